From an optimization exercise on the open Yosys and OpenROAD flow, aimed at small area; shortcuts taken in it are not production practice. Function was checked by simulation only, so behaviour that the tests miss may differ from the original. Order is by start time. A run may have started before the one above it ended, and the first run may already hold edits. The series may have gaps, and a smaller design here may also do less where the tests do not look. Power is estimated from default activity; no workload was simulated.

--- flow/run.sh ---
#!/bin/bash
# synth_recipe.tcl (not shown) runs the flow's synth.tcl, then flattens the netlist and writes it again
# the make line also repeats each setting of config.mk as NAME=value (left out here)
make -C /OpenROAD-flow-scripts/flow DESIGN_CONFIG=/design/flow/config.mk WORK_HOME=/design/flow/orfs CLKGATE_MAP_FILE= SYNTH_SCRIPT=/design/flow/synth_recipe.tcl finish
--- flow/config.mk ---
export PLATFORM = sky130hd
export DESIGN_NAME = NewDatabusArbiter_v2
export DESIGN_NICKNAME = NewDatabusArbiter_v2
export VERILOG_FILES = /design/flow/design.v
export SDC_FILE = /design/flow/constraint.sdc
export NUM_CORES = 4
export LEC_CHECK = 0
export CAP_MARGIN = 20
export CORE_MARGIN = 2
export CORE_UTILIZATION = 40
export SLEW_MARGIN = 20
--- flow/constraint.sdc ---
create_clock -name core_clock -period 5.0 [get_ports {sys_clk}]
set_input_delay 1.0000 -clock core_clock [delete_from_list [all_inputs] [get_ports {sys_clk}]]
set_output_delay 1.0000 -clock core_clock [all_outputs]
set_load 0.01 [all_outputs]
--- flow/design.v ---
module NewDatabusArbiter_v2 (
    sys_clk,
    data_in,  
    valid,
    porb,
    por_pulseb,
    timeoutb,
    eep_loadb,
    en_rail_rail,
    eeprom_cache,
    data_out,
    read_eep,
    pgm_eep,
    cache_out,
    p2s_en,
    reg0_ldb,
    reg1_ldb,
    reg2_ldb,
    reg3_ldb,
    eep_cycleb,
    eep_clrb
);
parameter MESSAGE_WIDTH         = 30;
parameter DATA_WIDTH                = 16;
parameter MODE_WIDTH                = 4;
parameter DATA_SEL_WIDTH        = 3;
parameter CHIP_ID_REV           = 16'hF001;
parameter CACHE_WIDTH           = 64;
input wire sys_clk;
input wire [MESSAGE_WIDTH-1:0] data_in;
input wire valid;
input wire porb;
input wire por_pulseb;
input wire timeoutb;
input wire eep_loadb;
input wire en_rail_rail;
input wire [CACHE_WIDTH-1:0] eeprom_cache;
output reg [DATA_WIDTH-1:0] data_out;
output reg read_eep;
output reg pgm_eep;
output wire [CACHE_WIDTH-1:0] cache_out;
output reg p2s_en;
output reg reg0_ldb;
output reg reg1_ldb;
output reg reg2_ldb;
output reg reg3_ldb;
output reg eep_cycleb;
output reg eep_clrb;
wire int_rstb;
assign int_rstb = porb & por_pulseb & timeoutb;
reg [MODE_WIDTH-1:0] int_mode;
reg [DATA_SEL_WIDTH-1:0] int_data_sel;
reg [DATA_WIDTH-1:0] reg0;
reg [DATA_WIDTH-1:0] reg1;
reg [DATA_WIDTH-1:0] reg2;
reg [DATA_WIDTH-1:0] reg3;
assign cache_out = {reg3, reg2, reg1, reg0};
reg en_rail_rail_ff;
reg [2:0] sel_eep_state;
reg [2:0] sel_reg_state;
reg readback_eep;
reg readback_reg;
reg write_reg;
reg [3:0] addr_code;
reg readback_id_rev;
reg [7:0] fxn_code;
reg select_eep;
reg select_reg;
reg selecting_eep;
reg selecting_reg;
wire eep_clrb_int;
assign eep_clrb_int = ~pgm_eep & porb;
reg write_reg_ff;
reg valid_ff;
always @(posedge sys_clk, negedge int_rstb) begin
    if (int_rstb == 1'b0) begin
        int_mode <= {MODE_WIDTH {1'b0}};
        int_data_sel <= {DATA_SEL_WIDTH {1'b0}};
        valid_ff <= 1'b0;
    end else if (valid == 1'b1) begin
        int_mode <= data_in[21:18];
        int_data_sel <= data_in[4:2];
        valid_ff <= 1'b1;
    end else if (valid == 1'b0) begin
        valid_ff <= 1'b0;
    end
end
always @(posedge sys_clk) begin
    eep_clrb <= eep_clrb_int;
end
always @(posedge sys_clk, negedge int_rstb) begin
    if (int_rstb == 1'b0) begin
        select_reg <= 1'b0;
        select_eep <= 1'b0;
        read_eep <= 1'b0;
        pgm_eep <= 1'b0;
        en_rail_rail_ff <= 1'b0;
        eep_cycleb <= 1'b1;
        p2s_en <= 1'b0;
        readback_eep <= 1'b0;
        readback_reg <= 1'b0;
        fxn_code <= 8'h00;
        readback_id_rev <= 1'b0;
        write_reg <= 1'b0;
        addr_code <= 4'h0;
    end else if (valid_ff == 1'b1) begin
        if (int_mode == 4'h0) begin
            write_reg <= 1'b1;
            addr_code <= 4'b0001;
        end else if (int_mode == 4'h1) begin
            write_reg <= 1'b1;
            addr_code <= 4'b0010;
        end else if (int_mode == 4'h2) begin
            write_reg <= 1'b1;
            addr_code <= 4'b0100;
        end else if (int_mode == 4'h3) begin
            write_reg <= 1'b1;
            addr_code <= 4'b1000;
        end else if (int_mode == 4'h4) begin
            readback_id_rev <= 1'b1;
            p2s_en <= 1'b1;
        end else if (int_mode == 4'h5 && int_data_sel == 3'b000) begin
            fxn_code <= 8'b00000001;
            readback_reg <= 1'b1;
            p2s_en <= 1'b1;
        end else if (int_mode == 4'h5 && int_data_sel == 3'b001) begin
            fxn_code <= 8'b00000010;
            readback_reg <= 1'b1;
            p2s_en <= 1'b1;
        end else if (int_mode == 4'h5 && int_data_sel == 3'b010) begin
            fxn_code <= 8'b00000100;
            readback_reg <= 1'b1;
            p2s_en <= 1'b1;
        end else if (int_mode == 4'h5 && int_data_sel == 3'b011) begin
            fxn_code <= 8'b00001000;
            readback_reg <= 1'b1;
            p2s_en <= 1'b1;
        end else if (int_mode == 4'h5 && int_data_sel == 3'b100) begin
            fxn_code <= 8'b00010000;
            read_eep <= 1'b1;
            readback_eep <= 1'b1;
            p2s_en <= 1'b1;
        end else if (int_mode == 4'h5 && int_data_sel == 3'b101) begin
            fxn_code <= 8'b00100000;
            read_eep <= 1'b1;
            readback_eep <= 1'b1;
            p2s_en <= 1'b1;
        end else if (int_mode == 4'h5 && int_data_sel == 3'b110) begin
            fxn_code <= 8'b01000000;
            read_eep <= 1'b1;
            readback_eep <= 1'b1;
            p2s_en <= 1'b1;
        end else if (int_mode == 4'h5 && int_data_sel == 3'b111) begin
            fxn_code <= 8'b10000000;
            read_eep <= 1'b1;
            readback_eep <= 1'b1;
            p2s_en <= 1'b1;
        end else if (int_mode == 4'h6) begin
            eep_cycleb <= 1'b0;
            if (en_rail_rail == 1'b1) begin
                en_rail_rail_ff <= 1'b1;
            end else if (en_rail_rail == 1'b0 && en_rail_rail_ff == 1'b1) begin
                pgm_eep <= 1'b1;
            end
        end else if (int_mode == 4'h7 && int_data_sel == 3'b000) begin
            read_eep <= 1'b1;
            select_eep <= 1'b1;
        end else if (int_mode == 4'h7 && int_data_sel == 3'b001) begin
            select_reg <= 1'b1;
        end     
    end else if (valid_ff == 1'b0) begin
        select_reg <= 1'b0;
        select_eep <= 1'b0;
        read_eep <= 1'b0;
        pgm_eep <= 1'b0;
        en_rail_rail_ff <= 1'b0;
        eep_cycleb <= 1'b1;
        p2s_en <= 1'b0;
        readback_eep <= 1'b0;
        readback_reg <= 1'b0;
        fxn_code <= 8'h00;
        readback_id_rev <= 1'b0;
        write_reg <= 1'b0;
        addr_code <= 4'h0;
    end
end
always @(posedge sys_clk, negedge porb) begin
    if (!porb) begin
        reg0 <= {DATA_WIDTH {1'b0}};
        reg1 <= {DATA_WIDTH {1'b0}};
        reg2 <= {DATA_WIDTH {1'b0}};
        reg3 <= {DATA_WIDTH {1'b0}};
    end else if (int_rstb == 1'b1 && write_reg == 1'b1 && write_reg_ff == 1'b0) begin
        case (addr_code)
            4'b0001:    reg0 <= data_in[17:2];
            4'b0010:    reg1 <= data_in[17:2];
            4'b0100: reg2 <= data_in[17:2];
            4'b1000: reg3 <= data_in[17:2];
        endcase
    end
end
always @(posedge sys_clk, negedge int_rstb) begin
    if (!int_rstb) begin
        sel_eep_state <= 3'b000;
        sel_reg_state <= 3'b000;
        data_out <= {DATA_WIDTH {1'b0}};
        reg0_ldb <= 1'b0;
        reg1_ldb <= 1'b0;
        reg2_ldb <= 1'b0;
        reg3_ldb <= 1'b0;
        selecting_eep <= 1'b0;
        selecting_reg <= 1'b0;
        write_reg_ff <= 1'b0;
    end else if (write_reg == 1'b1 && write_reg_ff == 1'b0) begin
        write_reg_ff <= 1'b1;
    end else if (readback_id_rev) begin
        data_out <= CHIP_ID_REV;
    end else if (readback_reg) begin
        case (fxn_code)
            8'b00000001: data_out <= reg0;
            8'b00000010: data_out <= reg1;
            8'b00000100: data_out <= reg2;
            8'b00001000: data_out <= reg3;
            default: data_out <= {DATA_WIDTH {1'b0}};
        endcase
    end else if (readback_eep) begin 
        case (fxn_code)
            8'b00010000: data_out <= eeprom_cache[15:0];
            8'b00100000: data_out <= eeprom_cache[31:16];
            8'b01000000: data_out <= eeprom_cache[47:32];
            8'b10000000: data_out <= eeprom_cache[63:48];
            default: data_out <= {DATA_WIDTH {1'b0}};
        endcase
    end else if (!eep_cycleb) begin
        data_out <= {DATA_WIDTH {1'b0}};
    end else if (select_eep == 1'b1 || selecting_eep == 1'b1) begin
        case (sel_eep_state)
            3'b000: begin
                selecting_eep <= 1'b1;
                data_out <= eeprom_cache[15:0];
                reg0_ldb <= 1'b1;
                reg1_ldb <= 1'b0;
                reg2_ldb <= 1'b0;
                reg3_ldb <= 1'b0;
                sel_eep_state <= 3'b001;
            end
            3'b001: begin
                selecting_eep <= 1'b1;
                data_out <= eeprom_cache[31:16];
                reg0_ldb <= 1'b0;
                reg1_ldb <= 1'b1;
                reg2_ldb <= 1'b0;
                reg3_ldb <= 1'b0;
                sel_eep_state <= 3'b010;
            end
            3'b010: begin
                selecting_eep <= 1'b1;
                data_out <= eeprom_cache[47:32];
                reg0_ldb <= 1'b0;
                reg1_ldb <= 1'b0;
                reg2_ldb <= 1'b1;
                reg3_ldb <= 1'b0;
                sel_eep_state <= 3'b011;
            end
            3'b011: begin
                selecting_eep <= 1'b1;
                data_out <= eeprom_cache[63:48];
                reg0_ldb <= 1'b0;
                reg1_ldb <= 1'b0;
                reg2_ldb <= 1'b0;
                reg3_ldb <= 1'b1;
                sel_eep_state <= 3'b100;
            end
            default: begin
                selecting_eep <= 1'b0;
                data_out <= {DATA_WIDTH {1'b0}};
                reg0_ldb <= 1'b0;
                reg1_ldb <= 1'b0;
                reg2_ldb <= 1'b0;
                reg3_ldb <= 1'b0;
                sel_eep_state <= 3'b100;
            end
        endcase
    end else if (select_reg == 1'b1 || selecting_reg == 1'b1) begin
        case(sel_reg_state)
            3'b000: begin
                selecting_reg <= 1'b1;
                data_out <= reg0;
                reg0_ldb <= 1'b1;
                reg1_ldb <= 1'b0;
                reg2_ldb <= 1'b0;
                reg3_ldb <= 1'b0;
                sel_reg_state <= 3'b001;
            end
            3'b001: begin
                selecting_reg <= 1'b1;
                data_out <= reg1;
                reg0_ldb <= 1'b0;
                reg1_ldb <= 1'b1;
                reg2_ldb <= 1'b0;
                reg3_ldb <= 1'b0;
                sel_reg_state <= 3'b010;
            end
            3'b010: begin
                selecting_reg <= 1'b1;
                data_out <= reg2;
                reg0_ldb <= 1'b0;
                reg1_ldb <= 1'b0;
                reg2_ldb <= 1'b1;
                reg3_ldb <= 1'b0;
                sel_reg_state <= 3'b011;
            end
            3'b011: begin
                selecting_reg <= 1'b1;
                data_out <= reg3;
                reg0_ldb <= 1'b0;
                reg1_ldb <= 1'b0;
                reg2_ldb <= 1'b0;
                reg3_ldb <= 1'b1;
                sel_reg_state <= 3'b100;
            end
            default: begin
                selecting_reg <= 1'b0;
                data_out <= {DATA_WIDTH {1'b0}};
                reg0_ldb <= 1'b0;
                reg1_ldb <= 1'b0;
                reg2_ldb <= 1'b0;
                reg3_ldb <= 1'b0;
                sel_reg_state <= 3'b100;
            end
        endcase
    end else begin
        sel_eep_state <= 3'b000;
        sel_reg_state <= 3'b000;
        data_out <= {DATA_WIDTH {1'b0}};
        reg0_ldb <= 1'b0;
        reg1_ldb <= 1'b0;
        reg2_ldb <= 1'b0;
        reg3_ldb <= 1'b0;
        if (addr_code == 4'h0) begin
            write_reg_ff <= 1'b0;
        end
    end
end
endmodule
==> summary.md, run 1 <==
The run finished with no timing, DRC or antenna violations. The tools report the number of antenna violations at the first check in global routing as 0. The growth of design area from synthesis to finish is 34.7%. The logs give 66 for the number of different library cells in the post-synthesis netlist and 5 for the number of iterations in the first detailed-routing pass.

The detailed router finished its first iteration with 505 violations. The sequential standard cell area was 3120 sq um; the ratio of total power to cell area was 347 nW/um^2. The worst-case IR drop observed on VDD is 275 uV. Total power for the finished layout comes to 3.37 mW.

The mean instance size in the synthesized netlist works out to 11.3 sq um. The global routing met1 resource utilization was 36.0%; the post-detailed-route wirelength per cell was 23.5 um. The maximum fanout count along the critical path works out to 16.

The region available for standard cell placement spans 17800 sq um. Of the total power, the share spent switching nets is 30.9%. For this design, the CTS-stage hold fixing added 0 buffers. Per report_power, the clock group accounts for 37.2% of the total. Max-cap violations in this run came to 0. Summing every instance area after synthesis gives 7210 sq um. The clock network latency to the later pin of the worst-skew pair was 0.42 ns. The CTS buffer count was 17. Entering global routing, the biggest net connects 66 pins. The initial utilization of the core area, before any placement, comes to 40.4%. The run gives 3.98 nW as the static leakage.

Detailed placement finished with a half-perimeter wire length of 17500 um. STA classifies the critical path endpoint as a flop. Combinational logic is responsible for 26.2% of the overall power.

The data arrival at the endpoint of the critical path is 3.15 ns, and the yosys synthesis warning count is 1. In this run the remaining antenna-violating nets after routing total 0. The internal power of the cells totals 2.33 mW. The total congestion overflow is 0, and the maximum clock rate is 0.350 GHz.

The clock passes through at most 2 buffers. Counting I/O delays and the setup requirement, the final critical path takes 2.86 ns. The run gives 5.44% as the met3 layer usage reported by global route.

The element type at the critical path start was an input pin. The first-pass GRT wire length was 38500 um. The tools report the sequential fraction of design power as 36.6%. The net count of the finished layout is 897.

When the netlist entered floorplanning its net count stood at 741. In the finished design, the share of the clock period the worst path needs comes to 57.2%. The final number of max-transition violations was 0; the transition time of the tightest slew-check pin was 1.09 ns.

The number of cells on the worst hold path came out at 1. The run gives 6444 as the number of global-route vias before repair. The overall fraction of global-route tracks in use is 25.7%, and the detail-routed via count per cell is 6.20. OpenSTA, run right after detailed placement, puts the worst setup slack at 1.72 ns. In the final layout, the multi-input gates occupy 3820 sq um. Routability-driven placement finished with a final weighted congestion of 0.888. Summed over all nets, the switching power comes to 1.04 mW. In this run the horizontal extent of the chip is 138 um. The run gives 43.3% as the sequential share of the synthesized area. For the synthesized netlist cell count, the log shows 640. The final layout contains routed wiring with a total length of 24400 um.

During I/O placement, the number of pins put on the boundary was 190. The number of cells on the worst reg-to-reg path is 5. In this run the number of H-tree levels came out at 4.

The buffers inserted during post-CTS setup optimization is 0, and the share of flip-flops with an asynchronous set or reset after synthesis is 99.2%. The start-to-end type of the worst setup path was input pin to flop. The vertical die dimension was 138 um. Data on the critical path is required at its endpoint by 5.29 ns. Setup total negative slack on the finished layout was measured at 0 ns. The tools report the area enclosed by the die boundary as 19100 sq um. Setup violations remaining at the end of the flow were counted as 0. Clock root buffer: sky130_fd_sc_hd__clkbuf_16. The clock arrives with 0.00678 ns of skew.

The global routing met2 resource utilization is 40.8%, and the clock sink count is 125. TritonCTS built the clock tree. In this run the worst hold path is classified as flop to flop.

The run gives 0 as the final hold violation count. The filler cells instantiated in the layout total 1527. The post-layout worst setup margin came out at 2.14 ns. In this run the most used layer during global routing was met2. Of the cells placed in the final design, the portion with a size suffix greater than 1 is 13.5%. Headroom to the max-slew limit came out at 26.9%. The tools report the via count of the routed design as 6432.

The count of input and output buffers is 178. Gates resized during post-CTS repair numbered 0. For the antenna diode instance count, the log shows 0.

Setup repair after global routing left no endpoint under its margin. The clock slew seen by the registers of the worst setup and hold paths is 0.06 ns. Most instantiated flip-flop cell in the synthesis netlist: sky130_fd_sc_hd__dfrtp_1. The post-synthesis register bit count is 125.

The number of placement rows came out at 49. In the routed design, unresolved DRC markers number 0. In this run, synthesis inferred 0 flip-flops with an integrated enable.
==> per-stage QoR <==
step / utilization [%] / std cells / hold slack (ns) / instance area (sq um)
6_report: 54.4 / 1038 / 0.464 / 9710
4_1_cts: 54.4 / 1038 / 0.467 / 9710
5_1_grt: 54.4 / 1038 / 0.492 / 9710
3_3_place_gp: 51.0 / 1006 / 0.449 / 9110
3_5_place_dp: 51.0 / 1006 / 0.459 / 9110
2_1_floorplan: - / 640 / 0.464 / 7210
==> path summary, 6_finish.rpt <==
kind,from,slack [ns],to
max,timeoutb,2.14,reg0[9]
min,pgm_eep,0.46,eep_clrb
max reg2reg,readback_reg,2.22,sel_reg_state[2]
min reg2reg,pgm_eep,0.46,eep_clrb
max in group asynchronous,timeoutb,3.16,data_out[10]
min in group asynchronous,porb,0.88,reg0[4]
==> cells in the mapped netlist, types with 4 or more instances <==
cell / count / area [sq um]
sky130_fd_sc_hd__a21boi_0: 9 / 67.6
sky130_fd_sc_hd__a21oi_1: 19 / 95.1
sky130_fd_sc_hd__a221o_1: 7 / 70.1
sky130_fd_sc_hd__a222oi_1: 6 / 60.1
sky130_fd_sc_hd__a22o_1: 26 / 228
sky130_fd_sc_hd__a22oi_1: 42 / 315
sky130_fd_sc_hd__a31oi_1: 13 / 81.3
sky130_fd_sc_hd__a32oi_1: 6 / 52.6
sky130_fd_sc_hd__and3_1: 8 / 50.1
sky130_fd_sc_hd__buf_2: 16 / 80.1
sky130_fd_sc_hd__clkbuf_1: 27 / 101
sky130_fd_sc_hd__dfrtp_1: 123 / 3080
sky130_fd_sc_hd__inv_1: 8 / 30.0
sky130_fd_sc_hd__mux2_1: 46 / 518
sky130_fd_sc_hd__mux2_2: 25 / 282
sky130_fd_sc_hd__mux2i_1: 12 / 120
sky130_fd_sc_hd__mux4_2: 26 / 586
sky130_fd_sc_hd__nand2_1: 34 / 128
sky130_fd_sc_hd__nand2b_1: 11 / 68.8
sky130_fd_sc_hd__nand3_1: 6 / 30.0
sky130_fd_sc_hd__nand4_1: 5 / 31.3
sky130_fd_sc_hd__nand4b_2: 4 / 60.1
sky130_fd_sc_hd__nor2_1: 28 / 105
sky130_fd_sc_hd__nor2b_1: 9 / 56.3
sky130_fd_sc_hd__nor3_1: 4 / 20.0
sky130_fd_sc_hd__o21a_1: 8 / 60.1
sky130_fd_sc_hd__o21ai_0: 30 / 150
sky130_fd_sc_hd__o21ai_1: 6 / 30.0
sky130_fd_sc_hd__o221ai_1: 4 / 35.0
sky130_fd_sc_hd__o22ai_1: 12 / 75.1
sky130_fd_sc_hd__o2bb2ai_1: 4 / 35.0
sky130_fd_sc_hd__o31ai_1: 4 / 30.0
==> per-layer routing <==
layer  up-vias  part of all wire, %  routed length (um)
li1       2830                    -                   -
met1      3258                   43               10600
met5         -                    0                   0
met4         0                  1.6                 399
met3        27                  7.9                1920
met2       317                   47               11500
==> critical path, stage by stage <==
cell and delay, ns:
sky130_fd_sc_hd__clkdlybuf4s50_1 0.45, sky130_fd_sc_hd__and3_2 0.20, sky130_fd_sc_hd__and2_1 0.24, sky130_fd_sc_hd__nand4b_2 0.67, sky130_fd_sc_hd__mux2_1 0.58
==> cell type report <==
class	count	area share [%]
well taps	229	2.95
clock buffers	18	4.42
clock inverters	14	1.78
multi-input cells	457	39.4
flip-flops and latches	125	32.2
inverters	8	0.309
repair buffers	187	19.0
==> cell usage in the layout, fill, tap and decap left out, types with 7 or more instances in the layout <==
cell / n
sky130_fd_sc_hd__dfrtp_1: 123
sky130_fd_sc_hd__o21ai_0: 30
sky130_fd_sc_hd__nand2_1: 34
sky130_fd_sc_hd__mux2_1: 46
sky130_fd_sc_hd__nand2b_1: 11
sky130_fd_sc_hd__nor2_1: 27
sky130_fd_sc_hd__o21a_1: 8
sky130_fd_sc_hd__a21oi_1: 19
sky130_fd_sc_hd__a22o_1: 26
sky130_fd_sc_hd__buf_4: 9
sky130_fd_sc_hd__a221o_1: 7
sky130_fd_sc_hd__nor2b_1: 9
sky130_fd_sc_hd__a21boi_0: 9
sky130_fd_sc_hd__a31oi_1: 13
sky130_fd_sc_hd__o22ai_1: 12
sky130_fd_sc_hd__inv_1: 8
sky130_fd_sc_hd__a22oi_1: 42
sky130_fd_sc_hd__mux4_2: 26
sky130_fd_sc_hd__clkdlybuf4s50_1: 177
sky130_fd_sc_hd__mux2i_1: 12
sky130_fd_sc_hd__clkbuf_16: 17
sky130_fd_sc_hd__and3_1: 7
sky130_fd_sc_hd__mux2_2: 25
==> power groups by stage <==
stage,clock network [mW],registers (mW),logic (mW)
6_report,1.25,1.23,0.881
4_1_cts,1.27,1.23,0.878
5_1_grt,1.32,1.25,0.948
3_5_place_dp,0,1.25,0.873
2_1_floorplan,0,1.23,0.501
3_3_place_gp,0,1.24,0.861
==> logic make-up after synthesis <==
| logic type | Yosys count | share of synthesized area [%] |
|---|---|---|
| AO/OA/AOI/OAI | 211 | 21.0 |
| AND/OR/NAND/NOR | 136 | 11.0 |
| flip-flops | 125 | 43.3 |
| multiplexers | 109 | 20.9 |
| buffers and inverters | 58 | 3.66 |
| XOR/XNOR | 1 | 0.122 |
==> run 2: changes to the inputs <==
==> flow/design.v (replaced) <==
module NewDatabusArbiter_v2 (
    sys_clk,
    data_in,  
    valid,
    porb,
    por_pulseb,
    timeoutb,
    eep_loadb,
    en_rail_rail,
    eeprom_cache,
    data_out,
    read_eep,
    pgm_eep,
    cache_out,
    p2s_en,
    reg0_ldb,
    reg1_ldb,
    reg2_ldb,
    reg3_ldb,
    eep_cycleb,
    eep_clrb
);
input wire sys_clk;
input wire [29:0] data_in;
input wire valid;
input wire porb;
input wire por_pulseb;
input wire timeoutb;
input wire eep_loadb;
input wire en_rail_rail;
input wire [63:0] eeprom_cache;
output reg [15:0] data_out;
output wire read_eep;
output wire pgm_eep;
output wire [63:0] cache_out;
output wire p2s_en;
output wire reg0_ldb;
output wire reg1_ldb;
output wire reg2_ldb;
output wire reg3_ldb;
output wire eep_cycleb;
output reg eep_clrb;
wire int_rstb = porb & por_pulseb & timeoutb;
localparam [2:0] T_INV  = 3'd0,    
                 T_NONE = 3'd1,    
                 T_WR   = 3'd2,    
                 T_ID   = 3'd3,    
                 T_RR   = 3'd4,    
                 T_RE   = 3'd5,    
                 T_PG   = 3'd6,    
                 T_SEL  = 3'd7;    
wire [3:0] in_mode = data_in[21:18];
wire [2:0] in_sel  = data_in[4:2];
reg [2:0] t_nxt;
always @* begin
    if (!valid)
        t_nxt = T_INV;
    else if (in_mode[3])
        t_nxt = T_NONE;
    else if (!in_mode[2])
        t_nxt = T_WR;
    else case (in_mode[1:0])
        2'd0: t_nxt = T_ID;
        2'd1: t_nxt = in_sel[2] ? T_RE : T_RR;
        2'd2: t_nxt = T_PG;
        default: t_nxt = (in_sel[2:1] == 2'b00) ? T_SEL : T_NONE;
    endcase
end
reg [2:0] cmd_t;
reg [1:0] cmd_k;
always @(posedge sys_clk, negedge int_rstb) begin
    if (!int_rstb)
        cmd_t <= T_INV;
    else
        cmd_t <= t_nxt;
end
always @(posedge sys_clk) begin
    cmd_k <= in_mode[2] ? in_sel[1:0] : in_mode[1:0];
end
wire c_inv = (cmd_t == T_INV);
wire c_wr  = (cmd_t == T_WR);
wire c_id  = (cmd_t == T_ID);
wire c_rr  = (cmd_t == T_RR);
wire c_re  = (cmd_t == T_RE);
wire c_pg  = (cmd_t == T_PG);
wire c_se  = (cmd_t == T_SEL) & ~cmd_k[0];
wire c_sr  = (cmd_t == T_SEL) &  cmd_k[0];
reg wr, id, rr, re, se, sr;
reg pg_p, pg_q;      
reg [1:0] addr;      
reg [2:0] fxn;       
always @(posedge sys_clk, negedge int_rstb) begin
    if (!int_rstb) begin
        wr <= 1'b0; id <= 1'b0; rr <= 1'b0; re <= 1'b0; se <= 1'b0; sr <= 1'b0;
        pg_p <= 1'b0; pg_q <= 1'b0;
    end else if (c_inv) begin
        wr <= 1'b0; id <= 1'b0; rr <= 1'b0; re <= 1'b0; se <= 1'b0; sr <= 1'b0;
        pg_p <= 1'b0; pg_q <= 1'b0;
    end else begin
        if (c_wr) wr <= 1'b1;
        if (c_id) id <= 1'b1;
        if (c_rr) rr <= 1'b1;
        if (c_re) re <= 1'b1;
        if (c_se) se <= 1'b1;
        if (c_sr) sr <= 1'b1;
        if (c_pg) begin
            pg_p <= pg_p | en_rail_rail;
            pg_q <= ~en_rail_rail | (pg_p & pg_q);
        end
    end
end
always @(posedge sys_clk) begin
    addr <= cmd_k;
    if (c_rr | c_re)
        fxn <= {c_re, cmd_k};
end
assign p2s_en     = id | rr | re;
assign read_eep   = re | se;
assign eep_cycleb = ~(pg_p | pg_q);
assign pgm_eep    = pg_p & pg_q;
always @(posedge sys_clk) begin
    eep_clrb <= ~pgm_eep & porb;
end
reg wff;
wire wstrobe = wr & ~wff;
reg [15:0] reg0, reg1, reg2, reg3;
assign cache_out = {reg3, reg2, reg1, reg0};
always @(posedge sys_clk, negedge porb) begin
    if (!porb) begin
        reg0 <= 16'd0;
        reg1 <= 16'd0;
        reg2 <= 16'd0;
        reg3 <= 16'd0;
    end else if (wstrobe) begin
        case (addr)
            2'd0: reg0 <= data_in[17:2];
            2'd1: reg1 <= data_in[17:2];
            2'd2: reg2 <= data_in[17:2];
            default: reg3 <= data_in[17:2];
        endcase
    end
end
reg       es_s, rs_s;
reg [1:0] es_i, rs_i;
reg       last_reg;      
wire e_go = se | es_s;
wire r_go = sr | rs_s;
wire e_on = es_s ^ (es_i == 2'd0);    
wire r_on = rs_s ^ (rs_i == 2'd0);
wire [15:0] eep_w0 = eeprom_cache[15:0];
wire [15:0] eep_w1 = eeprom_cache[31:16];
wire [15:0] eep_w2 = eeprom_cache[47:32];
wire [15:0] eep_w3 = eeprom_cache[63:48];
function [15:0] pick4;
    input [1:0] k;
    input [15:0] a0, a1, a2, a3;
    case (k)
        2'd0: pick4 = a0;
        2'd1: pick4 = a1;
        2'd2: pick4 = a2;
        default: pick4 = a3;
    endcase
endfunction
wire st_id  = ~wstrobe & id;
wire st_rr  = ~wstrobe & ~id & rr;
wire st_re  = ~wstrobe & ~id & ~rr & re;
wire st_seq = ~wstrobe & ~id & ~rr & ~re & ~(pg_p | pg_q);
wire st_e   = st_seq & e_go;
wire st_r   = st_seq & ~e_go & r_go;
wire st_idl = st_seq & ~e_go & ~r_go;
wire       rd_reg = (st_rr & ~fxn[2]) | (st_r & r_on);
wire       rd_eep = st_re | (st_e & e_on);
wire [1:0] rd_k   = (st_rr | st_re) ? fxn[1:0] : (st_e ? es_i : rs_i);
wire [3:0] rd_dec = {rd_k == 2'd3, rd_k == 2'd2, rd_k == 2'd1, rd_k == 2'd0};
wire [3:0] sel_r  = rd_dec & {4{rd_reg}};
wire [3:0] sel_e  = rd_dec & {4{rd_eep}};
wire [15:0] d_nxt = ({16{wstrobe}} & data_out)
                  | ({16{st_id}} & 16'hF001)
                  | ({16{sel_r[0]}} & reg0) | ({16{sel_r[1]}} & reg1)
                  | ({16{sel_r[2]}} & reg2) | ({16{sel_r[3]}} & reg3)
                  | ({16{sel_e[0]}} & eep_w0) | ({16{sel_e[1]}} & eep_w1)
                  | ({16{sel_e[2]}} & eep_w2) | ({16{sel_e[3]}} & eep_w3);
always @(posedge sys_clk, negedge int_rstb) begin
    if (!int_rstb) begin
        wff <= 1'b0;
        es_s <= 1'b0; es_i <= 2'd0;
        rs_s <= 1'b0; rs_i <= 2'd0;
        data_out <= 16'd0;
    end else begin
        data_out <= d_nxt;
        if (wstrobe)
            wff <= 1'b1;
        else if (st_idl)
            wff <= wr;
        if (st_e) begin
            es_s <= e_on;
            es_i <= es_s ? es_i + 2'd1 : 2'd1;
        end else if (st_idl) begin
            es_s <= 1'b0; es_i <= 2'd0;
        end
        if (st_r) begin
            rs_s <= r_on;
            rs_i <= rs_s ? rs_i + 2'd1 : 2'd1;
        end else if (st_idl) begin
            rs_s <= 1'b0; rs_i <= 2'd0;
        end
    end
end
always @(posedge sys_clk) begin
    if (st_e)
        last_reg <= 1'b0;
    else if (st_r)
        last_reg <= 1'b1;
end
wire       ld_s = last_reg ? rs_s : es_s;
wire [1:0] ld_i = last_reg ? rs_i : es_i;
assign reg0_ldb = ld_s & (ld_i == 2'd1);
assign reg1_ldb = ld_s & (ld_i == 2'd2);
assign reg2_ldb = ld_s & (ld_i == 2'd3);
assign reg3_ldb = ld_s & (ld_i == 2'd0);
endmodule
==> summary.md, run 2 <==
The logs give 107 (-14%) for the clock sink count and 190 (unchanged) for the number of I/O pins. The overall fraction of global-route tracks in use was 24.4% (-1.4 points); the clock skew was 0.00453 ns (-0.00224 ns). The tools report the category of the worst setup path capture point as a flop.

The run gives 9 (-8) as the CTS buffer count. The most frequent cell after synthesis is sky130_fd_sc_hd__dfrtp_1. The mean instance size in the synthesized netlist is 11.5 sq um (+2.1%). The count of input and output buffers is 178 (unchanged). The number of iterations in the first detailed-routing pass was 6 (+1); the met3 layer usage reported by global route was 5.03% (-0.41 points). Sequential share of the synthesized area: 48.8% (+5.4 points). The tools report the global routing met1 resource utilization as 31.7% (-4.3 points).

The buffer and inverter count on the worst path is 1 (unchanged), and the detail-routed via count per cell is 5.58 (-10%). The total congestion overflow was 0 (unchanged). The clock slew seen by the registers of the worst setup and hold paths works out to 0.08 ns (+0.02 ns). The clock network latency to the later pin of the worst-skew pair is 0.35 ns (-0.07 ns), and the first-pass GRT wire length is 26800 um (-30%).

For the yosys synthesis warning count, the log shows 1 (unchanged). Longest individual stage delay on the worst path: 0.69 ns (+0.02 ns). The tools report the area enclosed by the die boundary as 14600 sq um (-24%).

The number of enable flip-flop cells after synthesis works out to 3 (+3). The number of cells upsized or downsized after cts was 0 (unchanged); the placeable core region was 13300 sq um (-25%). The tools report the final hold violation count as 0 (unchanged). The leading cell type in the layout, fill and taps excluded is sky130_fd_sc_hd__clkdlybuf4s50_1.

The share of flip-flops with an asynchronous set or reset after synthesis is 91.6% (-7.6 points). The logs give 4745 (-26%) for the number of global-route vias before repair and 42 (-14%) for the number of placement rows. Relative to the synthesized area, the layout overhead comes to 40.9%. Horizontal extent of the die: 121 um (-13%). For the final RePlAce weighted congestion, the log shows 0.854 (-3.8%). The global routing met2 resource utilization was 40.8% (about the same); the synthesized netlist cell count was 475 (-26%). The post-route fraction of the period consumed by the critical path is 64.3% (+7.1 points), and the total power draw is 3.46 mW (+2.7%). The post-synth design cell area is 5460 sq um (-24%), and the maximum clock rate is 0.311 GHz (-11%).

The initial cell density of the core came out at 41.1% (+0.68 points). The residual DRC count came out at 0 (unchanged). sky130_fd_sc_hd__dfrtp_1 takes more of the synthesized area than any other cell. The critical path's slowest cell is sky130_fd_sc_hd__o211ai_4. Worst ir drop on vdd: 272 uV (-0.80%). The post-detailed-routing wire length was 17500 um (-28%); the via count of the routed design was 4617 (-28%). Post-layout worst setup margin: 1.78 ns (-0.358 ns). met2 is the most crowded layer. The maximum clock path buffer count came out at 2 (unchanged). The data required time at the worst endpoint came out at 5.23 ns (-0.06 ns). The worst setup path is launched from a flop.

The post-detailed-route wirelength per cell came out at 21.1 um (-10%). The vertical die dimension works out to 121 um (-13%). Broken down by cell family, the worst path's largest delay share belongs to compound AO/OA/AOI/OAI gates. The post-synth net total was 582 (-21%).

The top cell types in the final layout, fill and taps aside, are sky130_fd_sc_hd__clkdlybuf4s50_1, sky130_fd_sc_hd__dfrtp_1, sky130_fd_sc_hd__mux2_2. The transition time of the tightest slew-check pin is 1.14 ns (+0.0424 ns), and the number of fill cells in the layout is 1146 (-25%). The tools report the final number of max-transition violations as 0 (unchanged).

The logs give 24.1% (-2.8 points) for the worst slew margin relative to its limit and 754 (-16%) for the number of nets in the final layout. The logs give 3 (-1) for the level count of the clock H-tree and 66 (unchanged) for the largest net degree at the start of global routing. The post-synthesis register bit count was 107 (-14%). The start-to-end type of the worst setup path is flop to flop. Setup repair after global routing left no endpoint under its margin. The count of routing violations after the opening detailed-route iteration is 259 (-49%). The buffers inserted during post-CTS setup optimization was 0 (unchanged); the maximum fanout count along the critical path was 23 (+7). The tools report the setup-violating endpoint count in the final report as 0 (unchanged).

The signal on the critical path passes through or4_4, o31a_1, o211ai_4, buf_4, mux2i_1, o221a_1, nand3_1. The commonest cells after synthesis are sky130_fd_sc_hd__dfrtp_1, sky130_fd_sc_hd__mux2_2, sky130_fd_sc_hd__nor2_1, sky130_fd_sc_hd__o21ai_0, sky130_fd_sc_hd__mux2i_1. Ratio of total power to cell area: 449 nW/um^2 (+30%). The data arrival at the endpoint of the critical path came out at 3.45 ns (+0.30 ns). The logs give 0 (unchanged) for the number of antenna violations at the first check in global routing and 1.79 ns (+0.0793 ns) for the worst setup timing slack at the placement stage.

The number of buffers inserted by hold repair at cts is 0 (unchanged). In this run the worst hold path is classified as flop to flop. The top cell type's share of synthesized area came out at 44.9% (+2.2 points). The ratio of cells with drive above 1 in the final layout is 17.6% (+4.2 points). The tools report the static leakage as 3.12 nW (-22%). TritonCTS built the clock tree. The count of max-cap constraint violations was 0 (unchanged). Sorting the synthesized cells by area gives the leading types as sky130_fd_sc_hd__dfrtp_1, sky130_fd_sc_hd__mux2_2, sky130_fd_sc_hd__mux2i_1, sky130_fd_sc_hd__o21ai_0, sky130_fd_sc_hd__dfxtp_1. The post-layout utilization of the core was 57.9% (+3.5 points); the total half-perimeter wirelength after legalization and detailed placement was 12400 um (-29%).

The run finished with no timing, DRC or antenna violations. The tools report the number of different library cells in the post-synthesis netlist as 61 (-7.6%). The clock period minus worst slack is 3.22 ns (+0.357 ns), and the number of nets with antenna violations after detailed routing is 0 (unchanged). The final sum of negative setup slack is 0 ns (unchanged). The most instantiated flip-flop cell in the synthesis netlist was sky130_fd_sc_hd__dfrtp_1. The root buffer cell chosen for the clock tree is sky130_fd_sc_hd__clkbuf_16. The antenna diode instance count is 0 (unchanged).
## run 2: cell types whose count changed after synthesis, sizes merged, moves of 8 or more
| cell | change |
|---|---|
| a22o | -23 |
| mux2i | +10 |
| o22ai | -11 |
| dfrtp | -25 |
| nand2 | -17 |
| a31oi | -9 |
| o211ai | +8 |
| a21boi | -10 |
| clkbuf | -11 |
| mux2 | +10 |
| a22oi | -29 |
| buf | -14 |
| mux4 | -26 |
## run 2: layer usage
layer / part of all wire [%] / up-vias / wire [um]
li1: - / 2136 / -
met3: 5.8 / 20 / 1010
met1: 43 / 2306 / 7510
met4: 1.8 / 0 / 318
met5: 0 / - / 0
met2: 50 / 155 / 8660
## run 2: path summary, 6_finish.rpt
check | startpoint | to | slack, ns | cells past startpoint
setup / recovery | rr | data_out[12] | 1.78 | 7
hold / removal | cmd_k[1] | addr[1] | 0.38 | 0
setup reg to reg | rr | data_out[12] | 1.78 | 7
hold reg to reg | cmd_k[1] | addr[1] | 0.38 | 0
max in group asynchronous | timeoutb | data_out[5] | 3.13 | 2
min in group asynchronous | porb | reg2[2] | 0.86 | 2
## run 2: worst register-to-register path: cells and delay by family, from the launching register on
family                 cells  cell delay (ns)
AOI/OAI and AO/OA          3             1.30
and+or+nand+nor            2             0.69
DFF                        1             0.46
buffers and inverters      1             0.39
muxes                      1             0.25
## run 2: cells by family after synthesis
| logic type | after synthesis | synth area share, % |
|---|---|---|
| adders and majority gates | 6 | 1.37 |
| and+or+nand+nor | 96 | 9.21 |
| DFF | 107 | 48.8 |
| buffers and inverters | 39 | 3.44 |
| muxes | 103 | 20.9 |
| AOI/OAI and AO/OA | 124 | 16.4 |
## run 2: final cells by class
cell class	count	area (sq um)	share of cell area [%]
clock buffers	9	225	2.93
flip-flops and latches	107	2660	34.6
well taps	176	220	2.86
inverters	14	52.6	0.683
multi-input cells	329	2640	34.3
repair buffers	186	1840	23.9
clock inverters	7	58.8	0.764
## run 2: stage by stage
| stage | cells | area [sq um] | hold slack (ns) |
|---|---|---|---|
| floorplan | 475 | 5460 | 0.327 |
| global placement | 812 | 7410 | 0.370 |
| detailed placement | 812 | 7410 | 0.370 |
| CTS | 828 | 7700 | 0.381 |
| global route | 828 | 7700 | 0.397 |
| finish | 828 | 7700 | 0.382 |
## run 2: where the power goes
group | internal, mW | switching [mW] | total, mW
clock network | 0.346 | 0.347 | 0.693
registers | 1.13 | 0.237 | 1.37
logic | 0.815 | 0.580 | 1.40
total | 2.29 | 1.16 | 3.46
==> run 3: changes to the inputs <==
==> flow/flow/run.sh (new file) <==
#!/bin/bash
# Layout flow: the standard ORFS flow with two changes.
#  1. Synthesis is ORFS's own synthesis script (synth_recipe.tcl), but ABC maps the
#     combinational logic with an area-oriented script (flow/abc_map.script) in place
#     of ORFS's speed script. Registers are mapped before ABC runs, so they are the
#     same cells with the same names as in the standard synthesis.
#  2. Port buffers are sky130_fd_sc_hd__buf_1 (buffer_ports -buffer_cell).
# Each tool's output goes to a log file in the work folder, and ORFS keeps its own
# per-step logs under orfs/logs.
set -euo pipefail
W=$(pwd)

# A copy of ORFS's scripts folder whose only difference is the ABC script.
rm -rf "$W/scripts_area"
mkdir -p "$W/scripts_area"
cp -a "$FLOW_HOME/scripts/." "$W/scripts_area/"
cp "$W/flow/abc_map.script" "$W/scripts_area/abc_speed.script"

bash "$W/standard.sh" SCRIPTS_DIR="$W/scripts_area" synth > "$W/synth.log" 2>&1
bash "$W/standard.sh" "BUFFER_PORTS_ARGS=-buffer_cell sky130_fd_sc_hd__buf_1" finish > "$W/layout.log" 2>&1
==> flow/flow/abc_map.script (new file) <==
strash
dch -f
amap -A 10 -F 3
==> flow/standard.sh (new file) <==
#!/bin/bash
# synth_recipe.tcl (not shown) runs the flow's synth.tcl, then flattens the netlist and writes it again
# the make line also repeats each setting of config.mk as NAME=value (left out here)
make -C /OpenROAD-flow-scripts/flow DESIGN_CONFIG=/design/flow/config.mk WORK_HOME=/design/flow/orfs CLKGATE_MAP_FILE= SYNTH_SCRIPT=/design/flow/synth_recipe.tcl "${@:-finish}"
--- a/flow/config.mk
+++ b/flow/config.mk
@@ -10,2 +10,3 @@
 export CORE_UTILIZATION = 40
+export CTS_BUF_LIST = sky130_fd_sc_hd__clkbuf_8
 export SLEW_MARGIN = 20
removed: flow/run.sh
==> summary.md, run 3 <==
The antenna diode instance count was 0 (unchanged); the final number of max-transition violations was 0 (unchanged). The run gives 687 (-8.9%) as the number of nets in the final layout. Count of input and output buffers: 178 (unchanged).

For the sequential share of the synthesized area, the log shows 58.9% (+10 points). The number of buffers inserted by hold repair at cts was 0 (unchanged). The maximum fanout count along the critical path is 18 (-22%). For the level count of the clock H-tree, the log shows 3 (unchanged). The count of max-cap constraint violations is 0 (unchanged).

The run gives 41.4% (+0.27 points) as the initial cell density of the core. The area enclosed by the die boundary was 12200 sq um (-17%). STA classifies the critical path endpoint as a flop.

The endpoint identified for the worst register-to-register timing path is data_out[13]. The most instantiated flip-flop cell in the synthesis netlist is sky130_fd_sc_hd__dfrtp_1. Placeable core region: 10900 sq um (-18%). The critical path in this run is classified as flop to flop.

The final sum of negative setup slack was 0 ns (unchanged); the mean instance size in the synthesized netlist was 11.9 sq um (+3.5%). The path class of the tightest hold or removal check is flop to flop. The number of placement rows is 38 (-9.5%). Number of cells on the worst hold path: 0 (unchanged). The worst slew margin relative to its limit is 25.5% (+1.3 points). Number of enable flip-flop cells after synthesis: 3 (unchanged). In the post-synthesis netlist, the cell with the most instances is sky130_fd_sc_hd__dfrtp_1. The detail-routed via count per cell works out to 6.02 (+7.9%). From synthesis to final layout, the design area changed by 25.5%. The share of flip-flops with an asynchronous set or reset after synthesis was 91.6% (unchanged); the static leakage was 2.16 nW (-31%). For the clock skew, the log shows 0.0149 ns (+0.0103 ns).

The run gives 25.3% (+0.93 points) as the overall fraction of global-route tracks in use. The post-synthesis register bit count was 107 (unchanged). The worst hold path terminates at addr[1]. The transition time of the tightest slew-check pin is 1.11 ns (-0.0211 ns). Worst flop-to-flop path startpoint: wr. For the final RePlAce weighted congestion, the log shows 0.778 (-8.9%). The number of iterations in the first detailed-routing pass is 8 (+2), and the total half-perimeter wirelength after legalization and detailed placement is 10400 um (-16%). For the residual DRC count, the log shows 0 (unchanged).

Final hold violation count: 0 (unchanged). The number of cells upsized or downsized after cts came out at 0 (unchanged). The run gives 15300 um (-13%) as the post-detailed-routing wire length. The run finished with no timing, DRC or antenna violations.

Clock period minus worst slack: 3.91 ns (+0.693 ns). The vertical die dimension was 110 um (-8.7%); the horizontal extent of the die was 110 um (-8.7%). Setup repair after global routing left no endpoint under its margin.

The logs give 1.09 ns (-0.69 ns) for the slack of the worst reg-to-reg path and 9 (unchanged) for the CTS buffer count. The logs give 2 (unchanged) for the maximum clock path buffer count and 380 (-20%) for the synthesized netlist cell count. The ratio of total power to cell area came out at 526 nW/um^2 (+17%).

The logs give 4.23 ns (+0.78 ns) for the data arrival at the endpoint of the critical path and 1 (unchanged) for the yosys synthesis warning count. The number of nets with antenna violations after detailed routing is 0 (unchanged). The startpoint identified for the worst hold timing path is cmd_k[1].

Via count of the routed design: 4364 (-5.5%). TritonCTS built the clock tree. The buffers inserted during post-CTS setup optimization was 0 (unchanged). The total power draw was 2.98 mW (-14%). The worst reg2reg path depth was 14 (+7). The element type at the critical path start was a flop. Sorting the synthesized cells by area gives the leading types as sky130_fd_sc_hd__dfrtp_1, sky130_fd_sc_hd__o22a_1, sky130_fd_sc_hd__a222oi_1, sky130_fd_sc_hd__clkinv_1, sky130_fd_sc_hd__dfxtp_1. sky130_fd_sc_hd__dfrtp_1 takes more of the synthesized area than any other cell. The maximum clock rate is 0.256 GHz (-18%), and the largest net degree at the start of global routing is 44 (-33%). The worst ir drop on vdd was 232 uV (-15%). The tools report the first-pass GRT wire length as 22600 um (-16%). The data required time at the worst endpoint is 5.32 ns (+0.09 ns). The tree is rooted in a sky130_fd_sc_hd__clkbuf_8. The post-synth design cell area is 4520 sq um (-17%).

In the layout the commonest cells are sky130_fd_sc_hd__buf_1, sky130_fd_sc_hd__dfrtp_1, sky130_fd_sc_hd__o22a_1. The post-detailed-route wirelength per cell is 21.0 um (-0.42%). The number of global-route vias before repair was 4085 (-14%); the clock slew seen by the registers of the worst setup and hold paths was 0.11 ns (+0.03 ns).

For the count of routing violations after the opening detailed-route iteration, the log shows 476 (+84%). The leading cell type in the layout, fill and taps excluded is sky130_fd_sc_hd__buf_1. The tools report the clock sink count as 107 (unchanged).

The post-route fraction of the period consumed by the critical path works out to 78.2% (+14 points). The tools report the total congestion overflow as 0 (unchanged). For the number of I/O pins, the log shows 190 (unchanged). By count the netlist is led by sky130_fd_sc_hd__dfrtp_1, sky130_fd_sc_hd__o22a_1, sky130_fd_sc_hd__a222oi_1, sky130_fd_sc_hd__clkinv_1, sky130_fd_sc_hd__nor2_1. The run gives 28 (-54%) as the number of different library cells in the post-synthesis netlist.

The setup-violating endpoint count in the final report is 0 (unchanged), and the ratio of cells with drive above 1 in the final layout is 6.50% (-11 points). The top cell type's share of synthesized area is 54.2% (+9.3 points), and the clock network latency to the later pin of the worst-skew pair is 0.38 ns (+0.03 ns). Number of antenna violations at the first check in global routing: 0 (unchanged).

The tools report the post-synth net total as 487 (-16%).
-- run 3: cell count changes after synthesis, moves of 10 or more --
cell | before | now
sky130_fd_sc_hd__clkbuf_1 | 16 | 0
sky130_fd_sc_hd__nand2_1 | 17 | 6
sky130_fd_sc_hd__a222oi_1 | 2 | 43
sky130_fd_sc_hd__o21ai_0 | 27 | 7
sky130_fd_sc_hd__mux2i_1 | 22 | 0
sky130_fd_sc_hd__o22ai_1 | 1 | 11
sky130_fd_sc_hd__clkinv_1 | 0 | 39
sky130_fd_sc_hd__o22a_1 | 1 | 64
sky130_fd_sc_hd__inv_1 | 14 | 0
sky130_fd_sc_hd__mux2_2 | 70 | 0
-- run 3: layout make-up --
| class | instances | area [sq um] |
|---|---|---|
| flip-flops and latches | 107 | 2660 |
| clock inverters | 6 | 56.3 |
| inverters | 39 | 146 |
| clock buffers | 10 | 138 |
| repair buffers | 189 | 752 |
| fillers | 1038 | 5260 |
| multi-input cells | 234 | 1750 |
| well taps | 140 | 175 |
-- run 3: worst max path at each step --
stage / from / end / cells past startpoint
2_1_floorplan: wr / reg1[0] / 6
3_3_place_gp: id / data_out[9] / 11
3_5_place_dp: id / data_out[7] / 11
4_1_cts: wr / data_out[7] / 14
5_1_grt: wr / data_out[13] / 14
6_report: wr / data_out[13] / 14
-- run 3: kinds of logic after synthesis --
kind of cell             Yosys count  share of synthesized area, %
buffers and inverters             39                          3.24
AND/OR/NAND/NOR                   75                          7.78
flip-flops                       107                          58.9
adder cells (fa/ha/maj)            6                          1.66
AO/OA/AOI/OAI                    153                          28.4
-- run 3: report_power, final --
group,internal [mW],switching (mW),total [mW]
sequential,1.19,0.269,1.46
clock,0.206,0.315,0.521
combinational,0.445,0.558,1.00
total,1.84,1.14,2.98
-- run 3: critical path, cell delays in order, from the launching register on --
cell and delay (ns):
sky130_fd_sc_hd__dfrtp_1 0.37, sky130_fd_sc_hd__clkinv_1 0.08, sky130_fd_sc_hd__nor2_2 0.13, sky130_fd_sc_hd__buf_4 0.31, sky130_fd_sc_hd__clkinv_1 0.41, sky130_fd_sc_hd__nand2_1 0.17
sky130_fd_sc_hd__nor3_1 0.07, sky130_fd_sc_hd__a31oi_1 0.27, sky130_fd_sc_hd__clkinv_1 0.14, sky130_fd_sc_hd__o22ai_1 0.31, sky130_fd_sc_hd__clkinv_1 0.13, sky130_fd_sc_hd__or2_0 0.25
sky130_fd_sc_hd__nor2_2 0.77, sky130_fd_sc_hd__a222oi_1 0.27, sky130_fd_sc_hd__nand4_1 0.16
-- run 3: layer usage --
metal | up-vias | GRT usage (%) | share of wire (%)
met5 | - | 0 | 0
met4 | 0 | 8.21 | 1.5
met3 | 20 | 4.82 | 8.0
met2 | 205 | 42.5 | 50
met1 | 2178 | 33.1 | 41
li1 | 1961 | - | -
-- run 3: per-stage QoR --
| step | hold WS [ns] | area, sq um | util [%] | setup slack, ns | std cells |
|---|---|---|---|---|---|
| 2_1_floorplan | 0.327 | 4520 | - | 1.47 | 380 |
| 3_3_place_gp | 0.370 | 5480 | 50.1 | 1.31 | 709 |
| 3_5_place_dp | 0.381 | 5480 | 50.1 | 1.19 | 709 |
| 4_1_cts | 0.397 | 5680 | 51.9 | 1.17 | 725 |
| 5_1_grt | 0.398 | 5680 | 51.9 | 0.851 | 725 |
| 6_report | 0.393 | 5680 | 51.9 | 1.09 | 725 |
==> run 4: changes to the inputs <==
--- a/flow/flow/run.sh
+++ b/flow/flow/run.sh
@@ -7,2 +7,3 @@
 #  2. Port buffers are sky130_fd_sc_hd__buf_1 (buffer_ports -buffer_cell).
+#  3. Clock tree synthesis inserts no dummy loads (-dont_use_dummy_load).
 # Each tool's output goes to a log file in the work folder, and ORFS keeps its own
@@ -19,2 +20,5 @@
 bash "$W/standard.sh" SCRIPTS_DIR="$W/scripts_area" synth > "$W/synth.log" 2>&1
-bash "$W/standard.sh" "BUFFER_PORTS_ARGS=-buffer_cell sky130_fd_sc_hd__buf_1" finish > "$W/layout.log" 2>&1
+bash "$W/standard.sh" \
+  "BUFFER_PORTS_ARGS=-buffer_cell sky130_fd_sc_hd__buf_1" \
+  "CTS_ARGS=-sink_clustering_enable -repair_clock_nets -buf_list sky130_fd_sc_hd__clkbuf_8 -dont_use_dummy_load" \
+  finish > "$W/layout.log" 2>&1
--- a/flow/config.mk
+++ b/flow/config.mk
@@ -7,6 +7,6 @@
 export LEC_CHECK = 0
-export CAP_MARGIN = 20
+export CAP_MARGIN = 5
 export CORE_MARGIN = 2
-export CORE_UTILIZATION = 40
+export CORE_UTILIZATION = 55
 export CTS_BUF_LIST = sky130_fd_sc_hd__clkbuf_8
-export SLEW_MARGIN = 20
+export SLEW_MARGIN = 5
==> summary.md, run 4 <==
The tools report the yosys synthesis warning count as 1 (unchanged). CTS placed an instance of sky130_fd_sc_hd__clkbuf_8 at the clock tree root. The tools report the number of antenna violations at the first check in global routing as 0 (unchanged). For the synthesized netlist cell count, the log shows 380 (unchanged). Largest family of logic cells by synthesized area: compound AO/OA/AOI/OAI gates. The number of iterations in the first detailed-routing pass is 7 (-1). The logs give 107 (unchanged) for the clock sink count and 2 (unchanged) for the maximum clock path buffer count.

Ranked by total cell area, the synthesized netlist is headed by sky130_fd_sc_hd__dfrtp_1, sky130_fd_sc_hd__o22a_1, sky130_fd_sc_hd__a222oi_1, sky130_fd_sc_hd__clkinv_1, sky130_fd_sc_hd__dfxtp_1. Final hold violation count: 0 (unchanged). The longest individual stage delay on the worst path was 0.53 ns (-0.24 ns); the area of the multi-input gates was 1740 sq um (-0.57%). The worst setup path is launched from a flop. The post-detailed-routing wire length is 14100 um (-7.7%), and the number of cells upsized or downsized after cts is 0 (unchanged). TritonCTS built the clock tree.

Worst slew margin relative to its limit: 43.0% (+18 points). In the synthesized netlist the dominant register cell turns out to be sky130_fd_sc_hd__dfrtp_1. The post-synth net total is 487 (unchanged). The top cell type's share of synthesized area came out at 54.2% (unchanged). The final non-filler cell total was 686 (-5.4%); the largest net degree at the start of global routing was 50 (+14%).

For the buffers inserted during post-CTS setup optimization, the log shows 0 (unchanged). The flow ran to the end and the layout has no timing, DRC or antenna violations. Share of flip-flops with an asynchronous set or reset after synthesis: 91.6% (unchanged). The logs give 5580 sq um (-1.8%) for the cell area after layout and 496 (+4.2%) for the count of routing violations after the opening detailed-route iteration. The run gives 0 (unchanged) as the residual DRC count. The clock period minus worst slack was 3.74 ns (-0.165 ns); the clock network latency to the later pin of the worst-skew pair was 0.36 ns (-0.02 ns).

The clock slew seen by the registers of the worst setup and hold paths is 0.10 ns (about the same), and the number of placement rows is 33 (-13%). The post-synthesis adder-cell area fraction came out at 1.66% (unchanged). The worst ir drop on vdd is 265 uV (+14%).

The mux share of post-synthesis cell area is 0% (unchanged). Walking the worst path, the cells encountered are or3_1, nor4_1, o21ai_0, clkinv_1, o22ai_1, o22ai_1, clkinv_1, or2_0, nor2_1, buf_4, a222oi_1, nand4_1. Detail-routed via count per cell: 6.49 (+7.7%).

The logs give 0 (unchanged) for the number of nets with antenna violations after detailed routing and 1.26 ns (+0.17 ns) for the slack of the worst reg-to-reg path. The total congestion overflow was 0 (unchanged); the level count of the clock H-tree was 3 (unchanged). The xor and xnor area share after synthesis was 0% (unchanged). Maximum fanout count along the critical path: 10 (-8). In the layout the commonest cells are sky130_fd_sc_hd__buf_1, sky130_fd_sc_hd__dfrtp_1, sky130_fd_sc_hd__o22a_1.

The buffer and inverter count on the worst path is 3 (-2). For this design, the slowest cell found on the critical path is sky130_fd_sc_hd__dfrtp_1. Count of max-cap constraint violations: 0 (unchanged). The run gives 28 (unchanged) as the number of different library cells in the post-synthesis netlist. The vertical die dimension was 94.7 um (-14%); the placeable core region was 8090 sq um (-26%).

The area enclosed by the die boundary came out at 8960 sq um (-26%). The cell type with the highest aggregate area in the netlist is sky130_fd_sc_hd__dfrtp_1. The number of nets in the final layout is 690 (+0.44%), and the ratio of total power to cell area is 516 nW/um^2 (-1.9%).

The type of the most critical hold path was flop to flop. The start-to-end type of the worst setup path is flop to flop. The category of the worst setup path capture point is a flop. The logs give 55.9% (+15 points) for the initial cell density of the core and 58.9% (unchanged) for the sequential share of the synthesized area. Sequential standard cell area: 2660 sq um (unchanged).

Mean instance size in the synthesized netlist: 11.9 sq um (unchanged). The transition time of the tightest slew-check pin is 0.855 ns (-0.259 ns), and the data arrival at the endpoint of the critical path is 4.02 ns (-0.21 ns). Leaving out fill and tap cells, the most frequent cell in the layout is sky130_fd_sc_hd__buf_1. The post-route fraction of the period consumed by the critical path came out at 74.9% (-3.3 points).

For the number of fill cells in the layout, the log shows 674 (-35%). The post-placement cell count is 677 (-4.5%). The simple logic cell fraction of the synthesized area is 7.78% (unchanged), and the via count of the routed design is 4449 (+1.9%).

The CTS buffer count came out at 9 (unchanged). By instance count, the leading cell after synthesis is sky130_fd_sc_hd__dfrtp_1. Ratio of cells with drive above 1 in the final layout: 5.16% (-1.3 points). The post-detailed-route wirelength per cell is 20.5 um (-2.5%), and the clock skew is 0.0288 ns (+0.0139 ns).

The run gives 31.9% (+6.5 points) as the overall fraction of global-route tracks in use. The post-synthesis register bit count is 107 (unchanged). For the number of I/O pins, the log shows 190 (unchanged). The tools report the final number of max-transition violations as 0 (unchanged). The data required time at the worst endpoint is 5.28 ns (-0.04 ns). The count of input and output buffers came out at 178 (unchanged). For the number of buffers inserted by hold repair at cts, the log shows 0 (unchanged).

The horizontal extent of the die works out to 94.7 um (-14%). The run gives 21600 um (-4.5%) as the first-pass GRT wire length. For the antenna diode instance count, the log shows 0 (unchanged).

The final RePlAce weighted congestion was 0.823 (+5.8%). The final sum of negative setup slack is 0 ns (unchanged), and the maximum clock rate is 0.267 GHz (+4.4%). Setup repair after global routing left no endpoint under its margin. For the total half-perimeter wirelength after legalization and detailed placement, the log shows 10100 um (-3.6%). By count the netlist is led by sky130_fd_sc_hd__dfrtp_1, sky130_fd_sc_hd__o22a_1, sky130_fd_sc_hd__a222oi_1, sky130_fd_sc_hd__clkinv_1, sky130_fd_sc_hd__nor2_1.

The post-synth design cell area is 4520 sq um (unchanged), and the fraction of the mapped netlist area in compound gates is 28.4% (unchanged). The growth of design area from synthesis to finish works out to 23.3%. For the number of global-route vias before repair, the log shows 4106 (+0.51%). The number of enable flip-flop cells after synthesis was 3 (unchanged); the setup-violating endpoint count in the final report was 0 (unchanged). The critical path's top delay family is simple AND/OR/NAND/NOR gates.

The logs give 2.14 nW (-0.88%) for the static leakage and 5450 sq um (-0.57%) for the placement-stage cell area.
run 4: cell counts after synthesis:
Identical to the previous run, type by type.
run 4: path summary, 6_finish.rpt:
check / startpoint / end / cells after the start
setup reg to reg: id / data_out[12] / 12
hold reg to reg: cmd_k[1] / addr[1] / 0
setup / recovery: id / data_out[12] / 12
hold / removal: cmd_k[1] / addr[1] / 0
min in group asynchronous: porb / reg0[11] / 1
max in group asynchronous: porb / data_out[0] / 2
run 4: metrics by stage:
stage	util, %	worst slack (ns)	hold WS (ns)	power [mW]
after detailed placement	67.4	1.39	0.366	2.47
after CTS	68.9	1.32	0.403	2.88
after global placement	67.4	1.45	0.366	2.43
after global routing	68.9	0.946	0.414	3.06
final	68.9	1.26	0.398	2.87
after floorplan	-	1.47	0.327	2.02
run 4: metal layers:
metal | global-route usage (%) | part of all wire [%] | wire length, um
met5 | 0 | 0 | 0
met3 | 4.31 | 10 | 1450
met1 | 45.6 | 41 | 5720
met2 | 51.2 | 47 | 6620
met4 | 9.42 | 2.1 | 289
run 4: logic make-up (layout without fill, tap and decap cells):
family / count (synthesis) / after routing
and+or+nand+nor: 75 / 75
AOI/OAI and AO/OA: 153 / 153
adders and majority gates: 6 / 6
buffers and inverters: 39 / 240
DFF: 107 / 107
run 4: final cells by class:
cell class,instances,area share [%]
sequential,107,47.8
tap,105,2.36
clock buffer,9,2.22
multi-input combinational,234,31.1
timing repair buffer,192,13.9
inverter,39,2.63
run 4: power by group:
group	internal (mW)	switching (mW)
combinational	0.446	0.543
clock	0.163	0.257
sequential	1.19	0.275
==> run 5: changes to the inputs <==
--- a/flow/flow/run.sh
+++ b/flow/flow/run.sh
@@ -22,3 +22,3 @@
   "BUFFER_PORTS_ARGS=-buffer_cell sky130_fd_sc_hd__buf_1" \
-  "CTS_ARGS=-sink_clustering_enable -repair_clock_nets -buf_list sky130_fd_sc_hd__clkbuf_8 -dont_use_dummy_load" \
+  "CTS_ARGS=-sink_clustering_enable -repair_clock_nets -buf_list sky130_fd_sc_hd__clkbuf_8 -sink_clustering_size 27 -sink_clustering_max_diameter 200 -dont_use_dummy_load" \
   finish > "$W/layout.log" 2>&1
==> summary.md, run 5 <==
The number of placement rows is 33 (unchanged), and the synthesized netlist cell count is 380 (unchanged). The post-route fraction of the period consumed by the critical path is 74.9% (unchanged), and the worst-case hold slack is 0.398 ns (unchanged). For the sequential share of the synthesized area, the log shows 58.9% (unchanged). The post-placement cell count was 677 (unchanged). For the area of the multi-input gates, the log shows 1740 sq um (unchanged).

Yosys instantiated no cell more often than sky130_fd_sc_hd__dfrtp_1. The critical path goes through or3_1, nor4_1, o21ai_0, clkinv_1, o22ai_1, o22ai_1, clkinv_1, or2_0, nor2_1, buf_4, a222oi_1, nand4_1. By area the synthesized netlist is led by sky130_fd_sc_hd__dfrtp_1, sky130_fd_sc_hd__o22a_1, sky130_fd_sc_hd__a222oi_1, sky130_fd_sc_hd__clkinv_1, sky130_fd_sc_hd__dfxtp_1. Following the worst setup path forward leads to its endpoint at data_out[12]. The logs give 0.823 (unchanged) for the final RePlAce weighted congestion and 686 (unchanged) for the final non-filler cell total. The clock slew seen by the registers of the worst setup and hold paths is 0.10 ns (about the same). The cell depth of the worst setup path was 12 (unchanged). The critical path is of the flop to flop type.

The maximum clock rate is 0.267 GHz (unchanged), and the simple logic cell fraction of the synthesized area is 7.78% (unchanged). The logs give 674 (unchanged) for the number of fill cells in the layout and 0.36 ns (about the same) for the clock network latency to the later pin of the worst-skew pair. Number of enable flip-flop cells after synthesis: 3 (unchanged).

Leaving out fill and tap cells, the most frequent cells in the layout are sky130_fd_sc_hd__buf_1, sky130_fd_sc_hd__dfrtp_1, sky130_fd_sc_hd__o22a_1. The number of cells upsized or downsized after cts is 0 (unchanged), and the vertical die dimension is 94.7 um (unchanged). The run gives 690 (unchanged) as the number of nets in the final layout.

For this run, the leading register cell type out of synthesis is sky130_fd_sc_hd__dfrtp_1. The final hold violation count is 0 (unchanged). The total congestion overflow is 0 (unchanged), and the post-synth design cell area is 4520 sq um (unchanged).

The post-synthesis register bit count was 107 (unchanged). The total half-perimeter wirelength after legalization and detailed placement was 10100 um (unchanged). The number of global-route vias before repair is 4106 (unchanged), and the detail-routed via count per cell is 6.49 (unchanged). The fraction of the mapped netlist area in compound gates is 28.4% (unchanged), and the longest individual stage delay on the worst path is 0.53 ns (about the same). The logs give 0 (unchanged) for the number of antenna violations at the first check in global routing and 14100 um (unchanged) for the post-detailed-routing wire length.

The tools report the clock root buffer as sky130_fd_sc_hd__clkbuf_8. Clock sink count: 107 (unchanged). The tools report the worst ir drop on vdd as 265 uV (unchanged). The level count of the clock H-tree was 3 (unchanged). Setup-violating endpoint count in the final report: 0 (unchanged). The ratio of total power to cell area is 516 nW/um^2 (unchanged), and the growth of design area from synthesis to finish is 23.3% (unchanged).

The sequential standard cell area came out at 2660 sq um (unchanged). The number of iterations in the first detailed-routing pass came out at 7 (unchanged). For the count of max-cap constraint violations, the log shows 0 (unchanged).

The critical path starts at id. Via count of the routed design: 4449 (unchanged). Sorting the synthesized cells by how often they occur yields sky130_fd_sc_hd__dfrtp_1, sky130_fd_sc_hd__o22a_1, sky130_fd_sc_hd__a222oi_1, sky130_fd_sc_hd__clkinv_1, sky130_fd_sc_hd__nor2_1.

The flow ran to the end and the layout has no timing, DRC or antenna violations. Type of the most critical hold path: flop to flop. The overall fraction of global-route tracks in use is 31.9% (unchanged), and the residual DRC count is 0 (unchanged). The slack of the worst reg-to-reg path is 1.26 ns (about the same).

Leading cell type in the layout, fill and taps excluded: sky130_fd_sc_hd__buf_1. STA classifies the critical path endpoint as a flop. The data required time at the worst endpoint was 5.28 ns (about the same); the buffers inserted during post-CTS setup optimization was 0 (unchanged). The run gives 68.9% (unchanged) as the post-layout utilization of the core. The post-synth net total was 487 (unchanged). The share of flip-flops with an asynchronous set or reset after synthesis came out at 91.6% (unchanged).

The logs give 496 (unchanged) for the count of routing violations after the opening detailed-route iteration and 0 ns (unchanged) for the final sum of negative setup slack. The worst setup path is launched from a flop. The clock period minus worst slack is 3.74 ns (unchanged), and the initial cell density of the core is 55.9% (unchanged). The clock skew was 0.0288 ns (unchanged); the post-detailed-route wirelength per cell was 20.5 um (unchanged).

The startpoint identified for the worst register-to-register timing path is id. The synthesized design spends more area on one cell type than any other, namely sky130_fd_sc_hd__dfrtp_1. Worst reg2reg path endpoint: data_out[12].

The static leakage was 2.14 nW (unchanged). Number of I/O pins: 190 (unchanged). Post-synthesis adder-cell area fraction: 1.66% (unchanged). The mux share of post-synthesis cell area is 0% (unchanged), and the largest net degree at the start of global routing is 50 (unchanged). Antenna diode instance count: 0 (unchanged).

Setup repair after global routing left no endpoint under its margin. The mean instance size in the synthesized netlist works out to 11.9 sq um (unchanged). The kind of cell with the highest combined delay along the critical path is simple AND/OR/NAND/NOR gates. The maximum fanout count along the critical path was 10 (unchanged). Yosys synthesis warning count: 1 (unchanged). The number of different library cells in the post-synthesis netlist came out at 28 (unchanged).

The transition time of the tightest slew-check pin is 0.855 ns (unchanged), and the number of buffers inserted by hold repair at cts is 0 (unchanged). TritonCTS built the clock tree. The run gives 4.02 ns (about the same) as the data arrival at the endpoint of the critical path. The final number of max-transition violations is 0 (unchanged), and the worst slew margin relative to its limit is 43.0% (unchanged). The critical path's slowest cell is sky130_fd_sc_hd__dfrtp_1.

The worst reg2reg path depth was 12 (unchanged). The run gives 8090 sq um (unchanged) as the placeable core region. The tools report the first-pass GRT wire length as 21600 um (unchanged).

Horizontal extent of the die: 94.7 um (unchanged). The run gives 2 (unchanged) as the maximum clock path buffer count. The ratio of cells with drive above 1 in the final layout works out to 5.16% (unchanged).

The number of nets with antenna violations after detailed routing came out at 0 (unchanged). Largest family of logic cells by synthesized area: compound AO/OA/AOI/OAI gates. The xor and xnor area share after synthesis is 0% (unchanged). The top cell type's share of synthesized area works out to 54.2% (unchanged). The buffer and inverter count on the worst path is 3 (unchanged).

The tools report the area enclosed by the die boundary as 8960 sq um (unchanged). CTS buffer count: 9 (unchanged). The count of input and output buffers works out to 178 (unchanged).
==> run 5: layer usage <==
layer | track usage [%] | up-vias | part of all wire [%]
met5 | 0 | - | 0
met3 | 4.31 | 23 | 10
met4 | 9.42 | 0 | 2.1
li1 | - | 1955 | -
met2 | 51.2 | 282 | 47
met1 | 45.6 | 2189 | 41
==> run 5: logic make-up after synthesis <==
| logic type | Yosys count |
|---|---|
| DFF | 107 |
| AOI/OAI and AO/OA | 153 |
| buffers and inverters | 39 |
| and+or+nand+nor | 75 |
| adders and majority gates | 6 |
==> run 5: how the worst min path moves through the flow <==
stage | from | endpoint | slack (ns) | cells after the start
2_1_floorplan | cmd_k[1] | addr[1] | 0.33 | 0
3_3_place_gp | cmd_k[1] | addr[1] | 0.37 | 0
3_5_place_dp | cmd_k[1] | addr[1] | 0.37 | 0
4_1_cts | cmd_k[1] | addr[1] | 0.40 | 0
5_1_grt | cmd_k[1] | addr[1] | 0.41 | 0
6_report | cmd_k[1] | addr[1] | 0.40 | 0
==> run 5: where the power goes <==
part,internal [mW],switching [mW]
sequential,1.19,0.275
clock,0.163,0.257
combinational,0.446,0.543
==> run 5: final cells by class <==
type,instances,area share (%)
Clock buffer,9,2.22
Inverter,39,2.63
Multi-Input combinational cell,234,31.1
Sequential cell,107,47.8
Tap cell,105,2.36
Timing Repair Buffer,192,13.9
==> run 5: through the flow <==
stage          instance area, sq um  total power, mW  worst slack [ns]
6_report                       5580             2.87              1.26
5_1_grt                        5580             3.06             0.946
3_3_place_gp                   5450             2.43              1.45
4_1_cts                        5580             2.88              1.32
2_1_floorplan                  4520             2.02              1.47
3_5_place_dp                   5450             2.47              1.39
==> run 6: changes to the inputs <==
--- a/flow/flow/run.sh
+++ b/flow/flow/run.sh
@@ -22,3 +22,3 @@
   "BUFFER_PORTS_ARGS=-buffer_cell sky130_fd_sc_hd__buf_1" \
-  "CTS_ARGS=-sink_clustering_enable -repair_clock_nets -buf_list sky130_fd_sc_hd__clkbuf_8 -sink_clustering_size 27 -sink_clustering_max_diameter 200 -dont_use_dummy_load" \
+  "CTS_ARGS=-sink_clustering_enable -repair_clock_nets -buf_list sky130_fd_sc_hd__clkbuf_8 -dont_use_dummy_load" \
   finish > "$W/layout.log" 2>&1
--- a/flow/config.mk
+++ b/flow/config.mk
@@ -7,6 +7,6 @@
 export LEC_CHECK = 0
-export CAP_MARGIN = 5
+export CAP_MARGIN = 10
 export CORE_MARGIN = 2
-export CORE_UTILIZATION = 55
-export CTS_BUF_LIST = sky130_fd_sc_hd__clkbuf_8
-export SLEW_MARGIN = 5
+export CORE_UTILIZATION = 45
+export GPL_TIMING_DRIVEN = 0
+export SLEW_MARGIN = 10
==> summary.md, run 6 <==
The largest net degree at the start of global routing is 28 (-44%), and the maximum fanout count along the critical path is 16 (+6). The tools report the setup-violating endpoint count in the final report as 0 (unchanged). The residual DRC count was 0 (unchanged). The maximum clock path buffer count came out at 2 (unchanged).

The number of different library cells in the post-synthesis netlist was 28 (unchanged). TritonCTS built the clock tree. Clock tree synthesis selected as its root buffer the cell sky130_fd_sc_hd__clkbuf_8. The number of nets with antenna violations after detailed routing was 0 (unchanged); the transition time of the tightest slew-check pin was 0.945 ns (+0.0899 ns). The number of nets in the final layout is 689 (-0.14%), and the post-layout worst setup margin is 0.902 ns (-0.354 ns).

Net switching fraction of the power: 37.8% (+0.41 points). Final number of max-transition violations: 0 (unchanged). The total power draw is 2.91 mW (+1.1%), and the worst slew margin relative to its limit is 36.9% (-6.1 points). The tools report the element type at the critical path start as a flop. The logs give 14.6% (about the same) for the portion of total power attributed to the clock network and 6 (-1) for the number of iterations in the first detailed-routing pass.

The category of the worst setup path capture point was a flop. The post-synthesis register bit count is 107 (unchanged). The cell type with the highest aggregate area in the netlist was sky130_fd_sc_hd__dfrtp_1.

The number of placement rows was 36 (+9.1%). The detail-routed via count per cell works out to 6.08 (-6.2%). The run gives 2660 sq um (unchanged) as the sequential standard cell area. The count of routing violations after the opening detailed-route iteration came out at 503 (+1.4%). For the clock network latency to the later pin of the worst-skew pair, the log shows 0.37 ns (about the same).

In the layout the commonest cells are sky130_fd_sc_hd__buf_1, sky130_fd_sc_hd__dfrtp_1, sky130_fd_sc_hd__o22a_1. Start-to-end type of the worst setup path: flop to flop. Among all flip-flop cells after synthesis, the most frequent one is sky130_fd_sc_hd__dfrtp_1. The area of the multi-input gates is 1760 sq um (+1.2%), and the number of antenna violations at the first check in global routing is 0 (unchanged).

The logs give 34.8% (+0.4 points) for the combinational group share of total power and 1 (unchanged) for the yosys synthesis warning count. Post-synth design cell area: 4520 sq um (unchanged). The count of input and output buffers works out to 178 (unchanged). The run gives 0.0221 ns (-0.00667 ns) as the clock skew. The final RePlAce weighted congestion came out at 0.806 (-2.1%). The tools report the first-pass GRT wire length as 23500 um (+8.8%). Ranked by total cell area, the synthesized netlist is headed by sky130_fd_sc_hd__dfrtp_1, sky130_fd_sc_hd__o22a_1, sky130_fd_sc_hd__a222oi_1, sky130_fd_sc_hd__clkinv_1, sky130_fd_sc_hd__dfxtp_1. The data required time at the worst endpoint is 5.30 ns (+0.02 ns), and the clock slew seen by the registers of the worst setup and hold paths is 0.09 ns (about the same). The logs give 107 (unchanged) for the clock sink count and 3 (unchanged) for the level count of the clock H-tree.

The ratio of cells with drive above 1 in the final layout came out at 6.38% (+1.2 points). The type of the most critical hold path was flop to flop. The number of enable flip-flop cells after synthesis came out at 3 (unchanged).

The run gives 0 (unchanged) as the buffers inserted during post-CTS setup optimization. The number of buffers inserted by hold repair at cts is 0 (unchanged). Total half-perimeter wirelength after legalization and detailed placement: 10900 um (+8.2%). For the worst setup timing slack at the placement stage, the log shows 0.960 ns (-0.430 ns).

Placeable core region: 9770 sq um (+21%). The share of flip-flops with an asynchronous set or reset after synthesis is 91.6% (unchanged), and the mean instance size in the synthesized netlist is 11.9 sq um (unchanged). The post-synth net total was 487 (unchanged); the number of fill cells in the layout was 917 (+36%). The flow ran to the end and the layout has no timing, DRC or antenna violations. The ratio of total power to cell area was 508 nW/um^2 (-1.5%); the sequential fraction of design power was 50.6% (-0.4 points).

The area enclosed by the die boundary is 10900 sq um (+21%). Compared with the post-synthesis result, the final layout area differs by 26.6%. The vertical die dimension is 104 um (+10%), and the horizontal extent of the die is 104 um (+10%). The worst ir drop on vdd is 223 uV (-16%), and the post-detailed-route wirelength per cell is 21.2 um (+3.4%). The total congestion overflow was 0 (unchanged); the maximum clock rate was 0.244 GHz (-8.6%).

Leaving out fill and tap cells, the most frequent cell in the layout is sky130_fd_sc_hd__buf_1. The logs give 1.81 mW (+0.41%) for the cell internal power dissipation and 380 (unchanged) for the synthesized netlist cell count. The run gives 58.9% (unchanged) as the sequential share of the synthesized area.

Setup repair after global routing left no endpoint under its margin. The post-route fraction of the period consumed by the critical path works out to 82.0% (+7.1 points). The via count of the routed design was 4337 (-2.5%); the number of I/O pins was 190 (unchanged). For the initial cell density of the core, the log shows 46.3% (-9.6 points).

Yosys instantiated no cell more often than sky130_fd_sc_hd__dfrtp_1. The logs give 4298 (+4.7%) for the number of global-route vias before repair and 0 (unchanged) for the antenna diode instance count. The top cell type's share of synthesized area works out to 54.2% (unchanged). The number of cells upsized or downsized after cts came out at 0 (unchanged). After synthesis, the most frequently instantiated cells are sky130_fd_sc_hd__dfrtp_1, sky130_fd_sc_hd__o22a_1, sky130_fd_sc_hd__a222oi_1, sky130_fd_sc_hd__clkinv_1, sky130_fd_sc_hd__nor2_1. The CTS buffer count is 9 (unchanged).

The clock period minus worst slack is 4.10 ns (+0.354 ns), and the data arrival at the endpoint of the critical path is 4.40 ns (+0.38 ns). The logs give 15100 um (+7.5%) for the post-detailed-routing wire length and 2.16 nW (+1.0%) for the static leakage. The final hold violation count is 0 (unchanged), and the count of max-cap constraint violations is 0 (unchanged). The run gives 1.10 mW (+2.2%) as the power dissipated by switching net loads. Overall fraction of global-route tracks in use: 28.1% (-3.8 points).
## run 6: cell counts after synthesis
Identical to the previous run, type by type.
## run 6: metrics by stage
step / area, sq um / setup TNS (ns) / instances / utilization [%] / hold slack, ns
finish: 5720 / 0 / 713 / 58.6 / 0.378
global route: 5720 / 0 / 713 / 58.6 / 0.390
CTS: 5720 / 0 / 713 / 58.6 / 0.380
detailed placement: 5600 / 0 / 704 / 57.3 / 0.367
global placement: 5360 / -128.22 / 691 / 54.8 / 0.362
floorplan: 4520 / 0 / 380 / - / 0.327
## run 6: layer usage
metal  share of wire, %  wire length [um]  up-vias  GRT usage [%]
li1                   -                 -     1945              -
met1                 42              6340     2128           39.0
met2                 48              7200      244           43.7
met3                8.8              1340       20           5.51
met4                1.7               258        0           11.0
met5                  0                 0        -              0
## run 6: path summary, 6_finish.rpt
check / from / end / slack (ns) / cells after the start
worst max register to register: wr / data_out[3] / 0.90 / 14
worst min register to register: cmd_k[1] / addr[1] / 0.38 / 0
max in group asynchronous: porb / cmd_t[2] / 3.33 / 3
worst min-delay path: cmd_k[1] / addr[1] / 0.38 / 0
min in group asynchronous: porb / reg3[11] / 0.60 / 1
worst max-delay path: wr / data_out[3] / 0.90 / 14
## run 6: cell families after synthesis
group / synth area share, %
AND/OR/NAND/NOR: 7.78
adder cells (fa/ha/maj): 1.66
AO/OA/AOI/OAI: 28.4
flip-flops: 58.9
buffers and inverters: 3.24
## run 6: power by group through the flow
stage | sequential (mW) | combinational, mW | clock (mW)
after global routing | 1.51 | 1.10 | 0.465
after CTS | 1.46 | 1.02 | 0.430
after global placement | 1.47 | 0.966 | 0
after detailed placement | 1.48 | 1.02 | 0
final | 1.47 | 1.01 | 0.425
after floorplan | 1.56 | 0.458 | 0
## run 6: area by class of cell
type | instances | area share (%)
Inverter | 39 | 2.56
Clock buffer | 9 | 2.16
Tap cell | 133 | 2.91
Timing Repair Buffer | 191 | 15.2
Multi-Input combinational cell | 234 | 30.7
Sequential cell | 107 | 46.5
## run 6: critical path: stages (launching register included)
cell and delay (ns):
sky130_fd_sc_hd__dfrtp_1 0.38, sky130_fd_sc_hd__clkinv_1 0.10, sky130_fd_sc_hd__nor2_2 0.47, sky130_fd_sc_hd__buf_8 0.23, sky130_fd_sc_hd__clkinv_1 0.40, sky130_fd_sc_hd__nand2_1 0.19
sky130_fd_sc_hd__nor3_1 0.07, sky130_fd_sc_hd__a31oi_1 0.26, sky130_fd_sc_hd__clkinv_1 0.13, sky130_fd_sc_hd__o22ai_1 0.25, sky130_fd_sc_hd__clkinv_1 0.11, sky130_fd_sc_hd__or2_0 0.26
sky130_fd_sc_hd__nor2_2 0.74, sky130_fd_sc_hd__a222oi_1 0.30, sky130_fd_sc_hd__nand3_1 0.13
==> run 7: changes to the inputs <==
--- a/flow/design.v
+++ b/flow/design.v
@@ -43,9 +43,9 @@
 wire int_rstb = porb & por_pulseb & timeoutb;
-localparam [2:0] T_INV  = 3'd0,    
-                 T_NONE = 3'd1,    
-                 T_WR   = 3'd2,    
-                 T_ID   = 3'd3,    
-                 T_RR   = 3'd4,    
-                 T_RE   = 3'd5,    
-                 T_PG   = 3'd6,    
+localparam [2:0] T_INV  = 3'd2,    
+                 T_NONE = 3'd4,    
+                 T_WR   = 3'd6,    
+                 T_ID   = 3'd1,    
+                 T_RR   = 3'd3,    
+                 T_RE   = 3'd0,    
+                 T_PG   = 3'd5,    
                  T_SEL  = 3'd7;    
@@ -114,3 +114,3 @@
     if (c_rr | c_re)
-        fxn <= {c_re, cmd_k};
+        fxn <= {c_re, cmd_k[1], cmd_k[1] ^ cmd_k[0]};
 end
@@ -173,3 +173,3 @@
 wire [1:0] rd_k   = (st_rr | st_re) ? fxn[1:0] : (st_e ? es_i : rs_i);
-wire [3:0] rd_dec = {rd_k == 2'd3, rd_k == 2'd2, rd_k == 2'd1, rd_k == 2'd0};
+wire [3:0] rd_dec = {rd_k == 2'b10, rd_k == 2'b11, rd_k == 2'b01, rd_k == 2'b00};
 wire [3:0] sel_r  = rd_dec & {4{rd_reg}};
@@ -196,3 +196,3 @@
             es_s <= e_on;
-            es_i <= es_s ? es_i + 2'd1 : 2'd1;
+            es_i <= {es_s & es_i[0], ~(es_s & es_i[1])};
         end else if (st_idl) begin
@@ -202,3 +202,3 @@
             rs_s <= r_on;
-            rs_i <= rs_s ? rs_i + 2'd1 : 2'd1;
+            rs_i <= {rs_s & rs_i[0], ~(rs_s & rs_i[1])};
         end else if (st_idl) begin
@@ -216,6 +216,6 @@
 wire [1:0] ld_i = last_reg ? rs_i : es_i;
-assign reg0_ldb = ld_s & (ld_i == 2'd1);
-assign reg1_ldb = ld_s & (ld_i == 2'd2);
-assign reg2_ldb = ld_s & (ld_i == 2'd3);
-assign reg3_ldb = ld_s & (ld_i == 2'd0);
+assign reg0_ldb = ld_s & (ld_i == 2'b01);
+assign reg1_ldb = ld_s & (ld_i == 2'b11);
+assign reg2_ldb = ld_s & (ld_i == 2'b10);
+assign reg3_ldb = ld_s & (ld_i == 2'b00);
 endmodule
--- a/flow/config.mk
+++ b/flow/config.mk
@@ -7,6 +7,6 @@
 export LEC_CHECK = 0
-export CAP_MARGIN = 10
+export CAP_MARGIN = 5
 export CORE_MARGIN = 2
-export CORE_UTILIZATION = 45
-export GPL_TIMING_DRIVEN = 0
-export SLEW_MARGIN = 10
+export CORE_UTILIZATION = 55
+export CTS_BUF_LIST = sky130_fd_sc_hd__clkbuf_8
+export SLEW_MARGIN = 5
==> summary.md, run 7 <==
By count the netlist is led by sky130_fd_sc_hd__dfrtp_1, sky130_fd_sc_hd__o22a_1, sky130_fd_sc_hd__a222oi_1, sky130_fd_sc_hd__clkinv_1, sky130_fd_sc_hd__nor2_1. The share of flip-flops with an asynchronous set or reset after synthesis came out at 91.6% (unchanged). The CTS buffer count came out at 9 (unchanged).

The buffers inserted during post-CTS setup optimization came out at 0 (unchanged). The post-detailed-route wirelength per cell works out to 22.0 um (+3.8%). The synthesized design spends more area on one cell type than any other, namely sky130_fd_sc_hd__dfrtp_1. The worst reg2reg path depth works out to 13 (-1).

Among all flip-flop cells after synthesis, the most frequent one is sky130_fd_sc_hd__dfrtp_1. Initial cell density of the core: 57.0% (+11 points). Number of placement rows: 32 (-11%). The worst setup timing slack at the placement stage came out at 1.18 ns (+0.216 ns). The logs give 33.9% (+5.8 points) for the overall fraction of global-route tracks in use and 0 (unchanged) for the count of max-cap constraint violations. The number of nets in the final layout was 670 (-2.8%); the cell area after layout was 5480 sq um (-4.3%). The logs give 5.28 ns (-0.02 ns) for the data required time at the worst endpoint and 2 (unchanged) for the maximum clock path buffer count. Antenna diode instance count: 0 (unchanged).

The run gives 0.0274 ns (+0.00532 ns) as the clock skew. The number of different library cells in the post-synthesis netlist is 26 (-7.1%), and the post-synth design cell area is 4430 sq um (-2.0%). The placeable core region is 7770 sq um (-21%). The maximum clock rate is 0.255 GHz (+4.5%), and the residual DRC count is 0 (unchanged). Sequential share of the synthesized area: 60.1% (+1.2 points). The run gives 0 (unchanged) as the total congestion overflow. The maximum fanout count along the critical path is 14 (-2), and the post-detailed-routing wire length is 14700 um (-2.6%). Setup repair after global routing left no endpoint under its margin. The number of enable flip-flop cells after synthesis is 3 (unchanged). The horizontal extent of the die came out at 93.8 um (-10%).

The number of global-route vias before repair came out at 4233 (-1.5%). The run gives 0 (unchanged) as the number of buffers inserted by hold repair at cts. The number of cells upsized or downsized after cts is 0 (unchanged), and the number of iterations in the first detailed-routing pass is 7 (+1). For the final number of max-transition violations, the log shows 0 (unchanged). The vertical die dimension was 93.8 um (-10%); the data arrival at the endpoint of the critical path was 4.20 ns (-0.20 ns).

The run finished with no timing, DRC or antenna violations. Leaving out fill and tap cells, the most frequent cell in the layout is sky130_fd_sc_hd__buf_1. The run gives 10000 um (-7.9%) as the total half-perimeter wirelength after legalization and detailed placement.

TritonCTS built the clock tree. The transition time of the tightest slew-check pin is 0.875 ns (-0.0695 ns). The tools report the post-layout worst setup margin as 1.08 ns (+0.178 ns). The ratio of cells with drive above 1 in the final layout is 5.47% (-0.91 points), and the final hold violation count is 0 (unchanged). Area enclosed by the die boundary: 8790 sq um (-19%). For the count of routing violations after the opening detailed-route iteration, the log shows 478 (-5.0%).

The placement-stage cell area was 5360 sq um (-4.4%); the post-route fraction of the period consumed by the critical path was 78.4% (-3.6 points). The clock period minus worst slack is 3.92 ns (-0.178 ns). The number of cells on the worst hold path is 0 (unchanged), and the via count of the routed design is 4426 (+2.1%).

Synthesized netlist cell count: 366 (-3.7%). Element type at the critical path start: a flop. The detail-routed via count per cell works out to 6.62 (+8.8%).

The clock network latency to the later pin of the worst-skew pair was 0.35 ns (-0.02 ns). The tools report the level count of the clock H-tree as 3 (unchanged). Post-synth net total: 467 (-4.1%). The worst setup path is captured at a flop. The run gives 284 uV (+28%) as the worst ir drop on vdd.

The setup-violating endpoint count in the final report is 0 (unchanged). The ratio of total power to cell area works out to 575 nW/um^2 (+13%). The number of antenna violations at the first check in global routing was 0 (unchanged); the top cell type's share of synthesized area was 54.8% (+0.55 points). The tools report the final sum of negative setup slack as 0 ns (unchanged). The run gives 22300 um (-5.2%) as the first-pass GRT wire length.

Yosys attributes the largest share of cell area to sky130_fd_sc_hd__dfrtp_1, sky130_fd_sc_hd__o22a_1, sky130_fd_sc_hd__a222oi_1, sky130_fd_sc_hd__clkinv_1, sky130_fd_sc_hd__dfxtp_1. The run gives 0.400 ns (+0.0219 ns) as the worst-case hold slack. The post-synthesis register bit count works out to 107 (unchanged). In this run the clock root is driven by a sky130_fd_sc_hd__clkbuf_8. For the number of nets with antenna violations after detailed routing, the log shows 0 (unchanged). The run gives 190 (unchanged) as the number of I/O pins. Start-to-end type of the worst setup path: flop to flop. For the final RePlAce weighted congestion, the log shows 0.852 (+5.7%). The yosys synthesis warning count was 1 (unchanged); the growth of design area from synthesis to finish was 23.7%.

The mean instance size in the synthesized netlist came out at 12.1 sq um (+1.7%). Among all cell types in the netlist, the one instantiated most often is sky130_fd_sc_hd__dfrtp_1. For the largest net degree at the start of global routing, the log shows 49 (+75%). The top cell types in the final layout, fill and taps aside, are sky130_fd_sc_hd__buf_1, sky130_fd_sc_hd__dfrtp_1, sky130_fd_sc_hd__o22a_1. The type of the most critical hold path was flop to flop.

The count of input and output buffers was 178 (unchanged). The clock slew seen by the registers of the worst setup and hold paths is 0.09 ns (about the same). The worst slew margin relative to its limit was 41.6% (+4.7 points); the clock sink count was 107 (unchanged). The static leakage was 2.10 nW (-2.8%). The tools report the number of fill cells in the layout as 645 (-30%). The total power draw was 3.15 mW (+8.4%).
[run 7: worst max-delay path, stage by stage, from the launching register on]
cell                       delay, ns
sky130_fd_sc_hd__dfrtp_1        0.36
sky130_fd_sc_hd__clkinv_1       0.09
sky130_fd_sc_hd__nor2_2         0.41
sky130_fd_sc_hd__buf_4          0.33
sky130_fd_sc_hd__clkinv_1       0.36
sky130_fd_sc_hd__a31oi_1        0.38
sky130_fd_sc_hd__clkinv_1       0.13
sky130_fd_sc_hd__o32ai_1        0.35
sky130_fd_sc_hd__clkinv_1       0.14
sky130_fd_sc_hd__or2_0          0.24
sky130_fd_sc_hd__nor2_1         0.49
sky130_fd_sc_hd__buf_4          0.34
sky130_fd_sc_hd__a222oi_1       0.10
sky130_fd_sc_hd__nand4_1        0.10
[run 7: cells by family (layout without fill, tap and decap cells)]
family	Yosys count	after routing	synth area share [%]
AO/OA/AOI/OAI	155	155	29.5
buffers and inverters	37	238	3.13
flip-flops	107	107	60.1
AND/OR/NAND/NOR	67	67	7.23
[run 7: layer usage]
layer  up-vias  track usage (%)  wire [um]
li1       1920                -          -
met1      2160             45.2       5730
met2       315             55.3       7070
met3        31             6.18       1590
met4         0             13.2        338
met5         -             3.21          0
[run 7: final cells by class]
class	count	area, sq um	share of cell area, %
Sequential cell	107	2660	48.6
Clock buffer	9	124	2.26
Multi-Input combinational cell	222	1650	30.1
Timing Repair Buffer	192	774	14.1
Tap cell	102	128	2.33
Inverter	37	139	2.53
[run 7: worst paths after layout]
check / endpoint / slack, ns / start
hold / removal: addr[1] / 0.40 / cmd_k[1]
hold reg to reg: addr[1] / 0.40 / cmd_k[1]
min in group asynchronous: reg0[5] / 0.56 / porb
setup / recovery: data_out[15] / 1.08 / wr
setup reg to reg: data_out[15] / 1.08 / wr
max in group asynchronous: data_out[0] / 3.13 / porb
[run 7: metrics by stage]
step | instances | util [%]
final | 669 | 70.6
after global routing | 669 | 70.6
after CTS | 669 | 70.6
after detailed placement | 660 | 69.0
after global placement | 660 | 69.0
after floorplan | 366 | -
[run 7: power by group]
part | internal [mW] | switching (mW)
Sequential | 1.22 | 0.297
Combinational | 0.532 | 0.689
Clock | 0.162 | 0.253
==> run 8: changes to the inputs <==
--- a/flow/config.mk
+++ b/flow/config.mk
@@ -7,3 +7,3 @@
 export LEC_CHECK = 0
-export CAP_MARGIN = 5
+export CAP_MARGIN = 0
 export CORE_MARGIN = 2
@@ -11,2 +11,2 @@
 export CTS_BUF_LIST = sky130_fd_sc_hd__clkbuf_8
-export SLEW_MARGIN = 5
+export SLEW_MARGIN = 0
==> summary.md, run 8 <==
The flow ran to the end and the layout has no timing, DRC or antenna violations. The leading cell type in the layout, fill and taps excluded is sky130_fd_sc_hd__buf_1. The run gives 4233 (unchanged) as the number of global-route vias before repair. The number of buffers inserted by hold repair at cts came out at 0 (unchanged). The tools report the placeable core region as 7770 sq um (unchanged).

The number of enable flip-flop cells after synthesis came out at 3 (unchanged). The tools report the CTS buffer count as 9 (unchanged). The tools report the final sum of negative setup slack as 0 ns (unchanged).

The number of nets in the final layout was 670 (unchanged). The logs give 0 (unchanged) for the number of cells upsized or downsized after cts and 0.35 ns (about the same) for the clock network latency to the later pin of the worst-skew pair. The most instantiated flip-flop cell in the synthesis netlist is sky130_fd_sc_hd__dfrtp_1.

The count of input and output buffers is 178 (unchanged). The horizontal extent of the die came out at 93.8 um (unchanged). The number of different library cells in the post-synthesis netlist came out at 26 (unchanged). The tools report the element type at the critical path start as a flop.

The fraction of the mapped netlist area in compound gates is 29.5% (unchanged). The sequential share of the synthesized area was 60.1% (unchanged); the number of fill cells in the layout was 645 (unchanged). The combinational group share of total power is 38.8% (about the same).

The logs give 32 (unchanged) for the number of placement rows and 5360 sq um (unchanged) for the placement-stage cell area. After synthesis, the most frequently instantiated cells are sky130_fd_sc_hd__dfrtp_1, sky130_fd_sc_hd__o22a_1, sky130_fd_sc_hd__a222oi_1, sky130_fd_sc_hd__clkinv_1, sky130_fd_sc_hd__nor2_1. The tightest min-delay check is of the flop to flop type. The ratio of total power to cell area is 575 nW/um^2 (unchanged), and the ratio of cells with drive above 1 in the final layout is 5.47% (unchanged).

The total congestion overflow was 0 (unchanged); the count of max-cap constraint violations was 0 (unchanged). The clock sink count was 107 (unchanged); the net switching fraction of the power was 39.3% (unchanged). The logs give 0 (unchanged) for the residual DRC count and 13.2% (about the same) for the portion of total power attributed to the clock network. The run gives 0 (unchanged) as the final number of max-transition violations.

The transition time of the tightest slew-check pin was 0.875 ns (unchanged). The run gives 1.24 mW (unchanged) as the power dissipated by switching net loads. The post-synth design cell area was 4430 sq um (unchanged); the post-detailed-routing wire length was 14700 um (unchanged). The detail-routed via count per cell is 6.62 (unchanged). The share of flip-flops with an asynchronous set or reset after synthesis is 91.6% (unchanged), and the area enclosed by the die boundary is 8790 sq um (unchanged). Post-synthesis register bit count: 107 (unchanged). The simple logic cell fraction of the synthesized area was 7.23% (unchanged). The post-synthesis adder-cell area fraction works out to 0% (unchanged). TritonCTS built the clock tree.

The maximum fanout count along the critical path was 14 (unchanged). For the clock skew, the log shows 0.0274 ns (unchanged). The number of nets with antenna violations after detailed routing was 0 (unchanged). The post-route fraction of the period consumed by the critical path was 78.4% (unchanged); the mean instance size in the synthesized netlist was 12.1 sq um (unchanged). The tools report the number of I/O pins as 190 (unchanged).

For the sequential standard cell area, the log shows 2660 sq um (unchanged). The tools report the post-synth net total as 467 (unchanged). The worst setup timing slack at the placement stage came out at 1.18 ns (unchanged). The post-detailed-route wirelength per cell was 22.0 um (unchanged). The sequential fraction of design power is 48.1% (about the same), and the synthesized netlist cell count is 366 (unchanged). The top cell types in the final layout, fill and taps aside, are sky130_fd_sc_hd__buf_1, sky130_fd_sc_hd__dfrtp_1, sky130_fd_sc_hd__o22a_1.

The buffers inserted during post-CTS setup optimization was 0 (unchanged). The growth of design area from synthesis to finish came out at 23.7% (unchanged). The xor and xnor area share after synthesis came out at 0% (unchanged). Total half-perimeter wirelength after legalization and detailed placement: 10000 um (unchanged).

sky130_fd_sc_hd__dfrtp_1 takes more of the synthesized area than any other cell. Top cell type's share of synthesized area: 54.8% (unchanged). The clock period minus worst slack was 3.92 ns (unchanged); the overall fraction of global-route tracks in use was 33.9% (unchanged). The data required time at the worst endpoint was 5.28 ns (about the same).

The largest net degree at the start of global routing came out at 49 (unchanged). The worst setup path is of the flop to flop kind. The logs give 5480 sq um (unchanged) for the cell area after layout and 1.08 ns (unchanged) for the post-layout worst setup margin. Setup repair after global routing left no endpoint under its margin. The run gives 478 (unchanged) as the count of routing violations after the opening detailed-route iteration. The static leakage was 2.10 nW (unchanged); the level count of the clock H-tree was 3 (unchanged). The number of iterations in the first detailed-routing pass is 7 (unchanged), and the mux share of post-synthesis cell area is 0% (unchanged). The data arrival at the endpoint of the critical path came out at 4.20 ns (about the same). The clock slew seen by the registers of the worst setup and hold paths is 0.09 ns (about the same), and the worst ir drop on vdd is 284 uV (unchanged). By area the synthesized netlist is led by sky130_fd_sc_hd__dfrtp_1, sky130_fd_sc_hd__o22a_1, sky130_fd_sc_hd__a222oi_1, sky130_fd_sc_hd__clkinv_1, sky130_fd_sc_hd__dfxtp_1. The vertical die dimension works out to 93.8 um (unchanged). The number of antenna violations at the first check in global routing was 0 (unchanged); the final hold violation count was 0 (unchanged). The logs give 0 (unchanged) for the setup-violating endpoint count in the final report and 1.91 mW (unchanged) for the cell internal power dissipation.

The area of the multi-input gates was 1650 sq um (unchanged). CTS placed an instance of sky130_fd_sc_hd__clkbuf_8 at the clock tree root. The maximum clock path buffer count came out at 2 (unchanged). Category of the worst setup path capture point: a flop.

After synthesis, the largest family of logic cells by area is compound AO/OA/AOI/OAI gates. The yosys synthesis warning count is 1 (unchanged). The via count of the routed design came out at 4426 (unchanged). For the worst slew margin relative to its limit, the log shows 41.6% (unchanged). The run gives 22300 um (unchanged) as the first-pass GRT wire length. For the maximum clock rate, the log shows 0.255 GHz (unchanged). The logs give 0 (unchanged) for the antenna diode instance count and 0.852 (unchanged) for the final RePlAce weighted congestion. Most frequent cell after synthesis: sky130_fd_sc_hd__dfrtp_1. The initial cell density of the core came out at 57.0% (unchanged).
[run 8: cell counts after synthesis]
Identical to the previous run, type by type.
[run 8: cell type report]
type	count	area share [%]
multi-input cells	222	30.1
clock buffers	9	2.26
well taps	102	2.33
flip-flops and latches	107	48.6
repair buffers	192	14.1
inverters	37	2.53
[run 8: final timing paths]
check / from / end / slack (ns) / depth (start not counted)
min: cmd_k[1] / addr[1] / 0.40 / 0
min in group asynchronous: porb / reg0[5] / 0.56 / 1
max: wr / data_out[15] / 1.08 / 13
min reg2reg: cmd_k[1] / addr[1] / 0.40 / 0
max reg2reg: wr / data_out[15] / 1.08 / 13
max in group asynchronous: porb / data_out[0] / 3.13 / 2
[run 8: cells by family after synthesis]
family                 Yosys count
buffers and inverters           37
AOI/OAI and AO/OA              155
and+or+nand+nor                 67
DFF                            107
[run 8: routing by layer]
| layer | wire [um] | up-vias | track usage, % |
|---|---|---|---|
| met5 | 0 | - | 3.21 |
| met2 | 7070 | 315 | 55.3 |
| met1 | 5730 | 2160 | 45.2 |
| met3 | 1590 | 31 | 6.18 |
| met4 | 338 | 0 | 13.2 |
| li1 | - | 1920 | - |
[run 8: power groups by stage]
stage               sequential (mW)  clock (mW)  combinational, mW
floorplan                      1.61           0              0.591
global placement               1.51           0               1.18
detailed placement             1.52           0               1.22
CTS                            1.50       0.426               1.22
global route                   1.55       0.459               1.33
finish                         1.51       0.415               1.22
[run 8: critical path, cell delays in order, from the launching register on]
cell and delay (ns):
sky130_fd_sc_hd__dfrtp_1 0.36, sky130_fd_sc_hd__clkinv_1 0.09, sky130_fd_sc_hd__nor2_2 0.41, sky130_fd_sc_hd__buf_4 0.33
sky130_fd_sc_hd__clkinv_1 0.36, sky130_fd_sc_hd__a31oi_1 0.38, sky130_fd_sc_hd__clkinv_1 0.13, sky130_fd_sc_hd__o32ai_1 0.35
sky130_fd_sc_hd__clkinv_1 0.14, sky130_fd_sc_hd__or2_0 0.24, sky130_fd_sc_hd__nor2_1 0.49, sky130_fd_sc_hd__buf_4 0.34
sky130_fd_sc_hd__a222oi_1 0.10, sky130_fd_sc_hd__nand4_1 0.10
[run 8: per-stage QoR]
stage | utilization, % | hold WS (ns) | instances | total power, mW
after floorplan | - | 0.361 | 366 | 2.20
after global placement | 69.0 | 0.384 | 660 | 2.69
after detailed placement | 69.0 | 0.387 | 660 | 2.73
after CTS | 70.6 | 0.399 | 669 | 3.15
after global routing | 70.6 | 0.425 | 669 | 3.34
final | 70.6 | 0.400 | 669 | 3.15
==> run 9: changes to the inputs <==
--- a/flow/flow/run.sh
+++ b/flow/flow/run.sh
@@ -1,3 +1,3 @@
 #!/bin/bash
-# Layout flow: the standard ORFS flow with two changes.
+# Layout flow: the standard ORFS flow (standard.sh) with these changes.
 #  1. Synthesis is ORFS's own synthesis script (synth_recipe.tcl), but ABC maps the
@@ -6,5 +6,5 @@
 #     same cells with the same names as in the standard synthesis.
-#  2. Port buffers are sky130_fd_sc_hd__buf_1 (buffer_ports -buffer_cell).
-#  3. Clock tree synthesis inserts no dummy loads (-dont_use_dummy_load).
-# Each tool's output goes to a log file in the work folder, and ORFS keeps its own
+#  3. Port buffers are sky130_fd_sc_hd__buf_1 (buffer_ports -buffer_cell).
+#  4. Clock tree synthesis inserts no dummy loads (-dont_use_dummy_load).
+# Each tool's output goes to a log file in the work folder; ORFS also keeps its own
 # per-step logs under orfs/logs.
@@ -12,2 +12,4 @@
 W=$(pwd)
+R="$W/orfs/results/$FLOW_PLATFORM/NewDatabusArbiter_v2/base"
+LIB="$FLOW_HOME/platforms/$FLOW_PLATFORM/lib/sky130_fd_sc_hd__tt_025C_1v80.lib"
 
@@ -20,2 +22,9 @@
 bash "$W/standard.sh" SCRIPTS_DIR="$W/scripts_area" synth > "$W/synth.log" 2>&1
+
+# Upsize drivers of heavily loaded nets, then rebuild the synthesis database.
+cp "$R/1_2_yosys.v" "$W/1_2_yosys_before_upsize.v"
+python3 "$W/flow/upsize.py" "$LIB" "$R/1_2_yosys.v" 3 0.9 > "$W/upsize.log" 2>&1
+rm -f "$R/1_synth.odb" "$R/1_synth.sdc"
+bash "$W/standard.sh" synth > "$W/synth_odb.log" 2>&1
+
 bash "$W/standard.sh" \
==> flow/flow/upsize.py (new file) <==
"""Upsize weak drivers of heavily loaded nets in the synthesized netlist.

Area-oriented mapping leaves single-strength gates (nor2_1, nor3_1, ...) driving
nets with 16 or more loads. Placement's repair then adds a buffer on each such
net. Swapping the driver for a stronger cell of the same function (same cell
family, same pins) is cheaper. Only combinational cells are changed; registers
are left exactly as synthesis made them.

usage: upsize.py LIBERTY NETLIST [WIRE_FF_PER_LOAD] [CAP_FRACTION]
"""
import re
import sys
import collections

lib_path, net_path = sys.argv[1], sys.argv[2]
wire_ff = float(sys.argv[3]) if len(sys.argv) > 3 else 4.0
frac = float(sys.argv[4]) if len(sys.argv) > 4 else 0.8

# Liberty: per cell, area, pin directions, input caps, output max caps.
cells = {}
cur = None
pin = None
for line in open(lib_path):
    m = re.match(r'\s*cell\s*\(\s*"?([\w]+)"?\s*\)', line)
    if m:
        cur = {'area': 0.0, 'in': {}, 'out': {}, 'ff': False}
        cells[m.group(1)] = cur
        pin = None
        continue
    if cur is None:
        continue
    m = re.match(r'\s*area\s*:\s*([\d.]+)', line)
    if m:
        cur['area'] = float(m.group(1))
    if re.match(r'\s*(ff|latch|statetable)\s*\(', line):
        cur['ff'] = True
    m = re.match(r'\s*pin\s*\(\s*"?(\w+)"?\s*\)', line)
    if m:
        pin = m.group(1)
        cur.setdefault('dir', {})
        continue
    if pin:
        m = re.match(r'\s*direction\s*:\s*"?(\w+)"?', line)
        if m:
            cur['dir'][pin] = m.group(1)
        m = re.match(r'\s*capacitance\s*:\s*([\d.]+)', line)
        if m and cur['dir'].get(pin) == 'input':
            cur['in'][pin] = float(m.group(1)) * 1000.0
        m = re.match(r'\s*max_capacitance\s*:\s*([\d.]+)', line)
        if m:
            cur['out'][pin] = float(m.group(1)) * 1000.0

dont = set()
if len(sys.argv) > 5:
    dont = set(sys.argv[5].split())

text = open(net_path).read()
inst_re = re.compile(r'(sky130_fd_sc_hd__\w+)(\s+)(\S+)(\s*\()(.*?)(\);)', re.S)
insts = []
for m in inst_re.finditer(text):
    typ, name, body = m.group(1), m.group(3), m.group(5)
    pins = dict((p, s.strip()) for p, s in re.findall(r'\.(\w+)\(([^()]*)\)', body))
    insts.append([m.start(1), m.end(1), typ, name, pins])

load = collections.defaultdict(float)
fanout = collections.Counter()
driver = {}
for ins in insts:
    typ, pins = ins[2], ins[4]
    c = cells.get(typ)
    if not c:
        continue
    for p, s in pins.items():
        if c['dir'].get(p) == 'input':
            load[s] += c['in'].get(p, 2.0)
            fanout[s] += 1
        elif c['dir'].get(p) == 'output':
            driver[s] = (ins, p)

family = collections.defaultdict(list)
for n, c in cells.items():
    m = re.match(r'(sky130_fd_sc_hd__\w+?)_(\d+)$', n)
    if m and n not in dont:
        family[m.group(1)].append(n)

changes = []
for s, (ins, p) in driver.items():
    typ = ins[2]
    c = cells[typ]
    if c['ff'] or s not in fanout:
        continue
    need = load[s] + wire_ff * fanout[s]
    if c['out'].get(p, 1e9) * frac >= need:
        continue
    m = re.match(r'(sky130_fd_sc_hd__\w+?)_(\d+)$', typ)
    if not m:
        continue
    best = None
    for alt in family[m.group(1)]:
        a = cells[alt]
        if set(a['dir']) != set(c['dir']) or a['ff']:
            continue
        if a['out'].get(p, 0) * frac >= need and (best is None or a['area'] < cells[best]['area']):
            best = alt
    if best and best != typ:
        changes.append((ins, best, s, need))

out = []
last = 0
for ins, best, s, need in sorted(changes, key=lambda x: x[0][0]):
    out.append(text[last:ins[0]])
    out.append(best)
    last = ins[1]
out.append(text[last:])
open(net_path, 'w').write(''.join(out))
for ins, best, s, need in changes:
    print(f"{ins[3]}: {ins[2]} -> {best} (net {s}, fanout {fanout[s]}, est. load {need:.1f} fF)")
--- a/flow/config.mk
+++ b/flow/config.mk
@@ -7,3 +7,3 @@
 export LEC_CHECK = 0
-export CAP_MARGIN = 0
+export CAP_MARGIN = 5
 export CORE_MARGIN = 2
@@ -11,2 +11,2 @@
 export CTS_BUF_LIST = sky130_fd_sc_hd__clkbuf_8
-export SLEW_MARGIN = 0
+export SLEW_MARGIN = 5
==> summary.md, run 9 <==
The maximum fanout count along the critical path came out at 16 (+2). The worst ir drop on vdd is 270 uV (-4.8%), and the final number of max-transition violations is 0 (unchanged). Number of I/O pins: 190 (unchanged).

Cell internal power dissipation: 1.90 mW (-0.72%). The worst setup path is launched from a flop. Number of cells on the worst hold path: 0 (unchanged). The vertical die dimension works out to 94.4 um (+0.74%). Detail-routed via count per cell: 6.63 (+0.29%). Compared with the post-synthesis result, the final layout area differs by 20.8%. The critical path is of the flop to flop type. The post-layout utilization of the core is 69.6% (-0.94 points).

The tools report the combinational group share of total power as 38.4% (-0.4 points). Clock skew: 0.0231 ns (-0.00432 ns). The number of nets in the final layout is 658 (-1.8%).

The tools report the number of cells upsized or downsized after cts as 0 (unchanged). The worst setup timing slack at the placement stage is 1.02 ns (-0.153 ns), and the final sum of negative setup slack is 0 ns (unchanged). The worst flop-to-flop path startpoint is wr. TritonCTS built the clock tree.

Via count of the routed design: 4359 (-1.5%). The count of input and output buffers is 178 (unchanged), and the clock period minus worst slack is 4.09 ns (+0.167 ns). The antenna diode instance count was 0 (unchanged). The run gives 2 (unchanged) as the maximum clock path buffer count. The placement-stage cell area came out at 5310 sq um (-0.84%).

Terminating pin of the worst hold path: addr[1]. The data required time at the worst endpoint is 5.26 ns (-0.02 ns). The run gives 32.5% (-9.1 points) as the worst slew margin relative to its limit. The post-synth net total is 467 (unchanged).

The area enclosed by the die boundary is 8920 sq um (+1.5%), and the clock network latency to the later pin of the worst-skew pair is 0.36 ns (about the same). The logs give 32 (unchanged) for the number of placement rows and 57.6% (+0.59 points) for the initial cell density of the core. The portion of total power attributed to the clock network is 13.2% (about the same). The top cell types in the final layout, fill and taps aside, are sky130_fd_sc_hd__buf_1, sky130_fd_sc_hd__dfrtp_1, sky130_fd_sc_hd__o22a_1. The run gives 48.4% (+0.3 points) as the sequential fraction of design power. The run finished with no timing, DRC or antenna violations. The number of antenna violations at the first check in global routing is 0 (unchanged), and the net switching fraction of the power is 39.4% (+0.12 points). The CTS buffer count came out at 9 (unchanged).

The count of routing violations after the opening detailed-route iteration was 471 (-1.5%). The ratio of cells with drive above 1 in the final layout is 4.86% (-0.60 points). The number of nets with antenna violations after detailed routing came out at 0 (unchanged). The data arrival at the endpoint of the critical path was 4.35 ns (+0.15 ns). The run gives 0 (unchanged) as the buffers inserted during post-CTS setup optimization. Cell area after layout: 5440 sq um (-0.82%). The synthesized netlist cell count came out at 366 (unchanged). Setup repair after global routing left no endpoint under its margin.

Horizontal extent of the die: 94.4 um (+0.74%). The count of max-cap constraint violations is 0 (unchanged). The tools report the maximum clock rate as 0.245 GHz (-4.1%). For the level count of the clock H-tree, the log shows 3 (unchanged).

The static leakage was 2.05 nW (-2.6%). Ratio of total power to cell area: 577 nW/um^2 (+0.30%). The logs give 0.91 ns (-0.17 ns) for the slack of the worst reg-to-reg path and 14300 um (-2.9%) for the post-detailed-routing wire length. The number of buffers inserted by hold repair at cts was 0 (unchanged). The run gives 1 (unchanged) as the yosys synthesis warning count. For the overall fraction of global-route tracks in use, the log shows 32.2% (-1.7 points).

The clock slew seen by the registers of the worst setup and hold paths was 0.09 ns (about the same); the total congestion overflow was 0 (unchanged). The worst reg2reg path endpoint was data_out[12]. The placeable core region came out at 7810 sq um (+0.52%). The run gives 9600 um (-4.2%) as the total half-perimeter wirelength after legalization and detailed placement. Power dissipated by switching net loads: 1.24 mW (-0.22%).

The first-pass GRT wire length came out at 21400 um (-3.7%). The leading cell type in the layout, fill and taps excluded is sky130_fd_sc_hd__buf_1. The post-layout worst setup margin was 0.912 ns (-0.167 ns); the transition time of the tightest slew-check pin was 1.01 ns (+0.136 ns). The post-route fraction of the period consumed by the critical path was 81.8% (+3.3 points); the mean instance size in the synthesized netlist was 12.3 sq um (+1.6%). The type of the most critical hold path is flop to flop.

The final hold violation count is 0 (unchanged). Worst reg2reg path depth: 12 (-1). The startpoint identified for the worst hold timing path is cmd_k[1]. The number of iterations in the first detailed-routing pass came out at 8 (+1). The post-detailed-route wirelength per cell was 21.8 um (-1.1%). The logs give 0 (unchanged) for the setup-violating endpoint count in the final report and 4500 sq um (+1.6%) for the post-synth design cell area. The tools report the largest net degree at the start of global routing as 66 (+35%). CTS placed an instance of sky130_fd_sc_hd__clkbuf_8 at the clock tree root. The logs give 655 (+1.6%) for the number of fill cells in the layout and 107 (unchanged) for the clock sink count. The tools report the number of global-route vias before repair as 4110 (-2.9%).

The residual DRC count was 0 (unchanged). The worst setup path is captured at a flop. For the final RePlAce weighted congestion, the log shows 0.817 (-4.1%).
-- run 9: critical path: stages, from the launching register on --
cell                       delay, ns
sky130_fd_sc_hd__dfrtp_1        0.36
sky130_fd_sc_hd__clkinv_1       0.09
sky130_fd_sc_hd__nor2_2         0.34
sky130_fd_sc_hd__buf_4          0.33
sky130_fd_sc_hd__clkinv_1       0.44
sky130_fd_sc_hd__a31oi_1        0.41
sky130_fd_sc_hd__clkinv_1       0.13
sky130_fd_sc_hd__o32ai_1        0.37
sky130_fd_sc_hd__clkinv_1       0.15
sky130_fd_sc_hd__or2_0          0.27
sky130_fd_sc_hd__nor2_2         0.72
sky130_fd_sc_hd__a222oi_1       0.21
sky130_fd_sc_hd__nand4_1        0.16
-- run 9: worst max path at each step --
stage / start / endpoint / slack (ns) / cells past startpoint
final: wr / data_out[12] / 0.91 / 12
after global routing: wr / data_out[12] / 0.59 / 12
after CTS: wr / data_out[12] / 0.96 / 12
after detailed placement: wr / data_out[15] / 1.02 / 12
after global placement: wr / data_out[12] / 1.13 / 12
after floorplan: wr / data_out[0] / 1.82 / 11
-- run 9: power groups by stage --
stage	Clock [mW]	Sequential (mW)	Combinational (mW)
4_1_cts	0.421	1.51	1.21
2_1_floorplan	0	1.61	0.608
3_3_place_gp	0	1.51	1.17
3_5_place_dp	0	1.52	1.21
5_1_grt	0.452	1.55	1.32
6_report	0.415	1.52	1.20
-- run 9: per-stage QoR --
step	power (mW)	hold WS [ns]	cells
after floorplan	2.22	0.361	366
after global placement	2.68	0.382	648
after detailed placement	2.73	0.381	648
after CTS	3.13	0.425	657
after global routing	3.32	0.442	657
final	3.13	0.425	657
-- run 9: area by class of cell --
type,count,area (sq um),area share (%)
repair buffers,180,684,12.6
flip-flops and latches,107,2660,49.0
inverters,37,139,2.56
multi-input cells,222,1700,31.2
clock buffers,9,124,2.28
well taps,102,128,2.35
-- run 9: layer usage --
layer  up-vias  track usage, %  part of all wire [%]
met5         -               0                     0
met3        28            6.86                   9.5
met1      2157            41.9                    39
met4         0            10.1                   2.1
met2       274            54.3                    49
li1       1900               -                     -
==> run 10: changes to the inputs <==
==> flow/flow/upsize.py (replaced) <==
"""Give heavily loaded nets of the synthesized netlist strong enough drivers.

Area-oriented mapping leaves single-strength gates (nor2_1, nor3_1, ...) driving
nets with 16 or more loads; placement's repair would add a buffer to each. Two
cheaper fixes, applied to combinational cells only (registers are left exactly as
synthesis made them):
  * complement swap: when gate G (say nor3) drives net N and an inverter I turns N
    into M, G is replaced by its complement (or3) driving M, and I drives N from M.
    The function of every net is unchanged; the stronger complement and the
    inverter then share the load.
  * upsizing: the driver is replaced by a stronger size of the same cell.

usage: upsize.py LIBERTY NETLIST [WIRE_FF_PER_LOAD] [CAP_FRACTION]
"""
import re
import sys
import collections

lib_path, net_path = sys.argv[1], sys.argv[2]
wire_ff = float(sys.argv[3]) if len(sys.argv) > 3 else 3.0
frac = float(sys.argv[4]) if len(sys.argv) > 4 else 0.9
P = 'sky130_fd_sc_hd__'

# Liberty: per cell, area, pin directions, input caps (fF), output max caps (fF).
cells = {}
cur = None
pin = None
for line in open(lib_path):
    m = re.match(r'\s*cell\s*\(\s*"?([\w]+)"?\s*\)', line)
    if m:
        cur = {'area': 0.0, 'in': {}, 'out': {}, 'ff': False, 'dir': {}}
        cells[m.group(1)] = cur
        pin = None
        continue
    if cur is None:
        continue
    m = re.match(r'\s*area\s*:\s*([\d.]+)', line)
    if m:
        cur['area'] = float(m.group(1))
    if re.match(r'\s*(ff|latch|statetable)\s*\(', line):
        cur['ff'] = True
    m = re.match(r'\s*pin\s*\(\s*"?(\w+)"?\s*\)', line)
    if m:
        pin = m.group(1)
        continue
    if pin:
        m = re.match(r'\s*direction\s*:\s*"?(\w+)"?', line)
        if m:
            cur['dir'][pin] = m.group(1)
        m = re.match(r'\s*capacitance\s*:\s*([\d.]+)', line)
        if m and pin not in cur['in']:
            cur['in'][pin] = float(m.group(1)) * 1000.0
        m = re.match(r'\s*max_capacitance\s*:\s*([\d.]+)', line)
        if m:
            cur['out'][pin] = float(m.group(1)) * 1000.0

for c in cells.values():
    c['in'] = {p: v for p, v in c['in'].items() if c['dir'].get(p) == 'input'}

text = open(net_path).read()
inst_re = re.compile(r'(sky130_fd_sc_hd__\w+)\s+(\S+)\s*\((.*?)\);', re.S)


class Inst:
    def __init__(self, typ, name, pins):
        self.typ, self.name, self.pins = typ, name, pins


insts = []
spans = []
for m in inst_re.finditer(text):
    pins = dict((p, s.strip()) for p, s in re.findall(r'\.(\w+)\(([^()]*)\)', m.group(3)))
    insts.append(Inst(m.group(1), m.group(2), pins))
    spans.append((m.start(), m.end()))


def analyse():
    load = collections.defaultdict(float)
    loads = collections.defaultdict(list)
    driver = {}
    for ins in insts:
        c = cells.get(ins.typ)
        if not c:
            continue
        for p, s in ins.pins.items():
            if c['dir'].get(p) == 'input':
                load[s] += c['in'].get(p, 2.0)
                loads[s].append(ins)
            elif c['dir'].get(p) == 'output':
                driver[s] = (ins, p)
    return load, loads, driver


def need(load, loads, s):
    return load[s] + wire_ff * len(loads[s])


def out_pin(typ):
    return [p for p, d in cells[typ]['dir'].items() if d == 'output'][0]


def family_of(typ):
    m = re.match(r'(sky130_fd_sc_hd__\w+?)_(\d+)$', typ)
    return m.group(1) if m else None


families = collections.defaultdict(list)
for n in cells:
    f = family_of(n)
    if f:
        families[f].append(n)


def smallest(fam, pin, req, like):
    best = None
    for alt in families.get(fam, []):
        a = cells[alt]
        if a['ff'] or set(a['dir']) != set(cells[like]['dir']):
            continue
        if a['out'].get(pin, 0) * frac >= req and (best is None or a['area'] < cells[best]['area']):
            best = alt
    return best


COMPLEMENT = {'nor2': 'or2', 'nor3': 'or3', 'nor4': 'or4', 'nand2': 'and2', 'nand3': 'and3',
              'nand4': 'and4', 'or2': 'nor2', 'or3': 'nor3', 'or4': 'nor4', 'and2': 'nand2',
              'and3': 'nand3', 'and4': 'nand4'}
INVERTERS = ('inv', 'clkinv')
ports = set(re.findall(r'^\s*(?:input|output)\s+(?:\[[^\]]*\]\s*)?(\S+?)\s*;', text, re.M))
log = []

# Complement swaps.
load, loads, driver = analyse()
done = set()
for ins in insts:
    fam = family_of(ins.typ)
    if not fam or fam[len(P):] not in INVERTERS or ins.name in done:
        continue
    n_net, m_net = ins.pins.get('A'), ins.pins.get('Y')
    if n_net not in driver or n_net in ports or m_net in ports:
        continue
    g, gp = driver[n_net]
    gfam = family_of(g.typ)
    if not gfam or gfam[len(P):] not in COMPLEMENT or g.name in done or cells[g.typ]['ff']:
        continue
    if cells[g.typ]['out'][gp] * frac >= need(load, loads, n_net):
        continue
    cfam = P + COMPLEMENT[gfam[len(P):]]
    # After the swap: G' drives M plus the inverter; the inverter drives N's other loads.
    inv_in = cells[ins.typ]['in']['A']
    req_m = need(load, loads, m_net) + inv_in + wire_ff
    req_n = need(load, loads, n_net) - inv_in - wire_ff
    cands = [c for c in families.get(cfam, []) if set(cells[c]['in']) == set(cells[g.typ]['in'])
             and cells[c]['out'][out_pin(c)] * frac >= req_m]
    if not cands or cells[ins.typ]['out']['Y'] * frac < req_n:
        continue
    comp = min(cands, key=lambda c: cells[c]['area'])
    up = smallest(gfam, gp, need(load, loads, n_net), g.typ)
    cost_swap = cells[comp]['area'] - cells[g.typ]['area']
    cost_up = cells[up]['area'] - cells[g.typ]['area'] if up else 1e9
    if cost_swap >= cost_up:
        continue
    log.append(f"{g.name}: {g.typ} -> {comp} driving {m_net}; {ins.name} now drives {n_net} from {m_net}")
    old_out = out_pin(g.typ)
    g.pins = {(out_pin(comp) if p == old_out else p): (m_net if p == old_out else s)
              for p, s in g.pins.items()}
    g.typ = comp
    ins.pins['A'], ins.pins['Y'] = m_net, n_net
    done.update((g.name, ins.name))

# Upsizing.
load, loads, driver = analyse()
for s, (ins, p) in driver.items():
    c = cells[ins.typ]
    if c['ff'] or s not in loads or ins.name in done:
        continue
    req = need(load, loads, s)
    if c['out'].get(p, 1e9) * frac >= req:
        continue
    fam = family_of(ins.typ)
    best = smallest(fam, p, req, ins.typ) if fam else None
    if best and best != ins.typ:
        log.append(f"{ins.name}: {ins.typ} -> {best} (net {s}, {len(loads[s])} loads, est. {req:.1f} fF)")
        ins.typ = best

out = []
last = 0
for ins, (a, b) in zip(insts, spans):
    out.append(text[last:a])
    body = ',\n'.join(f"    .{p}({s}{' ' if s.startswith(chr(92)) else ''})"
                       for p, s in ins.pins.items())
    out.append(f"{ins.typ} {ins.name} (\n{body}\n  );")
    last = b
out.append(text[last:])
open(net_path, 'w').write(''.join(out))
print('\n'.join(log))
==> summary.md, run 10 <==
The tools report the buffers inserted during post-CTS setup optimization as 0 (unchanged). The post-layout worst setup margin came out at 1.09 ns (+0.178 ns). The clock sink count is 107 (unchanged). The number of buffers inserted by hold repair at cts was 0 (unchanged). Post-synthesis register bit count: 107. Data required time at the worst endpoint: 5.28 ns (+0.02 ns). The portion of total power attributed to the clock network is 13.3% (about the same). Number of antenna violations at the first check in global routing: 0 (unchanged). The residual DRC count is 0 (unchanged), and the count of input and output buffers is 178 (unchanged).

Setup repair after global routing left no endpoint under its margin. The CTS buffer count came out at 9 (unchanged). In the layout the commonest cells are sky130_fd_sc_hd__buf_1, sky130_fd_sc_hd__dfrtp_1, sky130_fd_sc_hd__o22a_1. For the post-synth net total, the log shows 467 (unchanged). Transition time of the tightest slew-check pin: 1.02 ns (+0.0136 ns). Count of max-cap constraint violations: 0 (unchanged). The net switching fraction of the power works out to 39.6% (+0.19 points). For the sequential fraction of design power, the log shows 48.1% (-0.3 points). The detail-routed via count per cell came out at 6.57 (-1.0%). The post-detailed-routing wire length was 14800 um (+3.7%); the number of nets with antenna violations after detailed routing was 0 (unchanged). The total half-perimeter wirelength after legalization and detailed placement was 9710 um (+1.1%); the post-route fraction of the period consumed by the critical path was 78.2% (-3.6 points). Placeable core region: 7810 sq um (unchanged). Ranked by instance count, the synthesized netlist is headed by sky130_fd_sc_hd__dfrtp_1, sky130_fd_sc_hd__o22a_1, sky130_fd_sc_hd__a222oi_1, sky130_fd_sc_hd__clkinv_1, sky130_fd_sc_hd__nor2_1. The number of cells upsized or downsized after cts is 0 (unchanged), and the horizontal extent of the die is 94.0 um (-0.42%).

The tools report the combinational group share of total power as 38.6% (+0.2 points). The number of I/O pins came out at 190 (unchanged). The worst ir drop on vdd was 304 uV (+13%); the synthesized netlist cell count was 366 (unchanged).

The ratio of total power to cell area was 583 nW/um^2 (+1.1%); the number of enable flip-flop cells after synthesis was 3. The number of nets in the final layout is 658 (unchanged), and the vertical die dimension is 94.0 um (-0.42%). The mean instance size in the synthesized netlist came out at 12.2 sq um (-0.89%). The run gives 0 ns (unchanged) as the final sum of negative setup slack.

The clock network latency to the later pin of the worst-skew pair came out at 0.36 ns (about the same). The final hold violation count is 0 (unchanged), and the clock skew is 0.0214 ns (-0.00169 ns). The number of cells on the worst hold path was 0 (unchanged). The element type at the critical path start is a flop.

The maximum fanout count along the critical path works out to 16 (unchanged). For the yosys synthesis warning count, the log shows 1 (unchanged). The run gives 4.19 ns (-0.16 ns) as the data arrival at the endpoint of the critical path. The antenna diode instance count is 0 (unchanged). The number of different library cells in the post-synthesis netlist is 26, and the area enclosed by the die boundary is 8840 sq um (-0.85%). The power dissipated by switching net loads is 1.25 mW (+0.79%), and the post-synth design cell area is 4460 sq um (-0.89%). The largest net degree at the start of global routing is 63 (-4.5%), and the number of iterations in the first detailed-routing pass is 7 (-1). The logs give 34.6% (+2.4 points) for the overall fraction of global-route tracks in use and 22700 um (+5.9%) for the first-pass GRT wire length. The maximum clock path buffer count is 2 (unchanged). Among all cell types in the netlist, the one instantiated most often is sky130_fd_sc_hd__dfrtp_1.

The logs give 60.1% for the sequential share of the synthesized area and 1.90 mW (about the same) for the cell internal power dissipation. The ratio of cells with drive above 1 in the final layout is 4.14% (-0.72 points), and the area figure in the yosys stat output is 4430 sq um. The logs give 3 (unchanged) for the level count of the clock H-tree and 0.853 (+4.4%) for the final RePlAce weighted congestion.

Number of placement rows: 32 (unchanged). In the post-synthesis netlist, the biggest area contributors are sky130_fd_sc_hd__dfrtp_1, sky130_fd_sc_hd__o22a_1, sky130_fd_sc_hd__a222oi_1, sky130_fd_sc_hd__clkinv_1, sky130_fd_sc_hd__dfxtp_1. The tools report the static leakage as 2.04 nW (-0.31%). The number of fill cells in the layout was 637 (-2.7%). The run gives 489 (+3.8%) as the count of routing violations after the opening detailed-route iteration. The clock root buffer was sky130_fd_sc_hd__clkbuf_8. Compared with the post-synthesis result, the final layout area differs by 21.0%. The final number of max-transition violations is 0 (unchanged), and the worst setup timing slack at the placement stage is 1.23 ns (+0.204 ns).

Of all cell types, the one taking the most synthesized area is sky130_fd_sc_hd__dfrtp_1. In this run the biggest area consumer among cell types represents 54.8% of the synthesized area. The flow ran to the end and the layout has no timing, DRC or antenna violations. For the via count of the routed design, the log shows 4314 (-1.0%). The worst reg2reg path depth is 12 (unchanged), and the post-detailed-route wirelength per cell is 22.6 um (+3.7%). The worst slew margin relative to its limit is 31.6% (-0.91 points).

TritonCTS built the clock tree. For the placement-stage cell area, the log shows 5270 sq um (-0.75%). The total congestion overflow came out at 0 (unchanged).

The clock slew seen by the registers of the worst setup and hold paths is 0.10 ns (about the same), and the cell area after layout is 5400 sq um (-0.74%). The path class of the tightest hold or removal check is flop to flop. The maximum clock rate is 0.256 GHz (+4.5%).

After synthesis, the share of flip-flops with an asynchronous set or reset is 91.6%. The clock period minus worst slack works out to 3.91 ns (-0.178 ns). Initial cell density of the core: 57.1% (-0.51 points). The logs give 0 (unchanged) for the setup-violating endpoint count in the final report and 4256 (+3.6%) for the number of global-route vias before repair.

Among all flip-flop cells after synthesis, the most frequent one is sky130_fd_sc_hd__dfrtp_1. The worst setup path is captured at a flop. Leaving out fill and tap cells, the most frequent cell in the layout is sky130_fd_sc_hd__buf_1. The critical path is of the flop to flop type.
[run 10: critical path, stage by stage, from the launching register on]
cell	delay, ns
sky130_fd_sc_hd__dfrtp_1	0.53
sky130_fd_sc_hd__clkinv_1	0.14
sky130_fd_sc_hd__nand3_1	0.13
sky130_fd_sc_hd__nor4_1	0.49
sky130_fd_sc_hd__o21ai_0	0.28
sky130_fd_sc_hd__clkinv_1	0.17
sky130_fd_sc_hd__nor2_1	0.06
sky130_fd_sc_hd__o32ai_1	0.40
sky130_fd_sc_hd__clkinv_1	0.17
sky130_fd_sc_hd__or2_0	0.28
sky130_fd_sc_hd__nor2_2	0.79
sky130_fd_sc_hd__a222oi_1	0.22
sky130_fd_sc_hd__nand4_1	0.16
[run 10: logic make-up (layout without fill, tap and decap cells)]
family          count (synthesis)  count (layout)  share of synthesized area (%)
compound gates                155             155                           29.5
buf+inv                        37             226                           3.13
flops                         107             107                           60.1
simple gates                   67              67                           7.23
[run 10: final timing paths]
check / to / startpoint / slack, ns
min: addr[1] / cmd_k[1] / 0.42
max reg2reg: data_out[15] / id / 1.09
max in group asynchronous: data_out[12] / porb / 3.35
min in group asynchronous: reg2[8] / porb / 0.44
min reg2reg: addr[1] / cmd_k[1] / 0.42
max: data_out[15] / id / 1.09
[run 10: per-stage QoR]
step	hold WS (ns)	instances	utilization (%)	power, mW
5_1_grt	0.440	657	69.1	3.34
2_1_floorplan	0.361	366	-	2.21
3_3_place_gp	0.385	648	67.5	2.67
6_report	0.424	657	69.1	3.14
4_1_cts	0.422	657	69.1	3.14
3_5_place_dp	0.385	648	67.5	2.73
[run 10: cell type report]
type | count | area [sq um] | share of cell area [%]
sequential | 107 | 2660 | 49.4
timing repair buffer | 180 | 684 | 12.7
inverter | 37 | 139 | 2.57
multi-input combinational | 222 | 1660 | 30.7
clock buffer | 9 | 124 | 2.30
tap | 102 | 128 | 2.37
[run 10: routing by layer]
| layer | GRT usage (%) | routed length, um | up-vias |
|---|---|---|---|
| met5 | 0 | 0 | - |
| met4 | 14.3 | 314 | 0 |
| met3 | 5.70 | 1530 | 21 |
| met2 | 55.8 | 7210 | 279 |
| met1 | 47.0 | 5780 | 2123 |
| li1 | - | - | 1891 |
[run 10: power by group through the flow]
stage               sequential (mW)  combinational [mW]  clock, mW
detailed placement             1.52                1.21          0
floorplan                      1.61               0.602          0
CTS                            1.50                1.21      0.423
global route                   1.55                1.33      0.450
global placement               1.50                1.17          0
finish                         1.51                1.21      0.419
==> run 11: changes to the inputs <==
--- a/flow/design.v
+++ b/flow/design.v
@@ -153,12 +153,2 @@
 wire [15:0] eep_w3 = eeprom_cache[63:48];
-function [15:0] pick4;
-    input [1:0] k;
-    input [15:0] a0, a1, a2, a3;
-    case (k)
-        2'd0: pick4 = a0;
-        2'd1: pick4 = a1;
-        2'd2: pick4 = a2;
-        default: pick4 = a3;
-    endcase
-endfunction
 wire st_id  = ~wstrobe & id;
@@ -208,4 +198,6 @@
 end
-always @(posedge sys_clk) begin
-    if (st_e)
+always @(posedge sys_clk, negedge int_rstb) begin
+    if (!int_rstb)
+        last_reg <= 1'b0;
+    else if (st_e)
         last_reg <= 1'b0;
==> summary.md, run 11 <==
The detailed-routed wire length on met2 was 7030 um (-2.4%); the data required time at the worst endpoint was 5.27 ns (about the same). The run gives 33 (+3.1%) as the number of placement rows. The number of fill cells in the layout was 668 (+4.9%).

The number of buffers inserted by hold repair at cts is 0 (unchanged). The sum of met3 wire segment lengths after detailed routing was 1290 um (-16%). The post-route fraction of the period consumed by the critical path was 89.2% (+11 points); the number of cells upsized or downsized after cts was 0 (unchanged). The post-synth design cell area was 4570 sq um (+2.6%).

Setup repair after global routing left no endpoint under its margin. Setup-violating endpoint count in the final report: 0 (unchanged). The signal on the critical path passes through clkinv_1, nor2_2, clkinv_1, nand3_1, nor4_1, o21ai_0, clkinv_1, o22ai_1, o22ai_1, clkinv_1, nor3_4, a222oi_1, nand4_1. The via count of the routed design is 4331 (+0.39%), and the data arrival at the endpoint of the critical path is 4.73 ns (+0.54 ns).

The startpoint identified for the worst register-to-register timing path is wr. Worst-case hold slack: 0.418 ns (-0.00626 ns). In the layout the commonest cells are sky130_fd_sc_hd__buf_1, sky130_fd_sc_hd__dfrtp_1, sky130_fd_sc_hd__o22a_1.

The leading cell type in the layout, fill and taps excluded is sky130_fd_sc_hd__buf_1. The yosys synthesis warning count is 1 (unchanged). The post-synth net total is 476 (+1.9%). The path with the worst hold slack has its endpoint at addr[1].

The critical path's top delay family was simple AND/OR/NAND/NOR gates. The overall fraction of global-route tracks in use is 32.4% (-2.2 points), and the ratio of cells with drive above 1 in the final layout is 4.25% (+0.10 points). Number of global-route vias before repair: 4058 (-4.7%). The number of antenna violations at the first check in global routing is 0 (unchanged), and the final number of max-transition violations is 0 (unchanged).

The ratio of total power to cell area came out at 575 nW/um^2 (-1.3%). The post-detailed-route wirelength per cell was 21.8 um (-3.3%). The worst setup path is launched from a flop.

The mean instance size in the synthesized netlist is 12.2 sq um (about the same). The worst ir drop on vdd was 294 uV (-3.4%). For the post-detailed-routing wire length, the log shows 14600 um (-1.4%).

The static leakage came out at 2.05 nW (+0.72%). The clock slew seen by the registers of the worst setup and hold paths came out at 0.10 ns (about the same). In this run the clock root is driven by a sky130_fd_sc_hd__clkbuf_8. The slack of the worst reg-to-reg path is 0.54 ns (-0.55 ns). The tools report the startpoint of the most critical hold path as cmd_k[1]. Detail-routed via count per cell: 6.46 (-1.6%). Number of nets with antenna violations after detailed routing: 0 (unchanged). TritonCTS built the clock tree. The tools report the post-placement cell count as 661 (+2.0%). The run gives 2 (unchanged) as the maximum clock path buffer count. The worst setup path is captured at a flop.

The count of routing violations after the opening detailed-route iteration is 401 (-18%), and the final hold violation count is 0 (unchanged). The clock skew was 0.0340 ns (+0.0126 ns). The tools report the placeable core region as 8130 sq um (+4.2%). The growth of design area from synthesis to finish was 20.7%. The tools report the final RePlAce weighted congestion as 0.853 (about the same). The worst reg2reg path depth was 13 (+1); the initial cell density of the core was 56.2% (-0.89 points). The flow ran to the end and the layout has no timing, DRC or antenna violations. The number of nets in the final layout is 668 (+1.5%), and the number of cells on the worst hold path is 0 (unchanged). The antenna diode instance count was 0 (unchanged); the placement-stage cell area was 5400 sq um (+2.4%). The run gives 9060 sq um (+2.4%) as the area enclosed by the die boundary. Routed signal wires occupy layers up through met4.

For the level count of the clock H-tree, the log shows 3 (unchanged). The cell area after layout is 5520 sq um (+2.3%). The horizontal extent of the die came out at 95.2 um (+1.2%).

The clock period minus worst slack was 4.46 ns (+0.549 ns); the cell depth of the worst setup path was 13 (+1). The transition time of the tightest slew-check pin was 0.927 ns (-0.0975 ns). The final sum of negative setup slack came out at 0 ns (unchanged). The first-pass GRT wire length was 21600 um (-4.8%); the largest net degree at the start of global routing was 66 (+4.8%). The logs give 107 (unchanged) for the clock sink count and 0 (unchanged) for the residual DRC count. The run gives 670 (+2.0%) as the final non-filler cell total. The buffers inserted during post-CTS setup optimization was 0 (unchanged). Type of the most critical hold path: flop to flop. The number of I/O pins was 190 (unchanged); the synthesized netlist cell count was 375 (+2.5%). The critical path is of the flop to flop type. The CTS buffer count was 9 (unchanged); the count of input and output buffers was 178 (unchanged). Buffer and inverter count on the worst path: 4 (+1). Critical path's slowest cell: sky130_fd_sc_hd__nor3_4. The total congestion overflow was 0 (unchanged); the worst slew margin relative to its limit was 38.0% (+6.4 points). The total half-perimeter wirelength after legalization and detailed placement is 9460 um (-2.5%). The run gives 0.37 ns (about the same) as the clock network latency to the later pin of the worst-skew pair.

Vertical die dimension: 95.2 um (+1.2%). The count of max-cap constraint violations was 0 (unchanged); the wire length on met1 was 6080 um (+5.2%). For the maximum clock rate, the log shows 0.224 GHz (-12%). The number of iterations in the first detailed-routing pass is 6 (-1). In this run the critical register-to-register path is captured at data_out[13]. The maximum fanout count along the critical path is 16 (unchanged), and the longest individual stage delay on the worst path is 0.86 ns (+0.07 ns).

The cell with the most instances on the worst path is sky130_fd_sc_hd__clkinv_1.
==> run 11: changes by cell type in the layout (fill, tap and decap cells not counted), moves of 8 or more <==
cell                       previous run  this run
sky130_fd_sc_hd__nand4_1              5        16
sky130_fd_sc_hd__nor2_2               9         1
sky130_fd_sc_hd__a222oi_1            43        21
sky130_fd_sc_hd__nand3_1             15         5
sky130_fd_sc_hd__a22oi_1             10        43
sky130_fd_sc_hd__nor3_4               0         8
==> run 11: layout make-up <==
cell class / count / area, sq um / share of cell area (%)
inverter: 39 / 146 / 2.65
tap: 105 / 131 / 2.38
multi-input combinational: 229 / 1760 / 31.8
sequential: 107 / 2670 / 48.3
clock buffer: 9 / 124 / 2.24
timing repair buffer: 181 / 692 / 12.5
==> run 11: worst max-delay path by stage <==
stage | to | start | slack (ns)
floorplan | data_out[0] | wr | 0.75
global placement | data_out[13] | wr | 0.82
detailed placement | data_out[7] | wr | 0.64
CTS | data_out[13] | wr | 0.59
global route | data_out[13] | wr | 0.26
finish | data_out[13] | wr | 0.54
==> run 11: per-stage QoR <==
step	util (%)	power (mW)	worst slack (ns)
after floorplan	-	2.25	0.746
after global placement	66.3	2.72	0.819
after detailed placement	66.3	2.76	0.643
after CTS	67.9	3.17	0.590
after global routing	67.9	3.37	0.261
final	67.9	3.17	0.540
==> run 11: where the power goes <==
part | total (mW) | leakage, nW | internal (mW) | switching (mW)
logic | 1.24 | 0.727 | 0.526 | 0.716
registers | 1.51 | 1.26 | 1.22 | 0.297
clock network | 0.419 | 0.0647 | 0.162 | 0.257
total | 3.17 | 2.05 | 1.91 | 1.27
==> run 11: routing by layer <==
layer	vias to the layer above	global-route usage, %
met4	0	11.2
met1	2154	45.8
met3	20	4.98
met2	240	51.7
met5	-	0
li1	1917	-
==> run 12: changes to the inputs <==
--- a/flow/design.v
+++ b/flow/design.v
@@ -43,10 +43,10 @@
 wire int_rstb = porb & por_pulseb & timeoutb;
-localparam [2:0] T_INV  = 3'd2,    
-                 T_NONE = 3'd4,    
-                 T_WR   = 3'd6,    
-                 T_ID   = 3'd1,    
-                 T_RR   = 3'd3,    
-                 T_RE   = 3'd0,    
-                 T_PG   = 3'd5,    
-                 T_SEL  = 3'd7;    
+localparam [2:0] T_INV  = 3'd1,    
+                 T_NONE = 3'd3,    
+                 T_WR   = 3'd0,    
+                 T_ID   = 3'd5,    
+                 T_RR   = 3'd4,    
+                 T_RE   = 3'd6,    
+                 T_PG   = 3'd7,    
+                 T_SEL  = 3'd2;    
 wire [3:0] in_mode = data_in[21:18];
@@ -198,6 +198,4 @@
 end
-always @(posedge sys_clk, negedge int_rstb) begin
-    if (!int_rstb)
-        last_reg <= 1'b0;
-    else if (st_e)
+always @(posedge sys_clk) begin
+    if (st_e | st_idl)
         last_reg <= 1'b0;
--- a/flow/flow/upsize.py
+++ b/flow/flow/upsize.py
@@ -10,3 +10,4 @@
     inverter then share the load.
-  * upsizing: the driver is replaced by a stronger size of the same cell.
+  * otherwise the cheaper of: a stronger size of the same cell, or the complement
+    gate followed by a new inverter (nor3_1 -> or3_1 + clkinv_1).
 
@@ -170,7 +171,8 @@
 
-# Upsizing.
 load, loads, driver = analyse()
-for s, (ins, p) in driver.items():
+INV = P + 'clkinv_1'
+added = []
+for s, (ins, p) in list(driver.items()):
     c = cells[ins.typ]
-    if c['ff'] or s not in loads or ins.name in done:
+    if c['ff'] or s not in loads or ins.name in done or s in ports:
         continue
@@ -181,3 +183,19 @@
     best = smallest(fam, p, req, ins.typ) if fam else None
-    if best and best != ins.typ:
+    cost_up = cells[best]['area'] - c['area'] if best else 1e9
+    comp = None
+    if fam and fam[len(P):] in COMPLEMENT and cells[INV]['out']['Y'] * frac >= req:
+        cfam = P + COMPLEMENT[fam[len(P):]]
+        cands = [x for x in families.get(cfam, []) if set(cells[x]['in']) == set(c['in'])]
+        if cands:
+            comp = min(cands, key=lambda x: cells[x]['area'])
+    cost_comp = cells[comp]['area'] + cells[INV]['area'] - c['area'] if comp else 1e9
+    if comp and cost_comp < cost_up:
+        mid = f"_upsz_n{len(added)}_"
+        log.append(f"{ins.name}: {ins.typ} -> {comp} + {INV} (net {s}, {len(loads[s])} loads, est. {req:.1f} fF)")
+        old_out = out_pin(ins.typ)
+        ins.pins = {(out_pin(comp) if q == old_out else q): (mid if q == old_out else v)
+                    for q, v in ins.pins.items()}
+        ins.typ = comp
+        added.append(Inst(INV, f"_upsz_i{len(added)}_", {'A': mid, 'Y': s}))
+    elif best and best != ins.typ:
         log.append(f"{ins.name}: {ins.typ} -> {best} (net {s}, {len(loads[s])} loads, est. {req:.1f} fF)")
@@ -193,3 +211,10 @@
     last = b
-out.append(text[last:])
+tail = text[last:]
+if added:
+    decl = ''.join(f"  wire {i.pins['A']};\n" for i in added)
+    body = ''.join(f"  {i.typ} {i.name} (\n    .A({i.pins['A']}),\n    .Y({i.pins['Y']}{' ' if i.pins['Y'].startswith(chr(92)) else ''})\n  );\n"
+                   for i in added)
+    k = tail.rindex('endmodule')
+    tail = tail[:k] + decl + body + tail[k:]
+out.append(tail)
 open(net_path, 'w').write(''.join(out))
==> summary.md, run 12 <==
The yosys synthesis warning count was 1 (unchanged). The cell type with the highest aggregate area in the netlist is sky130_fd_sc_hd__dfrtp_1. First-pass GRT wire length: 21000 um (-2.9%).

The initial cell density of the core came out at 57.1% (+0.89 points). The post-detailed-route wirelength per cell is 21.2 um (-2.8%). The final sum of negative setup slack was 0 ns (unchanged); the clock period minus worst slack was 3.52 ns (-0.941 ns).

The top cell type's share of synthesized area is 54.8%. The tools report the buffers inserted during post-CTS setup optimization as 0 (unchanged). The number of cells upsized or downsized after cts is 0 (unchanged), and the ratio of total power to cell area is 568 nW/um^2 (-1.3%). The level count of the clock H-tree came out at 3 (unchanged). Counting stages on the worst path, the most repeated cell is sky130_fd_sc_hd__o22ai_1. The tools report the maximum clock path buffer count as 2 (unchanged). Clock root buffer: sky130_fd_sc_hd__clkbuf_8. The worst setup path is launched from a flop. The logs give 0 (unchanged) for the number of antenna violations at the first check in global routing and 31.7% (-0.70 points) for the overall fraction of global-route tracks in use. The clock slew seen by the registers of the worst setup and hold paths is 0.10 ns (about the same). The tools report the slack of the worst reg-to-reg path as 1.48 ns (+0.94 ns). The count of input and output buffers is 178 (unchanged), and the CTS buffer count is 9 (unchanged). The min-delay analysis places its worst path in the category flop to flop. The tools report the total half-perimeter wirelength after legalization and detailed placement as 9520 um (+0.69%). The post-route fraction of the period consumed by the critical path is 70.4% (-19 points), and the buffer and inverter count on the worst path is 1 (-3).

The flow ran to the end and the layout has no timing, DRC or antenna violations. The total power draw was 3.06 mW (-3.5%); the worst reg2reg path depth was 10 (-3). The library cell used most frequently in the layout, excluding fill and tap cells, is sky130_fd_sc_hd__buf_1. The start-to-end type of the worst setup path is flop to flop. Sequential elements use 60.1% of the synthesized area. The ratio of cells with drive above 1 in the final layout is 4.09% (-0.16 points).

The clock network latency to the later pin of the worst-skew pair was 0.36 ns (about the same). The tools report the data required time at the worst endpoint as 5.28 ns (about the same). The final RePlAce weighted congestion was 0.853 (unchanged).

The tools report the cell internal power dissipation as 1.88 mW (-1.5%). Synthesis instantiated 26 different standard cells from the library. The detail-routed via count per cell works out to 6.49 (+0.46%). Count of routing violations after the opening detailed-route iteration: 464 (+16%). The area enclosed by the die boundary is 8840 sq um (-2.4%), and the largest net degree at the start of global routing is 36 (-45%). The residual DRC count came out at 0 (unchanged). The placeable core region was 7810 sq um (-4.0%); the longest individual stage delay on the worst path was 0.74 ns (-0.12 ns). After synthesis, the share of flip-flops with an asynchronous set or reset is 91.6%.

The post-synth net total is 474 (-0.42%), and the number of placement rows is 32 (-3.0%). For the post-detailed-routing wire length, the log shows 14100 um (-3.6%). The tools report the category of the worst setup path capture point as a flop. The portion of total power attributed to the clock network came out at 13.5% (+0.3 points). The total congestion overflow is 0 (unchanged).

Among all stages on the critical path, the largest delay is contributed by sky130_fd_sc_hd__nor2_2. The most frequent cell after synthesis is sky130_fd_sc_hd__dfrtp_1. Ranked by total cell area, the synthesized netlist is headed by sky130_fd_sc_hd__dfrtp_1, sky130_fd_sc_hd__o22a_1, sky130_fd_sc_hd__a222oi_1, sky130_fd_sc_hd__clkinv_1, sky130_fd_sc_hd__dfxtp_1. Sorting the synthesized cells by how often they occur yields sky130_fd_sc_hd__dfrtp_1, sky130_fd_sc_hd__o22a_1, sky130_fd_sc_hd__a222oi_1, sky130_fd_sc_hd__clkinv_1, sky130_fd_sc_hd__nor2_1. The antenna diode instance count is 0 (unchanged), and the post-synthesis register bit count is 107. The data arrival at the endpoint of the critical path is 3.80 ns (-0.93 ns). TritonCTS built the clock tree.

The static leakage is 2.05 nW (-0.46%), and the growth of design area from synthesis to finish is 21.0%. Endpoint of the worst setup timing path: data_out[14]. The run gives 4020 (-0.94%) as the number of global-route vias before repair.

The worst register-to-register path begins at id. Setup repair after global routing left no endpoint under its margin. Net switching fraction of the power: 38.7% (-1.2 points). The number of buffers inserted by hold repair at cts came out at 0 (unchanged).

The maximum fanout count along the critical path is 16 (unchanged), and the number of iterations in the first detailed-routing pass is 6 (unchanged). For the combinational group share of total power, the log shows 37.0% (-2.1 points). Among cell families on the critical path, the largest total delay comes from simple AND/OR/NAND/NOR gates.

The final hold violation count is 0 (unchanged). The horizontal extent of the die works out to 94.0 um (-1.2%). The cell depth of the worst setup path was 10 (-3). The most instantiated flip-flop cell in the synthesis netlist was sky130_fd_sc_hd__dfrtp_1. The run gives 0 (unchanged) as the setup-violating endpoint count in the final report. The final number of max-transition violations was 0 (unchanged); the post-synth design cell area was 4460 sq um (-2.5%). For the synthesized netlist cell count, the log shows 373 (-0.53%). The transition time of the tightest slew-check pin was 0.995 ns (+0.0678 ns); the number of nets with antenna violations after detailed routing was 0 (unchanged). The number of I/O pins is 190 (unchanged).

Via count of the routed design: 4312 (-0.44%). Post-synthesis, Yosys gives the total cell area as 4430 sq um. The logs give 274 uV (-6.9%) for the worst ir drop on vdd and 33.6% (-4.4 points) for the worst slew margin relative to its limit.

The maximum clock rate came out at 0.284 GHz (+27%). In this run the worst setup path begins at id. The number of enable flip-flop cells after synthesis was 3. Sequential fraction of design power: 49.5% (+1.8 points). The vertical die dimension was 94.0 um (-1.2%); the clock skew was 0.0222 ns (-0.0118 ns). The tools report the post-layout worst setup margin as 1.48 ns (+0.941 ns). In the layout the commonest cells are sky130_fd_sc_hd__buf_1, sky130_fd_sc_hd__dfrtp_1, sky130_fd_sc_hd__o22a_1. In this run the critical register-to-register path is captured at data_out[14]. The mean instance size in the synthesized netlist works out to 12.0 sq um (-2.0%). Number of nets in the final layout: 665 (-0.45%).

Walking the worst path, the cells encountered are or3_1, nor4_1, o21ai_0, clkinv_1, o22ai_1, o22ai_1, nand2_1, nor2_2, a222oi_1, nand4_1. Count of max-cap constraint violations: 0 (unchanged). The clock sink count came out at 107 (unchanged). The worst setup timing slack at the placement stage was 1.61 ns (+0.966 ns). Power dissipated by switching net loads: 1.19 mW (-6.5%).
==> run 12: cells by family after synthesis <==
group | after synthesis | share of synthesized area, %
and+or+nand+nor | 74 | 7.51
buffers and inverters | 40 | 3.39
AOI/OAI and AO/OA | 152 | 29.0
DFF | 107 | 60.1
==> run 12: worst min-delay path by stage <==
stage              from      end  depth (start not counted)
3_3_place_gp   cmd_k[1]  addr[1]                          0
4_1_cts        cmd_k[1]  addr[1]                          0
2_1_floorplan  cmd_k[1]  addr[1]                          0
6_report       cmd_k[1]  addr[1]                          0
5_1_grt        cmd_k[1]  addr[1]                          0
3_5_place_dp   cmd_k[1]  addr[1]                          0
==> run 12: power by group through the flow <==
stage	clock, mW	combinational [mW]	sequential [mW]
2_1_floorplan	0	0.547	1.62
3_3_place_gp	0	1.10	1.51
3_5_place_dp	0	1.14	1.52
4_1_cts	0.420	1.14	1.50
5_1_grt	0.449	1.24	1.56
6_report	0.413	1.13	1.51
==> run 12: final cells by class <==
type                       instances  area (sq um)
tap                              102           128
timing repair buffer             180           684
inverter                          40           150
multi-input combinational        226          1650
sequential                       107          2660
fill                             661          2410
clock buffer                       9           124
==> run 12: stage by stage <==
step                hold slack [ns]  area (sq um)  std cells  util [%]
finish                        0.390          5400        664      69.1
global route                  0.402          5400        664      69.1
CTS                           0.392          5400        664      69.1
detailed placement            0.381          5270        655      67.5
global placement              0.372          5270        655      67.5
floorplan                     0.361          4460        373         -
==> run 12: routing by layer <==
metal  track usage, %  part of all wire, %  wire length (um)
met1             44.1                   41              5710
met2             51.7                   48              6770
met3             6.10                   10              1460
met4             8.21                  1.1               153
met5                0                    0                 0

[port drivers added, routing unchanged]
The results above use ideal ports. As a check the final layouts listed here were re-extracted and re-timed, cells and wires unchanged.
Step 1 (the two cells are an assumption about what drives the block):
set clk [get_ports {sys_clk}]
set_driving_cell -lib_cell sky130_fd_sc_hd__clkbuf_16 $clk
set_driving_cell -lib_cell sky130_fd_sc_hd__buf_2 [delete_from_list [all_inputs] $clk]
Step 2 times the ports against the registers' clock, not the clock port: input delays grow and output delays shrink by t, the midpoint of the rising clock arrivals with the driver on.
Three values: ideal ports, drivers, drivers and shift; two values: the first two.
| run | t, ns | setup slack, ns | clock arrival spread, ns | slew at the worst register clock pin (ns) | worst slew at a driven data input, ns |
|---|---|---|---|---|---|
| run 1 | 0.458 | 2.141 / 2.159 / 1.702 | 0.007 / 0.007 | 0.06 / 0.06 | 0.05 |
| run 2 | 0.391 | 1.783 / 1.783 / 1.783 | 0.005 / 0.005 | 0.08 / 0.08 | 0.05 |
| run 3 | 0.409 | 1.090 / 1.090 / 1.090 | 0.015 / 0.016 | 0.11 / 0.11 | 0.05 |
| run 4 | 0.380 | 1.256 / 1.256 / 1.256 | 0.029 / 0.029 | 0.11 / 0.11 | 0.05 |
| run 5 | 0.380 | 1.256 / 1.256 / 1.256 | 0.029 / 0.029 | 0.11 / 0.11 | 0.05 |
| run 6 | 0.389 | 0.902 / 0.902 / 0.902 | 0.022 / 0.022 | 0.10 / 0.10 | 0.06 |
| run 7 | 0.379 | 1.079 / 1.079 / 1.079 | 0.032 / 0.032 | 0.10 / 0.10 | 0.05 |
| run 8 | 0.379 | 1.079 / 1.079 / 1.079 | 0.032 / 0.032 | 0.10 / 0.10 | 0.05 |
| run 9 | 0.379 | 0.912 / 0.912 / 0.912 | 0.023 / 0.023 | 0.10 / 0.10 | 0.07 |
| run 10 | 0.388 | 1.090 / 1.090 / 1.090 | 0.022 / 0.022 | 0.10 / 0.10 | 0.06 |
| run 11 | 0.390 | 0.540 / 0.540 / 0.540 | 0.034 / 0.034 | 0.11 / 0.11 | 0.05 |
| run 12 | 0.377 | 1.481 / 1.481 / 1.481 | 0.023 / 0.023 | 0.10 / 0.10 | 0.06 |
After both steps setup and hold are still met in every run listed. For run 1, which loses most, drivers alone change the setup slack by +0.018 ns; drivers and shift together by -0.439 ns.
